From an optimization exercise on the open Yosys and OpenROAD flow, aimed at small area; shortcuts taken in it are not production practice.
Where RTL was checked, it was by simulation tests only, not by an equivalence proof against the original.
Runs are listed by start time; runs that overlapped did not see each other's results, and the first one shown may already differ from the original design.
Not every run is shown, and edits may drop behaviour that the tests do not exercise.
Function not checked in runs 2 to 6 and 9: the RTL went through the layout flow alone.
No activity file was given, so power comes from the tool's default toggle rates.

File: flow/run.sh
#!/bin/bash
# synth_recipe.tcl (not shown) runs the flow's synth.tcl, then flattens the netlist and writes it again
# the make line also repeats each setting of config.mk as NAME=value (left out here)
make -C /OpenROAD-flow-scripts/flow DESIGN_CONFIG=/design/flow/config.mk WORK_HOME=/design/flow/orfs CLKGATE_MAP_FILE= SYNTH_SCRIPT=/design/flow/synth_recipe.tcl finish
File: flow/config.mk
export PLATFORM = sky130hd
export DESIGN_NAME = nidhogg
export DESIGN_NICKNAME = nidhogg
export VERILOG_FILES = /design/flow/design.v
export SDC_FILE = /design/flow/constraint.sdc
export NUM_CORES = 4
export LEC_CHECK = 0
export CAP_MARGIN = 20
export CORE_MARGIN = 2
export CORE_UTILIZATION = 40
export SLEW_MARGIN = 20
File: flow/constraint.sdc
create_clock -name core_clock -period 25.0 [get_ports {clk}]
set_input_delay 5.0000 -clock core_clock [delete_from_list [all_inputs] [get_ports {clk}]]
set_output_delay 5.0000 -clock core_clock [all_outputs]
set_load 0.01 [all_outputs]
File: flow/design.v
`timescale 1ns / 1ps
module nidhogg(
    input wire clk,
    input wire rst,
    input wire BTNL,
    input wire BTNR,
    input wire BTND,
    input wire BTNU,
    input wire BTNC,
    input wire sw,
    input wire PS2Data,
    input wire PS2Clk,
    output wire vs,
    output wire hs,
    output wire [3:0] r,
    output wire [3:0] g,
    output wire [3:0] b,
    output wire [11:0] rom_bg_addr,
    input  wire [11:0] rom_bg_data,
    output wire [11:0] rom_torch_up_addr,
    input  wire [11:0] rom_torch_up_data,
    output wire [11:0] rom_torch_down_addr,
    input  wire [11:0] rom_torch_down_data,
    output wire [11:0] rom_window_up_addr,
    input  wire [11:0] rom_window_up_data,
    output wire [11:0] rom_window_down_addr,
    input  wire [11:0] rom_window_down_data,
    output wire [11:0] rom_pl_head_addr,
    input  wire [11:0] rom_pl_head1_data,
    input  wire [11:0] rom_pl_head2_data,
    output wire [11:0] rom_pl_legs_addr,
    input  wire [11:0] rom_pl_legs1_data,
    input  wire [11:0] rom_pl_legs2_data,
    output wire [9:0]  rom_pl_sword_addr,
    input  wire [11:0] rom_pl_sword_data,
    output wire [11:0] rom_pr_head_addr,
    input  wire [11:0] rom_pr_head1_data,
    input  wire [11:0] rom_pr_head2_data,
    output wire [11:0] rom_pr_legs_addr,
    input  wire [11:0] rom_pr_legs1_data,
    input  wire [11:0] rom_pr_legs2_data,
    output wire [9:0]  rom_pr_sword_addr,
    input  wire [11:0] rom_pr_sword_data,
    output wire [13:0] rom_sign_l_addr,
    input  wire [11:0] rom_sign_l_data,
    output wire [13:0] rom_sign_r_addr,
    input  wire [11:0] rom_sign_r_data,
    output wire [9:0]  rom_crown_r_addr,
    input  wire [11:0] rom_crown_r_data,
    output wire [9:0]  rom_crown_l_addr,
    input  wire [11:0] rom_crown_l_data
);
    localparam [11:0] KEY = 12'h198;
    reg [10:0] H;
    reg [9:0]  V;
    always @(posedge clk)
        if (rst) begin
            H <= 0;
            V <= 0;
        end else if (H == 11'd1055) begin
            H <= 0;
            V <= (V == 10'd627) ? 10'd0 : V + 1'b1;
        end else
            H <= H + 1'b1;
    assign hs = (H >= 11'd845) && (H <= 11'd972);
    assign vs = (H >= 11'd845) ? ((V >= 10'd600) && (V <= 10'd622))
                               : ((V >= 10'd601) && (V <= 10'd623));
    wire vis0 = (H <= 11'd799) && (V <= 10'd599);
    reg [10:0] hb_, hc_, hd_, he_;
    reg [9:0]  vb_, vc_, vd_, ve_;
    reg visb, visc, visd, vise;
    always @(posedge clk)
        if (rst) begin
            hb_ <= 0; hc_ <= 0; hd_ <= 0; he_ <= 0;
            vb_ <= 0; vc_ <= 0; vd_ <= 0; ve_ <= 0;
            visb <= 1'b1; visc <= 1'b1; visd <= 1'b1; vise <= 1'b1;
        end else begin
            hb_ <= H;   vb_ <= V;   visb <= vis0;
            hc_ <= hb_; vc_ <= vb_; visc <= visb;
            hd_ <= hc_; vd_ <= vc_; visd <= visc;
            he_ <= hd_; ve_ <= vd_; vise <= visd;
        end
    reg [11:0] rgb_b;
    always @(posedge clk)
        if (rst || !vis0)      rgb_b <= 12'h000;
        else if (V > 10'd550)  rgb_b <= 12'h300;
        else if (V > 10'd520)  rgb_b <= 12'h333;
        else                   rgb_b <= rom_bg_data;
    assign rom_bg_addr = {vb_[5:0], hb_[5:0]};
    reg [4:0] board_out;
    reg [4:0] counterR, counterL, counterR_nxt, counterL_nxt;
    reg pos_reset;
    reg [11:0] xposR_o, xposL_o;      
    always @(posedge clk)
        if (rst) begin
            board_out <= 5;
            counterR <= 0;
            counterL <= 0;
            counterR_nxt <= 0;
            counterL_nxt <= 0;
            pos_reset <= 0;
        end else begin
            board_out <= 5'd5 - counterR + counterL;
            counterR <= counterR_nxt;
            counterL <= counterL_nxt;
            if ((xposR_o == 12'd40) && !pos_reset) begin
                pos_reset <= 1;
                counterR_nxt <= counterR + 1'b1;
            end else if ((xposL_o == 12'd696) && !pos_reset) begin
                counterL_nxt <= counterL + 1'b1;
                pos_reset <= 1;
            end else
                pos_reset <= 0;
        end
    wire [5:0] torch_ay = vc_[5:0] - 6'd36;
    wire [5:0] torch_ax = hc_[5:0] - 6'd10;
    assign rom_torch_up_addr    = {torch_ay, torch_ax};
    assign rom_torch_down_addr  = {torch_ay, torch_ax};
    assign rom_window_up_addr   = {torch_ay, torch_ax};
    assign rom_window_down_addr = {torch_ay, torch_ax};
    wire bo1 = (board_out == 5'd1) || (board_out == 5'd9);
    wire ltorch = bo1 || (board_out == 5'd7);
    wire rtorch = bo1 || (board_out == 5'd3);
    wire x_r  = (hb_ >= 11'd588) && (hb_ <= 11'd651);
    wire x_lt = (hb_ >= 11'd152) && (hb_ <= 11'd215);
    wire x_lw = (hb_ >= 11'd140) && (hb_ <= 11'd203);
    wire y_u  = (vb_ >= 10'd100) && (vb_ <= 10'd163);
    wire y_d  = (vb_ >= 10'd164) && (vb_ <= 10'd227);
    wire in_l = ltorch ? x_lt : x_lw;
    wire use_torch = in_l ? ltorch : rtorch;
    wire in_x = in_l || x_r;
    wire [11:0] d_down = use_torch ? rom_torch_down_data : rom_window_down_data;
    wire [11:0] d_up   = use_torch ? rom_torch_up_data   : rom_window_up_data;
    reg [11:0] rgb_c;
    always @(posedge clk)
        if (rst || !visb)                             rgb_c <= 12'h000;
        else if (in_x && y_d && (d_down != KEY))      rgb_c <= d_down;
        else if (in_x && y_u && (d_up != KEY))        rgb_c <= d_up;
        else                                          rgb_c <= rgb_b;
    wire dead_L, dead_R;           
    wire winL, winR;
    wire deadR_k = dead_R || winR || winL;
    wire deadL_k = dead_L || winL || winR;
    wire kclkf, kdataf;
    debouncer #(.COUNT_MAX(19), .COUNT_WIDTH(5)) db_clk (
        .clk(clk), .rst(rst), .I(PS2Clk), .O(kclkf));
    debouncer #(.COUNT_MAX(19), .COUNT_WIDTH(5)) db_data (
        .clk(clk), .rst(rst), .I(PS2Data), .O(kdataf));
    reg kclkf_prev;
    reg [7:0] datacur;
    reg [3:0] cnt;
    reg flag, pflag;
    localparam [2:0] K_OTHER = 3'd0, K_LEFT = 3'd1, K_RIGHT = 3'd2, K_JUMP = 3'd3,
                     K_UP = 3'd4, K_DOWN = 3'd5, K_THROW = 3'd6, K_BRK = 3'd7;
    reg [2:0] kc_lo;
    reg kc_hi_brk;
    reg [2:0] dc_class;
    always @(*)
        case (datacur)
            8'h6B:   dc_class = K_LEFT;
            8'h74:   dc_class = K_RIGHT;
            8'h29:   dc_class = K_JUMP;
            8'h75:   dc_class = K_UP;
            8'h72:   dc_class = K_DOWN;
            8'h5A:   dc_class = K_THROW;
            8'hF0:   dc_class = K_BRK;
            default: dc_class = K_OTHER;
        endcase
    always @(posedge clk)
        if (rst) begin
            kclkf_prev <= 1'b0;
            datacur <= 0;
            cnt <= 0;
            flag <= 1'b0;
            pflag <= 1'b0;
            kc_lo <= K_OTHER;
            kc_hi_brk <= 1'b0;
        end else begin
            kclkf_prev <= kclkf;
            if (kclkf_prev && !kclkf) begin
                if (cnt >= 4'd1 && cnt <= 4'd8) datacur <= {kdataf, datacur[7:1]};
                if (cnt == 4'd9) flag <= 1'b1;
                if (cnt == 4'd10) flag <= 1'b0;
                if (cnt <= 4'd9) cnt <= cnt + 1'b1;
                else if (cnt == 4'd10) cnt <= 0;
            end
            pflag <= flag;
            if (flag && !pflag) begin
                kc_hi_brk <= (kc_lo == K_BRK);
                kc_lo <= dc_class;
            end
        end
    wire kd_ok = (kc_lo != K_BRK) && !kc_hi_brk && !deadR_k;
    wire c_l = (kc_lo == K_LEFT),  c_r = (kc_lo == K_RIGHT), c_j = (kc_lo == K_JUMP);
    wire c_u = (kc_lo == K_UP),    c_d = (kc_lo == K_DOWN),  c_t = (kc_lo == K_THROW);
    reg RP_left_h, RP_right_h, RP_jump_h, RP_throw_h, RP_up_h, RP_down_h, sp_hold;
    wire RP_left  = kd_ok && (c_l || (RP_left_h  && (c_j || c_u || c_d || c_t)));
    wire RP_right = kd_ok && (c_r || (RP_right_h && (c_j || c_u || c_d || c_t)));
    wire RP_jump  = kd_ok && (c_j || (RP_jump_h  && (c_l || c_r || c_u || c_d || c_t)));
    wire RP_throw = kd_ok && (c_t || (RP_throw_h && (c_l || c_r || c_j || c_u || c_d)));
    wire RP_up    = RP_up_h   || (kd_ok && c_u);
    wire RP_down  = RP_down_h || (kd_ok && c_d);
    reg  RP_sp_nxt;                          
    wire RP_sp = kd_ok ? RP_sp_nxt : sp_hold;
    always @(posedge clk)
        if (rst) begin
            RP_left_h <= 0; RP_right_h <= 0; RP_jump_h <= 0; RP_throw_h <= 0;
            RP_up_h <= 0; RP_down_h <= 0; sp_hold <= 0;
        end else begin
            RP_left_h <= RP_left; RP_right_h <= RP_right; RP_jump_h <= RP_jump;
            RP_throw_h <= RP_throw; RP_up_h <= RP_up; RP_down_h <= RP_down;
            sp_hold <= RP_sp;
        end
    reg [11:0] RP_x_nxt, RP_x;
    reg [7:0]  RP_y_nxt, RP_y;
    reg [9:0]  RP_xs;
    reg [8:0]  RP_cnt;
    reg [6:0]  RP_cc;
    reg RP_falling, RP_legs;
    wire RP_S  = (RP_cnt == 9'd400);
    wire RP_Q  = (RP_cnt == 9'd0) || (RP_cnt == 9'd100) || (RP_cnt == 9'd200) || (RP_cnt == 9'd300);
    wire RP_y0 = (RP_y == 0);
    wire RP_s0 = (RP_xs == 0);
    wire RP_LR = RP_left || RP_right;
    always @(posedge clk)
        if (rst) begin
            RP_x_nxt <= 0; RP_y_nxt <= 0; RP_x <= 0; RP_y <= 0; RP_xs <= 0;
            RP_cnt <= 0; RP_cc <= 0; RP_falling <= 0; RP_sp_nxt <= 0; RP_legs <= 0;
        end else begin
            RP_x <= RP_x_nxt;
            RP_y <= RP_y_nxt;
            if (pos_reset) begin
                RP_x_nxt <= 0;
                RP_y_nxt <= 0;
            end else if (RP_S) begin
                RP_cnt <= 0;
                RP_cc <= RP_cc + 1'b1;
                if (RP_y0 && RP_s0) begin
                    if (RP_left)       RP_x_nxt <= RP_x + 1'b1;
                    else if (RP_right) RP_x_nxt <= RP_x - 1'b1;
                    else if (RP_jump)  begin RP_y_nxt <= RP_y + 1'b1; RP_falling <= 0; end
                    else if (RP_throw) RP_xs <= 1;
                    else if (RP_down)  RP_sp_nxt <= 0;
                    else if (RP_up)    RP_sp_nxt <= 1;
                end else if (!RP_y0 && RP_s0) begin
                    if (RP_y >= 8'd200) begin RP_y_nxt <= RP_y - 1'b1; RP_falling <= ~RP_falling; end
                    else if (RP_falling) RP_y_nxt <= RP_y - 1'b1;
                    else                 RP_y_nxt <= RP_y + 1'b1;
                    if (RP_left)       RP_x_nxt <= RP_x + 1'b1;
                    else if (RP_right) RP_x_nxt <= RP_x - 1'b1;
                    else if (RP_throw) RP_xs <= 1;
                    else if (RP_down)  RP_sp_nxt <= 0;
                    else if (RP_up)    RP_sp_nxt <= 1;
                end else if (RP_y0) begin
                    if (RP_xs > 10'd600) RP_xs <= 0;
                    else if (RP_left)  RP_x_nxt <= RP_x + 1'b1;
                    else if (RP_right) RP_x_nxt <= RP_x - 1'b1;
                    else if (RP_jump)  begin RP_y_nxt <= RP_y + 1'b1; RP_falling <= 0; end
                    else if (RP_down)  RP_sp_nxt <= 0;
                    else if (RP_up)    RP_sp_nxt <= 1;
                end else begin
                    if (RP_xs > 10'd200) RP_xs <= 0;
                    else if (RP_y >= 8'd200) begin RP_y_nxt <= RP_y - 1'b1; RP_falling <= ~RP_falling; end
                    else if (RP_falling) RP_y_nxt <= RP_y - 1'b1;
                    else                 RP_y_nxt <= RP_y + 1'b1;
                    if (RP_left)       RP_x_nxt <= RP_x + 1'b1;
                    else if (RP_right) RP_x_nxt <= RP_x - 1'b1;
                    else if (RP_down)  RP_sp_nxt <= 0;
                    else if (RP_up)    RP_sp_nxt <= 1;
                end
            end else begin
                RP_cnt <= RP_cnt + 1'b1;
                if (!RP_s0 && RP_Q)
                    RP_xs <= RP_xs + 1'b1;
                else if (RP_LR) begin
                    if (RP_cc < 7'd60)       RP_legs <= 1;
                    else if (RP_cc < 7'd120) RP_legs <= 0;
                    else                     RP_cc <= 0;
                end
            end
        end
    reg [11:0] LP_x_nxt, LP_x;
    reg [7:0]  LP_y_nxt, LP_y;
    reg [9:0]  LP_xs;
    reg [8:0]  LP_cnt;
    reg [6:0]  LP_cc;
    reg LP_falling, LP_legs, LP_sp_nxt, LP_sp;
    wire LP_S  = (LP_cnt == 9'd400);
    wire LP_Q  = (LP_cnt == 9'd0) || (LP_cnt == 9'd100) || (LP_cnt == 9'd200) || (LP_cnt == 9'd300);
    wire LP_y0 = (LP_y == 0);
    wire LP_s0 = (LP_xs == 0);
    wire LP_LR = BTNR || BTNL;
    always @(posedge clk)
        if (rst) begin
            LP_x_nxt <= 0; LP_y_nxt <= 0; LP_x <= 0; LP_y <= 0; LP_xs <= 0; LP_sp <= 0;
            LP_cnt <= 0; LP_cc <= 0; LP_falling <= 0; LP_sp_nxt <= 0; LP_legs <= 0;
        end else begin
            LP_x <= LP_x_nxt;
            LP_y <= LP_y_nxt;
            LP_sp <= LP_sp_nxt;
            if (pos_reset) begin
                LP_x_nxt <= 0;
                LP_y_nxt <= 0;
            end else if (deadL_k) begin
                if (BTNR || BTNL)    LP_x_nxt <= LP_x;
                else if (BTNC)       LP_y_nxt <= LP_y;
                else if (sw)         LP_xs <= 0;
                else if (BTND || BTNU) LP_sp_nxt <= LP_sp;
            end else if (LP_S) begin
                LP_cnt <= 0;
                LP_cc <= LP_cc + 1'b1;
                if (LP_y0 && LP_s0) begin
                    if (BTNR)      LP_x_nxt <= LP_x + 1'b1;
                    else if (BTNL) LP_x_nxt <= LP_x - 1'b1;
                    else if (BTNC) begin LP_y_nxt <= LP_y + 1'b1; LP_falling <= 0; end
                    else if (sw)   LP_xs <= 1;
                    else if (BTND) LP_sp_nxt <= 0;
                    else if (BTNU) LP_sp_nxt <= 1;
                end else if (!LP_y0 && LP_s0) begin
                    if (LP_y >= 8'd200) begin LP_y_nxt <= LP_y - 1'b1; LP_falling <= ~LP_falling; end
                    else if (LP_falling) LP_y_nxt <= LP_y - 1'b1;
                    else                 LP_y_nxt <= LP_y + 1'b1;
                    if (BTNR)      LP_x_nxt <= LP_x + 1'b1;
                    else if (BTNL) LP_x_nxt <= LP_x - 1'b1;
                    else if (sw)   LP_xs <= 1;
                    else if (BTND) LP_sp_nxt <= 0;
                    else if (BTNU) LP_sp_nxt <= 1;
                end else if (LP_y0) begin
                    if (LP_xs > 10'd600) LP_xs <= 0;
                    else if (BTNR) LP_x_nxt <= LP_x + 1'b1;
                    else if (BTNL) LP_x_nxt <= LP_x - 1'b1;
                    else if (BTNC) begin LP_y_nxt <= LP_y + 1'b1; LP_falling <= 0; end
                    else if (BTND) LP_sp_nxt <= 0;
                    else if (BTNU) LP_sp_nxt <= 1;
                end else begin
                    if (LP_xs > 10'd600) LP_xs <= 0;
                    else if (LP_y >= 8'd200) begin LP_y_nxt <= LP_y - 1'b1; LP_falling <= ~LP_falling; end
                    else if (LP_falling) LP_y_nxt <= LP_y - 1'b1;
                    else                 LP_y_nxt <= LP_y + 1'b1;
                    if (BTNR)      LP_x_nxt <= LP_x + 1'b1;
                    else if (BTNL) LP_x_nxt <= LP_x - 1'b1;
                    else if (BTND) LP_sp_nxt <= 0;
                    else if (BTNU) LP_sp_nxt <= 1;
                end
            end else begin
                LP_cnt <= LP_cnt + 1'b1;
                if (!LP_s0 && LP_Q)
                    LP_xs <= LP_xs + 1'b1;
                else if (LP_LR) begin
                    if (LP_cc < 7'd60)       LP_legs <= 1;
                    else if (LP_cc < 7'd120) LP_legs <= 0;
                    else                     LP_cc <= 0;
                end
            end
        end
    reg [11:0] RP_x_p, LP_x_p;
    reg [7:0]  RP_y_p, LP_y_p;
    reg [9:0]  RP_xs_p, LP_xs_p;
    reg RP_sp_p, LP_sp_p, RP_legs_p, LP_legs_p;
    always @(posedge clk) begin
        RP_x_p <= RP_x;   LP_x_p <= LP_x;
        RP_y_p <= RP_y;   LP_y_p <= LP_y;
        RP_xs_p <= RP_xs; LP_xs_p <= LP_xs;
        RP_sp_p <= RP_sp; LP_sp_p <= LP_sp;
        RP_legs_p <= RP_legs; LP_legs_p <= LP_legs;
    end
    wire [11:0] xposL  = 12'd75 + LP_x_p;
    wire [8:0]  yposL  = 9'd450 - LP_y_p;
    wire [11:0] xswL   = xposL + 12'd64 + LP_xs_p;
    wire [8:0]  yswL   = yposL + (LP_sp_p ? 9'd24 : 9'd55);
    wire [12:0] dxL  = {2'b0, hc_} - {1'b0, xposL};
    wire [10:0] dyL  = {1'b0, vc_} - {2'b0, yposL};
    wire [12:0] dxsL = {2'b0, hc_} - {1'b0, xswL};
    wire [10:0] dysL = {1'b0, vc_} - {2'b0, yswL};
    reg [8:0]  yposL_o, yswL_o;
    reg [11:0] xswL_o;
    reg [11:0] addrL;
    reg [9:0]  addrLs;
    always @(posedge clk) begin
        xposL_o <= xposL;
        yposL_o <= yposL;
        xswL_o  <= xswL;
        yswL_o  <= yswL;
        addrL   <= {dyL[5:0], dxL[5:0]};
        addrLs  <= {dysL[4:0], dxsL[4:0]};
    end
    assign rom_pl_head_addr  = addrL;
    assign rom_pl_legs_addr  = addrL;
    assign rom_pl_sword_addr = addrLs;
    wire inxL   = !dxL[12]  && (dxL[11:0]  >= 12'd2) && (dxL[11:0]  <= 12'd65);
    wire inyL   = !dyL[10]  && (dyL[9:0]   <= 10'd127);
    wire inHL   = inxL && inyL && !dyL[6];
    wire inLL   = inxL && inyL &&  dyL[6];
    wire inSL   = !dxsL[12] && (dxsL[11:0] >= 12'd2) && (dxsL[11:0] <= 12'd33)
               && !dysL[10] && (dysL[9:0] <= 10'd31);
    wire [11:0] headL = LP_sp_p   ? rom_pl_head2_data : rom_pl_head1_data;
    wire [11:0] legsL = LP_legs_p ? rom_pl_legs2_data : rom_pl_legs1_data;
    reg [11:0] rgb_d;
    always @(posedge clk)
        if (rst || !visc)                          rgb_d <= 12'h000;
        else if (inHL && (headL != KEY))           rgb_d <= dead_L ? 12'hf00 : headL;
        else if (inLL && (legsL != KEY))           rgb_d <= dead_L ? 12'hf00 : legsL;
        else if (inSL && (rom_pl_sword_data != KEY)) rgb_d <= dead_L ? 12'hf00 : 12'h000;
        else                                       rgb_d <= rgb_c;
    wire [11:0] xposR  = 12'd661 - RP_x_p;
    wire [8:0]  yposR  = 9'd450 - RP_y_p;
    wire [11:0] xswR   = xposR - 12'd32 - RP_xs_p;
    wire [8:0]  yswR   = yposR + (RP_sp_p ? 9'd24 : 9'd55);
    wire [12:0] dxR  = {2'b0, hd_} - {1'b0, xposR};
    wire [10:0] dyR  = {1'b0, vd_} - {2'b0, yposR};
    wire [12:0] dxsR = {2'b0, hd_} - {1'b0, xswR};
    wire [10:0] dysR = {1'b0, vd_} - {2'b0, yswR};
    reg [8:0]  yposR_o, yswR_o;
    reg [11:0] xswR_o;
    reg [11:0] addrR;
    reg [9:0]  addrRs;
    always @(posedge clk) begin
        xposR_o <= xposR;
        yposR_o <= yposR;
        xswR_o  <= xswR;
        yswR_o  <= yswR;
        addrR   <= {dyR[5:0], dxR[5:0]};
        addrRs  <= {dysR[4:0], dxsR[4:0]};
    end
    assign rom_pr_head_addr  = addrR;
    assign rom_pr_legs_addr  = addrR;
    assign rom_pr_sword_addr = addrRs;
    wire inxR   = !dxR[12]  && (dxR[11:0]  >= 12'd2) && (dxR[11:0]  <= 12'd65);
    wire inyR   = !dyR[10]  && (dyR[9:0]   <= 10'd127);
    wire inHR   = inxR && inyR && !dyR[6];
    wire inLR   = inxR && inyR &&  dyR[6];
    wire inSR   = !dxsR[12] && (dxsR[11:0] >= 12'd2) && (dxsR[11:0] <= 12'd33)
               && !dysR[10] && (dysR[9:0] <= 10'd31);
    wire [11:0] headR = RP_sp_p   ? rom_pr_head2_data : rom_pr_head1_data;
    wire [11:0] legsR = RP_legs_p ? rom_pr_legs2_data : rom_pr_legs1_data;
    reg [11:0] rgb_e;
    always @(posedge clk)
        if (rst || !visd)                          rgb_e <= 12'h000;
        else if (inHR && (headR != KEY))           rgb_e <= dead_R ? 12'hf00 : headR;
        else if (inLR && (legsR != KEY))           rgb_e <= dead_R ? 12'hf00 : legsR;
        else if (inSR && (rom_pr_sword_data != KEY)) rgb_e <= dead_R ? 12'hf00 : 12'h000;
        else                                       rgb_e <= rgb_d;
    reg dead_L_a, dead_R_a;
    wire [12:0] dA  = {1'b0, xswR_o} - {1'b0, xposL_o};
    wire [9:0]  dyA = {1'b0, yswR_o} - {1'b0, yposL_o};
    wire [13:0] dB  = {2'b0, xswL_o} + 14'd18 - {2'b0, xposR_o};
    wire [9:0]  dyB = {1'b0, yswL_o} - {1'b0, yposR_o};
    wire hitA = !dA[12] && (dA[11:0] >= 12'd7) && (dA[11:0] <= 12'd46)
             && !dyA[9] && (dyA[8:0] >= 9'd1) && (dyA[8:0] <= 9'd127);
    wire hitB = (xposR_o >= 12'd18) && !dB[13] && (dB[12:0] <= 13'd39)
             && !dyB[9] && (dyB[8:0] >= 9'd1) && (dyB[8:0] <= 9'd127);
    wire act_ok = (yswL_o != yswR_o) && !dead_L_a && !dead_R_a;
    always @(posedge clk)
        if (rst) begin
            dead_L_a <= 0;
            dead_R_a <= 0;
        end else begin
            dead_L_a <= act_ok && hitA;
            dead_R_a <= act_ok && !hitA && hitB;
        end
    dead_timer dt_R (.clk(clk), .reset(rst), .active(dead_R_a), .premature_stop(pos_reset), .death(dead_R));
    dead_timer dt_L (.clk(clk), .reset(rst), .active(dead_L_a), .premature_stop(pos_reset), .death(dead_L));
    wire [11:0] xcR = xposR_o + 12'd16;
    wire [8:0]  ycR = yposR_o - 9'd19;
    wire [11:0] xcL = xposL_o + 12'd16;
    wire [8:0]  ycL = yposL_o - 9'd19;
    wire [12:0] dxcR = {2'b0, he_} - {1'b0, xcR};
    wire [10:0] dycR = {1'b0, ve_} - {2'b0, ycR};
    wire [12:0] dxcL = {2'b0, he_} - {1'b0, xcL};
    wire [10:0] dycL = {1'b0, ve_} - {2'b0, ycL};
    reg [13:0] addr_sign;
    reg [9:0]  addr_cR, addr_cL;
    always @(posedge clk) begin
        addr_sign <= {ve_[6:0] - 7'd28, he_[6:0] - 7'd16};
        addr_cR   <= {dycR[4:0], dxcR[4:0]};
        addr_cL   <= {dycL[4:0], dxcL[4:0]};
    end
    assign rom_sign_l_addr  = addr_sign;
    assign rom_sign_r_addr  = addr_sign;
    assign rom_crown_r_addr = addr_cR;
    assign rom_crown_l_addr = addr_cL;
    wire in_cR = !dxcR[12] && (dxcR[11:0] >= 12'd2) && (dxcR[11:0] <= 12'd33)
              && !dycR[10] && (dycR[9:0] <= 10'd31);
    wire in_cL = !dxcL[12] && (dxcL[11:0] >= 12'd2) && (dxcL[11:0] <= 12'd33)
              && !dycL[10] && (dycL[9:0] <= 10'd31);
    wire sgn_y = (ve_ >= 10'd284) && (ve_ <= 10'd411);
    wire sgn_l = sgn_y && (he_ >= 11'd274) && (he_ <= 11'd401);
    wire sgn_r = sgn_y && (he_ >= 11'd402) && (he_ <= 11'd529);
    wire sgn   = sgn_l || sgn_r;
    wire [11:0] sgn_d = sgn_l ? rom_sign_l_data : rom_sign_r_data;
    wire condR = (board_out == 5'd1) && (xposR_o < 12'd200);
    wire condL = (board_out == 5'd9) && (xposL_o > 12'd536);
    reg winL_hold, winR_hold;
    assign winR = winR_hold || (vise && condR);
    assign winL = winL_hold || (vise && condL);
    always @(posedge clk)
        if (rst) begin
            winL_hold <= 0;
            winR_hold <= 0;
        end else begin
            winL_hold <= winL;
            winR_hold <= winR;
        end
    reg [11:0] rgb_f;
    always @(posedge clk)
        if (rst || !vise)                                rgb_f <= 12'h000;
        else if (condR) begin
            if (in_cR && (rom_crown_r_data != KEY))      rgb_f <= rom_crown_r_data;
            else if (sgn && (sgn_d == 12'hB0F))          rgb_f <= 12'hCF0;
            else if (sgn && (sgn_d == 12'h305))          rgb_f <= 12'h774;
            else                                         rgb_f <= rgb_e;
        end else if (condL) begin
            if (in_cL && (rom_crown_l_data != KEY))      rgb_f <= rom_crown_l_data;
            else if (sgn && (sgn_d != KEY))              rgb_f <= sgn_d;
            else                                         rgb_f <= rgb_e;
        end else                                         rgb_f <= rgb_e;
    assign {r, g, b} = rgb_f;
endmodule
module debouncer(
    input clk,
    input rst,
    input I,
    output reg O
    );
    parameter COUNT_MAX=255, COUNT_WIDTH=8;
    reg [COUNT_WIDTH-1:0] count;
    reg Iv;
    always@(posedge clk)
        if (rst) begin
            count <= 'b0;
            Iv <= 1'b0;
            O <= 1'b0;
        end else if (I == Iv) begin
            if (count == COUNT_MAX)
                O <= I;
            else
                count <= count + 1'b1;
        end else begin
            count <= 'b0;
            Iv <= I;
        end
endmodule
module dead_timer(
    input wire clk,
    input wire reset,
    input wire active,
    input wire premature_stop,
    output reg death
    );
    reg [15:0] counter;
    localparam DEAD_TIME = 50000;
    always @(posedge clk)
        if (reset || premature_stop) begin
            death <= 0;
            counter <= 0;
        end else if (active || ((counter < DEAD_TIME) && (counter != 0))) begin
            counter <= counter + 1'b1;
            death <= 1;
        end else begin
            death <= 0;
            counter <= 0;
        end
endmodule
==> flow_summary.yaml, run 1 <==
run_status:
  status: "no timing/DRC/antenna violations"
worst_setup_path:
  crit_path_frequent_cell: "inv_1"
  reg2reg_depth: 22
  worst-path-buf-inv: 3
  worstPathArrival_ns: 3.10
  cp_max_fo: 8
  cp_data_required_time_ns: 20.00
  slowest_delay_ns: 0.65
  critPathKind: "reg2out"
  end_kind: "output port"
  cp.depth: 6
  start_kind: "flop"
  crit_chain: "inv_1, ha_1, inv_1, a21oi_1, xor2_1, clkdlybuf4s50_1"
  cp_top_family: "buffers and inverters"
  slowest_stage: "clkdlybuf4s50_1"
timing:
  rsz0062_at_grt: "false"
  finalSetupViolCount: 0
  fin_setup_tns_ns: 0
  finalClockSkew_ns: 0.0281
  hold_ws_ns: 0.352
  fin_crit_ns: 8.10
  min_period_over_period: 0.324
  fmax_mhz: 123
  timing.final.hold_violations: 0
  slew_headroom: 0.272
  slew_violations: 0
  worst_pin_slew_ns: 1.08
grt:
  antenna_found_initial: 5
  grt_pass1_vias: 30000
  grt_overflow_total: 0
  grt.total_usage: 0.235
  grt_max_degree: 62
  grt_pass1_wl_mm: 173
final_layout:
  area_growth_pct: 20.6
  utilization: 0.485
  num-nets-final: 5151
  design_area_um2: 44300
  reg.largest.list: "dt_L.counter (16), dt_R.counter (16), addr_sign (14)"
  n_fill_cell: 8817
  drive_above_1_share: 0.0522
  finalNonFillerCells: 5842
clock_tree:
  cts_made_buffers: 76
  cts.path.max_buffers: 3
  clock-sinks: 638
  htreeDepth: 3
  clk_latency_ns: 0.63
  cts_root_buf: "clkbuf_16"
  path_clk_slew_ns: 0.06
  post-cts-setup-buffers: 0
  cts_tree: "yes"
  cts_resized: 0
  ctsHoldBuffers: 0
synthesis:
  synth_area_um2: 36700
  yosys.cell_types.count: 92
  synth_flop_cell: "dfxtp_1"
  seq_area_frac_synth: 0.348
  postSynth.asyncResetShare: 0
  yosys-top-cells-area: "dfxtp_1, ha_1, xnor2_1, nor2_1, inv_1"
  syn_nets: 4824
  yosys_warnings: 3
  synth_top_cell_by_area: "dfxtp_1"
  ys_ff_latch: 638
  syn_area_per_cell_um2: 8.62
  synth.top_cell.area_share: 0.348
  synthCells: 4263
  synth_edf_count: 0
die:
  start_util: 0.402
  core_um2: 91400
  die_height_um: 307
  rows: 111
  io_pins: 428
  dieWidth_um: 307
  dieArea_um2: 94300
pwr:
  p_int_w: 0.00180
  p_per_area_nw_per_um2: 52.6
  pwr-share-seq: 0.444
  comb_power_share: 0.056
  p_leak_nw: 17.9
  clockPowerShare: 0.500
  p_sw_w: 0.000524
  swShare: 0.225
  peakVddDrop_uv: 55.6
place:
  port_buffers: 427
  routabilityCongestion: 0.974
  dpl_cell_area_um2: 41600
  hpwl_mm: 90.5
  dp.cells: 5698
min_path:
  worstHoldPathType: "reg2reg"
  holdPathStages: 0
drt:
  totalWireLength_mm: 114
  routed_via_density: 5.38
  post-route-drc-count: 0
  antenna_left: 0
  vias: 31400
  drt_iter0_drc: 2150
  wl_per_cell_um: 19.4
  firstDrtPassIters: 5
flow_run:
  max_cap_viol_count: 0
==> layout make-up <==
class,instances,area [µm²],area share
Multi-Input combinational cell,3098,21700,0.489
Antenna cell,2,5.00,0.000113
Clock inverter,42,488,0.0110
Sequential cell,638,12800,0.288
Tap cell,1186,1480,0.0335
Inverter,323,1220,0.0275
Clock buffer,100,2180,0.0491
Timing Repair Buffer,453,4470,0.101
==> routing by layer <==
metal / vias up / global-route usage / share of wire
li1: 15600 / - / -
met3: 164 / 0.0316 / 0.045
met1: 14900 / 0.307 / 0.45
met4: 0 / 0.0863 / 0.035
met2: 759 / 0.394 / 0.47
met5: - / 0 / 0
==> power groups by stage <==
stage                     registers [W]  logic (W)  clock network, W
after CTS                       0.00103   0.000131           0.00119
after global routing            0.00103   0.000142           0.00123
final                           0.00103   0.000131           0.00116
after floorplan                 0.00105  0.0000595                 0
after detailed placement        0.00106   0.000130                 0
after global placement          0.00106   0.000129                 0
==> cells in the final DEF (no fill, tap or decap), drive strengths merged, types with 16 or more instances in the layout <==
cell	n
inv	324
o31ai	17
o21ai	176
clkinv	26
clkbuf	101
dfxtp	638
a211oi	52
buf	26
nand4	33
nand2	214
or3	31
or4	18
nand2b	39
xnor2	198
nor3	97
o2111ai	21
clkdlybuf4s50	426
nand3b	22
a211o	22
and2	26
mux2i	95
nor4b	47
nor2b	178
a21oi	239
fa	24
o21bai	17
and3	59
a31oi	47
nor2	437
xor2	104
o211ai	18
a2111oi	19
o21a	47
nor4bb	16
ha	299
nand3	119
nor4	39
or2	35
a21o	53
==> cell families after synthesis <==
group / Yosys count / synth area share
AND/OR/NAND/NOR: 1464 / 0.208
AO/OA/AOI/OAI: 895 / 0.161
flip-flops: 638 / 0.348
buffers and inverters: 527 / 0.0633
adder cells (fa/ha/maj): 324 / 0.115
XOR/XNOR: 306 / 0.0744
multiplexers: 109 / 0.0302
==> final timing paths <==
path                            startpoint                    to  slack (ns)
worst max-delay path                hc_[1]  rom_torch_up_addr[5]       16.90
worst min-delay path               RP_legs             RP_legs_p        0.35
worst max register to register   RP_x_p[1]              rgb_e[2]       18.96
worst min register to register     RP_legs             RP_legs_p        0.35
==> stage by stage <==
stage	power, W	setup WS [ns]
final	0.00233	16.90
after global routing	0.00240	16.70
after CTS	0.00235	16.81
after detailed placement	0.00119	16.58
after global placement	0.00119	16.64
after floorplan	0.00111	17.71
==> synthesized netlist by cell type, drive strengths merged (14+ instances only) <==
master and instances:
mux2i 95, a31oi 47, o211ai 18, nor4b 47, or2 35, xor2 104
o21bai 17, o2111ai 21, and3 59, nor4bb 16, a211o 22, a21oi 239
ha 299, nand4 33, nor3 97, mux2 14, a21o 53, nand2b 39
xnor2 198, nor2b 178, nand2 214, o21a 47, nor2 437, nand3 119
inv 321, and2 26, buf 105, nor4 39, nand3b 22, a2111oi 19
o21ai 176, clkbuf 99, o22ai 15, dfxtp 638, nor3b 15, a211oi 52
or4 18, or3 31, o31ai 17, fa 24
==> run 2, diff against run 1 <==
--- a/flow/design.v
+++ b/flow/design.v
@@ -71,12 +71,12 @@
     reg visb, visc, visd, vise;
+    always @(posedge clk) begin
+        hb_ <= H;   vb_ <= V;   visb <= vis0;
+        hc_ <= hb_; vc_ <= vb_; visc <= visb;
+        he_ <= hd_; ve_ <= vd_; vise <= visd;
+    end
     always @(posedge clk)
         if (rst) begin
-            hb_ <= 0; hc_ <= 0; hd_ <= 0; he_ <= 0;
-            vb_ <= 0; vc_ <= 0; vd_ <= 0; ve_ <= 0;
-            visb <= 1'b1; visc <= 1'b1; visd <= 1'b1; vise <= 1'b1;
+            hd_ <= 0; vd_ <= 0; visd <= 1'b1;
         end else begin
-            hb_ <= H;   vb_ <= V;   visb <= vis0;
-            hc_ <= hb_; vc_ <= vb_; visc <= visb;
             hd_ <= hc_; vd_ <= vc_; visd <= visc;
-            he_ <= hd_; ve_ <= vd_; vise <= visd;
         end
@@ -92,8 +92,11 @@
     reg pos_reset;
-    reg [11:0] xposR_o, xposL_o;      
+    reg [11:0] xposL_o;               
+    reg xR_at40_o, xR_lt200_o;        
+    always @(posedge clk) begin
+        board_out <= 5'd5 - counterR + counterL;
+        counterR <= counterR_nxt;
+        counterL <= counterL_nxt;
+    end
     always @(posedge clk)
         if (rst) begin
-            board_out <= 5;
-            counterR <= 0;
-            counterL <= 0;
             counterR_nxt <= 0;
@@ -102,6 +105,3 @@
         end else begin
-            board_out <= 5'd5 - counterR + counterL;
-            counterR <= counterR_nxt;
-            counterL <= counterL_nxt;
-            if ((xposR_o == 12'd40) && !pos_reset) begin
+            if (xR_at40_o && !pos_reset) begin
                 pos_reset <= 1;
@@ -144,5 +144,5 @@
     wire kclkf, kdataf;
-    debouncer #(.COUNT_MAX(19), .COUNT_WIDTH(5)) db_clk (
+    debouncer db_clk (
         .clk(clk), .rst(rst), .I(PS2Clk), .O(kclkf));
-    debouncer #(.COUNT_MAX(19), .COUNT_WIDTH(5)) db_data (
+    debouncer db_data (
         .clk(clk), .rst(rst), .I(PS2Data), .O(kdataf));
@@ -213,4 +213,5 @@
         end
-    reg [11:0] RP_x_nxt, RP_x;
-    reg [7:0]  RP_y_nxt, RP_y;
+    localparam [8:0] C0 = 9'h001, C100 = 9'h16f, C200 = 9'h07d, C300 = 9'h0e9, C400 = 9'h1f1;
+    reg [11:0] RX_nxt, RX;
+    reg [8:0]  RY_nxt, RY;
     reg [9:0]  RP_xs;
@@ -219,24 +220,24 @@
     reg RP_falling, RP_legs;
-    wire RP_S  = (RP_cnt == 9'd400);
-    wire RP_Q  = (RP_cnt == 9'd0) || (RP_cnt == 9'd100) || (RP_cnt == 9'd200) || (RP_cnt == 9'd300);
-    wire RP_y0 = (RP_y == 0);
+    wire RP_S  = (RP_cnt == C400);
+    wire RP_Q  = (RP_cnt == C0) || (RP_cnt == C100) || (RP_cnt == C200) || (RP_cnt == C300);
+    wire RP_y0 = (RY == 9'd450);
     wire RP_s0 = (RP_xs == 0);
     wire RP_LR = RP_left || RP_right;
+    wire RP_top = (RY <= 9'd250);               
+    wire [11:0] RX_mv = RX + {{11{RP_left}}, 1'b1};
+    wire [8:0]  RY_mv = RY + {{8{~(RP_top || RP_falling)}}, 1'b1};
     always @(posedge clk)
         if (rst) begin
-            RP_x_nxt <= 0; RP_y_nxt <= 0; RP_x <= 0; RP_y <= 0; RP_xs <= 0;
-            RP_cnt <= 0; RP_cc <= 0; RP_falling <= 0; RP_sp_nxt <= 0; RP_legs <= 0;
+            RX_nxt <= 12'd661; RY_nxt <= 9'd450; RP_xs <= 0;
+            RP_cnt <= C0; RP_cc <= 0; RP_falling <= 0; RP_sp_nxt <= 0; RP_legs <= 0;
         end else begin
-            RP_x <= RP_x_nxt;
-            RP_y <= RP_y_nxt;
             if (pos_reset) begin
-                RP_x_nxt <= 0;
-                RP_y_nxt <= 0;
+                RX_nxt <= 12'd661;
+                RY_nxt <= 9'd450;
             end else if (RP_S) begin
-                RP_cnt <= 0;
+                RP_cnt <= C0;
                 RP_cc <= RP_cc + 1'b1;
                 if (RP_y0 && RP_s0) begin
-                    if (RP_left)       RP_x_nxt <= RP_x + 1'b1;
-                    else if (RP_right) RP_x_nxt <= RP_x - 1'b1;
-                    else if (RP_jump)  begin RP_y_nxt <= RP_y + 1'b1; RP_falling <= 0; end
+                    if (RP_LR)         RX_nxt <= RX_mv;
+                    else if (RP_jump)  begin RY_nxt <= 9'd449; RP_falling <= 0; end
                     else if (RP_throw) RP_xs <= 1;
@@ -245,7 +246,5 @@
                 end else if (!RP_y0 && RP_s0) begin
-                    if (RP_y >= 8'd200) begin RP_y_nxt <= RP_y - 1'b1; RP_falling <= ~RP_falling; end
-                    else if (RP_falling) RP_y_nxt <= RP_y - 1'b1;
-                    else                 RP_y_nxt <= RP_y + 1'b1;
-                    if (RP_left)       RP_x_nxt <= RP_x + 1'b1;
-                    else if (RP_right) RP_x_nxt <= RP_x - 1'b1;
+                    RY_nxt <= RY_mv;
+                    if (RP_top) RP_falling <= ~RP_falling;
+                    if (RP_LR)         RX_nxt <= RX_mv;
                     else if (RP_throw) RP_xs <= 1;
@@ -255,5 +254,4 @@
                     if (RP_xs > 10'd600) RP_xs <= 0;
-                    else if (RP_left)  RP_x_nxt <= RP_x + 1'b1;
-                    else if (RP_right) RP_x_nxt <= RP_x - 1'b1;
-                    else if (RP_jump)  begin RP_y_nxt <= RP_y + 1'b1; RP_falling <= 0; end
+                    else if (RP_LR)    RX_nxt <= RX_mv;
+                    else if (RP_jump)  begin RY_nxt <= 9'd449; RP_falling <= 0; end
                     else if (RP_down)  RP_sp_nxt <= 0;
@@ -262,7 +260,7 @@
                     if (RP_xs > 10'd200) RP_xs <= 0;
-                    else if (RP_y >= 8'd200) begin RP_y_nxt <= RP_y - 1'b1; RP_falling <= ~RP_falling; end
-                    else if (RP_falling) RP_y_nxt <= RP_y - 1'b1;
-                    else                 RP_y_nxt <= RP_y + 1'b1;
-                    if (RP_left)       RP_x_nxt <= RP_x + 1'b1;
-                    else if (RP_right) RP_x_nxt <= RP_x - 1'b1;
+                    else begin
+                        RY_nxt <= RY_mv;
+                        if (RP_top) RP_falling <= ~RP_falling;
+                    end
+                    if (RP_LR)         RX_nxt <= RX_mv;
                     else if (RP_down)  RP_sp_nxt <= 0;
@@ -271,3 +269,3 @@
             end else begin
-                RP_cnt <= RP_cnt + 1'b1;
+                RP_cnt <= {RP_cnt[7:0], RP_cnt[8] ^ RP_cnt[4]};
                 if (!RP_s0 && RP_Q)
@@ -281,4 +279,4 @@
         end
-    reg [11:0] LP_x_nxt, LP_x;
-    reg [7:0]  LP_y_nxt, LP_y;
+    reg [11:0] LX_nxt, LX;
+    reg [8:0]  LY_nxt, LY;
     reg [9:0]  LP_xs;
@@ -287,30 +285,29 @@
     reg LP_falling, LP_legs, LP_sp_nxt, LP_sp;
-    wire LP_S  = (LP_cnt == 9'd400);
-    wire LP_Q  = (LP_cnt == 9'd0) || (LP_cnt == 9'd100) || (LP_cnt == 9'd200) || (LP_cnt == 9'd300);
-    wire LP_y0 = (LP_y == 0);
+    wire LP_S  = (LP_cnt == C400);
+    wire LP_Q  = (LP_cnt == C0) || (LP_cnt == C100) || (LP_cnt == C200) || (LP_cnt == C300);
+    wire LP_y0 = (LY == 9'd450);
     wire LP_s0 = (LP_xs == 0);
     wire LP_LR = BTNR || BTNL;
+    wire LP_top = (LY <= 9'd250);
+    wire [11:0] LX_mv = LX + {{11{~BTNR}}, 1'b1};
+    wire [8:0]  LY_mv = LY + {{8{~(LP_top || LP_falling)}}, 1'b1};
     always @(posedge clk)
         if (rst) begin
-            LP_x_nxt <= 0; LP_y_nxt <= 0; LP_x <= 0; LP_y <= 0; LP_xs <= 0; LP_sp <= 0;
-            LP_cnt <= 0; LP_cc <= 0; LP_falling <= 0; LP_sp_nxt <= 0; LP_legs <= 0;
+            LX_nxt <= 12'd75; LY_nxt <= 9'd450; LP_xs <= 0;
+            LP_cnt <= C0; LP_cc <= 0; LP_falling <= 0; LP_sp_nxt <= 0; LP_legs <= 0;
         end else begin
-            LP_x <= LP_x_nxt;
-            LP_y <= LP_y_nxt;
-            LP_sp <= LP_sp_nxt;
             if (pos_reset) begin
-                LP_x_nxt <= 0;
-                LP_y_nxt <= 0;
+                LX_nxt <= 12'd75;
+                LY_nxt <= 9'd450;
             end else if (deadL_k) begin
-                if (BTNR || BTNL)    LP_x_nxt <= LP_x;
-                else if (BTNC)       LP_y_nxt <= LP_y;
-                else if (sw)         LP_xs <= 0;
+                if (LP_LR)             LX_nxt <= LX;
+                else if (BTNC)         LY_nxt <= LY;
+                else if (sw)           LP_xs <= 0;
                 else if (BTND || BTNU) LP_sp_nxt <= LP_sp;
             end else if (LP_S) begin
-                LP_cnt <= 0;
+                LP_cnt <= C0;
                 LP_cc <= LP_cc + 1'b1;
                 if (LP_y0 && LP_s0) begin
-                    if (BTNR)      LP_x_nxt <= LP_x + 1'b1;
-                    else if (BTNL) LP_x_nxt <= LP_x - 1'b1;
-                    else if (BTNC) begin LP_y_nxt <= LP_y + 1'b1; LP_falling <= 0; end
+                    if (LP_LR)     LX_nxt <= LX_mv;
+                    else if (BTNC) begin LY_nxt <= 9'd449; LP_falling <= 0; end
                     else if (sw)   LP_xs <= 1;
@@ -319,7 +316,5 @@
                 end else if (!LP_y0 && LP_s0) begin
-                    if (LP_y >= 8'd200) begin LP_y_nxt <= LP_y - 1'b1; LP_falling <= ~LP_falling; end
-                    else if (LP_falling) LP_y_nxt <= LP_y - 1'b1;
-                    else                 LP_y_nxt <= LP_y + 1'b1;
-                    if (BTNR)      LP_x_nxt <= LP_x + 1'b1;
-                    else if (BTNL) LP_x_nxt <= LP_x - 1'b1;
+                    LY_nxt <= LY_mv;
+                    if (LP_top) LP_falling <= ~LP_falling;
+                    if (LP_LR)     LX_nxt <= LX_mv;
                     else if (sw)   LP_xs <= 1;
@@ -329,5 +324,4 @@
                     if (LP_xs > 10'd600) LP_xs <= 0;
-                    else if (BTNR) LP_x_nxt <= LP_x + 1'b1;
-                    else if (BTNL) LP_x_nxt <= LP_x - 1'b1;
-                    else if (BTNC) begin LP_y_nxt <= LP_y + 1'b1; LP_falling <= 0; end
+                    else if (LP_LR) LX_nxt <= LX_mv;
+                    else if (BTNC) begin LY_nxt <= 9'd449; LP_falling <= 0; end
                     else if (BTND) LP_sp_nxt <= 0;
@@ -336,7 +330,7 @@
                     if (LP_xs > 10'd600) LP_xs <= 0;
-                    else if (LP_y >= 8'd200) begin LP_y_nxt <= LP_y - 1'b1; LP_falling <= ~LP_falling; end
-                    else if (LP_falling) LP_y_nxt <= LP_y - 1'b1;
-                    else                 LP_y_nxt <= LP_y + 1'b1;
-                    if (BTNR)      LP_x_nxt <= LP_x + 1'b1;
-                    else if (BTNL) LP_x_nxt <= LP_x - 1'b1;
+                    else begin
+                        LY_nxt <= LY_mv;
+                        if (LP_top) LP_falling <= ~LP_falling;
+                    end
+                    if (LP_LR)     LX_nxt <= LX_mv;
                     else if (BTND) LP_sp_nxt <= 0;
@@ -345,3 +339,3 @@
             end else begin
-                LP_cnt <= LP_cnt + 1'b1;
+                LP_cnt <= {LP_cnt[7:0], LP_cnt[8] ^ LP_cnt[4]};
                 if (!LP_s0 && LP_Q)
@@ -355,4 +349,11 @@
         end
-    reg [11:0] RP_x_p, LP_x_p;
-    reg [7:0]  RP_y_p, LP_y_p;
+    always @(posedge clk) begin
+        RX <= RX_nxt;
+        RY <= RY_nxt;
+        LX <= LX_nxt;
+        LY <= LY_nxt;
+        LP_sp <= LP_sp_nxt;
+    end
+    reg [11:0] RX_p, LX_p;
+    reg [8:0]  RY_p, LY_p;
     reg [9:0]  RP_xs_p, LP_xs_p;
@@ -360,4 +361,4 @@
     always @(posedge clk) begin
-        RP_x_p <= RP_x;   LP_x_p <= LP_x;
-        RP_y_p <= RP_y;   LP_y_p <= LP_y;
+        RX_p <= RX;       LX_p <= LX;
+        RY_p <= RY;       LY_p <= LY;
         RP_xs_p <= RP_xs; LP_xs_p <= LP_xs;
@@ -366,6 +367,5 @@
     end
-    wire [11:0] xposL  = 12'd75 + LP_x_p;
-    wire [8:0]  yposL  = 9'd450 - LP_y_p;
+    wire [11:0] xposL  = LX_p;
+    wire [8:0]  yposL  = LY_p;
     wire [11:0] xswL   = xposL + 12'd64 + LP_xs_p;
-    wire [8:0]  yswL   = yposL + (LP_sp_p ? 9'd24 : 9'd55);
     wire [12:0] dxL  = {2'b0, hc_} - {1'b0, xposL};
@@ -373,5 +373,3 @@
     wire [12:0] dxsL = {2'b0, hc_} - {1'b0, xswL};
-    wire [10:0] dysL = {1'b0, vc_} - {2'b0, yswL};
-    reg [8:0]  yposL_o, yswL_o;
-    reg [11:0] xswL_o;
+    reg [8:0]  yposL_o;
     reg [11:0] addrL;
@@ -381,6 +379,4 @@
         yposL_o <= yposL;
-        xswL_o  <= xswL;
-        yswL_o  <= yswL;
         addrL   <= {dyL[5:0], dxL[5:0]};
-        addrLs  <= {dysL[4:0], dxsL[4:0]};
+        addrLs  <= {dyL[4:0] + (LP_sp_p ? 5'd8 : 5'd9), dxsL[4:0]};
     end
@@ -394,3 +390,4 @@
     wire inSL   = !dxsL[12] && (dxsL[11:0] >= 12'd2) && (dxsL[11:0] <= 12'd33)
-               && !dysL[10] && (dysL[9:0] <= 10'd31);
+               && !dyL[10] && (LP_sp_p ? ((dyL[9:0] >= 10'd24) && (dyL[9:0] <= 10'd55))
+                                     : ((dyL[9:0] >= 10'd55) && (dyL[9:0] <= 10'd86)));
     wire [11:0] headL = LP_sp_p   ? rom_pl_head2_data : rom_pl_head1_data;
@@ -404,6 +401,5 @@
         else                                       rgb_d <= rgb_c;
-    wire [11:0] xposR  = 12'd661 - RP_x_p;
-    wire [8:0]  yposR  = 9'd450 - RP_y_p;
+    wire [11:0] xposR  = RX_p;
+    wire [8:0]  yposR  = RY_p;
     wire [11:0] xswR   = xposR - 12'd32 - RP_xs_p;
-    wire [8:0]  yswR   = yposR + (RP_sp_p ? 9'd24 : 9'd55);
     wire [12:0] dxR  = {2'b0, hd_} - {1'b0, xposR};
@@ -411,5 +407,2 @@
     wire [12:0] dxsR = {2'b0, hd_} - {1'b0, xswR};
-    wire [10:0] dysR = {1'b0, vd_} - {2'b0, yswR};
-    reg [8:0]  yposR_o, yswR_o;
-    reg [11:0] xswR_o;
     reg [11:0] addrR;
@@ -417,8 +410,4 @@
     always @(posedge clk) begin
-        xposR_o <= xposR;
-        yposR_o <= yposR;
-        xswR_o  <= xswR;
-        yswR_o  <= yswR;
         addrR   <= {dyR[5:0], dxR[5:0]};
-        addrRs  <= {dysR[4:0], dxsR[4:0]};
+        addrRs  <= {dyR[4:0] + (RP_sp_p ? 5'd8 : 5'd9), dxsR[4:0]};
     end
@@ -432,3 +421,4 @@
     wire inSR   = !dxsR[12] && (dxsR[11:0] >= 12'd2) && (dxsR[11:0] <= 12'd33)
-               && !dysR[10] && (dysR[9:0] <= 10'd31);
+               && !dyR[10] && (RP_sp_p ? ((dyR[9:0] >= 10'd24) && (dyR[9:0] <= 10'd55))
+                                     : ((dyR[9:0] >= 10'd55) && (dyR[9:0] <= 10'd86)));
     wire [11:0] headR = RP_sp_p   ? rom_pr_head2_data : rom_pr_head1_data;
@@ -442,12 +432,24 @@
         else                                       rgb_e <= rgb_d;
+    wire crR_x = (dxR[11:0] >= 12'd18) && (dxR[11:0] <= 12'd49) && (dxR[12] == (xposR[11:4] == 8'hFF));
+    wire crR_y = (!dyR[10] && (dyR[9:0] <= 10'd12)) || (dyR[10] && (dyR[9:0] >= 10'd1005));
+    reg in_cR;
+    always @(posedge clk) begin
+        in_cR      <= crR_x && crR_y;
+        xR_at40_o  <= (xposR == 12'd40);
+        xR_lt200_o <= (xposR < 12'd200);
+    end
+    wire [12:0] dA = {1'b0, xswR} - {1'b0, xposL};
+    wire [13:0] dB = {2'b0, xswL} + 14'd18 - {2'b0, xposR};
+    wire [9:0]  dY = {1'b0, yposR} + 10'd256 - {1'b0, yposL};    
+    wire hitA_y = RP_sp_p ? ((dY >= 10'd233) && (dY <= 10'd359)) : ((dY >= 10'd202) && (dY <= 10'd328));
+    wire hitB_y = LP_sp_p ? ((dY >= 10'd153) && (dY <= 10'd279)) : ((dY >= 10'd184) && (dY <= 10'd310));
+    wire [9:0] dY_eq = (LP_sp_p == RP_sp_p) ? 10'd256 : (LP_sp_p ? 10'd225 : 10'd287);
+    reg hitA, hitB, sw_ne;
+    always @(posedge clk) begin
+        hitA  <= !dA[12] && (dA[11:0] >= 12'd7) && (dA[11:0] <= 12'd46) && hitA_y;
+        hitB  <= (xposR >= 12'd18) && !dB[13] && (dB[12:0] <= 13'd39) && hitB_y;
+        sw_ne <= (dY != dY_eq);
+    end
     reg dead_L_a, dead_R_a;
-    wire [12:0] dA  = {1'b0, xswR_o} - {1'b0, xposL_o};
-    wire [9:0]  dyA = {1'b0, yswR_o} - {1'b0, yposL_o};
-    wire [13:0] dB  = {2'b0, xswL_o} + 14'd18 - {2'b0, xposR_o};
-    wire [9:0]  dyB = {1'b0, yswL_o} - {1'b0, yposR_o};
-    wire hitA = !dA[12] && (dA[11:0] >= 12'd7) && (dA[11:0] <= 12'd46)
-             && !dyA[9] && (dyA[8:0] >= 9'd1) && (dyA[8:0] <= 9'd127);
-    wire hitB = (xposR_o >= 12'd18) && !dB[13] && (dB[12:0] <= 13'd39)
-             && !dyB[9] && (dyB[8:0] >= 9'd1) && (dyB[8:0] <= 9'd127);
-    wire act_ok = (yswL_o != yswR_o) && !dead_L_a && !dead_R_a;
+    wire act_ok = sw_ne && !dead_L_a && !dead_R_a;
     always @(posedge clk)
@@ -462,8 +464,4 @@
     dead_timer dt_L (.clk(clk), .reset(rst), .active(dead_L_a), .premature_stop(pos_reset), .death(dead_L));
-    wire [11:0] xcR = xposR_o + 12'd16;
-    wire [8:0]  ycR = yposR_o - 9'd19;
     wire [11:0] xcL = xposL_o + 12'd16;
     wire [8:0]  ycL = yposL_o - 9'd19;
-    wire [12:0] dxcR = {2'b0, he_} - {1'b0, xcR};
-    wire [10:0] dycR = {1'b0, ve_} - {2'b0, ycR};
     wire [12:0] dxcL = {2'b0, he_} - {1'b0, xcL};
@@ -474,3 +472,3 @@
         addr_sign <= {ve_[6:0] - 7'd28, he_[6:0] - 7'd16};
-        addr_cR   <= {dycR[4:0], dxcR[4:0]};
+        addr_cR   <= {addrR[10:6] + 5'd19, ~addrR[4], addrR[3:0]};
         addr_cL   <= {dycL[4:0], dxcL[4:0]};
@@ -481,4 +479,2 @@
     assign rom_crown_l_addr = addr_cL;
-    wire in_cR = !dxcR[12] && (dxcR[11:0] >= 12'd2) && (dxcR[11:0] <= 12'd33)
-              && !dycR[10] && (dycR[9:0] <= 10'd31);
     wire in_cL = !dxcL[12] && (dxcL[11:0] >= 12'd2) && (dxcL[11:0] <= 12'd33)
@@ -490,3 +486,3 @@
     wire [11:0] sgn_d = sgn_l ? rom_sign_l_data : rom_sign_r_data;
-    wire condR = (board_out == 5'd1) && (xposR_o < 12'd200);
+    wire condR = (board_out == 5'd1) && xR_lt200_o;
     wire condL = (board_out == 5'd9) && (xposL_o > 12'd536);
@@ -524,4 +520,3 @@
     );
-    parameter COUNT_MAX=255, COUNT_WIDTH=8;
-    reg [COUNT_WIDTH-1:0] count;
+    reg [4:0] count;
     reg Iv;
@@ -529,3 +524,3 @@
         if (rst) begin
-            count <= 'b0;
+            count <= 5'h01;
             Iv <= 1'b0;
@@ -533,8 +528,8 @@
         end else if (I == Iv) begin
-            if (count == COUNT_MAX)
+            if (count == 5'h06)
                 O <= I;
             else
-                count <= count + 1'b1;
+                count <= {count[3:0], count[4] ^ count[2]};
         end else begin
-            count <= 'b0;
+            count <= 5'h01;
             Iv <= I;
@@ -550,3 +545,3 @@
     reg [15:0] counter;
-    localparam DEAD_TIME = 50000;
+    wire running = (counter != 16'h0001) && (counter != 16'hb10e) && (counter != 16'h621d);
     always @(posedge clk)
@@ -554,5 +549,5 @@
             death <= 0;
-            counter <= 0;
-        end else if (active || ((counter < DEAD_TIME) && (counter != 0))) begin
-            counter <= counter + 1'b1;
+            counter <= 16'h0001;
+        end else if (active || running) begin
+            counter <= {counter[14:0], counter[15] ^ counter[13] ^ counter[12] ^ counter[10]};
             death <= 1;
@@ -560,3 +555,3 @@
             death <= 0;
-            counter <= 0;
+            counter <= 16'h0001;
         end
==> run 2 against run 1 <==
  * Still clean on timing, DRC and antenna
  * Sequential power about the same
  * Via count shrank 14%
  * Routed wire length shrank 14%
  * Global-route usage shrank 0.38 points
  * Synthesized cell count shrank 16%
  * First-iteration DRC count fell by 15%
  * Highest routed layer unchanged
==> flow_summary.yaml, run 2 <==
pwr:
  comb_power_share: 0.145
  swShare: 0.262
  peakVddDrop_uv: 51.8
  pwr-share-seq: 0.413
  p_leak_nw: 15.6
  clockPowerShare: 0.442
  p_per_area_nw_per_um2: 61.9
  p_sw_w: 0.000632
  p_int_w: 0.00178
worst_setup_path:
  cp_max_fo: 6
  crit_path_frequent_cell: "o21ai_0"
  r2r_end: "RX_nxt[10]"
  worstPathArrival_ns: 3.10
  slowest_delay_ns: 0.60
  r2r_slack_ns: 19.27
  r2r_start: "board_out[1]"
  reg2reg_depth: 17
  end_kind: "output port"
  start_kind: "flop"
  crit_chain: "inv_1, ha_1, nor3_1, o21ai_0, a21oi_1, or2_2, nor2b_1, o21ai_0, a21boi_0, a311oi_1, clkdlybuf4s50_1"
  worst-path-buf-inv: 2
  critPathKind: "reg2out"
  cp_top_family: "compound AO/OA/AOI/OAI gates"
  slowest_stage: "clkdlybuf4s50_1"
  cp_data_required_time_ns: 20.00
clock_tree:
  clock-sinks: 587
  cts_tree: "yes"
  cts_root_buf: "clkbuf_16"
  post-cts-setup-buffers: 0
  cts.path.max_buffers: 3
  path_clk_slew_ns: 0.05
  clk_latency_ns: 0.63
  cts_made_buffers: 68
  htreeDepth: 3
  cts_resized: 0
  ctsHoldBuffers: 0
min_path:
  min_from: "LX_nxt[9]"
  worstHoldPathType: "reg2reg"
  holdPathStages: 0
  whs_endpoint: "LX[9]"
synthesis:
  seq_area_frac_synth: 0.368
  yosysMostFrequentCell: "dfxtp_1"
  synthCells: 3575
  postSynth.asyncResetShare: 0
  synth.top_cell.area_share: 0.368
  syn_nets: 4085
  ys_ff_latch: 587
  yosys-top-cells-count: "dfxtp_1, nor2_1, ha_1"
  synth_edf_count: 0
  synth_top_cell_by_area: "dfxtp_1"
  yosys_warnings: 3
  synth_area_um2: 31900
  yosys.cell_types.count: 104
  yosys-top-cells-area: "dfxtp_1, ha_1, nor2_1, a21oi_1, inv_1"
  syn_area_per_cell_um2: 8.92
  synth_flop_cell: "dfxtp_1"
place:
  routabilityCongestion: 0.931
  port_buffers: 427
  hpwl_mm: 78.6
  pre_cts_slack_ns: 17.11
  dp.cells: 4895
  dpl_cell_area_um2: 36600
die:
  io_pins: 428
  dieWidth_um: 286
  rows: 103
  dieArea_um2: 82000
  start_util: 0.404
  die_height_um: 286
  core_um2: 79000
timing:
  slew_headroom: 0.152
  fin_setup_tns_ns: 0
  min_period_over_period: 0.324
  fin_crit_ns: 8.10
  slew_violations: 0
  finalSetupViolCount: 0
  finalClockSkew_ns: 0.0349
  fmax_mhz: 124
  worst_slack_ns: 16.90
  timing.final.hold_violations: 0
  rsz0062_at_grt: "false"
  worst_pin_slew_ns: 1.26
flow_run:
  max_cap_viol_count: 0
final_layout:
  num-nets-final: 4425
  utilization: 0.494
  finalNonFillerCells: 5016
  mostFrequentLayoutCells: "dfxtp_1, clkdlybuf4s50_1, nor2_1"
  reg.largest.list: "dt_L.counter (16), dt_R.counter (16), addr_sign (14)"
  design_area_um2: 39000
  antenna_cells: 0
  area_growth_pct: 22.4
  drive_above_1_share: 0.0628
  layout_commonest_cell: "dfxtp_1"
grt:
  antenna_found_initial: 0
  grt_overflow_total: 0
  grt_pass1_wl_mm: 148
  grt_pass1_vias: 25700
  grt.total_usage: 0.231
  grt_max_degree: 55
drt:
  firstDrtPassIters: 6
  routed_via_density: 5.40
  drt_iter0_drc: 1826
  vias: 27100
  totalWireLength_mm: 97.8
  wl_per_cell_um: 19.5
  post-route-drc-count: 0
  antenna_left: 0
run_status:
  status: "no timing/DRC/antenna violations"
[run 2: cell count changes after synthesis, moves of 26 or more]
cell,delta
nor2_1,-130
nor2b_1,-98
xnor2_1,-95
inv_1,-70
dfxtp_1,-51
ha_1,-46
and2_1,+37
a21oi_1,-34
clkbuf_1,-33
nand2_1,-30
xor2_1,-28
mux2_2,+26
[run 2: worst max path at each step]
stage | from | endpoint | slack [ns] | depth (start not counted)
global placement | BTNR | LX_nxt[10] | 17.10 | 12
floorplan | rom_pr_sword_data[8] | rgb_e[2] | 17.99 | 10
detailed placement | rom_pr_sword_data[3] | rgb_e[4] | 17.11 | 11
global route | H[1] | vs | 16.55 | 11
finish | H[1] | vs | 16.90 | 11
CTS | H[1] | vs | 16.88 | 11
[run 2: per-stage QoR]
stage                     hold WS [ns]  total power (W)
after floorplan                  0.324          0.00122
after global placement           0.329          0.00137
after detailed placement         0.335          0.00137
after CTS                        0.349          0.00244
after global routing             0.348          0.00251
final                            0.345          0.00242
[run 2: cell type report]
cell class                 count  area (µm²)
clock buffer                  83        1850
clock inverter                38         583
fill                        7481       40000
inverter                     252         946
multi-input combinational   2562       18200
sequential                   587       11800
tap                         1050        1310
timing repair buffer         444        4400
[run 2: layer usage]
| layer | GRT usage | routed length [µm] | up-vias |
|---|---|---|---|
| met5 | 0 | 0 | - |
| met4 | 0.0771 | 3260 | 0 |
| met3 | 0.0289 | 4710 | 169 |
| met2 | 0.378 | 44800 | 779 |
| met1 | 0.314 | 45000 | 12700 |
| li1 | - | - | 13500 |
[run 2: power by group through the flow]
stage / clock network (W) / logic (W) / registers (W)
final: 0.00107 / 0.000351 / 0.000999
after global routing: 0.00113 / 0.000385 / 0.00100
after CTS: 0.00109 / 0.000351 / 0.000998
after detailed placement: 0 / 0.000349 / 0.00102
after global placement: 0 / 0.000349 / 0.00102
after floorplan: 0 / 0.000214 / 0.00101
[run 2: cell families after synthesis]
logic type	after synthesis	synth area share
XOR/XNOR	181	0.0506
flip-flops	587	0.368
buffers and inverters	426	0.0616
AND/OR/NAND/NOR	1153	0.192
adder cells (fa/ha/maj)	272	0.111
AO/OA/AOI/OAI	841	0.178
multiplexers	115	0.0377
==> run 3, diff against run 2 <==
--- a/flow/config.mk
+++ b/flow/config.mk
@@ -9,3 +9,4 @@
 export CORE_MARGIN = 2
-export CORE_UTILIZATION = 40
+export CORE_UTILIZATION = 55
+export CTS_BUF_LIST = sky130_fd_sc_hd__clkbuf_4
 export SLEW_MARGIN = 20
==> run 3 against run 2 <==
  * Core utilization grew 17 points
  * Critical path depth unchanged
  * Clock skew grew 0.040 ns
  * Final area decreased by 2.2%
  * Routed wire length fell by 0.49%
  * Maximum frequency is 8.4% lower
  * Via count is 4.9% higher
  * Largest cell class unchanged
==> flow_summary.yaml, run 3 <==
run_status:
  status: "no timing/DRC/antenna violations"
clock_tree:
  cts_resized: 0
  ctsHoldBuffers: 0
  cts_made_buffers: 151
  post-cts-setup-buffers: 0
  clk_latency_ns: 1.03
  path_clk_slew_ns: 0.08
  cts_tree: "yes"
  clock-sinks: 587
  htreeDepth: 4
  cts_root_buf: "clkbuf_4"
  cts.path.max_buffers: 3
die:
  io_pins: 428
  dieWidth_um: 245
  dieArea_um2: 59900
  core_um2: 57500
  start_util: 0.555
  die_height_um: 245
  rows: 88
grt:
  grtUsageMet2: 0.531
  use_met3: 0.0609
  grt_overflow_total: 0
  grt_busiest_layer: "met2"
  grt_pass1_vias: 27600
  grt_max_degree: 63
  antenna_found_initial: 5
  grt_pass1_wl_mm: 149
  met1_usage: 0.394
  grt.total_usage: 0.315
worst_setup_path:
  critPathKind: "reg2out"
  crit_path_frequent_cell: "o21ai_0"
  slowest_delay_ns: 0.61
  worstPathArrival_ns: 3.84
  reg2reg_depth: 21
  cp_max_fo: 6
  worst-path-buf-inv: 2
  slowest_stage: "clkdlybuf4s50_1"
  r2r_start: "RP_xs_p[2]"
  cp_data_required_time_ns: 20.00
  crit_chain: "inv_1, ha_1, nor3_1, o21ai_0, a21oi_1, or2_2, nor2b_1, o21ai_0, a21boi_0, a311oi_1, clkdlybuf4s50_1"
  r2r_end: "rgb_e[4]"
  start_kind: "flop"
  cp_top_family: "compound AO/OA/AOI/OAI gates"
  r2r_slack_ns: 18.85
  end_kind: "output port"
drt:
  totalWireLength_mm: 97.4
  wl_per_cell_um: 20.0
  post-route-drc-count: 0
  drt_iter0_drc: 1915
  antenna_left: 0
  routed_via_density: 5.83
  vias: 28400
  firstDrtPassIters: 5
timing:
  fmax_mhz: 113
  finalSetupViolCount: 0
  fin_crit_ns: 8.84
  slew_violations: 0
  worst_pin_slew_ns: 1.08
  timing.final.hold_violations: 0
  slew_headroom: 0.278
  fin_setup_tns_ns: 0
  min_period_over_period: 0.354
  finalClockSkew_ns: 0.0747
  rsz0062_at_grt: "false"
place:
  routabilityCongestion: 0.956
  hpwl_mm: 77.4
  port_buffers: 427
min_path:
  whs_endpoint: "LY[6]"
  worstHoldPathType: "reg2reg"
  holdPathStages: 0
  min_from: "LY_nxt[6]"
synthesis:
  synth_edf_count: 0
  yosys-top-cells-area: "dfxtp_1, ha_1, nor2_1, a21oi_1, inv_1"
  synth_top_cell_by_area: "dfxtp_1"
  yosys_warnings: 3
  synthCells: 3575
  postSynth.asyncResetShare: 0
  yosys-top-cells-count: "dfxtp_1, nor2_1, ha_1"
  syn_nets: 4085
  ys_ff_latch: 587
  syn_area_per_cell_um2: 8.92
  synth_flop_cell: "dfxtp_1"
  yosys.cell_types.count: 104
  seq_area_frac_synth: 0.368
  synth.top_cell.area_share: 0.368
  yosysMostFrequentCell: "dfxtp_1"
  synth_area_um2: 31900
final_layout:
  area_growth_pct: 19.7
  layout_commonest_cell: "dfxtp_1"
  utilization: 0.664
  drive_above_1_share: 0.0882
  reg.largest.list: "dt_L.counter (16), dt_R.counter (16), addr_sign (14)"
  n_fill_cell: 4737
  mostFrequentLayoutCells: "dfxtp_1, clkdlybuf4s50_1, nor2_1"
  num-nets-final: 4506
flow_run:
  max_cap_viol_count: 0
pwr:
  p_per_area_nw_per_um2: 56.8
  p_leak_nw: 15.5
  peakVddDrop_uv: 58.3
run 3: cell count changes in the layout (fill, tap and decap cells not counted), sizes merged:
cell | before | now
clkinvlp | 9 | 2
buf | 18 | 16
clkbuf | 83 | 208
bufinv | 11 | 1
clkinv | 18 | 45
inv | 252 | 258
diode | 0 | 4
run 3: layout make-up:
class / count / area (µm²) / area share
multi-input combinational: 2562 / 18200 / 0.477
clock inverter: 54 / 350 / 0.00918
inverter: 252 / 946 / 0.0248
clock buffer: 208 / 1560 / 0.0409
sequential: 587 / 11800 / 0.308
antenna: 4 / 10.0 / 0.000262
tap: 765 / 957 / 0.0251
timing repair buffer: 442 / 4390 / 0.115
run 3: logic make-up after synthesis:
| family | share of synthesized area |
|---|---|
| AOI/OAI and AO/OA | 0.178 |
| xor gates and xnor gates | 0.0506 |
| adders and majority gates | 0.111 |
| buffers and inverters | 0.0616 |
| DFF | 0.368 |
| muxes | 0.0377 |
| and+or+nand+nor | 0.192 |
run 3: metal layers:
layer | part of all wire | wire length, µm
met5 | 0 | 0
met4 | 0.034 | 3360
met3 | 0.066 | 6400
met2 | 0.48 | 46300
met1 | 0.42 | 41300
run 3: where the power goes:
part / internal, W / switching, W
combinational: 0.000171 / 0.000185
sequential: 0.000967 / 0.0000296
clock: 0.000404 / 0.000412
total: 0.00154 / 0.000627
run 3: how the worst max path moves through the flow:
stage	slack, ns	from	to	depth (start not counted)
2_1_floorplan	17.99	rom_pr_sword_data[8]	rgb_e[2]	10
6_report	16.16	H[1]	vs	11
3_5_place_dp	16.54	rom_pr_sword_data[8]	rgb_e[4]	10
4_1_cts	16.08	H[1]	vs	11
3_3_place_gp	16.66	rom_pr_sword_data[3]	rgb_e[0]	10
5_1_grt	15.95	H[1]	vs	11
run 3: through the flow:
stage	std cells	setup slack [ns]	cell area (µm²)	total power [W]	hold WS (ns)
finish	4874	16.16	38200	0.00217	0.314
global placement	4607	16.66	36200	0.00136	0.329
detailed placement	4607	16.54	36200	0.00137	0.335
global route	4873	15.95	38200	0.00228	0.313
CTS	4869	16.08	38100	0.00219	0.311
floorplan	3575	17.99	31900	0.00122	0.324
==> run 4, diff against run 3 <==
==> flow/flow/run.sh (new file) <==
#!/bin/bash
# Standard layout, except that the port buffers are the smallest buffer
# (sky130_fd_sc_hd__buf_1) instead of the one buffer_ports picks by default.
# Every input and output port still gets its own buffer.
export BUFFER_PORTS_ARGS="-buffer_cell sky130_fd_sc_hd__buf_1"
bash standard.sh > standard.log 2>&1
==> flow/standard.sh (new file) <==
#!/bin/bash
# synth_recipe.tcl (not shown) runs the flow's synth.tcl, then flattens the netlist and writes it again
# the make line also repeats each setting of config.mk as NAME=value (left out here)
make -C /OpenROAD-flow-scripts/flow DESIGN_CONFIG=/design/flow/config.mk WORK_HOME=/design/flow/orfs CLKGATE_MAP_FILE= SYNTH_SCRIPT=/design/flow/synth_recipe.tcl "${@:-finish}"
removed: flow/run.sh
==> run 4 against run 3 <==
  * Still clean
  * Synthesized cell count unchanged
  * Sequential share of layout area increased by 2.3 points
  * Clock-buffer cell count up 1
  * Maximum frequency is 4.4% higher
  * Synthesized area stayed put
  * Clock skew fell by 0.019 ns
  * Register-to-register slack lost 0.13 ns
  * Total power decreased by 2.4%
  * Clock power about the same
  * Highest routed layer unchanged
==> flow_summary.yaml, run 4 <==
synthesis:
  yosys-top-cells-count: "dfxtp_1, nor2_1, ha_1"
  synth.top_cell.area_share: 0.368
  seq_area_frac_synth: 0.368
  synthCells: 3575
  yosysMostFrequentCell: "dfxtp_1"
  synth_top_cell_by_area: "dfxtp_1"
  syn_area_per_cell_um2: 8.92
  synth_flop_cell: "dfxtp_1"
  syn_nets: 4085
  yosys_warnings: 3
  synth_edf_count: 0
  synth_area_um2: 31900
  yosys-top-cells-area: "dfxtp_1, ha_1, nor2_1, a21oi_1, inv_1"
  postSynth.asyncResetShare: 0
  ys_ff_latch: 587
  yosys.cell_types.count: 104
drt:
  vias: 28300
  drt_iter0_drc: 1906
  firstDrtPassIters: 7
  wl_per_cell_um: 19.3
  antenna_left: 0
  post-route-drc-count: 0
  routed_via_density: 5.79
  totalWireLength_mm: 94.3
final_layout:
  n_fill_cell: 5131
  layout_commonest_cell: "dfxtp_1"
  drive_above_1_share: 0.0907
  num-nets-final: 4511
  regArea_um2: 11800
  reg.largest.list: "dt_L.counter (16), dt_R.counter (16), addr_sign (14)"
  mostFrequentLayoutCells: "dfxtp_1, buf_1, nor2_1"
  area_growth_pct: 11.4
  finalNonFillerCells: 4882
  multi_input_comb_area_um2: 18200
worst_setup_path:
  critPathKind: "reg2out"
  slowest_stage: "nor2b_1"
  end_kind: "output port"
  reg2reg_depth: 21
  crit_chain: "inv_1, ha_1, nor3_1, o21ai_0, a21oi_1, or2_2, nor2b_1, o21ai_0, a21boi_0, a311oi_1, buf_1"
  start_kind: "flop"
  crit_path_frequent_cell: "o21ai_0"
  worstPathArrival_ns: 3.47
  cp_max_fo: 6
  cp_data_required_time_ns: 20.00
  slowest_delay_ns: 0.44
timing:
  finalSetupViolCount: 0
  fin_crit_ns: 8.47
  finalClockSkew_ns: 0.0559
  slew_violations: 0
  hold_ws_ns: 0.340
  min_period_over_period: 0.339
  timing.final.hold_violations: 0
  worst_pin_slew_ns: 1.08
  rsz0062_at_grt: "false"
  fin_setup_tns_ns: 0
  slew_headroom: 0.273
  fmax_mhz: 118
pwr:
  p_int_w: 0.00151
  peakVddDrop_uv: 52.5
  pwr-share-seq: 0.470
  p_leak_nw: 14.4
  comb_power_share: 0.144
  clockPowerShare: 0.386
  p_per_area_nw_per_um2: 59.6
  swShare: 0.288
  p_sw_w: 0.000611
  total_power_w: 0.00212
die:
  rows: 88
  io_pins: 428
  core_um2: 57500
  dieWidth_um: 245
  die_height_um: 245
  start_util: 0.555
  dieArea_um2: 59900
clock_tree:
  htreeDepth: 4
  clock-sinks: 587
  cts_made_buffers: 153
  ctsHoldBuffers: 0
  post-cts-setup-buffers: 0
  cts_resized: 0
  cts_tree: "yes"
  cts.path.max_buffers: 3
  clk_latency_ns: 0.98
  cts_root_buf: "clkbuf_4"
  path_clk_slew_ns: 0.07
place:
  port_buffers: 427
  routabilityCongestion: 0.996
  hpwl_mm: 74.9
  dp.cells: 4610
grt:
  grt.total_usage: 0.304
  grt_max_degree: 79
  grt_pass1_vias: 27000
  grt_overflow_total: 0
  antenna_found_initial: 3
  grt_pass1_wl_mm: 144
min_path:
  holdPathStages: 0
  worstHoldPathType: "reg2reg"
run_status:
  status: "no timing/DRC/antenna violations"
flow_run:
  max_cap_viol_count: 0
## run 4: cell count changes in the layout (fill, tap and decap cells not counted), moves of 2 or more
cell / delta
buf_1: +426
clkdlybuf4s50_1: -426
clkinv_2: +8
clkinv_8: -6
clkinv_1: -4
clkinvlp_4: +3
buf_4: +2
clkbuf_4: +2
clkinv_4: +2
## run 4: layer usage
| metal | GRT usage | vias to the layer above | part of all wire |
|---|---|---|---|
| met5 | 0 | - | 0 |
| met4 | 0.114 | 0 | 0.029 |
| met3 | 0.0585 | 167 | 0.060 |
| met2 | 0.510 | 981 | 0.48 |
| met1 | 0.387 | 13400 | 0.43 |
| li1 | - | 13700 | - |
## run 4: power groups by stage
stage	registers, W	logic [W]	clock network [W]
final	0.000996	0.000305	0.000816
after global routing	0.000998	0.000336	0.000888
after CTS	0.000995	0.000303	0.000839
after detailed placement	0.00102	0.000301	0
after global placement	0.00101	0.000293	0
after floorplan	0.00101	0.000214	0
## run 4: worst paths after layout
path | from | end | slack [ns]
worst max-delay path | H[1] | vs | 16.53
worst min register to register | addrR[0] | addr_cR[0] | 0.34
worst max register to register | RP_xs_p[2] | rgb_e[0] | 18.72
worst min-delay path | addrR[0] | addr_cR[0] | 0.34
## run 4: cells by family after synthesis
logic type	Yosys count	synth area share
compound gates	841	0.178
xor+xnor	181	0.0506
fa+ha+maj	272	0.111
buf+inv	426	0.0616
flops	587	0.368
mux	115	0.0377
simple gates	1153	0.192
## run 4: worst max-delay path, delay by kind of cell (launching register included)
family                     cells  cell delay, ns
adders and majority gates      1            0.18
and+or+nand+nor                3            0.72
DFF                            1            0.41
buffers and inverters          2            0.30
AOI/OAI and AO/OA              5            0.89
## run 4: area by class of cell
type,count,area share
Multi-Input combinational cell,2562,0.512
Sequential cell,587,0.331
Timing Repair Buffer,445,0.0496
Clock buffer,209,0.0441
Tap cell,765,0.0269
Inverter,252,0.0266
Clock inverter,58,0.00972
Antenna cell,4,0.000282
## run 4: stage by stage
step / area, µm² / setup WS (ns) / util
CTS: 35500 / 16.37 / 0.618
global route: 35500 / 16.15 / 0.618
global placement: 33600 / 16.90 / 0.584
floorplan: 31900 / 17.99 / -
finish: 35500 / 16.53 / 0.618
detailed placement: 33600 / 16.76 / 0.584
==> run 5, diff against run 4 <==
--- a/flow/design.v
+++ b/flow/design.v
@@ -52,2 +52,22 @@
 );
+    function ge16(input [15:0] x, input [15:0] k);
+        integer i;
+        reg r;
+        begin
+            r = 1'b1;
+            for (i = 0; i < 16; i = i + 1)
+                r = k[i] ? (x[i] & r) : (x[i] | r);
+            ge16 = r;
+        end
+    endfunction
+    function le16(input [15:0] x, input [15:0] k);
+        integer i;
+        reg r;
+        begin
+            r = 1'b1;
+            for (i = 0; i < 16; i = i + 1)
+                r = k[i] ? (~x[i] | r) : (~x[i] & r);
+            le16 = r;
+        end
+    endfunction
     localparam [11:0] KEY = 12'h198;
@@ -55,2 +75,6 @@
     reg [9:0]  V;
+    wire [10:0] H_inc;
+    wire [9:0]  V_inc;
+    rinc #(11) u_H (.a(H), .s(H_inc));
+    rinc #(10) u_V (.a(V), .s(V_inc));
     always @(posedge clk)
@@ -61,16 +85,28 @@
             H <= 0;
-            V <= (V == 10'd627) ? 10'd0 : V + 1'b1;
+            V <= (V == 10'd627) ? 10'd0 : V_inc;
         end else
-            H <= H + 1'b1;
-    assign hs = (H >= 11'd845) && (H <= 11'd972);
-    assign vs = (H >= 11'd845) ? ((V >= 10'd600) && (V <= 10'd622))
-                               : ((V >= 10'd601) && (V <= 10'd623));
-    wire vis0 = (H <= 11'd799) && (V <= 10'd599);
-    reg [10:0] hb_, hc_, hd_, he_;
-    reg [9:0]  vb_, vc_, vd_, ve_;
+            H <= H_inc;
+    assign hs = (ge16(H, 16'd845)) && (le16(H, 16'd972));
+    assign vs = (ge16(H, 16'd845)) ? ((ge16(V, 16'd600)) && (le16(V, 16'd622)))
+                               : ((ge16(V, 16'd601)) && (le16(V, 16'd623)));
+    wire vis0 = (le16(H, 16'd799)) && (le16(V, 16'd599));
+    reg [10:0] hb_, hc_, hd_;
+    reg [6:0]  he_;                  
+    reg [9:0]  Vp;
+    always @(posedge clk)
+        if (rst)                Vp <= 0;
+        else if (H == 11'd1055) Vp <= V;
+    wire h_lt1 = (H == 11'd0);
+    wire h_lt2 = (H[10:1] == 10'd0);
+    wire h_lt3 = h_lt2 || (H == 11'd2);
+    wire h_lt4 = (H[10:2] == 9'd0);
+    wire [5:0] vb_ = h_lt1 ? Vp[5:0] : V[5:0];
+    wire [9:0] vc_ = h_lt2 ? Vp : V;
+    wire [9:0] vd_ = h_lt3 ? Vp : V;
+    wire [6:0] ve_ = h_lt4 ? Vp[6:0] : V[6:0];
     reg visb, visc, visd, vise;
     always @(posedge clk) begin
-        hb_ <= H;   vb_ <= V;   visb <= vis0;
-        hc_ <= hb_; vc_ <= vb_; visc <= visb;
-        he_ <= hd_; ve_ <= vd_; vise <= visd;
+        hb_ <= H;   visb <= vis0;
+        hc_ <= hb_; visc <= visb;
+        he_ <= hd_[6:0]; vise <= visd;
     end
@@ -78,5 +114,5 @@
         if (rst) begin
-            hd_ <= 0; vd_ <= 0; visd <= 1'b1;
+            hd_ <= 0; visd <= 1'b1;
         end else begin
-            hd_ <= hc_; vd_ <= vc_; visd <= visc;
+            hd_ <= hc_; visd <= visc;
         end
@@ -85,4 +121,4 @@
         if (rst || !vis0)      rgb_b <= 12'h000;
-        else if (V > 10'd550)  rgb_b <= 12'h300;
-        else if (V > 10'd520)  rgb_b <= 12'h333;
+        else if (ge16(V, 16'd551))  rgb_b <= 12'h300;
+        else if (ge16(V, 16'd521))  rgb_b <= 12'h333;
         else                   rgb_b <= rom_bg_data;
@@ -92,3 +128,4 @@
     reg pos_reset;
-    reg [11:0] xposL_o;               
+    reg [4:0]  xposL_o;               
+    reg xL_at696_o, xL_gt536_o;       
     reg xR_at40_o, xR_lt200_o;        
@@ -108,3 +145,3 @@
                 counterR_nxt <= counterR + 1'b1;
-            end else if ((xposL_o == 12'd696) && !pos_reset) begin
+            end else if (xL_at696_o && !pos_reset) begin
                 counterL_nxt <= counterL + 1'b1;
@@ -123,7 +160,7 @@
     wire rtorch = bo1 || (board_out == 5'd3);
-    wire x_r  = (hb_ >= 11'd588) && (hb_ <= 11'd651);
-    wire x_lt = (hb_ >= 11'd152) && (hb_ <= 11'd215);
-    wire x_lw = (hb_ >= 11'd140) && (hb_ <= 11'd203);
-    wire y_u  = (vb_ >= 10'd100) && (vb_ <= 10'd163);
-    wire y_d  = (vb_ >= 10'd164) && (vb_ <= 10'd227);
+    wire x_r  = (ge16(hb_, 16'd588)) && (le16(hb_, 16'd651));
+    wire x_lt = (ge16(hb_, 16'd152)) && (le16(hb_, 16'd215));
+    wire x_lw = (ge16(hb_, 16'd140)) && (le16(hb_, 16'd203));
+    wire y_u  = (ge16(V, 16'd100)) && (le16(V, 16'd163));
+    wire y_d  = (ge16(V, 16'd164)) && (le16(V, 16'd227));
     wire in_l = ltorch ? x_lt : x_lw;
@@ -183,3 +220,3 @@
                 if (cnt == 4'd10) flag <= 1'b0;
-                if (cnt <= 4'd9) cnt <= cnt + 1'b1;
+                if (le16(cnt, 16'd9)) cnt <= cnt + 1'b1;
                 else if (cnt == 4'd10) cnt <= 0;
@@ -216,3 +253,3 @@
     reg [8:0]  RY_nxt, RY;
-    reg [9:0]  RP_xs;
+    reg [9:0]  RP_xs;                        
     reg [8:0]  RP_cnt;
@@ -223,10 +260,16 @@
     wire RP_y0 = (RY == 9'd450);
-    wire RP_s0 = (RP_xs == 0);
+    wire RP_s0 = (RP_xs == 10'd32);
     wire RP_LR = RP_left || RP_right;
-    wire RP_top = (RY <= 9'd250);               
-    wire [11:0] RX_mv = RX + {{11{RP_left}}, 1'b1};
-    wire [8:0]  RY_mv = RY + {{8{~(RP_top || RP_falling)}}, 1'b1};
+    wire [6:0] RP_cc_inc;
+    wire [9:0] RP_xs_inc;
+    rinc #(7)  u_RP_cc (.a(RP_cc), .s(RP_cc_inc));
+    rinc #(10) u_RP_xs (.a(RP_xs), .s(RP_xs_inc));
+    wire RP_top = (le16(RY, 16'd250));               
+    wire [11:0] RX_mv;
+    radd #(12) u_RX_mv (.a(RX), .b({{11{RP_left}}, 1'b1}), .s(RX_mv));
+    wire [8:0]  RY_mv;
+    radd #(9) u_RY_mv (.a(RY), .b({{8{~(RP_top || RP_falling)}}, 1'b1}), .s(RY_mv));
     always @(posedge clk)
         if (rst) begin
-            RX_nxt <= 12'd661; RY_nxt <= 9'd450; RP_xs <= 0;
+            RX_nxt <= 12'd661; RY_nxt <= 9'd450; RP_xs <= 10'd32;
             RP_cnt <= C0; RP_cc <= 0; RP_falling <= 0; RP_sp_nxt <= 0; RP_legs <= 0;
@@ -238,3 +281,3 @@
                 RP_cnt <= C0;
-                RP_cc <= RP_cc + 1'b1;
+                RP_cc <= RP_cc_inc;
                 if (RP_y0 && RP_s0) begin
@@ -242,3 +285,3 @@
                     else if (RP_jump)  begin RY_nxt <= 9'd449; RP_falling <= 0; end
-                    else if (RP_throw) RP_xs <= 1;
+                    else if (RP_throw) RP_xs <= 10'd33;
                     else if (RP_down)  RP_sp_nxt <= 0;
@@ -249,3 +292,3 @@
                     if (RP_LR)         RX_nxt <= RX_mv;
-                    else if (RP_throw) RP_xs <= 1;
+                    else if (RP_throw) RP_xs <= 10'd33;
                     else if (RP_down)  RP_sp_nxt <= 0;
@@ -253,3 +296,3 @@
                 end else if (RP_y0) begin
-                    if (RP_xs > 10'd600) RP_xs <= 0;
+                    if (ge16(RP_xs, 16'd633)) RP_xs <= 10'd32;
                     else if (RP_LR)    RX_nxt <= RX_mv;
@@ -259,3 +302,3 @@
                 end else begin
-                    if (RP_xs > 10'd200) RP_xs <= 0;
+                    if (ge16(RP_xs, 16'd233)) RP_xs <= 10'd32;
                     else begin
@@ -271,6 +314,6 @@
                 if (!RP_s0 && RP_Q)
-                    RP_xs <= RP_xs + 1'b1;
+                    RP_xs <= RP_xs_inc;
                 else if (RP_LR) begin
-                    if (RP_cc < 7'd60)       RP_legs <= 1;
-                    else if (RP_cc < 7'd120) RP_legs <= 0;
+                    if (!ge16(RP_cc, 16'd60))       RP_legs <= 1;
+                    else if (!ge16(RP_cc, 16'd120)) RP_legs <= 0;
                     else                     RP_cc <= 0;
@@ -281,3 +324,3 @@
     reg [8:0]  LY_nxt, LY;
-    reg [9:0]  LP_xs;
+    reg [9:0]  LP_xs;                        
     reg [8:0]  LP_cnt;
@@ -288,10 +331,16 @@
     wire LP_y0 = (LY == 9'd450);
-    wire LP_s0 = (LP_xs == 0);
+    wire LP_s0 = (LP_xs == 10'd64);
     wire LP_LR = BTNR || BTNL;
-    wire LP_top = (LY <= 9'd250);
-    wire [11:0] LX_mv = LX + {{11{~BTNR}}, 1'b1};
-    wire [8:0]  LY_mv = LY + {{8{~(LP_top || LP_falling)}}, 1'b1};
+    wire [6:0] LP_cc_inc;
+    wire [9:0] LP_xs_inc;
+    rinc #(7)  u_LP_cc (.a(LP_cc), .s(LP_cc_inc));
+    rinc #(10) u_LP_xs (.a(LP_xs), .s(LP_xs_inc));
+    wire LP_top = (le16(LY, 16'd250));
+    wire [11:0] LX_mv;
+    radd #(12) u_LX_mv (.a(LX), .b({{11{~BTNR}}, 1'b1}), .s(LX_mv));
+    wire [8:0]  LY_mv;
+    radd #(9) u_LY_mv (.a(LY), .b({{8{~(LP_top || LP_falling)}}, 1'b1}), .s(LY_mv));
     always @(posedge clk)
         if (rst) begin
-            LX_nxt <= 12'd75; LY_nxt <= 9'd450; LP_xs <= 0;
+            LX_nxt <= 12'd75; LY_nxt <= 9'd450; LP_xs <= 10'd64;
             LP_cnt <= C0; LP_cc <= 0; LP_falling <= 0; LP_sp_nxt <= 0; LP_legs <= 0;
@@ -304,3 +353,3 @@
                 else if (BTNC)         LY_nxt <= LY;
-                else if (sw)           LP_xs <= 0;
+                else if (sw)           LP_xs <= 10'd64;
                 else if (BTND || BTNU) LP_sp_nxt <= LP_sp;
@@ -308,3 +357,3 @@
                 LP_cnt <= C0;
-                LP_cc <= LP_cc + 1'b1;
+                LP_cc <= LP_cc_inc;
                 if (LP_y0 && LP_s0) begin
@@ -312,3 +361,3 @@
                     else if (BTNC) begin LY_nxt <= 9'd449; LP_falling <= 0; end
-                    else if (sw)   LP_xs <= 1;
+                    else if (sw)   LP_xs <= 10'd65;
                     else if (BTND) LP_sp_nxt <= 0;
@@ -319,3 +368,3 @@
                     if (LP_LR)     LX_nxt <= LX_mv;
-                    else if (sw)   LP_xs <= 1;
+                    else if (sw)   LP_xs <= 10'd65;
                     else if (BTND) LP_sp_nxt <= 0;
@@ -323,3 +372,3 @@
                 end else if (LP_y0) begin
-                    if (LP_xs > 10'd600) LP_xs <= 0;
+                    if (ge16(LP_xs, 16'd665)) LP_xs <= 10'd64;
                     else if (LP_LR) LX_nxt <= LX_mv;
@@ -329,3 +378,3 @@
                 end else begin
-                    if (LP_xs > 10'd600) LP_xs <= 0;
+                    if (ge16(LP_xs, 16'd665)) LP_xs <= 10'd64;
                     else begin
@@ -341,6 +390,6 @@
                 if (!LP_s0 && LP_Q)
-                    LP_xs <= LP_xs + 1'b1;
+                    LP_xs <= LP_xs_inc;
                 else if (LP_LR) begin
-                    if (LP_cc < 7'd60)       LP_legs <= 1;
-                    else if (LP_cc < 7'd120) LP_legs <= 0;
+                    if (!ge16(LP_cc, 16'd60))       LP_legs <= 1;
+                    else if (!ge16(LP_cc, 16'd120)) LP_legs <= 0;
                     else                     LP_cc <= 0;
@@ -369,7 +418,13 @@
     wire [8:0]  yposL  = LY_p;
-    wire [11:0] xswL   = xposL + 12'd64 + LP_xs_p;
-    wire [12:0] dxL  = {2'b0, hc_} - {1'b0, xposL};
-    wire [10:0] dyL  = {1'b0, vc_} - {2'b0, yposL};
-    wire [12:0] dxsL = {2'b0, hc_} - {1'b0, xswL};
-    reg [8:0]  yposL_o;
+    wire [11:0] xswL;
+    radd #(12) u_xswL (.a(xposL), .b({2'b0, LP_xs_p}), .s(xswL));
+    wire [10:0] dxL;
+    rsub #(11) u_dxL (.a(hc_), .b(xposL[10:0]), .d(dxL));
+    wire [9:0] dyL;
+    rsub #(10) u_dyL (.a(vc_), .b({1'b0, yposL}), .d(dyL));
+    wire [10:0] dxsL;
+    rsub #(11) u_dxsL (.a(hc_), .b(xswL[10:0]), .d(dxsL));
+    wire nearL  = (!ge16(xposL, 16'd1056));
+    wire nearsL = (!ge16(xswL, 16'd1056));
+    reg [4:0]  yposL_o;
     reg [11:0] addrL;
@@ -377,4 +432,6 @@
     always @(posedge clk) begin
-        xposL_o <= xposL;
-        yposL_o <= yposL;
+        xposL_o <= xposL[4:0] ^ 5'h10;        
+        yposL_o <= yposL[4:0] - 5'd19;
+        xL_at696_o <= (xposL == 12'd696);
+        xL_gt536_o <= (ge16(xposL, 16'd537));
         addrL   <= {dyL[5:0], dxL[5:0]};
@@ -385,9 +442,9 @@
     assign rom_pl_sword_addr = addrLs;
-    wire inxL   = !dxL[12]  && (dxL[11:0]  >= 12'd2) && (dxL[11:0]  <= 12'd65);
-    wire inyL   = !dyL[10]  && (dyL[9:0]   <= 10'd127);
+    wire inxL   = nearL && (ge16(dxL, 16'd2)) && (le16(dxL, 16'd65));
+    wire inyL   = (le16(dyL, 16'd127));
     wire inHL   = inxL && inyL && !dyL[6];
     wire inLL   = inxL && inyL &&  dyL[6];
-    wire inSL   = !dxsL[12] && (dxsL[11:0] >= 12'd2) && (dxsL[11:0] <= 12'd33)
-               && !dyL[10] && (LP_sp_p ? ((dyL[9:0] >= 10'd24) && (dyL[9:0] <= 10'd55))
-                                     : ((dyL[9:0] >= 10'd55) && (dyL[9:0] <= 10'd86)));
+    wire inSL   = nearsL && (ge16(dxsL, 16'd2)) && (le16(dxsL, 16'd33))
+               && (LP_sp_p ? ((ge16(dyL, 16'd24)) && (le16(dyL, 16'd55)))
+                                     : ((ge16(dyL, 16'd55)) && (le16(dyL, 16'd86))));
     wire [11:0] headL = LP_sp_p   ? rom_pl_head2_data : rom_pl_head1_data;
@@ -403,6 +460,12 @@
     wire [8:0]  yposR  = RY_p;
-    wire [11:0] xswR   = xposR - 12'd32 - RP_xs_p;
-    wire [12:0] dxR  = {2'b0, hd_} - {1'b0, xposR};
-    wire [10:0] dyR  = {1'b0, vd_} - {2'b0, yposR};
-    wire [12:0] dxsR = {2'b0, hd_} - {1'b0, xswR};
+    wire [11:0] xswR;
+    rsub #(12) u_xswR (.a(xposR), .b({2'b0, RP_xs_p}), .d(xswR));
+    wire [10:0] dxR;
+    rsub #(11) u_dxR (.a(hd_), .b(xposR[10:0]), .d(dxR));
+    wire [9:0] dyR;
+    rsub #(10) u_dyR (.a(vd_), .b({1'b0, yposR}), .d(dyR));
+    wire [10:0] dxsR;
+    rsub #(11) u_dxsR (.a(hd_), .b(xswR[10:0]), .d(dxsR));
+    wire nearR  = (!ge16(xposR, 16'd1056));
+    wire nearsR = (!ge16(xswR, 16'd1056));
     reg [11:0] addrR;
@@ -416,9 +479,9 @@
     assign rom_pr_sword_addr = addrRs;
-    wire inxR   = !dxR[12]  && (dxR[11:0]  >= 12'd2) && (dxR[11:0]  <= 12'd65);
-    wire inyR   = !dyR[10]  && (dyR[9:0]   <= 10'd127);
+    wire inxR   = nearR && (ge16(dxR, 16'd2)) && (le16(dxR, 16'd65));
+    wire inyR   = (le16(dyR, 16'd127));
     wire inHR   = inxR && inyR && !dyR[6];
     wire inLR   = inxR && inyR &&  dyR[6];
-    wire inSR   = !dxsR[12] && (dxsR[11:0] >= 12'd2) && (dxsR[11:0] <= 12'd33)
-               && !dyR[10] && (RP_sp_p ? ((dyR[9:0] >= 10'd24) && (dyR[9:0] <= 10'd55))
-                                     : ((dyR[9:0] >= 10'd55) && (dyR[9:0] <= 10'd86)));
+    wire inSR   = nearsR && (ge16(dxsR, 16'd2)) && (le16(dxsR, 16'd33))
+               && (RP_sp_p ? ((ge16(dyR, 16'd24)) && (le16(dyR, 16'd55)))
+                                     : ((ge16(dyR, 16'd55)) && (le16(dyR, 16'd86))));
     wire [11:0] headR = RP_sp_p   ? rom_pr_head2_data : rom_pr_head1_data;
@@ -432,4 +495,4 @@
         else                                       rgb_e <= rgb_d;
-    wire crR_x = (dxR[11:0] >= 12'd18) && (dxR[11:0] <= 12'd49) && (dxR[12] == (xposR[11:4] == 8'hFF));
-    wire crR_y = (!dyR[10] && (dyR[9:0] <= 10'd12)) || (dyR[10] && (dyR[9:0] >= 10'd1005));
+    wire crR_x = (ge16(dxR, 16'd18)) && (le16(dxR, 16'd49)) && ((le16(xposR, 16'd1037)) || (ge16(xposR, 16'd4080)));
+    wire crR_y = (!dyR[9] && (le16(dyR, 16'd12))) || (dyR[9] && (ge16(dyR, 16'd1005)));
     reg in_cR;
@@ -438,15 +501,23 @@
         xR_at40_o  <= (xposR == 12'd40);
-        xR_lt200_o <= (xposR < 12'd200);
+        xR_lt200_o <= (!ge16(xposR, 16'd200));
     end
-    wire [12:0] dA = {1'b0, xswR} - {1'b0, xposL};
-    wire [13:0] dB = {2'b0, xswL} + 14'd18 - {2'b0, xposR};
-    wire [9:0]  dY = {1'b0, yposR} + 10'd256 - {1'b0, yposL};    
-    wire hitA_y = RP_sp_p ? ((dY >= 10'd233) && (dY <= 10'd359)) : ((dY >= 10'd202) && (dY <= 10'd328));
-    wire hitB_y = LP_sp_p ? ((dY >= 10'd153) && (dY <= 10'd279)) : ((dY >= 10'd184) && (dY <= 10'd310));
-    wire [9:0] dY_eq = (LP_sp_p == RP_sp_p) ? 10'd256 : (LP_sp_p ? 10'd225 : 10'd287);
+    wire [12:0] dA;
+    rsub #(13) u_dA (.a({1'b0, xswR}), .b({1'b0, xposL}), .d(dA));
+    wire [12:0] dB;
+    rsub #(13) u_dB (.a({1'b0, xswL}), .b({1'b0, xposR}), .d(dB));
+    wire [9:0] dY;
+    rsub #(10) u_dY (.a({1'b0, yposR}), .b({1'b0, yposL}), .d(dY));
+    wire dY_n = dY[9];
+    wire hitA_y = RP_sp_p ? ((!dY_n && (le16(dY, 16'd103))) || (dY_n && (ge16(dY, 16'd1001))))
+                          : ((!dY_n && (le16(dY, 16'd72)))  || (dY_n && (ge16(dY, 16'd970))));
+    wire hitB_y = LP_sp_p ? ((!dY_n && (le16(dY, 16'd23)))  || (dY_n && (ge16(dY, 16'd921))))
+                          : ((!dY_n && (le16(dY, 16'd54)))  || (dY_n && (ge16(dY, 16'd952))));
+    wire dY_eq = (LP_sp_p == RP_sp_p) ? (dY == 10'd0)
+               : (LP_sp_p ? (dY == 10'h3e1) : (dY == 10'd31));
     reg hitA, hitB, sw_ne;
     always @(posedge clk) begin
-        hitA  <= !dA[12] && (dA[11:0] >= 12'd7) && (dA[11:0] <= 12'd46) && hitA_y;
-        hitB  <= (xposR >= 12'd18) && !dB[13] && (dB[12:0] <= 13'd39) && hitB_y;
-        sw_ne <= (dY != dY_eq);
+        hitA  <= !dA[12] && (ge16(dA[11:0], 16'd7)) && (le16(dA[11:0], 16'd46)) && hitA_y;
+        hitB  <= (ge16(xposR, 16'd18)) && ((!dB[12] && (le16(dB[11:0], 16'd21))) || (dB[12] && (ge16(dB[11:0], 16'd4078))))
+                 && hitB_y;
+        sw_ne <= !dY_eq;
     end
@@ -464,12 +535,11 @@
     dead_timer dt_L (.clk(clk), .reset(rst), .active(dead_L_a), .premature_stop(pos_reset), .death(dead_L));
-    wire [11:0] xcL = xposL_o + 12'd16;
-    wire [8:0]  ycL = yposL_o - 9'd19;
-    wire [12:0] dxcL = {2'b0, he_} - {1'b0, xcL};
-    wire [10:0] dycL = {1'b0, ve_} - {2'b0, ycL};
     reg [13:0] addr_sign;
     reg [9:0]  addr_cR, addr_cL;
+    wire [4:0] acL_y, acL_x;
+    rsub #(5) u_acL_y (.a(ve_[4:0]), .b(yposL_o), .d(acL_y));
+    rsub #(5) u_acL_x (.a(he_[4:0]), .b(xposL_o), .d(acL_x));
     always @(posedge clk) begin
-        addr_sign <= {ve_[6:0] - 7'd28, he_[6:0] - 7'd16};
+        addr_sign <= {ve_ - 7'd28, he_ - 7'd16};
         addr_cR   <= {addrR[10:6] + 5'd19, ~addrR[4], addrR[3:0]};
-        addr_cL   <= {dycL[4:0], dxcL[4:0]};
+        addr_cL   <= {acL_y, acL_x};
     end
@@ -479,7 +549,15 @@
     assign rom_crown_l_addr = addr_cL;
-    wire in_cL = !dxcL[12] && (dxcL[11:0] >= 12'd2) && (dxcL[11:0] <= 12'd33)
-              && !dycL[10] && (dycL[9:0] <= 10'd31);
-    wire sgn_y = (ve_ >= 10'd284) && (ve_ <= 10'd411);
-    wire sgn_l = sgn_y && (he_ >= 11'd274) && (he_ <= 11'd401);
-    wire sgn_r = sgn_y && (he_ >= 11'd402) && (he_ <= 11'd529);
+    wire [10:0] dxLe;
+    rsub #(11) u_dxLe (.a(hd_), .b(xposL[10:0]), .d(dxLe));
+    wire [9:0] dyLe;
+    rsub #(10) u_dyLe (.a(V), .b({1'b0, yposL}), .d(dyLe));
+    wire crL_x = (ge16(dxLe, 16'd18)) && (le16(dxLe, 16'd49)) && ((le16(xposL, 16'd1037)) || (ge16(xposL, 16'd4080)));
+    wire crL_y = (!dyLe[9] && (le16(dyLe, 16'd12))) || (dyLe[9] && (ge16(dyLe, 16'd1005)));
+    wire sgn_y_e = (ge16(V, 16'd284)) && (le16(V, 16'd411));
+    reg in_cL, sgn_l, sgn_r;
+    always @(posedge clk) begin
+        in_cL <= crL_x && crL_y;
+        sgn_l <= sgn_y_e && (ge16(hd_, 16'd274)) && (le16(hd_, 16'd401));
+        sgn_r <= sgn_y_e && (ge16(hd_, 16'd402)) && (le16(hd_, 16'd529));
+    end
     wire sgn   = sgn_l || sgn_r;
@@ -487,3 +565,3 @@
     wire condR = (board_out == 5'd1) && xR_lt200_o;
-    wire condL = (board_out == 5'd9) && (xposL_o > 12'd536);
+    wire condL = (board_out == 5'd9) && xL_gt536_o;
     reg winL_hold, winR_hold;
@@ -558 +636,46 @@
 endmodule
+module rsub #(parameter W = 8) (
+    input  wire [W-1:0] a,
+    input  wire [W-1:0] b,
+    output wire [W-1:0] d
+    );
+    wire [W:0] c;
+    assign c[0] = 1'b1;
+    genvar i;
+    generate
+        for (i = 0; i < W; i = i + 1) begin : bitn
+            wire nb = ~b[i];
+            assign d[i]   = a[i] ^ nb ^ c[i];
+            assign c[i+1] = (a[i] & nb) | (a[i] & c[i]) | (nb & c[i]);
+        end
+    endgenerate
+endmodule
+module radd #(parameter W = 8) (
+    input  wire [W-1:0] a,
+    input  wire [W-1:0] b,
+    output wire [W-1:0] s
+    );
+    wire [W:0] c;
+    assign c[0] = 1'b0;
+    genvar i;
+    generate
+        for (i = 0; i < W; i = i + 1) begin : bitn
+            assign s[i]   = a[i] ^ b[i] ^ c[i];
+            assign c[i+1] = (a[i] & b[i]) | (a[i] & c[i]) | (b[i] & c[i]);
+        end
+    endgenerate
+endmodule
+module rinc #(parameter W = 8) (
+    input  wire [W-1:0] a,
+    output wire [W-1:0] s
+    );
+    wire [W:0] c;
+    assign c[0] = 1'b1;
+    genvar i;
+    generate
+        for (i = 0; i < W; i = i + 1) begin : bitn
+            assign s[i]   = a[i] ^ c[i];
+            assign c[i+1] = a[i] & c[i];
+        end
+    endgenerate
+endmodule
==> flow/flow/run.sh (replaced) <==
#!/bin/bash
# Standard layout (bash standard.sh), with two changes:
#  - the port buffers are the smallest buffer (sky130_fd_sc_hd__buf_1) instead
#    of the one buffer_ports picks by default; every input and output port
#    still gets its own buffer;
#  - clock tree synthesis uses clkbuf_4 buffers, sink clusters of up to 10
#    flip-flops within 40 um, and no dummy loads.
export BUFFER_PORTS_ARGS="-buffer_cell sky130_fd_sc_hd__buf_1"
export CTS_ARGS="-sink_clustering_enable -repair_clock_nets -dont_use_dummy_load -buf_list sky130_fd_sc_hd__clkbuf_4 -sink_clustering_size 10 -sink_clustering_max_diameter 40"
bash standard.sh > standard.log 2>&1
--- a/flow/config.mk
+++ b/flow/config.mk
@@ -9,4 +9,3 @@
 export CORE_MARGIN = 2
-export CORE_UTILIZATION = 55
-export CTS_BUF_LIST = sky130_fd_sc_hd__clkbuf_4
+export CORE_UTILIZATION = 65
 export SLEW_MARGIN = 20
==> run 5 against run 4 <==
  * Final cell count fell by 25%
  * Largest cell class unchanged
  * Non-clock buffer count is 2 lower
  * Sequential power is 6.6% lower
  * Via count decreased by 22%
  * Critical path type is now in2reg
  * Register-to-register slack got worse by 1.0 ns
  * Total power is 27% lower
  * Die area decreased by 28%
  * Clock power fell by 49%
  * Critical path depth is 6 higher
  * Clock skew rose by 0.092 ns
==> flow_summary.yaml, run 5 <==
die:
  dieArea_um2: 43300
  dieWidth_um: 208
  start_util: 0.660
  die_height_um: 208
  rows: 74
  io_pins: 428
  core_um2: 41000
drt:
  totalWireLength_mm: 76.1
  wl_per_cell_um: 20.8
  drt_iter0_drc: 1955
  post-route-drc-count: 0
  maxUsedRoutingLayer: "met4"
  routed_via_density: 6.02
  vias: 22000
  wl_met1_mm: 31.2
  wl_met2_mm: 36.0
  dr_wl_met3_mm: 5.58
  firstDrtPassIters: 8
  antenna_left: 0
run_status:
  status: "no timing/DRC/antenna violations"
worst_setup_path:
  reg2reg_depth: 19
  critPathKind: "in2reg"
  worstPathArrival_ns: 9.94
  crit_chain: "buf_1, inv_1, fa_1, inv_1, fa_1, fa_1, fa_1, fa_1, fa_1, fa_1, fa_1, fa_1, fa_1, xnor2_1, nor2_1, xnor2_1, a211oi_1"
  cp_data_required_time_ns: 25.71
  crit_path_frequent_cell: "fa_1"
  start_kind: "input port"
  worst-path-buf-inv: 3
  cp_top_family: "adder cells"
  r2r_end: "rgb_d[7]"
  end_kind: "flop"
  r2r_start: "LX_p[1]"
  r2r_slack_ns: 17.72
  slowest_stage: "fa_1"
  cp_max_fo: 12
  slowest_delay_ns: 0.42
synthesis:
  syn_area_per_cell_um2: 9.75
  postSynth.asyncResetShare: 0
  yosys-top-cells-area: "dfxtp_1, fa_1, ha_1, mux2i_1, inv_1"
  synth_area_um2: 27100
  yosysMostFrequentCell: "dfxtp_1"
  ys_ff_latch: 547
  yosys-top-cells-count: "dfxtp_1, inv_1, nor2_1"
  synth_edf_count: 0
  synth_flop_cell: "dfxtp_1"
  synthCells: 2778
  synth_top_cell_by_area: "dfxtp_1"
  synth.top_cell.area_share: 0.404
  seq_area_frac_synth: 0.404
  syn_nets: 3264
  yosys.cell_types.count: 93
  yosys_warnings: 3
timing:
  timing.final.hold_violations: 0
  min_period_over_period: 0.369
  finalClockSkew_ns: 0.147
  fin_setup_tns_ns: 0
  slew_violations: 0
  fin_crit_ns: 9.24
  finalSetupViolCount: 0
  rsz0062_at_grt: "false"
  slew_headroom: 0.279
  worst_pin_slew_ns: 1.08
  fmax_mhz: 108
grt:
  grt_max_degree: 66
  grt_overflow_total: 0
  antenna_found_initial: 3
  grt_pass1_wl_mm: 119
  grt.total_usage: 0.348
  grt_pass1_vias: 22000
clock_tree:
  path_clk_slew_ns: 0.10
  cts_root_buf: "clkbuf_4"
  cts_resized: 0
  ctsHoldBuffers: 0
  cts_made_buffers: 79
  clock-sinks: 547
  post-cts-setup-buffers: 0
  clk_latency_ns: 0.85
  cts_tree: "yes"
  htreeDepth: 3
  cts.path.max_buffers: 3
min_path:
  holdPathStages: 0
  worstHoldPathType: "reg2reg"
  min_from: "counterL_nxt[3]"
  whs_endpoint: "counterL[3]"
flow_run:
  max_cap_viol_count: 0
final_layout:
  mostFrequentLayoutCells: "dfxtp_1, buf_1, inv_1"
  reg.largest.list: "dt_L.counter (16), dt_R.counter (16), addr_sign (14)"
  design_area_um2: 29100
  layout_commonest_cell: "dfxtp_1"
  drive_above_1_share: 0.0493
  num-nets-final: 3611
  area_growth_pct: 7.46
  n_fill_cell: 3215
place:
  dpl_cell_area_um2: 28500
  routabilityCongestion: 0.962
  port_buffers: 427
  hpwl_mm: 60.5
pwr:
  p_leak_nw: 11.4
  peakVddDrop_uv: 45.7
  p_per_area_nw_per_um2: 53.0
run 5: stage by stage:
stage          hold WS, ns  utilization  std cells  total power, W  setup WS, ns
2_1_floorplan        0.326            -       2778         0.00106         15.74
3_3_place_gp         0.330        0.695       3576         0.00113         15.03
3_5_place_dp         0.337        0.695       3576         0.00114         14.97
4_1_cts              0.260        0.709       3655         0.00155         15.84
5_1_grt              0.267        0.709       3658         0.00161         15.50
6_report             0.255        0.709       3658         0.00154         15.76
run 5: how the worst max path moves through the flow:
stage	depth (start not counted)	to	from
floorplan	16	LX_nxt[11]	BTNR
global placement	17	LX_nxt[11]	BTNR
detailed placement	17	LX_nxt[11]	BTNR
CTS	17	LX_nxt[11]	BTNR
global route	17	LX_nxt[11]	BTNR
finish	17	LX_nxt[11]	BTNR
run 5: kinds of logic after synthesis:
family / Yosys count / share of synthesized area
simple gates: 850 / 0.167
flops: 547 / 0.404
compound gates: 526 / 0.129
buf+inv: 401 / 0.0676
fa+ha+maj: 248 / 0.158
mux: 125 / 0.0475
xor+xnor: 81 / 0.0262
run 5: layer usage:
layer  vias up  GRT usage
li1      10300          -
met1     10600      0.446
met2       947      0.575
met3       177     0.0634
met4         0      0.164
met5         -          0
run 5: power breakdown:
group | total, W | switching [W] | internal [W]
combinational | 0.000193 | 0.000119 | 0.0000736
sequential | 0.000930 | 0.0000318 | 0.000899
clock | 0.000419 | 0.000275 | 0.000145
run 5: area by class of cell:
type | instances | area (µm²) | share of cell area
Multi-Input combinational cell | 1830 | 14300 | 0.492
Sequential cell | 547 | 11000 | 0.376
Timing Repair Buffer | 443 | 1730 | 0.0593
Inverter | 224 | 841 | 0.0289
Tap cell | 532 | 666 | 0.0229
Clock buffer | 79 | 593 | 0.0204
Antenna cell | 3 | 7.51 | 0.000258
run 5: worst register-to-register path, cell delays in order (launching register included):
cell and delay [ns]:
dfxtp_1 0.66, inv_1 0.14, fa_1 0.47, fa_1 0.55, fa_1 0.48, fa_1 0.40
fa_1 0.39, fa_1 0.39, fa_1 0.40, fa_1 0.39, fa_1 0.41, fa_1 0.46
nor3_1 0.23, nand4_1 0.21, a2111oi_0 0.79, buf_4 0.27, a21oi_4 0.09, nand2_1 0.11
o21ai_1 0.12, o211a_1 0.23
==> run 6, diff against run 5 <==
==> flow/flow/run.sh (replaced) <==
#!/bin/bash
# Standard layout (bash standard.sh), with two changes:
#  - the port buffers are the smallest buffer (sky130_fd_sc_hd__buf_1) instead
#    of the one buffer_ports picks by default; every input and output port
#    still gets its own buffer;
#  - clock tree synthesis uses clkbuf_8 buffers, sink clusters of up to 16
#    flip-flops within 60 um, and no dummy loads.
export BUFFER_PORTS_ARGS="-buffer_cell sky130_fd_sc_hd__buf_1"
export CTS_ARGS="-sink_clustering_enable -repair_clock_nets -dont_use_dummy_load -buf_list sky130_fd_sc_hd__clkbuf_8 -sink_clustering_size 16 -sink_clustering_max_diameter 60"
bash standard.sh > standard.log 2>&1
--- a/flow/config.mk
+++ b/flow/config.mk
@@ -9,3 +9,3 @@
 export CORE_MARGIN = 2
-export CORE_UTILIZATION = 65
+export CORE_UTILIZATION = 55
 export SLEW_MARGIN = 20
==> run 6 against run 5 <==
  * Still clean on timing, DRC and antenna
  * Non-clock buffer count stayed put
  * Clock power is 4.8% higher
  * Final cell count is 2.9% higher
  * Largest cell class unchanged
==> flow_summary.yaml, run 6 <==
die:
  dieArea_um2: 51000
  dieWidth_um: 226
  start_util: 0.555
  io_pins: 428
  rows: 81
  die_height_um: 226
  core_um2: 48700
synthesis:
  ys_ff_latch: 547
  synthCells: 2778
  syn_area_per_cell_um2: 9.75
  synth.top_cell.area_share: 0.404
  yosys-top-cells-count: "dfxtp_1, inv_1, nor2_1"
  yosys_warnings: 3
  synth_edf_count: 0
  synth_top_cell_by_area: "dfxtp_1"
  postSynth.asyncResetShare: 0
  synth_flop_cell: "dfxtp_1"
  synth_area_um2: 27100
  yosysMostFrequentCell: "dfxtp_1"
  seq_area_frac_synth: 0.404
  yosys-top-cells-area: "dfxtp_1, fa_1, ha_1, mux2i_1, inv_1"
  syn_nets: 3264
  yosys.cell_types.count: 93
worst_setup_path:
  critPathKind: "in2reg"
  slowest_delay_ns: 0.40
  worstPathArrival_ns: 9.90
  crit_chain: "buf_1, inv_1, fa_1, inv_1, fa_1, fa_1, fa_1, fa_1, fa_1, fa_1, fa_1, fa_1, fa_1, xnor2_1, nor2_1, xnor2_1, a211oi_1"
  slowest_stage: "fa_1"
  start_kind: "input port"
  end_kind: "flop"
  cp_data_required_time_ns: 25.56
  cp_max_fo: 12
  crit_path_frequent_cell: "fa_1"
place:
  hpwl_mm: 62.3
  dpl_cell_area_um2: 28700
  pre_cts_slack_ns: 14.98
  port_buffers: 427
  routabilityCongestion: 0.935
drt:
  routed_via_density: 5.67
  firstDrtPassIters: 6
  vias: 21300
  drt_iter0_drc: 1463
  totalWireLength_mm: 77.6
  antenna_left: 0
  wl_per_cell_um: 20.6
  post-route-drc-count: 0
clock_tree:
  clk_latency_ns: 0.67
  path_clk_slew_ns: 0.09
  clock-sinks: 547
  htreeDepth: 2
  cts_root_buf: "clkbuf_8"
  cts.path.max_buffers: 3
  cts_resized: 0
  cts_tree: "yes"
  cts_made_buffers: 46
  post-cts-setup-buffers: 0
  ctsHoldBuffers: 0
grt:
  grt_overflow_total: 0
  grt_pass1_wl_mm: 118
  grt.total_usage: 0.299
  grt_max_degree: 59
  grt_pass1_vias: 20700
  antenna_found_initial: 11
timing:
  timing.final.hold_violations: 0
  worst_slack_ns: 15.65
  rsz0062_at_grt: "false"
  finalClockSkew_ns: 0.0755
  worst_pin_slew_ns: 1.01
  finalSetupViolCount: 0
  min_period_over_period: 0.374
  fin_crit_ns: 9.35
  fin_setup_tns_ns: 0
  slew_headroom: 0.322
  slew_violations: 0
  fmax_mhz: 107
pwr:
  peakVddDrop_uv: 43.6
  p_per_area_nw_per_um2: 53.2
  p_leak_nw: 11.3
  total_power_w: 0.00156
final_layout:
  drive_above_1_share: 0.0388
  n_fill_cell: 4363
  num-nets-final: 3578
  design_area_um2: 29300
  mostFrequentLayoutCells: "dfxtp_1, buf_1, inv_1"
  reg.largest.list: "dt_L.counter (16), dt_R.counter (16), addr_sign (14)"
  area_growth_pct: 8.28
  layout_commonest_cell: "dfxtp_1"
flow_run:
  max_cap_viol_count: 0
run_status:
  status: "no timing/DRC/antenna violations"
min_path:
  worstHoldPathType: "reg2reg"
==> run 6: cell counts after synthesis <==
No cell type changed its count.
==> run 6: worst paths after layout <==
| path | cells after the start | to | from | slack, ns |
|---|---|---|---|---|
| max | 17 | LX_nxt[11] | BTNR | 15.65 |
| min | 0 | counterL[1] | counterL_nxt[1] | 0.32 |
| max reg2reg | 19 | rgb_d[0] | LX_p[1] | 17.63 |
| min reg2reg | 0 | counterL[1] | counterL_nxt[1] | 0.32 |
==> run 6: logic make-up (layout without fill, tap and decap cells) <==
kind of cell / count (synthesis) / in the layout / synth area share
AO/OA/AOI/OAI: 526 / 526 / 0.129
flip-flops: 547 / 547 / 0.404
AND/OR/NAND/NOR: 850 / 850 / 0.167
adder cells (fa/ha/maj): 248 / 248 / 0.158
multiplexers: 125 / 125 / 0.0475
buffers and inverters: 401 / 713 / 0.0676
XOR/XNOR: 81 / 81 / 0.0262
other: 0 / 11 / 0
==> run 6: per-layer routing <==
metal,track usage,share of wire,up-vias
met5,0,0,-
met2,0.498,0.48,658
met4,0.102,0.030,0
met3,0.0449,0.055,119
li1,-,-,10200
met1,0.399,0.44,10400
==> run 6: critical path, delay by kind of cell <==
kind,cells,cell delay [ns]
adders and majority gates,10,3.67
buffers and inverters,3,0.63
and+or+nand+nor,1,0.16
AOI/OAI and AO/OA,1,0.22
xor gates and xnor gates,2,0.21
==> run 6: metrics by stage <==
stage / utilization / hold WS (ns) / cells
floorplan: - / 0.326 / 2778
global placement: 0.588 / 0.329 / 3707
detailed placement: 0.588 / 0.335 / 3707
CTS: 0.601 / 0.315 / 3753
global route: 0.601 / 0.320 / 3763
finish: 0.601 / 0.317 / 3765
==> run 6: final cells by class <==
type                       count  area (µm²)  share of cell area
multi-input combinational   1830       14300               0.488
clock buffer                  46         633              0.0216
antenna                       11        27.5            0.000939
tap                          664         831              0.0283
inverter                     224         841              0.0287
sequential                   547       11000               0.373
timing repair buffer         443        1730              0.0589
==> run 6: report_power, final <==
group          switching (W)  internal (W)  total, W
Clock               0.000275      0.000164  0.000439
Sequential         0.0000301      0.000898  0.000929
Combinational       0.000118     0.0000728  0.000190
Total               0.000423       0.00114   0.00156
==> run 7, diff against run 6 <==
--- a/flow/design.v
+++ b/flow/design.v
@@ -131,4 +131,9 @@
     reg xR_at40_o, xR_lt200_o;        
+    wire [4:0] board_5mR, board_nxt, counterR_inc, counterL_inc;
+    rsub #(5) u_b5mR (.a(5'd5), .b(counterR), .d(board_5mR));
+    radd #(5) u_bnxt (.a(board_5mR), .b(counterL), .s(board_nxt));
+    rinc #(5) u_cRi (.a(counterR), .s(counterR_inc));
+    rinc #(5) u_cLi (.a(counterL), .s(counterL_inc));
     always @(posedge clk) begin
-        board_out <= 5'd5 - counterR + counterL;
+        board_out <= board_nxt;
         counterR <= counterR_nxt;
@@ -144,5 +149,5 @@
                 pos_reset <= 1;
-                counterR_nxt <= counterR + 1'b1;
+                counterR_nxt <= counterR_inc;
             end else if (xL_at696_o && !pos_reset) begin
-                counterL_nxt <= counterL + 1'b1;
+                counterL_nxt <= counterL_inc;
                 pos_reset <= 1;
@@ -188,2 +193,4 @@
     reg [3:0] cnt;
+    wire [3:0] cnt_inc;
+    rinc #(4) u_cnt (.a(cnt), .s(cnt_inc));
     reg flag, pflag;
@@ -220,3 +227,3 @@
                 if (cnt == 4'd10) flag <= 1'b0;
-                if (le16(cnt, 16'd9)) cnt <= cnt + 1'b1;
+                if (le16(cnt, 16'd9)) cnt <= cnt_inc;
                 else if (cnt == 4'd10) cnt <= 0;
==> flow/flow/run.sh (replaced) <==
#!/bin/bash
# Standard layout (bash standard.sh), with two changes:
#  - the port buffers are the smallest buffer (sky130_fd_sc_hd__buf_1) instead
#    of the one buffer_ports picks by default; every input and output port
#    still gets its own buffer;
#  - clock tree synthesis uses clkbuf_4 buffers, sink clusters of up to 10
#    flip-flops within 40 um, and no dummy loads.
export BUFFER_PORTS_ARGS="-buffer_cell sky130_fd_sc_hd__buf_1"
export CTS_ARGS="-sink_clustering_enable -repair_clock_nets -dont_use_dummy_load -buf_list sky130_fd_sc_hd__clkbuf_4 -sink_clustering_size 10 -sink_clustering_max_diameter 40"
bash standard.sh > standard.log 2>&1
--- a/flow/config.mk
+++ b/flow/config.mk
@@ -9,3 +9,3 @@
 export CORE_MARGIN = 2
-export CORE_UTILIZATION = 55
+export CORE_UTILIZATION = 65
 export SLEW_MARGIN = 20
==> run 7 against run 6 <==
  * Sequential share of layout area up 0.43 points
  * Final area is 1.1% lower
  * Clock power shrank 5.5%
  * Synthesized cell count fell by 1.3%
  * Combinational power is 9% lower
  * Core utilization rose by 11 points
  * Critical path type is now reg2out
  * Largest power group unchanged
==> flow_summary.yaml, run 7 <==
run_status:
  status: "no timing/DRC/antenna violations"
synthesis:
  synth_top_cell_by_area: "dfxtp_1"
  yosysMostFrequentCell: "dfxtp_1"
  seq_area_frac_synth: 0.406
  synthCells: 2742
  yosys-top-cells-area: "dfxtp_1, fa_1, ha_1, mux2i_1, nor2_1"
  synth_edf_count: 0
  syn_area_per_cell_um2: 9.83
  postSynth.asyncResetShare: 0
  yosys-top-cells-count: "dfxtp_1, nor2_1, inv_1"
  syn_nets: 3232
  synth_area_um2: 27000
  synth_flop_cell: "dfxtp_1"
  ys_ff_latch: 547
  yosys_warnings: 3
  yosys.cell_types.count: 92
  synth.top_cell.area_share: 0.406
grt:
  grt.total_usage: 0.359
  grt_max_degree: 72
  grt_pass1_wl_mm: 121
  grt_pass1_vias: 21600
  antenna_found_initial: 9
  grt_overflow_total: 0
die:
  rows: 74
  die_height_um: 208
  dieArea_um2: 43100
  io_pins: 428
  core_um2: 40900
  start_util: 0.659
  dieWidth_um: 208
worst_setup_path:
  critPathKind: "reg2out"
  slowest_stage: "mux2i_1"
  start_kind: "flop"
  end_kind: "output port"
  crit_chain: "nor4_1, nand4_1, mux2i_1, nand3_1, xor2_1, buf_1"
  r2r_start: "LX_p[0]"
  r2r_slack_ns: 17.50
  startpoint: "H[3]"
  cp_data_required_time_ns: 20.00
  slowest_delay_ns: 0.77
  r2r_end: "rgb_d[2]"
  reg2reg_depth: 20
  cp_max_fo: 10
  worstPathArrival_ns: 4.06
pwr:
  p_per_area_nw_per_um2: 51.8
  peakVddDrop_uv: 39.5
  p_leak_nw: 11.1
min_path:
  holdPathStages: 0
  whs_endpoint: "RY[0]"
  min_from: "RY_nxt[0]"
  worstHoldPathType: "reg2reg"
place:
  dp.cells: 3545
  port_buffers: 427
  routabilityCongestion: 1.02
  hpwl_mm: 62.4
drt:
  vias: 22000
  post-route-drc-count: 0
  routed_via_density: 6.07
  antenna_left: 0
  firstDrtPassIters: 6
  drt_iter0_drc: 1853
  wl_per_cell_um: 21.6
  totalWireLength_mm: 78.6
timing:
  fmax_mhz: 110
  slew_violations: 0
  timing.final.hold_violations: 0
  finalSetupViolCount: 0
  rsz0062_at_grt: "false"
  fin_setup_tns_ns: 0
  finalClockSkew_ns: 0.118
  min_period_over_period: 0.362
  slew_headroom: 0.253
  worst_pin_slew_ns: 1.12
  fin_crit_ns: 9.06
clock_tree:
  cts.path.max_buffers: 3
  clk_latency_ns: 0.87
  post-cts-setup-buffers: 0
  path_clk_slew_ns: 0.10
  clock-sinks: 547
  cts_root_buf: "clkbuf_4"
  cts_made_buffers: 75
  ctsHoldBuffers: 0
  cts_tree: "yes"
  htreeDepth: 3
  cts_resized: 0
final_layout:
  num-nets-final: 3580
  layout_commonest_cell: "dfxtp_1"
  finalNonFillerCells: 3632
  drive_above_1_share: 0.0528
  area_growth_pct: 7.50
  mostFrequentLayoutCells: "dfxtp_1, buf_1, nor2_1"
  reg.largest.list: "dt_L.counter (16), dt_R.counter (16), addr_sign (14)"
flow_run:
  max_cap_viol_count: 0
==> run 7: cells by family after synthesis <==
family / after synthesis / share of synthesized area
muxes: 147 / 0.0562
xor gates and xnor gates: 70 / 0.0227
DFF: 547 / 0.406
buffers and inverters: 399 / 0.0680
adders and majority gates: 252 / 0.161
AOI/OAI and AO/OA: 505 / 0.127
and+or+nand+nor: 822 / 0.159
==> run 7: worst max-delay path by stage <==
stage,end,slack (ns)
floorplan,LX_nxt[11],15.74
global placement,LX_nxt[11],15.26
detailed placement,LX_nxt[11],15.16
CTS,rom_torch_up_addr[11],15.97
global route,rom_torch_up_addr[11],15.58
finish,rom_torch_up_addr[11],15.94
==> run 7: report_power, final <==
part	leakage, nW	total [W]	internal [W]	switching [W]
clock network	0.345	0.000415	0.000138	0.000277
logic	6.29	0.000172	0.0000631	0.000109
registers	4.43	0.000916	0.000894	0.0000217
total	11.1	0.00150	0.00110	0.000408
==> run 7: final cells by class <==
cell class	count	area [µm²]
Clock buffer	75	563
Sequential cell	547	11000
Fill cell	3194	11900
Tap cell	532	666
Inverter	227	852
Multi-Input combinational cell	1796	14200
Antenna cell	12	30.0
Timing Repair Buffer	443	1730
==> run 7: metal layers <==
layer | up-vias | global-route usage | part of all wire
met4 | 0 | 0.153 | 0.045
li1 | 10100 | - | -
met3 | 192 | 0.0716 | 0.079
met5 | - | 0 | 0
met1 | 10700 | 0.471 | 0.41
met2 | 995 | 0.581 | 0.46
==> run 7: per-stage QoR <==
stage	util	setup slack [ns]	total power, W	hold WS, ns	cell area (µm²)
after global placement	0.694	15.26	0.00110	0.332	28400
after CTS	0.707	15.97	0.00151	0.310	28900
final	0.708	15.94	0.00150	0.309	29000
after floorplan	-	15.74	0.00104	0.325	27000
after detailed placement	0.694	15.16	0.00110	0.338	28400
after global routing	0.708	15.58	0.00156	0.316	29000
==> run 7: critical path, delay by kind of cell (launching register included) <==
| family | cells | cell delay, ns |
|---|---|---|
| flops | 1 | 0.35 |
| xor+xnor | 1 | 0.37 |
| buf+inv | 1 | 0.21 |
| simple gates | 3 | 1.53 |
| mux | 1 | 0.77 |
==> run 8, diff against run 7 <==
--- a/flow/design.v
+++ b/flow/design.v
@@ -93,3 +93,3 @@
     reg [10:0] hb_, hc_, hd_;
-    reg [6:0]  he_;                  
+    reg [6:0]  he_, hf_;             
     reg [9:0]  Vp;
@@ -106,2 +106,4 @@
     wire [6:0] ve_ = h_lt4 ? Vp[6:0] : V[6:0];
+    wire h_lt5 = h_lt4 || (H == 11'd4);
+    wire [6:0] vf_ = h_lt5 ? Vp[6:0] : V[6:0];
     reg visb, visc, visd, vise;
@@ -111,2 +113,3 @@
         he_ <= hd_[6:0]; vise <= visd;
+        hf_ <= he_;
     end
@@ -542,3 +545,2 @@
     dead_timer dt_L (.clk(clk), .reset(rst), .active(dead_L_a), .premature_stop(pos_reset), .death(dead_L));
-    reg [13:0] addr_sign;
     reg [9:0]  addr_cR, addr_cL;
@@ -548,3 +550,2 @@
     always @(posedge clk) begin
-        addr_sign <= {ve_ - 7'd28, he_ - 7'd16};
         addr_cR   <= {addrR[10:6] + 5'd19, ~addrR[4], addrR[3:0]};
@@ -552,2 +553,3 @@
     end
+    wire [13:0] addr_sign = {vf_ - 7'd28, hf_ - 7'd16};
     assign rom_sign_l_addr  = addr_sign;
@@ -556,8 +558,4 @@
     assign rom_crown_l_addr = addr_cL;
-    wire [10:0] dxLe;
-    rsub #(11) u_dxLe (.a(hd_), .b(xposL[10:0]), .d(dxLe));
-    wire [9:0] dyLe;
-    rsub #(10) u_dyLe (.a(V), .b({1'b0, yposL}), .d(dyLe));
-    wire crL_x = (ge16(dxLe, 16'd18)) && (le16(dxLe, 16'd49)) && ((le16(xposL, 16'd1037)) || (ge16(xposL, 16'd4080)));
-    wire crL_y = (!dyLe[9] && (le16(dyLe, 16'd12))) || (dyLe[9] && (ge16(dyLe, 16'd1005)));
+    wire crL_x = (ge16(dxL, 16'd19)) && (le16(dxL, 16'd50)) && ((le16(xposL, 16'd1037)) || (ge16(xposL, 16'd4080)));
+    wire crL_y = (!dyL[9] && (le16(dyL, 16'd12))) || (dyL[9] && (ge16(dyL, 16'd1005)));
     wire sgn_y_e = (ge16(V, 16'd284)) && (le16(V, 16'd411));
==> run 8 against run 7 <==
  * Largest cell class unchanged
  * Highest routed layer is now met5
  * Worst hold slack gained 0.020 ns
  * Non-clock buffer count shrank 2
  * Sequential share of layout area shrank 0.34 points
  * Critical endpoint is now LX_nxt[11]
  * Total power grew 5.9%
  * Final area shrank 0.38%
  * Global-route usage grew 0.20 points
  * Clock-buffer cell count grew 2
  * Combinational power grew 42%
  * Largest power group unchanged
==> flow_summary.yaml, run 8 <==
run_status:
  status: "no timing/DRC/antenna violations"
grt:
  grt_pass1_wl_mm: 122
  met1_usage: 0.482
  use_met3: 0.0939
  grt.total_usage: 0.361
  grt_overflow_total: 0
  grt_pass1_vias: 21600
  grt_max_degree: 69
  antenna_found_initial: 13
  grt_busiest_layer: "met2"
  grtUsageMet2: 0.564
timing:
  timing.final.hold_violations: 0
  min_period_over_period: 0.368
  finalClockSkew_ns: 0.0745
  fmax_mhz: 109
  slew_headroom: 0.290
  worst_slack_ns: 15.79
  worst_pin_slew_ns: 1.06
  finalSetupViolCount: 0
  fin_setup_tns_ns: 0
  rsz0062_at_grt: "false"
  fin_crit_ns: 9.21
  slew_violations: 0
clock_tree:
  cts_made_buffers: 77
  cts_resized: 0
  ctsHoldBuffers: 0
  cts.path.max_buffers: 3
  clk_latency_ns: 0.84
  cts_root_buf: "clkbuf_4"
  cts_tree: "yes"
  path_clk_slew_ns: 0.11
  htreeDepth: 3
  clock-sinks: 540
  post-cts-setup-buffers: 0
synthesis:
  syn_nets: 3211
  synth_top_cell_by_area: "dfxtp_1"
  seq_area_frac_synth: 0.401
  postSynth.asyncResetShare: 0
  yosys-top-cells-area: "dfxtp_1, fa_1, ha_1, mux2i_1, nor2_1"
  synth_edf_count: 0
  yosys-top-cells-count: "dfxtp_1, nor2_1, inv_1"
  synth_xor_area_frac: 0.0256
  synthCells: 2739
  yosys.cell_types.count: 97
  muxShareOfSynthArea: 0.0656
  synthAdderAreaFrac: 0.149
  yosys_warnings: 3
  synth_compound_area_frac: 0.125
  ys_ff_latch: 540
  synth_top_family_by_area: "simple AND/OR/NAND/NOR gates"
  yosys.area_share.simple: 0.164
  synth_area_um2: 26900
  syn_area_per_cell_um2: 9.83
  yosysMostFrequentCell: "dfxtp_1"
  synth_flop_cell: "dfxtp_1"
  synth.top_cell.area_share: 0.401
worst_setup_path:
  end_kind: "flop"
  cp_data_required_time_ns: 25.73
  slowest_stage: "fa_1"
  cp_max_fo: 13
  critPathKind: "in2reg"
  cp_top_family: "adder cells"
  crit_chain: "buf_1, inv_1, fa_1, inv_1, fa_1, fa_1, fa_1, fa_1, fa_1, fa_1, fa_1, fa_1, fa_1, xnor2_1, nor2_1, xnor2_1, a211oi_1"
  worst-path-buf-inv: 3
  crit_path_frequent_cell: "fa_1"
  worstPathArrival_ns: 9.94
  slowest_delay_ns: 0.41
  start_kind: "input port"
final_layout:
  area_growth_pct: 7.23
  mostFrequentLayoutCells: "dfxtp_1, buf_1, nor2_1"
  finalNonFillerCells: 3620
  drive_above_1_share: 0.0683
  reg.largest.list: "dt_L.counter (16), dt_R.counter (16)"
  num-nets-final: 3548
  layout_commonest_cell: "dfxtp_1"
  utilization: 0.707
drt:
  wl_per_cell_um: 21.9
  post-route-drc-count: 0
  totalWireLength_mm: 79.3
  vias: 22300
  firstDrtPassIters: 5
  routed_via_density: 6.15
  drt_iter0_drc: 2107
  antenna_left: 0
place:
  routabilityCongestion: 1.07
  dp.cells: 3529
  port_buffers: 427
  pre_cts_slack_ns: 14.92
  hpwl_mm: 62.8
flow_run:
  max_cap_viol_count: 0
die:
  rows: 74
  dieArea_um2: 43100
  io_pins: 428
  dieWidth_um: 208
  core_um2: 40800
  die_height_um: 208
  start_util: 0.660
pwr:
  total_power_w: 0.00159
  p_leak_nw: 11.2
  peakVddDrop_uv: 49.8
  p_per_area_nw_per_um2: 55.1
min_path:
  worstHoldPathType: "reg2reg"
-- run 8: changes by cell type after synthesis, moves of 17 or more --
cell and change:
mux2i_1 -20, fa_1 -17, a21oi_1 +17, and3_1 +17, mux2_2 +40, a22oi_1 -22
-- run 8: layer usage --
| layer | part of all wire | routed length (µm) |
|---|---|---|
| met3 | 0.10 | 7940 |
| met2 | 0.45 | 36000 |
| met1 | 0.41 | 32400 |
| met4 | 0.037 | 2920 |
| met5 | 0.0010 | 80 |
-- run 8: cells by family after synthesis --
logic type      after synthesis
buf+inv                     407
fa+ha+maj                   234
flops                       540
mux                         167
simple gates                815
compound gates              499
xor+xnor                     77
-- run 8: area by class of cell --
class,count,area [µm²]
sequential,540,10800
tap,532,666
multi-input combinational,1792,14200
clock buffer,77,578
timing repair buffer,441,1710
antenna,14,35.0
inverter,224,841
fill,3125,12000
-- run 8: through the flow --
stage	hold WS, ns	cell area (µm²)
2_1_floorplan	0.310	26900
3_3_place_gp	0.316	28300
3_5_place_dp	0.312	28300
4_1_cts	0.327	28800
5_1_grt	0.335	28900
6_report	0.329	28900
-- run 8: power breakdown --
group | leakage [nW] | internal [W] | total [W] | switching (W)
registers | 4.37 | 0.000892 | 0.000924 | 0.0000318
clock network | 0.354 | 0.000141 | 0.000425 | 0.000283
logic | 6.50 | 0.0000918 | 0.000244 | 0.000152
-- run 8: worst paths after layout --
check | slack, ns | cells past startpoint | from | endpoint
worst min-delay path | 0.33 | 0 | H[0] | hb_[0]
worst max register to register | 17.84 | 20 | RP_xs_p[0] | rgb_e[2]
worst max-delay path | 15.79 | 17 | BTNR | LX_nxt[11]
worst min register to register | 0.33 | 0 | H[0] | hb_[0]
-- run 8: worst reg2reg max path: stages (launching register included) --
cell and delay [ns]:
dfxtp_1 0.41, ha_1 0.18, inv_1 0.05, fa_1 0.38
fa_1 0.40, fa_1 0.40, fa_1 0.39, fa_1 0.61
inv_1 0.11, fa_1 0.42, fa_1 0.39, fa_1 0.40
fa_1 0.39, fa_1 0.38, xor2_1 0.16, nor4_1 0.17
a21oi_1 0.08, nor3_1 0.74, a32oi_2 0.41, a221oi_1 0.42
nor3_1 0.09
==> run 9, diff against run 8 <==
--- a/flow/design.v
+++ b/flow/design.v
@@ -92,3 +92,3 @@
     wire vis0 = (le16(H, 16'd799)) && (le16(V, 16'd599));
-    reg [10:0] hb_, hc_, hd_;
+    reg [10:0] hb_, hc_;
     reg [6:0]  he_, hf_;             
@@ -112,3 +112,3 @@
         hc_ <= hb_; visc <= visb;
-        he_ <= hd_[6:0]; vise <= visd;
+        he_ <= hd_lo; vise <= visd;
         hf_ <= he_;
@@ -117,6 +117,12 @@
         if (rst) begin
-            hd_ <= 0; visd <= 1'b1;
+            visd <= 1'b1;
         end else begin
-            hd_ <= hc_; visd <= visc;
+            visd <= visc;
         end
+    wire hc0    = (hc_ == 11'd0);
+    wire hd_cin = hc0 && visd;         
+    wire hd_wrap = hc0 && !visd;       
+    wire [6:0] hc_m1;
+    rsubc #(7) u_hcm1 (.a(hc_[6:0]), .b(7'd0), .cin(1'b0), .d(hc_m1));
+    wire [6:0] hd_lo = hc0 ? (visd ? 7'd0 : 7'd31) : hc_m1;
     reg [11:0] rgb_b;
@@ -473,3 +479,3 @@
     wire [10:0] dxR;
-    rsub #(11) u_dxR (.a(hd_), .b(xposR[10:0]), .d(dxR));
+    rsubc #(11) u_dxR (.a(hc_), .b(xposR[10:0]), .cin(hd_cin), .d(dxR));
     wire [9:0] dyR;
@@ -477,3 +483,3 @@
     wire [10:0] dxsR;
-    rsub #(11) u_dxsR (.a(hd_), .b(xswR[10:0]), .d(dxsR));
+    rsubc #(11) u_dxsR (.a(hc_), .b(xswR[10:0]), .cin(hd_cin), .d(dxsR));
     wire nearR  = (!ge16(xposR, 16'd1056));
@@ -483,3 +489,3 @@
     always @(posedge clk) begin
-        addrR   <= {dyR[5:0], dxR[5:0]};
+        addrR   <= {dyR[5:0], dxR[5] ^ hd_wrap, dxR[4:0]};
         addrRs  <= {dyR[4:0] + (RP_sp_p ? 5'd8 : 5'd9), dxsR[4:0]};
@@ -564,4 +570,4 @@
         in_cL <= crL_x && crL_y;
-        sgn_l <= sgn_y_e && (ge16(hd_, 16'd274)) && (le16(hd_, 16'd401));
-        sgn_r <= sgn_y_e && (ge16(hd_, 16'd402)) && (le16(hd_, 16'd529));
+        sgn_l <= sgn_y_e && (ge16(hc_, 16'd275)) && (le16(hc_, 16'd402));
+        sgn_r <= sgn_y_e && (ge16(hc_, 16'd403)) && (le16(hc_, 16'd530));
     end
@@ -684,2 +690,19 @@
         end
+    endgenerate
+endmodule
+module rsubc #(parameter W = 8) (
+    input  wire [W-1:0] a,
+    input  wire [W-1:0] b,
+    input  wire         cin,
+    output wire [W-1:0] d
+    );
+    wire [W:0] c;
+    assign c[0] = cin;
+    genvar i;
+    generate
+        for (i = 0; i < W; i = i + 1) begin : bitn
+            wire nb = ~b[i];
+            assign d[i]   = a[i] ^ nb ^ c[i];
+            assign c[i+1] = (a[i] & nb) | (a[i] & c[i]) | (nb & c[i]);
+        end
     endgenerate
==> run 9 against run 8 <==
  * Via count is essentially flat
  * Core utilization shrank 0.24 points
  * First-iteration DRC count grew 1.5%
  * Final area shrank 0.79%
  * Highest routed layer unchanged
==> flow_summary.yaml, run 9 <==
final_layout:
  drive_above_1_share: 0.0508
  area_growth_pct: 7.32
  num-nets-final: 3573
  mostFrequentLayoutCells: "dfxtp_1, buf_1, inv_1"
  layout_commonest_cell: "dfxtp_1"
  finalNonFillerCells: 3638
  design_area_um2: 28600
  reg.largest.list: "dt_L.counter (16), dt_R.counter (16)"
  utilization: 0.705
synthesis:
  postSynth.asyncResetShare: 0
  yosysMostFrequentCell: "dfxtp_1"
  seq_area_frac_synth: 0.397
  yosys-top-cells-count: "dfxtp_1, inv_1, nor2_1"
  synth_top_cell_by_area: "dfxtp_1"
  synth_flop_cell: "dfxtp_1"
  yosys.cell_types.count: 87
  yosys-top-cells-area: "dfxtp_1, fa_1, ha_1, mux2i_1, inv_1"
  synthCells: 2763
  syn_area_per_cell_um2: 9.66
  synth_area_um2: 26700
  syn_nets: 3242
  ys_ff_latch: 529
  yosys_warnings: 3
  synth_edf_count: 0
  synth.top_cell.area_share: 0.397
run_status:
  status: "no timing/DRC/antenna violations"
drt:
  firstDrtPassIters: 7
  vias: 22200
  post-route-drc-count: 0
  drt_iter0_drc: 2138
  wl_per_cell_um: 21.7
  antenna_left: 0
  routed_via_density: 6.11
  totalWireLength_mm: 79.0
timing:
  fmax_mhz: 104
  timing.final.hold_violations: 0
  min_period_over_period: 0.383
  rsz0062_at_grt: "false"
  finalSetupViolCount: 0
  fin_crit_ns: 9.59
  finalClockSkew_ns: 0.101
  slew_headroom: 0.215
  fin_setup_tns_ns: 0
  worst_pin_slew_ns: 1.18
  slew_violations: 0
clock_tree:
  cts_root_buf: "clkbuf_4"
  ctsHoldBuffers: 0
  cts_made_buffers: 78
  clk_latency_ns: 0.84
  cts.path.max_buffers: 3
  clock-sinks: 529
  cts_resized: 0
  cts_tree: "yes"
  path_clk_slew_ns: 0.09
  post-cts-setup-buffers: 0
  htreeDepth: 3
worst_setup_path:
  reg2reg_depth: 23
  end_kind: "output port"
  start_kind: "flop"
  worstPathArrival_ns: 4.59
  critPathKind: "reg2out"
  cp_max_fo: 15
  cp_data_required_time_ns: 20.00
pwr:
  p_leak_nw: 11.1
  peakVddDrop_uv: 57.8
  p_per_area_nw_per_um2: 52.7
place:
  dp.cells: 3546
  dpl_cell_area_um2: 28000
  routabilityCongestion: 0.936
  hpwl_mm: 62.5
  port_buffers: 427
grt:
  grt.total_usage: 0.360
  antenna_found_initial: 20
  grt_max_degree: 68
  grt_overflow_total: 0
  grt_pass1_wl_mm: 117
  grt_pass1_vias: 21300
die:
  io_pins: 428
  core_um2: 40600
  die_height_um: 207
  start_util: 0.657
  rows: 74
  dieArea_um2: 42700
  dieWidth_um: 207
min_path:
  worstHoldPathType: "reg2reg"
  holdPathStages: 0
flow_run:
  max_cap_viol_count: 0
==> run 9: changes by cell type after synthesis, moves of 13 or more <==
cell      previous run  this run
o21ai_1              3        42
mux2i_1             92       107
nand3b_1             4        20
mux2_2              75        38
clkbuf_1            72        88
nor2_1             237       212
nand2_1            135       156
a22oi_1              5        21
o41ai_1             18         5
nand2b_1            20        33
==> run 9: through the flow <==
step                hold WS [ns]  setup slack [ns]  power, W
floorplan                  0.310             15.74   0.00104
global placement           0.316             15.27   0.00110
detailed placement         0.320             15.12   0.00111
CTS                        0.331             15.44   0.00152
global route               0.331             15.14   0.00158
finish                     0.334             15.41   0.00151
==> run 9: kinds of logic (layout without fill, tap and decap cells) <==
kind of cell	count (synthesis)	count (layout)	share of synthesized area
xor gates and xnor gates	73	73	0.0240
AOI/OAI and AO/OA	535	535	0.131
and+or+nand+nor	816	816	0.163
other	0	14	0
DFF	529	529	0.397
adders and majority gates	241	241	0.154
buffers and inverters	412	741	0.0703
muxes	157	157	0.0613
==> run 9: layout make-up <==
class                   count  area (µm²)
flip-flops and latches    529       10600
clock buffers              78         586
multi-input cells        1822       14200
well taps                 532         666
inverters                 223         837
repair buffers            440        1700
fillers                  3211       12000
diodes                     14        35.0
==> run 9: critical path: stages (launching register included) <==
cell,delay [ns]
dfxtp_1,0.36
or3_4,0.43
nand4bb_1,0.44
nor2_1,0.92
mux2i_1,0.79
nand3_1,0.17
xor2_1,0.43
buf_1,0.23
==> run 9: path summary, 6_finish.rpt <==
path           from                       to  slack, ns
max            H[7]  rom_torch_down_addr[11]      15.41
min          he_[6]                   hf_[6]       0.33
max reg2reg  hc_[1]                 rgb_e[1]      16.64
min reg2reg  he_[6]                   hf_[6]       0.33
==> run 9: power by group <==
part / leakage [nW] / internal, W / switching, W
Sequential: 4.29 / 0.000873 / 0.0000244
Combinational: 6.44 / 0.0000725 / 0.000122
Clock: 0.359 / 0.000143 / 0.000277
Total: 11.1 / 0.00109 / 0.000423
==> run 9: per-layer routing <==
metal	wire [µm]	track usage	up-vias
li1	-	-	10200
met1	32400	0.463	10800
met2	36600	0.565	1027
met3	6620	0.0918	227
met4	3360	0.182	10
met5	65	0	-
==> run 10, diff against run 9 <==
--- a/flow/design.v
+++ b/flow/design.v
@@ -134,4 +134,3 @@
     assign rom_bg_addr = {vb_[5:0], hb_[5:0]};
-    reg [4:0] board_out;
-    reg [4:0] counterR, counterL, counterR_nxt, counterL_nxt;
+    reg [4:0] board_out, board, board_d;
     reg pos_reset;
@@ -140,11 +139,9 @@
     reg xR_at40_o, xR_lt200_o;        
-    wire [4:0] board_5mR, board_nxt, counterR_inc, counterL_inc;
-    rsub #(5) u_b5mR (.a(5'd5), .b(counterR), .d(board_5mR));
-    radd #(5) u_bnxt (.a(board_5mR), .b(counterL), .s(board_nxt));
-    rinc #(5) u_cRi (.a(counterR), .s(counterR_inc));
-    rinc #(5) u_cLi (.a(counterL), .s(counterL_inc));
+    wire scoreR = xR_at40_o && !pos_reset;
+    wire scoreL = xL_at696_o && !pos_reset;
+    wire [4:0] board_mv;
+    radd #(5) u_bmv (.a(board), .b({{4{scoreR}}, 1'b1}), .s(board_mv));
     always @(posedge clk) begin
-        board_out <= board_nxt;
-        counterR <= counterR_nxt;
-        counterL <= counterL_nxt;
+        board_d <= board;
+        board_out <= board_d;
     end
@@ -152,14 +149,8 @@
         if (rst) begin
-            counterR_nxt <= 0;
-            counterL_nxt <= 0;
+            board <= 5'd5;
             pos_reset <= 0;
         end else begin
-            if (xR_at40_o && !pos_reset) begin
-                pos_reset <= 1;
-                counterR_nxt <= counterR_inc;
-            end else if (xL_at696_o && !pos_reset) begin
-                counterL_nxt <= counterL_inc;
-                pos_reset <= 1;
-            end else
-                pos_reset <= 0;
+            pos_reset <= scoreR || scoreL;
+            if (scoreR || scoreL)
+                board <= board_mv;
         end
==> run 10 against run 9 <==
  * Still clean
  * Sequential share of layout area is 0.32 points lower
  * Routed wire length is 3.3% lower
  * Global-route usage is 0.56 points lower
  * Clock power is 5% lower
  * Register-to-register slack worse by 0.23 ns
  * Synthesized cell count is 0.90% lower
  * Sequential power is 2.9% higher
  * Final cell count is 0.80% lower
  * Combinational power is 73% higher
  * Critical path depth is 10 higher
  * Non-clock buffer count is 6 higher
  * First-iteration DRC count is 18% lower
==> flow_summary.yaml, run 10 <==
run_status:
  status: "no timing/DRC/antenna violations"
pwr:
  peakVddDrop_uv: 59.7
  clockPowerShare: 0.242
  p_leak_nw: 11.1
  p_int_w: 0.00114
  pwr-share-seq: 0.557
  p_sw_w: 0.000519
  p_per_area_nw_per_um2: 58.5
  comb_power_share: 0.202
  swShare: 0.313
die:
  start_util: 0.660
  die_height_um: 205
  dieWidth_um: 205
  io_pins: 428
  core_um2: 39900
  dieArea_um2: 42200
  rows: 73
worst_setup_path:
  worstPathArrival_ns: 10.09
  crit_path_frequent_cell: "fa_1"
  cp_max_fo: 13
  r2r_slack_ns: 16.41
  slowest_stage: "fa_1"
  reg2reg_depth: 23
  cp_top_family: "adder cells"
  crit_chain: "buf_1, inv_1, fa_1, inv_1, fa_1, fa_1, fa_1, fa_1, fa_1, fa_1, fa_1, fa_1, fa_1, xnor2_1, nor2_1, xnor2_1, a211oi_1"
  end_kind: "flop"
  critPathKind: "in2reg"
  r2r_end: "rgb_e[2]"
  start_kind: "input port"
  r2r_start: "hc_[1]"
  worst-path-buf-inv: 3
  cp_data_required_time_ns: 25.70
  slowest_delay_ns: 0.41
synthesis:
  synth_flop_cell: "dfxtp_1"
  syn_nets: 3208
  synth_area_um2: 26400
  yosys-top-cells-area: "dfxtp_1, fa_1, ha_1, nor2_1, inv_1"
  synthCells: 2738
  yosysMostFrequentCell: "dfxtp_1"
  yosys.cell_types.count: 89
  syn_area_per_cell_um2: 9.63
  ys_ff_latch: 519
  synth.top_cell.area_share: 0.394
  synth_edf_count: 0
  seq_area_frac_synth: 0.394
  synth_top_cell_by_area: "dfxtp_1"
  yosys-top-cells-count: "dfxtp_1, nor2_1, inv_1"
  yosys_warnings: 3
  postSynth.asyncResetShare: 0
grt:
  grt_max_degree: 78
  antenna_found_initial: 9
  grt_pass1_vias: 21300
  grt.total_usage: 0.355
  grt_pass1_wl_mm: 115
  grt_overflow_total: 0
drt:
  totalWireLength_mm: 76.4
  vias: 21900
  antenna_left: 0
  firstDrtPassIters: 6
  post-route-drc-count: 0
  drt_iter0_drc: 1753
  routed_via_density: 6.08
  wl_per_cell_um: 21.2
clock_tree:
  post-cts-setup-buffers: 0
  cts_resized: 0
  cts_made_buffers: 74
  cts_tree: "yes"
  cts_root_buf: "clkbuf_4"
  clock-sinks: 519
  path_clk_slew_ns: 0.11
  htreeDepth: 3
  cts.path.max_buffers: 3
  ctsHoldBuffers: 0
  clk_latency_ns: 0.83
flow_run:
  max_cap_viol_count: 0
final_layout:
  num-nets-final: 3547
  layout_commonest_cell: "dfxtp_1"
  n_fill_cell: 3068
  area_growth_pct: 7.59
  reg.largest.list: "dt_L.counter (16), dt_R.counter (16)"
  mostFrequentLayoutCells: "dfxtp_1, buf_1, nor2_1"
  drive_above_1_share: 0.0618
timing:
  fin_setup_tns_ns: 0
  timing.final.hold_violations: 0
  worst_pin_slew_ns: 1.07
  hold_ws_ns: 0.316
  slew_headroom: 0.286
  finalSetupViolCount: 0
  slew_violations: 0
  min_period_over_period: 0.376
  rsz0062_at_grt: "false"
  finalClockSkew_ns: 0.133
  fin_crit_ns: 9.39
  fmax_mhz: 107
min_path:
  holdPathStages: 0
  min_from: "RX_nxt[7]"
  whs_endpoint: "RX[7]"
  worstHoldPathType: "reg2reg"
place:
  port_buffers: 427
  routabilityCongestion: 0.987
  hpwl_mm: 60.1
==> run 10: cell types whose count changed after synthesis, moves of 11 or more <==
| cell | delta |
|---|---|
| o21ai_1 | -39 |
| mux2i_1 | -33 |
| o21ai_0 | +32 |
| nor3_1 | +31 |
| mux2_2 | +17 |
| nand2_1 | -16 |
| nor4_1 | -15 |
| nand3b_1 | -14 |
| mux2_1 | -11 |
| nor3b_1 | +11 |
==> run 10: kinds of logic after synthesis <==
family / count (synthesis) / share of synthesized area
compound gates: 556 / 0.141
xor+xnor: 68 / 0.0226
fa+ha+maj: 232 / 0.151
buf+inv: 393 / 0.0686
flops: 519 / 0.394
mux: 129 / 0.0516
simple gates: 841 / 0.171
==> run 10: layer usage <==
| metal | track usage | share of wire | vias up |
|---|---|---|---|
| met5 | 0 | 0.00017 | - |
| met4 | 0.161 | 0.042 | 2 |
| met3 | 0.0668 | 0.075 | 184 |
| met2 | 0.588 | 0.48 | 1032 |
| met1 | 0.450 | 0.41 | 10500 |
| li1 | - | - | 10200 |
==> run 10: metrics by stage <==
step,total power [W],util,cells,setup slack (ns),area (µm²)
6_report,0.00166,0.710,3609,15.61,28400
5_1_grt,0.00173,0.710,3607,15.48,28400
4_1_cts,0.00166,0.709,3598,15.70,28300
3_5_place_dp,0.00127,0.695,3524,14.86,27800
3_3_place_gp,0.00125,0.695,3524,15.06,27800
2_1_floorplan,0.00115,-,2738,15.74,26400
==> run 10: final cells by class <==
class	instances	area (µm²)	share of cell area
timing repair buffer	446	1740	0.0615
tap	525	657	0.0232
sequential	519	10400	0.366
clock buffer	74	556	0.0196
multi-input combinational	1826	14200	0.501
antenna	9	22.5	0.000794
inverter	210	788	0.0278
==> run 10: worst max-delay path by stage <==
stage,startpoint,to,slack [ns],cells past startpoint
finish,BTNR,LX_nxt[11],15.61,17
global route,BTNR,LX_nxt[11],15.48,17
CTS,BTNR,LX_nxt[11],15.70,17
detailed placement,BTNR,LX_nxt[11],14.86,17
global placement,BTNR,LX_nxt[11],15.06,17
floorplan,BTNR,LX_nxt[11],15.74,16
==> run 10: power groups by stage <==
stage	sequential [W]	combinational, W	clock [W]
2_1_floorplan	0.000926	0.000225	0
3_3_place_gp	0.000939	0.000312	0
3_5_place_dp	0.000941	0.000326	0
4_1_cts	0.000922	0.000328	0.000407
5_1_grt	0.000929	0.000366	0.000439
6_report	0.000923	0.000335	0.000401
==> run 11, diff against run 10 <==
--- a/flow/design.v
+++ b/flow/design.v
@@ -92,4 +92,2 @@
     wire vis0 = (le16(H, 16'd799)) && (le16(V, 16'd599));
-    reg [10:0] hb_, hc_;
-    reg [6:0]  he_, hf_;             
     reg [9:0]  Vp;
@@ -108,8 +106,11 @@
     wire [6:0] vf_ = h_lt5 ? Vp[6:0] : V[6:0];
+    wire first_line = (V == 10'd0) && (Vp == 10'd0);
+    wire [6:0] hf_ = h_lt5 ? (first_line ? 7'd0 : H[6:0] + 7'd27) : H[6:0] - 7'd5;
+    wire [5:0]  hb_ = h_lt1 ? (first_line ? 6'd0 : 6'd31) : H[5:0] - 6'd1;
+    wire [10:0] hc_ = h_lt2 ? (first_line ? 11'd0 : {10'b1000001111, H[0]}) : H - 11'd2;
     reg visb, visc, visd, vise;
     always @(posedge clk) begin
-        hb_ <= H;   visb <= vis0;
-        hc_ <= hb_; visc <= visb;
-        he_ <= hd_lo; vise <= visd;
-        hf_ <= he_;
+        visb <= vis0;
+        visc <= visb;
+        vise <= visd;
     end
@@ -124,5 +125,2 @@
     wire hd_wrap = hc0 && !visd;       
-    wire [6:0] hc_m1;
-    rsubc #(7) u_hcm1 (.a(hc_[6:0]), .b(7'd0), .cin(1'b0), .d(hc_m1));
-    wire [6:0] hd_lo = hc0 ? (visd ? 7'd0 : 7'd31) : hc_m1;
     reg [11:0] rgb_b;
@@ -136,3 +134,2 @@
     reg pos_reset;
-    reg [4:0]  xposL_o;               
     reg xL_at696_o, xL_gt536_o;       
@@ -165,5 +162,5 @@
     wire rtorch = bo1 || (board_out == 5'd3);
-    wire x_r  = (ge16(hb_, 16'd588)) && (le16(hb_, 16'd651));
-    wire x_lt = (ge16(hb_, 16'd152)) && (le16(hb_, 16'd215));
-    wire x_lw = (ge16(hb_, 16'd140)) && (le16(hb_, 16'd203));
+    wire x_r  = (ge16(H, 16'd589)) && (le16(H, 16'd652));
+    wire x_lt = (ge16(H, 16'd153)) && (le16(H, 16'd216));
+    wire x_lw = (ge16(H, 16'd141)) && (le16(H, 16'd204));
     wire y_u  = (ge16(V, 16'd100)) && (le16(V, 16'd163));
@@ -435,3 +432,3 @@
     wire nearsL = (!ge16(xswL, 16'd1056));
-    reg [4:0]  yposL_o;
+    reg cr_clamp, cr_lwrap, cr_fwrap;
     reg [11:0] addrL;
@@ -439,4 +436,5 @@
     always @(posedge clk) begin
-        xposL_o <= xposL[4:0] ^ 5'h10;        
-        yposL_o <= yposL[4:0] - 5'd19;
+        cr_clamp <= hd_cin;
+        cr_lwrap <= hd_wrap && (vc_ != 10'd0);
+        cr_fwrap <= hd_wrap && (vc_ == 10'd0);
         xL_at696_o <= (xposL == 12'd696);
@@ -543,5 +541,4 @@
     reg [9:0]  addr_cR, addr_cL;
-    wire [4:0] acL_y, acL_x;
-    rsub #(5) u_acL_y (.a(ve_[4:0]), .b(yposL_o), .d(acL_y));
-    rsub #(5) u_acL_x (.a(he_[4:0]), .b(xposL_o), .d(acL_x));
+    wire [4:0] acL_y = addrL[10:6] + (cr_fwrap ? 5'd6 : (cr_lwrap ? 5'd18 : 5'd19));
+    wire [4:0] acL_x = addrL[4:0] + (cr_clamp ? 5'd16 : 5'd15);
     always @(posedge clk) begin
@@ -622,17 +619,12 @@
     input wire premature_stop,
-    output reg death
+    output wire death
     );
     reg [15:0] counter;
-    wire running = (counter != 16'h0001) && (counter != 16'hb10e) && (counter != 16'h621d);
+    assign death = (counter != 16'h0001);
+    wire running = death && (counter != 16'hb10e) && (counter != 16'h621d);
     always @(posedge clk)
-        if (reset || premature_stop) begin
-            death <= 0;
+        if (reset || premature_stop || !(active || running))
             counter <= 16'h0001;
-        end else if (active || running) begin
+        else
             counter <= {counter[14:0], counter[15] ^ counter[13] ^ counter[12] ^ counter[10]};
-            death <= 1;
-        end else begin
-            death <= 0;
-            counter <= 16'h0001;
-        end
 endmodule
==> run 11 against run 10 <==
  * Maximum frequency shrank 4.7%
  * Still clean on timing, DRC and antenna
  * Sequential power fell by 8.6%
  * Clock power decreased by 7.2%
  * Synthesized area shrank 1.3%
==> flow_summary.yaml, run 11 <==
worst_setup_path:
  r2r_start: "H[2]"
  critPathKind: "reg2out"
  crit_chain: "inv_1, ha_1, nor3b_2, nand3_1, nor4_4, a21oi_1, inv_1, ha_1, o21ai_0, xnor2_1, buf_1"
  cp_max_fo: 13
  r2r_end: "rgb_e[9]"
  cp_data_required_time_ns: 20.00
  cp_top_family: "simple AND/OR/NAND/NOR gates"
  slowest_stage: "nor4_4"
  worstPathArrival_ns: 4.85
  end_kind: "output port"
  worst-path-buf-inv: 3
  slowest_delay_ns: 0.77
  r2r_slack_ns: 15.74
  start_kind: "flop"
  reg2reg_depth: 28
timing:
  finalSetupViolCount: 0
  slew_violations: 0
  fmax_mhz: 102
  hold_ws_ns: 0.331
  rsz0062_at_grt: "false"
  finalClockSkew_ns: 0.0976
  worst_pin_slew_ns: 1.09
  worst_slack_ns: 15.15
  fin_setup_tns_ns: 0
  timing.final.hold_violations: 0
  min_period_over_period: 0.394
  fin_crit_ns: 9.85
  slew_headroom: 0.275
synthesis:
  syn_nets: 3244
  synth_area_um2: 26000
  synth_edf_count: 0
  yosys_warnings: 3
  ys_ff_latch: 474
  synth_top_cell_by_area: "dfxtp_1"
  synth.top_cell.area_share: 0.365
  yosys-top-cells-area: "dfxtp_1, fa_1, ha_1, nand2_1, a21oi_1"
  postSynth.asyncResetShare: 0
  synthCells: 2777
  synth_flop_cell: "dfxtp_1"
  yosysMostFrequentCell: "dfxtp_1"
  syn_area_per_cell_um2: 9.36
  yosys.cell_types.count: 100
  yosys-top-cells-count: "dfxtp_1, nand2_1, inv_1"
  seq_area_frac_synth: 0.365
place:
  routabilityCongestion: 0.994
  port_buffers: 427
  pre_cts_slack_ns: 15.12
  hpwl_mm: 61.7
  dpl_cell_area_um2: 27400
drt:
  totalWireLength_mm: 77.6
  drt_iter0_drc: 1761
  routed_via_density: 6.19
  firstDrtPassIters: 6
  vias: 22500
  antenna_left: 0
  post-route-drc-count: 0
  wl_per_cell_um: 21.3
pwr:
  swShare: 0.340
  p_sw_w: 0.000563
  pwr-share-seq: 0.509
  peakVddDrop_uv: 60.3
  p_per_area_nw_per_um2: 59.4
  comb_power_share: 0.267
  p_leak_nw: 11.0
  p_int_w: 0.00110
  clockPowerShare: 0.224
die:
  start_util: 0.656
  dieWidth_um: 204
  rows: 73
  core_um2: 39600
  io_pins: 428
  die_height_um: 204
  dieArea_um2: 41600
grt:
  grt_max_degree: 97
  antenna_found_initial: 8
  grt_pass1_wl_mm: 118
  grt_pass1_vias: 21500
  grt_overflow_total: 0
  grt.total_usage: 0.363
clock_tree:
  cts_root_buf: "clkbuf_4"
  ctsHoldBuffers: 0
  cts.path.max_buffers: 3
  post-cts-setup-buffers: 0
  cts_resized: 0
  cts_made_buffers: 68
  cts_tree: "yes"
  htreeDepth: 3
  clk_latency_ns: 0.77
  clock-sinks: 474
  path_clk_slew_ns: 0.11
min_path:
  holdPathStages: 0
  whs_endpoint: "RY[6]"
  min_from: "RY_nxt[6]"
  worstHoldPathType: "reg2reg"
final_layout:
  design_area_um2: 27900
  utilization: 0.705
  n_fill_cell: 3137
  layout_commonest_cell: "dfxtp_1"
  reg.largest.list: "dt_L.counter (16), dt_R.counter (16)"
  area_growth_pct: 7.44
  mostFrequentLayoutCells: "dfxtp_1, buf_1, nand2_1"
  num-nets-final: 3574
  drive_above_1_share: 0.0644
flow_run:
  max_cap_viol_count: 0
run_status:
  status: "no timing/DRC/antenna violations"
## run 11: cell count changes after synthesis, sizes merged, moves of 12 or more
cell	previous run	this run
a21oi	151	163
and3	15	27
dfxtp	519	474
nand2	141	221
nand3	64	79
nand4	21	33
nor2	222	168
o21ai	110	93
xor2	19	31
## run 11: worst register-to-register path: cells and delay by family, from the launching register on
| family | cells | cell delay [ns] |
|---|---|---|
| AOI/OAI and AO/OA | 5 | 1.95 |
| adders and majority gates | 11 | 4.10 |
| buffers and inverters | 3 | 0.33 |
| DFF | 1 | 0.42 |
| and+or+nand+nor | 9 | 2.41 |
## run 11: kinds of logic after synthesis
logic type,share of synthesized area
multiplexers,0.0585
XOR/XNOR,0.0249
flip-flops,0.365
AO/OA/AOI/OAI,0.145
AND/OR/NAND/NOR,0.188
adder cells (fa/ha/maj),0.151
buffers and inverters,0.0675
## run 11: metrics by stage
stage / total power, W / std cells
global route: 0.00174 / 3633
global placement: 0.00127 / 3562
floorplan: 0.00116 / 2777
CTS: 0.00166 / 3630
detailed placement: 0.00129 / 3562
finish: 0.00166 / 3637
## run 11: cell type report
type                    count  area (µm²)  area share
multi-input cells        1916       14800       0.529
well taps                 525         657      0.0235
repair buffers            441        1710      0.0613
diodes                      7        17.5    0.000627
inverters                 206         773      0.0277
flip-flops and latches    474        9490       0.340
clock buffers              68         510      0.0183
## run 11: worst max path at each step
stage,from,endpoint,slack [ns],cells past startpoint
2_1_floorplan,BTNR,LX_nxt[11],15.71,16
3_3_place_gp,BTNR,LX_nxt[11],15.23,18
3_5_place_dp,BTNR,LX_nxt[11],15.12,18
6_report,H[2],rom_window_down_addr[5],15.15,11
4_1_cts,H[2],rom_window_down_addr[5],15.19,11
5_1_grt,H[2],rom_window_down_addr[5],14.73,11
## run 11: routing by layer
layer | wire, µm | share of wire | vias to the layer above | track usage
li1 | - | - | 10400 | -
met1 | 31300 | 0.40 | 10900 | 0.466
met2 | 36900 | 0.48 | 1039 | 0.596
met3 | 5960 | 0.077 | 194 | 0.0674
met4 | 3330 | 0.043 | 6 | 0.167
met5 | 37 | 0.00048 | - | 0
## run 11: power by group through the flow
stage          clock network (W)  registers (W)  logic (W)
2_1_floorplan                  0       0.000856   0.000302
3_3_place_gp                   0       0.000858   0.000416
3_5_place_dp                   0       0.000861   0.000432
4_1_cts                 0.000377       0.000843   0.000435
5_1_grt                 0.000408       0.000850   0.000483
6_report                0.000372       0.000844   0.000442
==> run 12, diff against run 11 <==
==> flow/flow/run.sh (replaced) <==
#!/bin/bash
# Standard layout (bash standard.sh), with two changes:
#  - the port buffers are the smallest buffer (sky130_fd_sc_hd__buf_1) instead
#    of the one buffer_ports picks by default; every input and output port
#    still gets its own buffer;
#  - clock tree synthesis uses clkbuf_8 buffers, sink clusters of up to 22
#    flip-flops within 45 um, and no dummy loads.
export BUFFER_PORTS_ARGS="-buffer_cell sky130_fd_sc_hd__buf_1"
export CTS_ARGS="-sink_clustering_enable -repair_clock_nets -dont_use_dummy_load -buf_list sky130_fd_sc_hd__clkbuf_8 -sink_clustering_size 22 -sink_clustering_max_diameter 45"
bash standard.sh > standard.log 2>&1
==> run 12 against run 11 <==
  * Still clean
  * Routed wire length is essentially flat
  * Core utilization grew 0.37 points
  * Sequential share of layout area shrank 0.18 points
  * Maximum frequency rose by 1.3%
  * Clock skew is 0.020 ns lower
  * Critical path depth is the same
  * Register-to-register slack worse by 0.04 ns
  * Clock-buffer cell count fell by 20
  * Synthesized area is the same
  * Sequential cell count did not move
  * Synthesized cell count unchanged
  * Combinational power is essentially flat
  * Highest routed layer unchanged
==> flow_summary.yaml, run 12 <==
run_status:
  status: "no timing/DRC/antenna violations"
final_layout:
  layout_commonest_cell: "dfxtp_1"
  mostFrequentLayoutCells: "dfxtp_1, buf_1, nand2_1"
  area_growth_pct: 8.01
  reg.largest.list: "dt_L.counter (16), dt_R.counter (16)"
  drive_above_1_share: 0.0583
  num-nets-final: 3554
pwr:
  p_sw_w: 0.000566
  total_power_w: 0.00171
  comb_power_share: 0.259
  p_int_w: 0.00114
  p_leak_nw: 11.1
  swShare: 0.332
  pwr-share-seq: 0.495
  peakVddDrop_uv: 51.6
  clockPowerShare: 0.246
  p_per_area_nw_per_um2: 60.8
die:
  dieWidth_um: 204
  die_height_um: 204
  start_util: 0.656
  rows: 73
  core_um2: 39600
  dieArea_um2: 41600
  io_pins: 428
worst_setup_path:
  slowest_delay_ns: 0.76
  crit_chain: "inv_1, ha_1, nor3b_2, nand3_1, nor4_4, a21oi_1, inv_1, ha_1, o21ai_0, xnor2_1, buf_1"
  cp_data_required_time_ns: 20.00
  cp_top_family: "simple AND/OR/NAND/NOR gates"
  critPathKind: "reg2out"
  cp_max_fo: 13
  end_kind: "output port"
  worstPathArrival_ns: 4.72
  start_kind: "flop"
  worst-path-buf-inv: 3
  slowest_stage: "nor4_4"
synthesis:
  synth_top_cell_by_area: "dfxtp_1"
  ys_ff_latch: 474
  postSynth.asyncResetShare: 0
  synth_area_um2: 26000
  syn_nets: 3244
  yosys-top-cells-count: "dfxtp_1, nand2_1, inv_1"
  synthCells: 2777
  synth_flop_cell: "dfxtp_1"
  yosys.cell_types.count: 100
  seq_area_frac_synth: 0.365
  synth_edf_count: 0
  yosys-top-cells-area: "dfxtp_1, fa_1, ha_1, nand2_1, a21oi_1"
  synth.top_cell.area_share: 0.365
  yosysMostFrequentCell: "dfxtp_1"
  yosys_warnings: 3
  syn_area_per_cell_um2: 9.36
clock_tree:
  clk_latency_ns: 0.68
  htreeDepth: 2
  post-cts-setup-buffers: 0
  cts.path.max_buffers: 3
  cts_made_buffers: 48
  cts_tree: "yes"
  ctsHoldBuffers: 0
  cts_root_buf: "clkbuf_8"
  clock-sinks: 474
  cts_resized: 0
  path_clk_slew_ns: 0.11
place:
  hpwl_mm: 61.7
  routabilityCongestion: 0.994
  port_buffers: 427
timing:
  fin_crit_ns: 9.72
  finalClockSkew_ns: 0.0777
  timing.final.hold_violations: 0
  fmax_mhz: 103
  finalSetupViolCount: 0
  slew_headroom: 0.279
  worst_pin_slew_ns: 1.08
  slew_violations: 0
  fin_setup_tns_ns: 0
  min_period_over_period: 0.389
  rsz0062_at_grt: "false"
drt:
  antenna_left: 0
  routed_via_density: 6.19
  firstDrtPassIters: 6
  drt_iter0_drc: 1987
  post-route-drc-count: 0
  totalWireLength_mm: 77.6
  vias: 22400
  wl_per_cell_um: 21.5
grt:
  grt_max_degree: 97
  antenna_found_initial: 4
  grt_pass1_vias: 21400
  grt.total_usage: 0.362
  grt_pass1_wl_mm: 118
  grt_overflow_total: 0
min_path:
  worstHoldPathType: "reg2reg"
flow_run:
  max_cap_viol_count: 0
## run 12: cell counts after synthesis
Identical to the previous run, type by type.
## run 12: worst reg2reg max path, delay by kind of cell (launching register included)
family	cells	cell delay [ns]
buffers and inverters	3	0.33
AO/OA/AOI/OAI	5	1.94
AND/OR/NAND/NOR	9	2.41
flip-flops	1	0.41
adder cells (fa/ha/maj)	11	4.14
## run 12: per-layer routing
metal | track usage | up-vias | share of wire
met5 | 0 | - | 0.00017
met2 | 0.604 | 1038 | 0.48
met3 | 0.0636 | 177 | 0.075
met1 | 0.468 | 10800 | 0.40
li1 | - | 10300 | -
met4 | 0.145 | 2 | 0.038
## run 12: final timing paths
kind | start | to | slack, ns | cells past startpoint
worst max-delay path | H[2] | rom_window_down_addr[5] | 15.28 | 11
worst min register to register | RY_nxt[0] | RY[0] | 0.32 | 0
worst min-delay path | RY_nxt[0] | RY[0] | 0.32 | 0
worst max register to register | H[2] | rgb_e[9] | 15.70 | 28
## run 12: cell type report
| type | instances | area, µm² |
|---|---|---|
| diodes | 6 | 15.0 |
| clock buffers | 48 | 661 |
| fillers | 3103 | 11600 |
| inverters | 206 | 773 |
| multi-input cells | 1916 | 14800 |
| flip-flops and latches | 474 | 9490 |
| well taps | 525 | 657 |
| repair buffers | 441 | 1710 |
## run 12: per-stage QoR
| step | util | cells | cell area (µm²) | hold slack, ns | setup slack (ns) |
|---|---|---|---|---|---|
| after floorplan | - | 2777 | 26000 | 0.310 | 15.71 |
| after global placement | 0.691 | 3562 | 27400 | 0.312 | 15.23 |
| after detailed placement | 0.691 | 3562 | 27400 | 0.312 | 15.12 |
| after CTS | 0.708 | 3610 | 28100 | 0.318 | 15.33 |
| after global routing | 0.708 | 3612 | 28100 | 0.324 | 14.88 |
| final | 0.709 | 3616 | 28100 | 0.321 | 15.28 |
## run 12: power groups by stage
stage          logic (W)  clock network (W)  registers [W]
2_1_floorplan   0.000302                  0       0.000856
4_1_cts         0.000435           0.000424       0.000844
3_5_place_dp    0.000432                  0       0.000861
5_1_grt         0.000482           0.000451       0.000850
6_report        0.000442           0.000420       0.000844
3_3_place_gp    0.000416                  0       0.000858
## run 12: cells by family after synthesis
| kind of cell | Yosys count | synth area share |
|---|---|---|
| compound gates | 563 | 0.145 |
| xor+xnor | 74 | 0.0249 |
| fa+ha+maj | 229 | 0.151 |
| buf+inv | 387 | 0.0675 |
| flops | 474 | 0.365 |
| mux | 143 | 0.0585 |
| simple gates | 907 | 0.188 |
==> run 13, diff against run 12 <==
--- a/flow/design.v
+++ b/flow/design.v
@@ -434,3 +434,4 @@
     reg [11:0] addrL;
-    reg [9:0]  addrLs;
+    reg [4:0]  addrLs;               
+    reg        spL_d;
     always @(posedge clk) begin
@@ -442,3 +443,4 @@
         addrL   <= {dyL[5:0], dxL[5:0]};
-        addrLs  <= {dyL[4:0] + (LP_sp_p ? 5'd8 : 5'd9), dxsL[4:0]};
+        addrLs  <= dxsL[4:0];
+        spL_d   <= LP_sp_p;
     end
@@ -446,3 +448,3 @@
     assign rom_pl_legs_addr  = addrL;
-    assign rom_pl_sword_addr = addrLs;
+    assign rom_pl_sword_addr = {addrL[10:6] + (spL_d ? 5'd8 : 5'd9), addrLs};
     wire inxL   = nearL && (ge16(dxL, 16'd2)) && (le16(dxL, 16'd65));
@@ -476,6 +478,8 @@
     reg [11:0] addrR;
-    reg [9:0]  addrRs;
+    reg [4:0]  addrRs;               
+    reg        spR_d;
     always @(posedge clk) begin
         addrR   <= {dyR[5:0], dxR[5] ^ hd_wrap, dxR[4:0]};
-        addrRs  <= {dyR[4:0] + (RP_sp_p ? 5'd8 : 5'd9), dxsR[4:0]};
+        addrRs  <= dxsR[4:0];
+        spR_d   <= RP_sp_p;
     end
@@ -483,3 +487,3 @@
     assign rom_pr_legs_addr  = addrR;
-    assign rom_pr_sword_addr = addrRs;
+    assign rom_pr_sword_addr = {addrR[10:6] + (spR_d ? 5'd8 : 5'd9), addrRs};
     wire inxR   = nearR && (ge16(dxR, 16'd2)) && (le16(dxR, 16'd65));
@@ -554,9 +558,9 @@
     wire crL_y = (!dyL[9] && (le16(dyL, 16'd12))) || (dyL[9] && (ge16(dyL, 16'd1005)));
-    wire sgn_y_e = (ge16(V, 16'd284)) && (le16(V, 16'd411));
-    reg in_cL, sgn_l, sgn_r;
+    reg in_cL;
     always @(posedge clk) begin
         in_cL <= crL_x && crL_y;
-        sgn_l <= sgn_y_e && (ge16(hc_, 16'd275)) && (le16(hc_, 16'd402));
-        sgn_r <= sgn_y_e && (ge16(hc_, 16'd403)) && (le16(hc_, 16'd530));
     end
+    wire sgn_y = (ge16(V, 16'd284)) && (le16(V, 16'd411));
+    wire sgn_l = sgn_y && (ge16(H, 16'd278)) && (le16(H, 16'd405));
+    wire sgn_r = sgn_y && (ge16(H, 16'd406)) && (le16(H, 16'd533));
     wire sgn   = sgn_l || sgn_r;
==> flow/flow/run.sh (replaced) <==
#!/bin/bash
# Standard layout (bash standard.sh), with two changes:
#  - the port buffers are the smallest buffer (sky130_fd_sc_hd__buf_1) instead
#    of the one buffer_ports picks by default; every input and output port
#    still gets its own buffer;
#  - clock tree synthesis uses clkbuf_4 buffers, sink clusters of up to 10
#    flip-flops within 40 um, and no dummy loads.
export BUFFER_PORTS_ARGS="-buffer_cell sky130_fd_sc_hd__buf_1"
export CTS_ARGS="-sink_clustering_enable -repair_clock_nets -dont_use_dummy_load -buf_list sky130_fd_sc_hd__clkbuf_4 -sink_clustering_size 10 -sink_clustering_max_diameter 40"
bash standard.sh > standard.log 2>&1
==> run 13 against run 12 <==
  * Synthesized area rose by 0.21%
  * Worst hold slack lost 0.018 ns
  * Highest routed layer is now met4
  * Global-route usage is 0.88 points lower
==> flow_summary.yaml, run 13 <==
die:
  core_um2: 39600
  start_util: 0.657
  rows: 73
  dieWidth_um: 204
  dieArea_um2: 41700
  die_height_um: 204
  io_pins: 428
grt:
  antenna_found_initial: 2
  grt_pass1_wl_mm: 116
  grt.total_usage: 0.353
  grt_overflow_total: 0
  grt_pass1_vias: 21600
  grt_max_degree: 82
run_status:
  status: "no timing/DRC/antenna violations"
timing:
  worst_slack_ns: 15.45
  slew_violations: 0
  timing.final.hold_violations: 0
  min_period_over_period: 0.382
  fmax_mhz: 105
  slew_headroom: 0.255
  fin_setup_tns_ns: 0
  rsz0062_at_grt: "false"
  fin_crit_ns: 9.55
  worst_pin_slew_ns: 1.11
  finalSetupViolCount: 0
  finalClockSkew_ns: 0.151
clock_tree:
  cts_tree: "yes"
  cts_root_buf: "clkbuf_4"
  htreeDepth: 3
  cts.path.max_buffers: 3
  path_clk_slew_ns: 0.11
  ctsHoldBuffers: 0
  clk_latency_ns: 0.81
  post-cts-setup-buffers: 0
  cts_resized: 0
  clock-sinks: 464
  cts_made_buffers: 69
synthesis:
  yosys-top-cells-area: "dfxtp_1, fa_1, ha_1, mux2i_1, nand2_1"
  yosys_warnings: 3
  ys_ff_latch: 464
  syn_nets: 3316
  synth_flop_cell: "dfxtp_1"
  yosys-top-cells-count: "dfxtp_1, nand2_1, nor2_1"
  synth_top_cell_by_area: "dfxtp_1"
  synthCells: 2849
  yosysMostFrequentCell: "dfxtp_1"
  synth_area_um2: 26100
  seq_area_frac_synth: 0.356
  postSynth.asyncResetShare: 0
  synth.top_cell.area_share: 0.356
  synth_edf_count: 0
  yosys.cell_types.count: 87
  syn_area_per_cell_um2: 9.15
final_layout:
  regArea_um2: 9290
  multi_input_comb_area_um2: 15000
  utilization: 0.707
  layout_commonest_cell: "dfxtp_1"
  mostFrequentLayoutCells: "dfxtp_1, buf_1, nand2_1"
  drive_above_1_share: 0.0609
  num-nets-final: 3639
  n_fill_cell: 3174
  reg.largest.list: "dt_L.counter (16), dt_R.counter (16)"
  area_growth_pct: 7.49
pwr:
  p_per_area_nw_per_um2: 53.2
  total_power_w: 0.00149
  p_leak_nw: 11.0
  peakVddDrop_uv: 59.4
drt:
  vias: 22900
  firstDrtPassIters: 6
  routed_via_density: 6.19
  post-route-drc-count: 0
  wl_per_cell_um: 20.5
  totalWireLength_mm: 75.9
  drt_iter0_drc: 2191
  antenna_left: 0
worst_setup_path:
  slowest_delay_ns: 0.60
  crit_path_frequent_cell: "fa_1"
  end_kind: "flop"
  crit_chain: "nor3_1, and4_1, nand3_1, o21ai_0, nand3_1, a211oi_1, and2_1, inv_1, fa_1, fa_1, fa_1, fa_1, fa_1, fa_1, fa_1, fa_1, fa_1, fa_1, nand3_1, or4_1, a211oi_1, and4_1, nand2_1, o211ai_1"
  critPathKind: "reg2reg"
  reg2reg_depth: 24
  slowest_stage: "or4_1"
  worstPathArrival_ns: 10.17
  cp_max_fo: 18
  r2r_start: "H[5]"
  cp_data_required_time_ns: 25.62
  r2r_slack_ns: 15.45
  r2r_end: "rgb_e[5]"
  start_kind: "flop"
min_path:
  whs_endpoint: "addr_cR[0]"
  min_from: "addrR[0]"
  worstHoldPathType: "reg2reg"
  holdPathStages: 0
flow_run:
  max_cap_viol_count: 0
place:
  hpwl_mm: 59.4
  routabilityCongestion: 0.983
  port_buffers: 427
  pre_cts_slack_ns: 15.19
## run 13: cell types whose count changed after synthesis, sizes merged, moves of 12 or more
cell / previous run / this run
a22oi: 26 / 14
mux2i: 81 / 94
nand2b: 41 / 23
nand3: 79 / 97
nor2: 168 / 202
nor3: 77 / 91
o21ai: 93 / 108
## run 13: final cells by class
cell class	count	share of cell area
well taps	525	0.0235
repair buffers	445	0.0625
inverters	201	0.0269
flip-flops and latches	464	0.332
diodes	2	0.000179
clock buffers	69	0.0185
multi-input cells	1991	0.537
## run 13: routing by layer
metal  GRT usage  share of wire
met3      0.0611          0.073
met2       0.587           0.48
met1       0.462           0.41
met5           0              0
met4       0.131          0.036
## run 13: logic make-up (layout without fill, tap and decap cells)
logic type	after synthesis	count (layout)	share of synthesized area
AOI/OAI and AO/OA	543	543	0.137
xor gates and xnor gates	69	69	0.0232
adders and majority gates	229	229	0.150
buffers and inverters	394	715	0.0681
DFF	464	464	0.356
muxes	153	153	0.0616
other	0	2	0
and+or+nand+nor	997	997	0.203
## run 13: worst max path at each step
stage          startpoint                    end  slack, ns  depth (start not counted)
5_1_grt              H[5]               rgb_e[5]      15.05                         24
4_1_cts              H[5]  rom_torch_up_addr[10]      15.53                          6
3_5_place_dp         BTNR             LX_nxt[11]      15.19                         18
3_3_place_gp         BTNR             LX_nxt[11]      15.29                         18
2_1_floorplan        BTNR             LX_nxt[11]      15.74                         16
6_report             H[5]               rgb_e[5]      15.45                         24
## run 13: metrics by stage
step	cells	hold slack (ns)	cell area [µm²]
CTS	3694	0.289	28000
global route	3697	0.296	28000
finish	3697	0.303	28000
global placement	3625	0.312	27500
detailed placement	3625	0.315	27500
floorplan	2849	0.310	26100
## run 13: report_power, final
part	leakage (nW)	switching [W]	internal, W	total (W)
combinational	6.97	0.000199	0.000118	0.000317
sequential	3.76	0.0000292	0.000777	0.000806
clock	0.317	0.000241	0.000127	0.000368
total	11.0	0.000470	0.00102	0.00149
## run 13: worst max-delay path, delay by kind of cell (launching register included)
family	cells	cell delay, ns
buffers and inverters	1	0.08
flip-flops	1	0.56
adder cells (fa/ha/maj)	10	4.12
AND/OR/NAND/NOR	9	3.31
AO/OA/AOI/OAI	4	1.34
==> run 14, diff against run 13 <==
--- a/flow/design.v
+++ b/flow/design.v
@@ -343,3 +343,3 @@
     wire [11:0] LX_mv;
-    radd #(12) u_LX_mv (.a(LX), .b({{11{~BTNR}}, 1'b1}), .s(LX_mv));
+    raddc #(12) u_LX_mv (.a(LX), .b({12{~BTNR && !deadL_k}}), .cin(BTNR && !deadL_k), .s(LX_mv));
     wire [8:0]  LY_mv;
@@ -355,3 +355,3 @@
             end else if (deadL_k) begin
-                if (LP_LR)             LX_nxt <= LX;
+                if (LP_LR)             LX_nxt <= LX_mv;
                 else if (BTNC)         LY_nxt <= LY;
@@ -451,4 +451,3 @@
     wire inyL   = (le16(dyL, 16'd127));
-    wire inHL   = inxL && inyL && !dyL[6];
-    wire inLL   = inxL && inyL &&  dyL[6];
+    wire inBL   = inxL && inyL;            
     wire inSL   = nearsL && (ge16(dxsL, 16'd2)) && (le16(dxsL, 16'd33))
@@ -457,2 +456,3 @@
     wire [11:0] headL = LP_sp_p   ? rom_pl_head2_data : rom_pl_head1_data;
+    wire [11:0] bodyL = dyL[6] ? legsL : headL;
     wire [11:0] legsL = LP_legs_p ? rom_pl_legs2_data : rom_pl_legs1_data;
@@ -461,4 +461,3 @@
         if (rst || !visc)                          rgb_d <= 12'h000;
-        else if (inHL && (headL != KEY))           rgb_d <= dead_L ? 12'hf00 : headL;
-        else if (inLL && (legsL != KEY))           rgb_d <= dead_L ? 12'hf00 : legsL;
+        else if (inBL && (bodyL != KEY))           rgb_d <= dead_L ? 12'hf00 : bodyL;
         else if (inSL && (rom_pl_sword_data != KEY)) rgb_d <= dead_L ? 12'hf00 : 12'h000;
@@ -490,4 +489,3 @@
     wire inyR   = (le16(dyR, 16'd127));
-    wire inHR   = inxR && inyR && !dyR[6];
-    wire inLR   = inxR && inyR &&  dyR[6];
+    wire inBR   = inxR && inyR;            
     wire inSR   = nearsR && (ge16(dxsR, 16'd2)) && (le16(dxsR, 16'd33))
@@ -496,2 +494,3 @@
     wire [11:0] headR = RP_sp_p   ? rom_pr_head2_data : rom_pr_head1_data;
+    wire [11:0] bodyR = dyR[6] ? legsR : headR;
     wire [11:0] legsR = RP_legs_p ? rom_pr_legs2_data : rom_pr_legs1_data;
@@ -500,4 +499,3 @@
         if (rst || !visd)                          rgb_e <= 12'h000;
-        else if (inHR && (headR != KEY))           rgb_e <= dead_R ? 12'hf00 : headR;
-        else if (inLR && (legsR != KEY))           rgb_e <= dead_R ? 12'hf00 : legsR;
+        else if (inBR && (bodyR != KEY))           rgb_e <= dead_R ? 12'hf00 : bodyR;
         else if (inSR && (rom_pr_sword_data != KEY)) rgb_e <= dead_R ? 12'hf00 : 12'h000;
@@ -694,2 +692,18 @@
         end
+    endgenerate
+endmodule
+module raddc #(parameter W = 8) (
+    input  wire [W-1:0] a,
+    input  wire [W-1:0] b,
+    input  wire         cin,
+    output wire [W-1:0] s
+    );
+    wire [W:0] c;
+    assign c[0] = cin;
+    genvar i;
+    generate
+        for (i = 0; i < W; i = i + 1) begin : bitn
+            assign s[i]   = a[i] ^ b[i] ^ c[i];
+            assign c[i+1] = (a[i] & b[i]) | (a[i] & c[i]) | (b[i] & c[i]);
+        end
     endgenerate
==> run 14 against run 13 <==
  * Worst setup slack worse by 0.023 ns
  * Total power up 20%
  * Sequential power up 5.3%
  * Register-to-register slack better by 0.56 ns
  * Critical path type is now in2reg
  * Largest cell class unchanged
==> flow_summary.yaml, run 14 <==
synthesis:
  yosys-top-cells-count: "dfxtp_1, inv_1, nand2_1"
  yosys-top-cells-area: "dfxtp_1, fa_1, ha_1, mux2i_1, inv_1"
  synth_compound_area_frac: 0.143
  syn_nets: 3179
  seq_area_frac_synth: 0.365
  yosys.area_share.simple: 0.193
  synth_area_um2: 25500
  yosysMostFrequentCell: "dfxtp_1"
  yosys_warnings: 3
  syn_area_per_cell_um2: 9.39
  ys_ff_latch: 464
  synth.top_cell.area_share: 0.365
  synth_top_family_by_area: "simple AND/OR/NAND/NOR gates"
  synth_flop_cell: "dfxtp_1"
  muxShareOfSynthArea: 0.0502
  synth_top_cell_by_area: "dfxtp_1"
  synthCells: 2711
  synth_edf_count: 0
  postSynth.asyncResetShare: 0
  yosys.cell_types.count: 100
  synth_xor_area_frac: 0.0258
  synthAdderAreaFrac: 0.155
timing:
  worst_pin_slew_ns: 1.13
  fin_crit_ns: 9.57
  fmax_mhz: 105
  fin_setup_tns_ns: 0
  slew_headroom: 0.233
  slew_violations: 0
  rsz0062_at_grt: "false"
  finalSetupViolCount: 0
  min_period_over_period: 0.383
  finalClockSkew_ns: 0.118
  timing.final.hold_violations: 0
min_path:
  whs_endpoint: "RY[5]"
  holdPathStages: 0
  worstHoldPathType: "reg2reg"
  min_from: "RY_nxt[5]"
clock_tree:
  path_clk_slew_ns: 0.11
  ctsHoldBuffers: 0
  clock-sinks: 464
  cts_made_buffers: 71
  cts_resized: 0
  htreeDepth: 3
  cts_tree: "yes"
  cts.path.max_buffers: 3
  post-cts-setup-buffers: 0
  clk_latency_ns: 0.83
  cts_root_buf: "clkbuf_4"
die:
  io_pins: 428
  start_util: 0.659
  dieArea_um2: 40800
  die_height_um: 202
  rows: 72
  dieWidth_um: 202
  core_um2: 38600
pwr:
  peakVddDrop_uv: 48.8
  p_leak_nw: 11.0
  p_per_area_nw_per_um2: 65.3
  total_power_w: 0.00179
grt:
  grt_max_degree: 81
  grt_pass1_vias: 21700
  grt_pass1_wl_mm: 121
  antenna_found_initial: 7
  grt_overflow_total: 0
  grt.total_usage: 0.382
place:
  port_buffers: 427
  hpwl_mm: 63.5
  dp.cells: 3492
  routabilityCongestion: 1.00
worst_setup_path:
  r2r_slack_ns: 16.01
  critPathKind: "in2reg"
  worstPathArrival_ns: 10.28
  cp_max_fo: 12
  r2r_start: "H[1]"
  start_kind: "input port"
  r2r_end: "rgb_e[0]"
  end_kind: "flop"
  reg2reg_depth: 24
  cp_data_required_time_ns: 25.71
  startpoint: "BTNR"
run_status:
  status: "no timing/DRC/antenna violations"
final_layout:
  layout_commonest_cell: "dfxtp_1"
  utilization: 0.709
  area_growth_pct: 7.63
  num-nets-final: 3515
  finalNonFillerCells: 3571
  reg.largest.list: "dt_L.counter (16), dt_R.counter (16)"
  drive_above_1_share: 0.0519
  mostFrequentLayoutCells: "dfxtp_1, buf_1, inv_1"
drt:
  antenna_left: 0
  wl_per_cell_um: 22.3
  vias: 22300
  totalWireLength_mm: 79.8
  routed_via_density: 6.26
  drt_iter0_drc: 2000
  post-route-drc-count: 0
  firstDrtPassIters: 8
flow_run:
  max_cap_viol_count: 0
==> run 14: cell types whose count changed after synthesis, sizes merged, moves of 11 or more <==
cell	delta
a211oi	+37
mux2	-37
nand2	-28
o21ai	-24
clkbuf	-23
nor3	-21
nor2b	+19
nor2	-17
and2	-13
buf	+12
nand3	-12
o211ai	-12
or4	-11
xnor2	+11
==> run 14: routing by layer <==
| metal | share of wire | routed length (µm) | up-vias | track usage |
|---|---|---|---|---|
| met5 | 0.00016 | 13 | - | 0 |
| met4 | 0.045 | 3580 | 2 | 0.175 |
| met3 | 0.082 | 6560 | 219 | 0.0703 |
| met2 | 0.47 | 37800 | 1117 | 0.633 |
| met1 | 0.40 | 31900 | 10900 | 0.488 |
| li1 | - | - | 10100 | - |
==> run 14: area by class of cell <==
| type | count | area, µm² |
|---|---|---|
| repair buffers | 445 | 1740 |
| diodes | 8 | 20.0 |
| flip-flops and latches | 464 | 9290 |
| fillers | 3048 | 11200 |
| inverters | 197 | 739 |
| clock buffers | 71 | 533 |
| multi-input cells | 1868 | 14400 |
| well taps | 518 | 648 |
==> run 14: where the power goes <==
part           leakage (nW)  switching [W]  internal (W)
sequential             3.76      0.0000508      0.000798
clock                 0.327       0.000243      0.000130
combinational          6.87       0.000353      0.000215
==> run 14: worst max-delay path by stage <==
stage	end	slack (ns)	depth (start not counted)
finish	LX_nxt[11]	15.43	20
global route	LX_nxt[11]	15.22	20
CTS	LX_nxt[11]	15.52	20
detailed placement	LX_nxt[11]	14.65	20
global placement	LX_nxt[11]	14.74	20
floorplan	LX_nxt[11]	15.04	18
==> run 14: cells by family (layout without fill, tap and decap cells) <==
| family | after synthesis | count (layout) |
|---|---|---|
| simple gates | 907 | 907 |
| fa+ha+maj | 230 | 230 |
| mux | 125 | 125 |
| buf+inv | 379 | 713 |
| xor+xnor | 75 | 75 |
| flops | 464 | 464 |
| other cells | 0 | 8 |
| compound gates | 531 | 531 |
==> run 14: worst max-delay path, stage by stage <==
cell and delay, ns:
buf_1 0.22, nor2_1 0.08, buf_4 0.22, inv_1 0.10, fa_1 0.17, inv_1 0.05, fa_1 0.40, fa_1 0.40
fa_1 0.39, fa_1 0.39, fa_1 0.39, fa_1 0.38, fa_1 0.40, fa_1 0.39, fa_1 0.39, fa_1 0.41
xnor2_1 0.21, xnor2_1 0.09, mux2i_1 0.14, nor2_1 0.05
==> run 14: through the flow <==
stage	hold slack, ns	worst slack [ns]	area, µm²
after floorplan	0.310	15.04	25500
after global placement	0.313	14.74	26900
after detailed placement	0.312	14.65	26900
after CTS	0.324	15.52	27400
after global routing	0.322	15.22	27400
final	0.321	15.43	27400
==> run 15, diff against run 14 <==
--- a/flow/config.mk
+++ b/flow/config.mk
@@ -9,3 +9,3 @@
 export CORE_MARGIN = 2
-export CORE_UTILIZATION = 65
+export CORE_UTILIZATION = 55
 export SLEW_MARGIN = 20
==> run 15 against run 14 <==
  * Worst hold slack worse by 0.020 ns
  * Clock-buffer cell count up 2
  * Maximum frequency up 0.86%
==> flow_summary.yaml, run 15 <==
run_status:
  status: "no timing/DRC/antenna violations"
pwr:
  peakVddDrop_uv: 54.0
  p_leak_nw: 11.0
  total_power_w: 0.00180
  p_per_area_nw_per_um2: 65.2
synthesis:
  synth_area_um2: 25500
  synth.top_cell.area_share: 0.365
  synthCells: 2711
  yosysMostFrequentCell: "dfxtp_1"
  yosys_warnings: 3
  yosys-top-cells-count: "dfxtp_1, inv_1, nand2_1"
  yosys-top-cells-area: "dfxtp_1, fa_1, ha_1, mux2i_1, inv_1"
  syn_area_per_cell_um2: 9.39
  seq_area_frac_synth: 0.365
  postSynth.asyncResetShare: 0
  synth_flop_cell: "dfxtp_1"
  ys_ff_latch: 464
  syn_nets: 3179
  yosys.cell_types.count: 100
  synth_edf_count: 0
  synth_top_cell_by_area: "dfxtp_1"
worst_setup_path:
  startpoint: "BTNR"
  critPathCapture: "LX_nxt[11]"
  cp_max_fo: 12
  r2r_end: "rgb_e[1]"
  r2r_slack_ns: 16.14
  cp_data_required_time_ns: 25.72
  critPathKind: "in2reg"
  end_kind: "flop"
  r2r_start: "H[2]"
  start_kind: "input port"
  reg2reg_depth: 25
  worstPathArrival_ns: 10.20
timing:
  slew_headroom: 0.318
  fin_crit_ns: 9.49
  min_period_over_period: 0.379
  finalSetupViolCount: 0
  finalClockSkew_ns: 0.0980
  fmax_mhz: 105
  fin_setup_tns_ns: 0
  slew_violations: 0
  rsz0062_at_grt: "false"
  worst_pin_slew_ns: 1.02
  timing.final.hold_violations: 0
die:
  dieArea_um2: 48000
  dieWidth_um: 219
  rows: 78
  start_util: 0.559
  io_pins: 428
  core_um2: 45600
  die_height_um: 219
final_layout:
  drive_above_1_share: 0.0538
  reg.largest.list: "dt_L.counter (16), dt_R.counter (16)"
  utilization: 0.605
  layout_commonest_cell: "dfxtp_1"
  area_growth_pct: 8.24
  mostFrequentLayoutCells: "dfxtp_1, buf_1, inv_1"
  num-nets-final: 3521
  n_fill_cell: 4085
  finalNonFillerCells: 3662
drt:
  totalWireLength_mm: 78.9
  antenna_left: 0
  vias: 21600
  post-route-drc-count: 0
  wl_per_cell_um: 21.5
  routed_via_density: 5.90
  drt_iter0_drc: 1757
  firstDrtPassIters: 5
clock_tree:
  cts_root_buf: "clkbuf_4"
  cts_resized: 0
  htreeDepth: 3
  cts_tree: "yes"
  post-cts-setup-buffers: 0
  cts.path.max_buffers: 3
  clock-sinks: 464
  ctsHoldBuffers: 0
  path_clk_slew_ns: 0.09
  cts_made_buffers: 73
  clk_latency_ns: 0.85
grt:
  grt_pass1_vias: 20800
  antenna_found_initial: 12
  grt_max_degree: 66
  grt_pass1_wl_mm: 118
  grt_overflow_total: 0
  grt.total_usage: 0.322
flow_run:
  max_cap_viol_count: 0
place:
  routabilityCongestion: 0.956
  hpwl_mm: 62.5
  dp.cells: 3578
  port_buffers: 427
min_path:
  worstHoldPathType: "reg2reg"
==> run 15: cell counts after synthesis <==
Identical to the previous run, type by type.
==> run 15: worst min path at each step <==
stage	from	endpoint	slack, ns	depth (start not counted)
global placement	board_d[3]	board_out[3]	0.31	0
floorplan	board_d[0]	board_out[0]	0.31	0
detailed placement	board_d[3]	board_out[3]	0.31	0
CTS	RY_nxt[4]	RY[4]	0.30	0
finish	RY_nxt[4]	RY[4]	0.30	0
global route	LY_nxt[0]	LY[0]	0.32	0
==> run 15: area by class of cell <==
cell class              instances  area, µm²  area share
inverters                     197        739      0.0268
multi-input cells            1868      14400       0.524
flip-flops and latches        464       9290       0.337
diodes                         11       27.5    0.000999
clock buffers                  73        548      0.0199
well taps                     600        751      0.0272
repair buffers                449       1770      0.0643
==> run 15: cells by family after synthesis <==
kind of cell,synth area share
buf+inv,0.0687
mux,0.0502
flops,0.365
fa+ha+maj,0.155
xor+xnor,0.0258
simple gates,0.193
compound gates,0.143
==> run 15: worst max-delay path, cell delays in order <==
cell and delay, ns:
buf_1 0.20, nor2_1 0.08, buf_4 0.22, inv_1 0.10
fa_1 0.18, inv_1 0.05, fa_1 0.39, fa_1 0.40
fa_1 0.39, fa_1 0.40, fa_1 0.39, fa_1 0.39
fa_1 0.38, fa_1 0.39, fa_1 0.39, fa_1 0.39
xnor2_1 0.20, xnor2_1 0.08, mux2i_1 0.12, nor2_1 0.05
==> run 15: layer usage <==
metal | vias to the layer above | GRT usage | part of all wire
li1 | 10200 | - | -
met1 | 10400 | 0.409 | 0.42
met2 | 826 | 0.544 | 0.48
met3 | 164 | 0.0563 | 0.063
met4 | 2 | 0.128 | 0.037
met5 | - | 0 | 0.00015
==> run 15: where the power goes <==
part           internal, W  switching [W]
Combinational     0.000217       0.000353
Sequential        0.000798      0.0000471
Clock             0.000134       0.000247
==> run 15: through the flow <==
stage | hold WS, ns | setup slack, ns | cell area, µm²
after floorplan | 0.310 | 15.04 | 25500
after global placement | 0.311 | 14.72 | 27000
after detailed placement | 0.312 | 14.73 | 27000
after CTS | 0.305 | 15.62 | 27500
after global routing | 0.316 | 15.33 | 27600
final | 0.300 | 15.51 | 27600
==> run 16, diff against run 15 <==
--- a/flow/design.v
+++ b/flow/design.v
@@ -132,3 +132,4 @@
     assign rom_bg_addr = {vb_[5:0], hb_[5:0]};
-    reg [4:0] board_out, board, board_d;
+    reg [4:0] board;
+    reg [3:0] board_d, board_out;     
     reg pos_reset;
@@ -141,3 +142,3 @@
     always @(posedge clk) begin
-        board_d <= board;
+        board_d <= {board == 5'd1, board == 5'd9, board == 5'd7, board == 5'd3};
         board_out <= board_d;
@@ -159,5 +160,5 @@
     assign rom_window_down_addr = {torch_ay, torch_ax};
-    wire bo1 = (board_out == 5'd1) || (board_out == 5'd9);
-    wire ltorch = bo1 || (board_out == 5'd7);
-    wire rtorch = bo1 || (board_out == 5'd3);
+    wire bo1 = board_out[3] || board_out[2];
+    wire ltorch = bo1 || board_out[1];
+    wire rtorch = bo1 || board_out[0];
     wire x_r  = (ge16(H, 16'd589)) && (le16(H, 16'd652));
@@ -192,3 +193,3 @@
     rinc #(4) u_cnt (.a(cnt), .s(cnt_inc));
-    reg flag, pflag;
+    reg kc_take;
     localparam [2:0] K_OTHER = 3'd0, K_LEFT = 3'd1, K_RIGHT = 3'd2, K_JUMP = 3'd3,
@@ -214,4 +215,3 @@
             cnt <= 0;
-            flag <= 1'b0;
-            pflag <= 1'b0;
+            kc_take <= 1'b0;
             kc_lo <= K_OTHER;
@@ -222,4 +222,2 @@
                 if (cnt >= 4'd1 && cnt <= 4'd8) datacur <= {kdataf, datacur[7:1]};
-                if (cnt == 4'd9) flag <= 1'b1;
-                if (cnt == 4'd10) flag <= 1'b0;
                 if (le16(cnt, 16'd9)) cnt <= cnt_inc;
@@ -227,4 +225,4 @@
             end
-            pflag <= flag;
-            if (flag && !pflag) begin
+            kc_take <= kclkf_prev && !kclkf && (cnt == 4'd9);
+            if (kc_take) begin
                 kc_hi_brk <= (kc_lo == K_BRK);
@@ -565,4 +563,4 @@
     wire [11:0] sgn_d = sgn_l ? rom_sign_l_data : rom_sign_r_data;
-    wire condR = (board_out == 5'd1) && xR_lt200_o;
-    wire condL = (board_out == 5'd9) && xL_gt536_o;
+    wire condR = board_out[3] && xR_lt200_o;
+    wire condL = board_out[2] && xL_gt536_o;
     reg winL_hold, winR_hold;
--- a/flow/config.mk
+++ b/flow/config.mk
@@ -9,3 +9,3 @@
 export CORE_MARGIN = 2
-export CORE_UTILIZATION = 55
+export CORE_UTILIZATION = 65
 export SLEW_MARGIN = 20
==> run 16 against run 15 <==
  * Critical path depth is 7 higher
  * Clock-buffer cell count is 7 lower
  * Final area is 0.83% lower
  * Clock skew is 0.0037 ns lower
  * Final cell count is 2.5% lower
  * Synthesized area is 0.23% lower
  * Still clean on timing, DRC and antenna
  * Die area is 15% lower
  * Sequential share of layout area is 0.061 points higher
  * Critical path type is now reg2reg
  * Clock power is 6.3% lower
  * Sequential cell count is 3 lower
  * Total power is 7.9% lower
  * Non-clock buffer count is 3 lower
==> flow_summary.yaml, run 16 <==
worst_setup_path:
  slowest_delay_ns: 0.73
  cp_max_fo: 12
  r2r_start: "H[2]"
  cp_data_required_time_ns: 25.66
  r2r_end: "rgb_e[9]"
  crit_path_frequent_cell: "fa_1"
  end_kind: "flop"
  reg2reg_depth: 27
  slowest_stage: "a21oi_1"
  worstPathArrival_ns: 10.36
  r2r_slack_ns: 15.30
  start_kind: "flop"
  critPathKind: "reg2reg"
grt:
  grt_pass1_vias: 21300
  antenna_found_initial: 3
  grt.total_usage: 0.359
  grt_overflow_total: 0
  grt_max_degree: 50
  grt_pass1_wl_mm: 114
die:
  dieArea_um2: 40700
  core_um2: 38600
  rows: 72
  io_pins: 428
  dieWidth_um: 202
  start_util: 0.657
  die_height_um: 202
final_layout:
  design_area_um2: 27300
  num-nets-final: 3517
  reg.largest.list: "dt_L.counter (16), dt_R.counter (16)"
  layout_commonest_cell: "dfxtp_1"
  drive_above_1_share: 0.0555
  area_growth_pct: 7.58
  finalNonFillerCells: 3569
  mostFrequentLayoutCells: "dfxtp_1, buf_1, nor2_1"
drt:
  antenna_left: 0
  vias: 22100
  wl_met2_mm: 36.0
  drt_iter0_drc: 1710
  maxUsedRoutingLayer: "met4"
  firstDrtPassIters: 5
  totalWireLength_mm: 74.7
  wl_met1_mm: 29.7
  post-route-drc-count: 0
  dr_wl_met3_mm: 5.45
  wl_per_cell_um: 20.9
  routed_via_density: 6.19
timing:
  rsz0062_at_grt: "false"
  hold_ws_ns: 0.314
  finalSetupViolCount: 0
  finalClockSkew_ns: 0.0943
  slew_violations: 0
  min_period_over_period: 0.388
  fin_crit_ns: 9.70
  slew_headroom: 0.308
  fmax_mhz: 103
  timing.final.hold_violations: 0
  fin_setup_tns_ns: 0
  worst_pin_slew_ns: 1.04
pwr:
  clockPowerShare: 0.216
  p_sw_w: 0.000567
  p_int_w: 0.00109
  pwr-share-seq: 0.503
  p_leak_nw: 10.9
  peakVddDrop_uv: 67.0
  comb_power_share: 0.280
  swShare: 0.343
  p_per_area_nw_per_um2: 60.5
synthesis:
  yosys-top-cells-count: "dfxtp_1, nor2_1, inv_1"
  synthCells: 2719
  ys_ff_latch: 461
  synth_edf_count: 0
  seq_area_frac_synth: 0.363
  synth_area_um2: 25400
  yosysMostFrequentCell: "dfxtp_1"
  postSynth.asyncResetShare: 0
  syn_nets: 3187
  yosys-top-cells-area: "dfxtp_1, fa_1, ha_1, mux2i_1, a21oi_1"
  synth_top_cell_by_area: "dfxtp_1"
  synth.top_cell.area_share: 0.363
  yosys.cell_types.count: 87
  synth_flop_cell: "dfxtp_1"
  yosys_warnings: 3
  syn_area_per_cell_um2: 9.34
flow_run:
  max_cap_viol_count: 0
clock_tree:
  ctsHoldBuffers: 0
  cts_tree: "yes"
  cts_made_buffers: 66
  cts_root_buf: "clkbuf_4"
  clock-sinks: 461
  post-cts-setup-buffers: 0
  cts.path.max_buffers: 3
  cts_resized: 0
  htreeDepth: 3
  path_clk_slew_ns: 0.09
  clk_latency_ns: 0.80
min_path:
  whs_endpoint: "LX[4]"
  min_from: "LX_nxt[4]"
  worstHoldPathType: "reg2reg"
  holdPathStages: 0
place:
  routabilityCongestion: 1.00
  dpl_cell_area_um2: 26800
  hpwl_mm: 58.6
  port_buffers: 427
  dp.cells: 3499
run_status:
  status: "no timing/DRC/antenna violations"
-- run 16: cell count changes in the layout (fill, tap and decap cells not counted), sizes merged, moves of 11 or more --
| cell | change |
|---|---|
| nand2 | -36 |
| nand3 | -14 |
| nor2 | +25 |
| mux2 | +15 |
| o21ai | +14 |
| a21oi | +17 |
| a211oi | -19 |
| and3 | +11 |
-- run 16: kinds of logic after synthesis --
| group | synth area share |
|---|---|
| xor+xnor | 0.0248 |
| flops | 0.363 |
| simple gates | 0.190 |
| mux | 0.0567 |
| fa+ha+maj | 0.155 |
| compound gates | 0.143 |
| buf+inv | 0.0672 |
-- run 16: worst max path at each step --
stage,slack [ns],end,depth (start not counted),from
3_3_place_gp,14.73,LX_nxt[11],20,BTNR
5_1_grt,14.86,rgb_e[10],26,H[2]
4_1_cts,15.45,LX_nxt[11],20,BTNR
6_report,15.30,rgb_e[9],27,H[2]
2_1_floorplan,15.03,LX_nxt[11],18,BTNR
3_5_place_dp,14.63,LX_nxt[11],20,BTNR
-- run 16: power by group through the flow --
stage	clock network [W]	registers (W)	logic, W
after floorplan	0	0.000839	0.000313
after global placement	0	0.000847	0.000438
after detailed placement	0	0.000848	0.000451
after CTS	0.000364	0.000831	0.000455
after global routing	0.000395	0.000837	0.000505
final	0.000357	0.000833	0.000464
-- run 16: per-stage QoR --
| stage | util | power [W] | setup slack [ns] |
|---|---|---|---|
| 5_1_grt | 0.707 | 0.00174 | 14.86 |
| 2_1_floorplan | - | 0.00115 | 15.03 |
| 4_1_cts | 0.707 | 0.00165 | 15.45 |
| 6_report | 0.707 | 0.00165 | 15.30 |
| 3_3_place_gp | 0.694 | 0.00129 | 14.73 |
| 3_5_place_dp | 0.694 | 0.00130 | 14.63 |
-- run 16: metal layers --
layer,GRT usage,up-vias
met3,0.0551,201
met4,0.169,0
li1,-,10200
met2,0.610,1032
met1,0.449,10700
met5,0,-
-- run 16: area by class of cell --
| type | instances | area, µm² |
|---|---|---|
| repair buffers | 446 | 1750 |
| well taps | 518 | 648 |
| fillers | 3075 | 11300 |
| clock buffers | 66 | 495 |
| inverters | 192 | 721 |
| diodes | 4 | 10.0 |
| flip-flops and latches | 461 | 9230 |
| multi-input cells | 1882 | 14500 |
-- run 16: worst max-delay path: cells and delay by family (launching register included) --
kind | cells | cell delay [ns]
AND/OR/NAND/NOR | 10 | 3.29
AO/OA/AOI/OAI | 3 | 1.06
flip-flops | 1 | 0.41
adder cells (fa/ha/maj) | 11 | 4.30
buffers and inverters | 3 | 0.50
==> run 17, diff against run 16 <==
--- a/flow/design.v
+++ b/flow/design.v
@@ -272,3 +272,3 @@
     wire [8:0]  RY_mv;
-    radd #(9) u_RY_mv (.a(RY), .b({{8{~(RP_top || RP_falling)}}, 1'b1}), .s(RY_mv));
+    radd #(9) u_RY_mv (.a(RY), .b({{8{~(!RP_y0 && (RP_top || RP_falling))}}, 1'b1}), .s(RY_mv));
     always @(posedge clk)
@@ -286,3 +286,3 @@
                     if (RP_LR)         RX_nxt <= RX_mv;
-                    else if (RP_jump)  begin RY_nxt <= 9'd449; RP_falling <= 0; end
+                    else if (RP_jump)  begin RY_nxt <= RY_mv; RP_falling <= 0; end
                     else if (RP_throw) RP_xs <= 10'd33;
@@ -300,3 +300,3 @@
                     else if (RP_LR)    RX_nxt <= RX_mv;
-                    else if (RP_jump)  begin RY_nxt <= 9'd449; RP_falling <= 0; end
+                    else if (RP_jump)  begin RY_nxt <= RY_mv; RP_falling <= 0; end
                     else if (RP_down)  RP_sp_nxt <= 0;
@@ -343,3 +343,4 @@
     wire [8:0]  LY_mv;
-    radd #(9) u_LY_mv (.a(LY), .b({{8{~(LP_top || LP_falling)}}, 1'b1}), .s(LY_mv));
+    wire LY_dn = !deadL_k && !LP_y0 && (LP_top || LP_falling);
+    raddc #(9) u_LY_mv (.a(LY), .b({9{!deadL_k && !LY_dn}}), .cin(LY_dn), .s(LY_mv));
     always @(posedge clk)
@@ -354,3 +355,3 @@
                 if (LP_LR)             LX_nxt <= LX_mv;
-                else if (BTNC)         LY_nxt <= LY;
+                else if (BTNC)         LY_nxt <= LY_mv;
                 else if (sw)           LP_xs <= 10'd64;
@@ -362,3 +363,3 @@
                     if (LP_LR)     LX_nxt <= LX_mv;
-                    else if (BTNC) begin LY_nxt <= 9'd449; LP_falling <= 0; end
+                    else if (BTNC) begin LY_nxt <= LY_mv; LP_falling <= 0; end
                     else if (sw)   LP_xs <= 10'd65;
@@ -376,3 +377,3 @@
                     else if (LP_LR) LX_nxt <= LX_mv;
-                    else if (BTNC) begin LY_nxt <= 9'd449; LP_falling <= 0; end
+                    else if (BTNC) begin LY_nxt <= LY_mv; LP_falling <= 0; end
                     else if (BTND) LP_sp_nxt <= 0;
==> run 17 against run 16 <==
  * Via count is 0.10% lower
  * Highest routed layer unchanged
  * Critical path type is now in2reg
  * Clock skew is 0.032 ns lower
  * Worst hold slack improved by 0.013 ns
==> flow_summary.yaml, run 17 <==
drt:
  drt_iter0_drc: 2258
  firstDrtPassIters: 6
  vias: 22100
  totalWireLength_mm: 76.9
  post-route-drc-count: 0
  antenna_left: 0
  routed_via_density: 6.23
  wl_per_cell_um: 21.7
die:
  start_util: 0.658
  core_um2: 38600
  io_pins: 428
  dieArea_um2: 40700
  rows: 72
  dieWidth_um: 202
  die_height_um: 202
timing:
  finalClockSkew_ns: 0.0621
  slew_violations: 0
  hold_ws_ns: 0.327
  fin_crit_ns: 9.50
  worst_pin_slew_ns: 1.07
  min_period_over_period: 0.380
  rsz0062_at_grt: "false"
  finalSetupViolCount: 0
  slew_headroom: 0.283
  fin_setup_tns_ns: 0
  fmax_mhz: 105
  timing.final.hold_violations: 0
  worst_slack_ns: 15.50
clock_tree:
  cts_made_buffers: 60
  clock-sinks: 461
  htreeDepth: 2
  cts_resized: 0
  cts_root_buf: "clkbuf_4"
  cts.path.max_buffers: 3
  ctsHoldBuffers: 0
  clk_latency_ns: 0.84
  post-cts-setup-buffers: 0
  cts_tree: "yes"
  path_clk_slew_ns: 0.11
place:
  dpl_cell_area_um2: 26900
  routabilityCongestion: 1.00
  hpwl_mm: 61.2
  pre_cts_slack_ns: 14.71
  port_buffers: 427
grt:
  grt_overflow_total: 0
  antenna_found_initial: 4
  grt_pass1_vias: 21100
  grt.total_usage: 0.369
  grt_pass1_wl_mm: 118
  grt_max_degree: 47
synthesis:
  yosys-top-cells-area: "dfxtp_1, fa_1, mux2i_1, ha_1, nor2_1"
  yosys.cell_types.count: 95
  synth_top_cell_by_area: "dfxtp_1"
  synth_edf_count: 0
  syn_area_per_cell_um2: 9.45
  synth_area_um2: 25400
  ys_ff_latch: 461
  yosysMostFrequentCell: "dfxtp_1"
  seq_area_frac_synth: 0.363
  syn_nets: 3162
  yosys_warnings: 3
  yosys-top-cells-count: "dfxtp_1, nor2_1, inv_1"
  postSynth.asyncResetShare: 0
  synthCells: 2693
  synth_flop_cell: "dfxtp_1"
  synth.top_cell.area_share: 0.363
pwr:
  peakVddDrop_uv: 82.4
  p_per_area_nw_per_um2: 82.1
  p_leak_nw: 11.1
  total_power_w: 0.00224
min_path:
  holdPathStages: 0
  worstHoldPathType: "reg2reg"
final_layout:
  drive_above_1_share: 0.0580
  num-nets-final: 3490
  layout_commonest_cell: "dfxtp_1"
  area_growth_pct: 7.41
  reg.largest.list: "dt_L.counter (16), dt_R.counter (16)"
  mostFrequentLayoutCells: "dfxtp_1, buf_1, nor2_1"
  design_area_um2: 27300
run_status:
  status: "no timing/DRC/antenna violations"
worst_setup_path:
  cp_data_required_time_ns: 25.72
  cp_max_fo: 12
  critPathKind: "in2reg"
  end_kind: "flop"
  reg2reg_depth: 23
  start_kind: "input port"
  worstPathArrival_ns: 10.21
flow_run:
  max_cap_viol_count: 0
[run 17: changes by cell type after synthesis, sizes merged, moves of 10 or more]
| cell | delta |
|---|---|
| nand4b | -10 |
| mux2i | +12 |
| clkbuf | -11 |
| nand2 | -11 |
| a21oi | -30 |
| or4b | +12 |
| a32o | +12 |
| nor4 | +15 |
| and3 | -14 |
[run 17: kinds of logic after synthesis]
| logic type | count (synthesis) | share of synthesized area |
|---|---|---|
| AO/OA/AOI/OAI | 510 | 0.138 |
| AND/OR/NAND/NOR | 896 | 0.193 |
| multiplexers | 143 | 0.0577 |
| buffers and inverters | 382 | 0.0688 |
| flip-flops | 461 | 0.363 |
| XOR/XNOR | 70 | 0.0241 |
| adder cells (fa/ha/maj) | 231 | 0.155 |
[run 17: critical path, stage by stage]
cell,delay [ns]
buf_1,0.20
nor2_1,0.09
buf_4,0.22
inv_1,0.10
fa_1,0.17
inv_1,0.05
fa_1,0.39
fa_1,0.39
fa_1,0.38
fa_1,0.41
fa_1,0.39
fa_1,0.40
fa_1,0.39
fa_1,0.39
fa_1,0.39
fa_1,0.39
xnor2_1,0.20
xnor2_1,0.08
mux2i_1,0.13
nor2_1,0.05
[run 17: power breakdown]
group / internal, W / switching (W) / total [W]
Combinational: 0.000384 / 0.000619 / 0.00100
Clock: 0.000109 / 0.000234 / 0.000343
Sequential: 0.000821 / 0.0000759 / 0.000897
Total: 0.00131 / 0.000929 / 0.00224
[run 17: per-layer routing]
layer / global-route usage / part of all wire
met5: 0 / 0
met4: 0.133 / 0.037
met3: 0.0579 / 0.084
met2: 0.606 / 0.47
met1: 0.495 / 0.41
[run 17: area by class of cell]
type,instances,area (µm²)
tap,518,648
multi-input combinational,1850,14500
sequential,461,9230
timing repair buffer,448,1760
clock buffer,60,450
inverter,200,751
fill,3047,11300
antenna,3,7.51
[run 17: final timing paths]
| path | to | from | slack (ns) |
|---|---|---|---|
| max | LX_nxt[11] | BTNR | 15.50 |
| min | RY[1] | RY_nxt[1] | 0.33 |
| max reg2reg | rgb_e[4] | H[1] | 16.26 |
| min reg2reg | RY[1] | RY_nxt[1] | 0.33 |
[run 17: stage by stage]
| step | util | cells |
|---|---|---|
| finish | 0.707 | 3540 |
| global route | 0.707 | 3540 |
| CTS | 0.707 | 3537 |
| detailed placement | 0.695 | 3477 |
| global placement | 0.695 | 3477 |
| floorplan | - | 2693 |
==> run 18, diff against run 17 <==
--- a/flow/design.v
+++ b/flow/design.v
@@ -577,2 +577,4 @@
         end
+    wire in_c = condR ? in_cR : in_cL;
+    wire [11:0] crown_d = condR ? rom_crown_r_data : rom_crown_l_data;
     reg [11:0] rgb_f;
@@ -581,3 +583,3 @@
         else if (condR) begin
-            if (in_cR && (rom_crown_r_data != KEY))      rgb_f <= rom_crown_r_data;
+            if (in_c && (crown_d != KEY))                rgb_f <= crown_d;
             else if (sgn && (sgn_d == 12'hB0F))          rgb_f <= 12'hCF0;
@@ -586,3 +588,3 @@
         end else if (condL) begin
-            if (in_cL && (rom_crown_l_data != KEY))      rgb_f <= rom_crown_l_data;
+            if (in_c && (crown_d != KEY))                rgb_f <= crown_d;
             else if (sgn && (sgn_d != KEY))              rgb_f <= sgn_d;
==> run 18 against run 17 <==
  * Clock power about the same
  * Sequential share of layout area decreased by 0.21 points
  * Sequential power decreased by 2.8%
  * Critical path depth unchanged
  * Combinational power decreased by 32%
==> flow_summary.yaml, run 18 <==
drt:
  antenna_left: 0
  drt_iter0_drc: 1974
  post-route-drc-count: 0
  routed_via_density: 6.12
  firstDrtPassIters: 6
  totalWireLength_mm: 73.0
  vias: 21800
  wl_per_cell_um: 20.5
timing:
  rsz0062_at_grt: "false"
  min_period_over_period: 0.380
  fmax_mhz: 105
  slew_violations: 0
  fin_setup_tns_ns: 0
  timing.final.hold_violations: 0
  worst_pin_slew_ns: 1.15
  fin_crit_ns: 9.49
  finalClockSkew_ns: 0.0941
  finalSetupViolCount: 0
  slew_headroom: 0.231
place:
  hpwl_mm: 57.8
  routabilityCongestion: 1.00
  port_buffers: 427
clock_tree:
  post-cts-setup-buffers: 0
  htreeDepth: 2
  cts_made_buffers: 60
  cts_resized: 0
  cts_tree: "yes"
  path_clk_slew_ns: 0.10
  cts.path.max_buffers: 3
  clock-sinks: 461
  clk_latency_ns: 0.84
  ctsHoldBuffers: 0
  cts_root_buf: "clkbuf_4"
grt:
  antenna_found_initial: 4
  grt_pass1_wl_mm: 114
  grt.total_usage: 0.350
  grt_max_degree: 80
  grt_overflow_total: 0
  grt_pass1_vias: 21100
synthesis:
  synth_flop_cell: "dfxtp_1"
  postSynth.asyncResetShare: 0
  yosys-top-cells-area: "dfxtp_1, fa_1, ha_1, mux2i_1, inv_1"
  yosys-top-cells-count: "dfxtp_1, inv_1, nor2_1"
  synth_area_um2: 25600
  synthCells: 2711
  synth.top_cell.area_share: 0.360
  syn_nets: 3180
  seq_area_frac_synth: 0.360
  synth_edf_count: 0
  yosys_warnings: 3
  ys_ff_latch: 461
  synth_top_cell_by_area: "dfxtp_1"
  yosysMostFrequentCell: "dfxtp_1"
  syn_area_per_cell_um2: 9.46
  yosys.cell_types.count: 102
final_layout:
  area_growth_pct: 7.22
  layout_commonest_cell: "dfxtp_1"
  mostFrequentLayoutCells: "dfxtp_1, buf_1, inv_1"
  num-nets-final: 3505
  reg.largest.list: "dt_L.counter (16), dt_R.counter (16)"
  drive_above_1_share: 0.0587
worst_setup_path:
  critPathKind: "in2reg"
  cp_max_fo: 12
  start_kind: "input port"
  critPathCapture: "LX_nxt[11]"
  cp_data_required_time_ns: 25.71
  reg2reg_depth: 24
  end_kind: "flop"
  r2r_end: "rgb_e[0]"
  startpoint: "BTNR"
  worstPathArrival_ns: 10.20
  r2r_start: "H[7]"
  r2r_slack_ns: 16.33
min_path:
  worstHoldPathType: "reg2reg"
  min_from: "board_d[2]"
die:
  io_pins: 428
  dieArea_um2: 41100
  dieWidth_um: 203
  die_height_um: 203
  core_um2: 38800
  rows: 72
  start_util: 0.661
pwr:
  p_leak_nw: 10.8
  peakVddDrop_uv: 67.7
  total_power_w: 0.00189
  p_per_area_nw_per_um2: 68.8
run_status:
  status: "no timing/DRC/antenna violations"
flow_run:
  max_cap_viol_count: 0
run 18: cell type report:
class                   count  area, µm²
multi-input cells        1866      14700
clock buffers              60        450
flip-flops and latches    461       9230
well taps                 518        648
inverters                 206        774
repair buffers            441       1710
diodes                      4       10.0
fillers                  3139      11300
run 18: per-layer routing:
layer | track usage | wire length, µm
met2 | 0.579 | 34600
met3 | 0.0514 | 5520
met4 | 0.148 | 3020
met5 | 0 | 0
met1 | 0.461 | 29800
run 18: logic make-up (layout without fill, tap and decap cells):
kind of cell / count (synthesis) / in the layout / synth area share
XOR/XNOR: 69 / 69 / 0.0236
flip-flops: 461 / 461 / 0.360
buffers and inverters: 384 / 707 / 0.0689
multiplexers: 159 / 159 / 0.0644
other: 0 / 4 / 0
AND/OR/NAND/NOR: 884 / 884 / 0.189
adder cells (fa/ha/maj): 231 / 231 / 0.154
AO/OA/AOI/OAI: 523 / 523 / 0.140
run 18: report_power, final:
group / internal (W) / switching, W
Sequential: 0.000805 / 0.0000662
Combinational: 0.000268 / 0.000412
Clock: 0.000109 / 0.000231
run 18: stage by stage:
stage | cell area (µm²) | hold WS [ns] | worst slack, ns | std cells | util
3_3_place_gp | 27000 | 0.310 | 14.77 | 3492 | 0.696
3_5_place_dp | 27000 | 0.312 | 14.67 | 3492 | 0.696
4_1_cts | 27500 | 0.273 | 15.62 | 3552 | 0.708
5_1_grt | 27500 | 0.281 | 15.27 | 3556 | 0.708
6_report | 27500 | 0.275 | 15.51 | 3556 | 0.708
2_1_floorplan | 25600 | 0.310 | 15.03 | 2711 | -
run 18: worst min-delay path by stage:
stage,cells past startpoint,end
2_1_floorplan,0,board_out[0]
3_3_place_gp,0,board_out[2]
3_5_place_dp,0,board_out[2]
4_1_cts,0,board_out[2]
5_1_grt,0,board_out[3]
6_report,0,board_out[2]
run 18: worst max-delay path, cell delays in order:
cell and delay (ns):
buf_1 0.18, nor2_1 0.08, buf_4 0.22, inv_1 0.09, fa_1 0.17, inv_1 0.05
fa_1 0.38, fa_1 0.41, fa_1 0.39, fa_1 0.39, fa_1 0.40, fa_1 0.39
fa_1 0.39, fa_1 0.39, fa_1 0.41, fa_1 0.39, xnor2_1 0.21, xnor2_1 0.09
mux2i_1 0.13, nor2_1 0.05
==> run 19, diff against run 18 <==
--- a/flow/design.v
+++ b/flow/design.v
@@ -173,2 +173,3 @@
     wire [11:0] d_up   = use_torch ? rom_torch_up_data   : rom_window_up_data;
+    wire [11:0] d_tw   = y_d ? d_down : d_up;      
     reg [11:0] rgb_c;
@@ -176,4 +177,3 @@
         if (rst || !visb)                             rgb_c <= 12'h000;
-        else if (in_x && y_d && (d_down != KEY))      rgb_c <= d_down;
-        else if (in_x && y_u && (d_up != KEY))        rgb_c <= d_up;
+        else if (in_x && (y_d || y_u) && (d_tw != KEY)) rgb_c <= d_tw;
         else                                          rgb_c <= rgb_b;
==> run 19 against run 18 <==
  * Maximum frequency fell by 0.95%
  * Worst hold slack improved by 0.051 ns
  * Largest cell class unchanged
  * Critical path depth did not move
  * Critical path type unchanged
  * Largest power group unchanged
  * Highest routed layer is now met5
  * Synthesized cell count fell by 2.5%
  * Total power rose by 6.5%
  * Clock skew fell by 0.014 ns
  * Clock power rose by 7.6%
  * Non-clock buffer count rose by 6
==> flow_summary.yaml, run 19 <==
run_status:
  status: "no timing/DRC/antenna violations"
pwr:
  p_int_w: 0.00124
  p_sw_w: 0.000773
  pwr-share-seq: 0.438
  p_leak_nw: 10.8
  p_per_area_nw_per_um2: 74.3
  swShare: 0.384
  clockPowerShare: 0.182
  peakVddDrop_uv: 99.4
  comb_power_share: 0.381
drt:
  wl_met1_mm: 30.5
  routed_via_density: 6.00
  wl_per_cell_um: 20.8
  wl_met2_mm: 34.9
  drt_iter0_drc: 1589
  firstDrtPassIters: 8
  dr_wl_met3_mm: 4.67
  antenna_left: 0
  maxUsedRoutingLayer: "met5"
  vias: 21000
  post-route-drc-count: 0
  totalWireLength_mm: 72.9
synthesis:
  synthCells: 2642
  yosys.cell_types.count: 92
  yosys-top-cells-area: "dfxtp_1, fa_1, mux2i_1, ha_1, nor2_1"
  syn_area_per_cell_um2: 9.51
  seq_area_frac_synth: 0.367
  synth_flop_cell: "dfxtp_1"
  syn_nets: 3111
  ys_ff_latch: 461
  postSynth.asyncResetShare: 0
  yosys-top-cells-count: "dfxtp_1, nor2_1, inv_1"
  synth_edf_count: 0
  yosys_warnings: 3
  synth_area_um2: 25100
  yosysMostFrequentCell: "dfxtp_1"
  synth.top_cell.area_share: 0.367
  synth_top_cell_by_area: "dfxtp_1"
final_layout:
  utilization: 0.706
  design_area_um2: 27100
  layout_commonest_cell: "dfxtp_1"
  drive_above_1_share: 0.0590
  reg.largest.list: "dt_L.counter (16), dt_R.counter (16)"
  regArea_um2: 9230
  multi_input_comb_area_um2: 14200
  n_fill_cell: 2990
  num-nets-final: 3453
  area_growth_pct: 7.86
  mostFrequentLayoutCells: "dfxtp_1, buf_1, nor2_1"
place:
  dpl_cell_area_um2: 26600
  port_buffers: 427
  hpwl_mm: 57.5
  routabilityCongestion: 1.03
timing:
  fin_setup_tns_ns: 0
  slew_violations: 0
  finalSetupViolCount: 0
  rsz0062_at_grt: "false"
  min_period_over_period: 0.383
  fin_crit_ns: 9.58
  slew_headroom: 0.312
  fmax_mhz: 104
  timing.final.hold_violations: 0
  finalClockSkew_ns: 0.0805
  worst_pin_slew_ns: 1.03
grt:
  grt_pass1_vias: 20700
  grt_max_degree: 63
  antenna_found_initial: 6
  grt.total_usage: 0.356
  grt_overflow_total: 0
  grt_pass1_wl_mm: 114
worst_setup_path:
  slowest_stage: "fa_1"
  crit_chain: "buf_1, nor2_1, buf_4, inv_1, fa_1, inv_1, fa_1, fa_1, fa_1, fa_1, fa_1, fa_1, fa_1, fa_1, fa_1, fa_1, xnor2_1, xnor2_1, mux2i_1, nor2_1"
  worstPathArrival_ns: 10.27
  slowest_delay_ns: 0.40
  crit_path_frequent_cell: "fa_1"
  cp_max_fo: 12
  end_kind: "flop"
  cp_data_required_time_ns: 25.69
  start_kind: "input port"
  critPathKind: "in2reg"
clock_tree:
  clk_latency_ns: 0.81
  cts_tree: "yes"
  path_clk_slew_ns: 0.10
  htreeDepth: 3
  cts.path.max_buffers: 3
  cts_resized: 0
  cts_root_buf: "clkbuf_4"
  clock-sinks: 461
  ctsHoldBuffers: 0
  post-cts-setup-buffers: 0
  cts_made_buffers: 68
flow_run:
  max_cap_viol_count: 0
min_path:
  worstHoldPathType: "reg2reg"
die:
  start_util: 0.655
  dieArea_um2: 40200
  dieWidth_um: 201
  core_um2: 38400
  rows: 72
  io_pins: 428
  die_height_um: 201
## run 19: cell types whose count changed after synthesis, moves of 11 or more
| cell | change |
|---|---|
| nand3_1 | -12 |
| o21ai_1 | -14 |
| nor2_1 | +25 |
| o21ai_0 | +11 |
| inv_1 | -13 |
| mux2i_1 | +12 |
| nor2b_1 | -23 |
| a211oi_1 | -33 |
## run 19: critical path, delay by kind of cell
family	cells	cell delay, ns
adders and majority gates	11	4.12
buffers and inverters	4	0.58
xor gates and xnor gates	2	0.31
and+or+nand+nor	2	0.13
muxes	1	0.13
## run 19: layout make-up
type / instances / share of cell area
antenna: 4 / 0.000369
clock buffer: 68 / 0.0188
inverter: 193 / 0.0267
multi-input combinational: 1813 / 0.525
sequential: 461 / 0.341
tap: 518 / 0.0239
timing repair buffer: 447 / 0.0648
## run 19: cell families after synthesis
logic type	after synthesis	share of synthesized area
simple gates	859	0.183
compound gates	485	0.132
flops	461	0.367
buf+inv	368	0.0673
fa+ha+maj	231	0.157
mux	165	0.0687
xor+xnor	73	0.0254
## run 19: power by group through the flow
| stage | registers, W | logic [W] | clock network [W] |
|---|---|---|---|
| after floorplan | 0.000882 | 0.000531 | 0 |
| after global placement | 0.000893 | 0.000725 | 0 |
| after detailed placement | 0.000897 | 0.000753 | 0 |
| after CTS | 0.000880 | 0.000756 | 0.000372 |
| after global routing | 0.000889 | 0.000847 | 0.000399 |
| final | 0.000881 | 0.000766 | 0.000366 |
## run 19: metal layers
layer	GRT usage	vias up
met4	0.139	4
met2	0.601	890
li1	-	9833
met5	0	-
met1	0.459	10100
met3	0.0571	177
## run 19: worst paths after layout
| kind | from | endpoint | slack, ns | cells past startpoint |
|---|---|---|---|---|
| worst max-delay path | BTNR | LX_nxt[11] | 15.42 | 20 |
| worst min-delay path | LY_nxt[0] | LY[0] | 0.33 | 0 |
| worst max register to register | H[1] | rgb_e[0] | 16.11 | 25 |
| worst min register to register | LY_nxt[0] | LY[0] | 0.33 | 0 |
## run 19: stage by stage
step           total power [W]  hold WS [ns]  setup slack (ns)  std cells
5_1_grt                0.00214         0.339             15.21       3504
2_1_floorplan          0.00141         0.310             15.03       2642
6_report               0.00201         0.327             15.42       3504
4_1_cts                0.00201         0.332             15.41       3500
3_3_place_gp           0.00162         0.312             14.74       3432
3_5_place_dp           0.00165         0.318             14.57       3432

separate check: timing with driven ports:
In the flow no input, the clock included, has a driving cell. The finished layouts below were timed again as built, in two steps.
Step 1 assumes that a clkbuf_16 drives the clock port and a buf_2 every other input.
Step 2 moves the port delays by t, midway between the first and last clock arrival at a register: inputs arrive t later, outputs are due t later. That takes back most of the time a late clock gives input paths.
Slacks: ideal ports / drivers / drivers and shift; pairs: ideal ports / drivers.
run	t, ns	slack for setup (ns)	worst setup path at the end
run 1	0.686	16.898 / 16.830 / 16.579	input to register
run 2	0.681	16.903 / 16.838 / 17.051	input to register
run 3	1.047	16.156 / 16.097 / 16.680	input to register
run 4	1.014	16.531 / 16.469 / 16.897	input to register
run 5	0.837	15.764 / 15.801 / 14.964	input to register
run 6	0.681	15.653 / 15.691 / 15.009	input to register
run 7	0.856	15.940 / 15.884 / 15.208	input to register
run 8	0.857	15.789 / 15.825 / 14.968	input to register
run 9	0.854	15.415 / 15.359 / 15.081	input to register
run 10	0.815	15.611 / 15.645 / 14.830	input to register
run 11	0.783	15.150 / 15.093 / 15.078	input to register
run 12	0.693	15.281 / 15.226 / 15.082	input to register
run 13	0.788	15.454 / 15.452 / 15.250	input to register
run 14	0.826	15.431 / 15.462 / 14.636	input to register
run 15	0.855	15.513 / 15.543 / 14.688	input to register
run 16	0.813	15.297 / 15.297 / 14.676	input to register
run 17	0.861	15.504 / 15.466 / 14.675	input to register
run 18	0.852	15.508 / 15.539 / 14.687	input to register
run 19	0.823	15.417 / 15.451 / 14.628	input to register
After both steps every run listed still meets setup and hold. The setup slack of run 17, which loses most, moves by -0.038 ns with the drivers and by -0.829 ns with both steps.
